This design comes from an exercise in tuning for small area on the open sky130 flow, not from production work. Where RTL was checked, it was by simulation tests only, not by an equivalence proof against the original. Runs are listed by start time; runs that overlapped did not see each other's results, and the first one shown may already differ from the original design. The series may have gaps, and a smaller design here may also do less where the tests do not look. For runs 1 to 5, only the layout was checked, not whether the RTL still works. Power and IR drop assume default switching activity.

==> flow/design.v <==
module i2c_clock(
	apb_csel, pclk, prst_n, i_clock_en, i_clock_stop,
	i_clk
	);
input [1:0]apb_csel;
input pclk;
input prst_n;
input i_clock_en;
input i_clock_stop;
  output i_clk; 
wire ice_down;
wire ics_down;
wire ice_enable;
wire ics_enable;
wire clear;
wire pre_iclk;
wire [8:0]clock_rate;
reg [1:0] ice_counter;
reg [1:0] ics_counter;
reg [8:0]clock_counter;
reg i_clock_en_pre;
reg i_clock_stop_longer_edge_pre;
assign ice_down = i_clock_en_pre & (~i_clock_en);
assign ics_down = i_clock_stop_longer_edge_pre & (~i_clock_stop);
assign ice_enable = (ice_counter > 0); 
assign ics_enable = (ics_counter > 0);
assign clock_rate = apb_csel[1] ? (apb_csel[0] ? 15 : 125) : (apb_csel[0] ? 50 : 500);
assign pre_iclk = (clock_counter >= clock_rate/2);
assign clear = (clock_counter == clock_rate);
assign i_clk = (ics_enable | ~ice_enable | i_clock_en)?1'b1:pre_iclk;
always @(posedge pclk,negedge prst_n) 
begin
	if(~prst_n) 
	begin 
		i_clock_en_pre <= 1'b0;
		i_clock_stop_longer_edge_pre <= 1'b0;
	end
    else 
	begin 
        i_clock_en_pre <= i_clock_en;
        i_clock_stop_longer_edge_pre <= i_clock_stop;
	end
end
always @(posedge pclk, negedge prst_n)
begin
	if(~prst_n) ice_counter <= 2'b0;
	else 
	begin
	casex({ice_down, ics_down})
		2'b01: ice_counter <= 2'b00;
		2'b11: ice_counter <= 2'b00;
		2'b10: ice_counter <= ice_counter + 1'd1;
		2'b00: ice_counter <= ice_counter;
		default: ice_counter <= ice_counter;
	endcase
	end
end
always @(posedge pclk, negedge prst_n)
begin
	if(~prst_n) ics_counter <= 2'b0;
	else 
	begin
	case({ics_down, ice_down})
		2'b01: ics_counter <= 2'b00;
		2'b11: ics_counter <= 2'b00;
		2'b10: ics_counter <= ics_counter + 1'd1;
		2'b00: ics_counter <= ics_counter;
	default: ics_counter <= ics_counter;
	endcase
	end
end
always @(posedge pclk, negedge prst_n)
begin
	if (~prst_n) clock_counter <= 9'd0;
	else
	begin
		if ((~ice_enable)) 
			clock_counter <= 9'd0;
		else 
			clock_counter <= clock_counter + 9'd1; 
	end 
end
endmodule
module i2c_txff(
  txff_data,
  txff_txnf,
  txff_empty,
  pclk,
  prst_n,
  apb_ctx,
  i_txff_rd,
  apb_data,
  apb_txff_wr);
output [7:0]txff_data;
output txff_txnf;
output txff_empty;
input [7:0] apb_data;
input pclk;
input prst_n;
input apb_ctx;
input i_txff_rd;
input apb_txff_wr;
wire fbit_comp;
wire equal;
wire dt_we_txfifo, dt_re_txfifo;
wire overflow_set;
wire txff_full;
wire txff_txne ;  
wire apb_ctx_up;
reg [4:0]txff_wptr,txff_rptr;
reg [127:0]txff_memory;
reg txff_ov;
reg apb_ctx1;
reg dt_we_txfifo1;
reg dt_we_txfifo2;
reg dt_we_txfifo3;
reg dt_re_txfifo1;
reg dt_re_txfifo2;
reg dt_re_txfifo3;
assign apb_ctx_up = apb_ctx & ~apb_ctx1;
assign fbit_comp 	=  (txff_wptr[4] ^txff_rptr[4]);
assign equal 		= (txff_wptr[3:0] == txff_rptr[3:0]);
assign txff_full 	= fbit_comp & equal;
assign txff_txne 	= ~(~fbit_comp & equal);
assign txff_empty 	= ~fbit_comp & equal;
assign dt_we_txfifo = (~txff_full)& apb_txff_wr;
assign dt_re_txfifo = txff_txne & i_txff_rd;
assign overflow_set = txff_full & dt_we_txfifo;
assign txff_txnf = ~txff_full;
assign txff_data =  txff_memory[txff_rptr[3:0]*8 +: 8];
always @(posedge pclk or negedge prst_n) 
begin
	if(~prst_n)
	txff_memory <= 128'd0;
	else if(dt_we_txfifo|dt_we_txfifo1) 
	txff_memory[txff_wptr[3:0]*8 +: 8] <= apb_data;
end
always @(posedge pclk or negedge prst_n) 
begin
	if(~prst_n) 
		txff_rptr <= 5'd0;
	else if (apb_ctx_up)
		txff_rptr <= 5'd0;
	else begin
		if(dt_re_txfifo3) 
			txff_rptr <= txff_rptr + 5'd1;
        else 
			txff_rptr <= txff_rptr;
	end
end
always @(posedge pclk or negedge prst_n) 
begin
	if(~prst_n) 
		txff_wptr <= 5'd0;
	else begin
	case ({apb_ctx_up,dt_we_txfifo3})
		2'b00:  txff_wptr <= txff_wptr;
		2'b01:  txff_wptr <= txff_wptr + 5'd1;
		2'b10:  txff_wptr <= txff_rptr;
		2'b11:  txff_wptr <= txff_rptr;          
	endcase
	end
end
always @(posedge pclk or negedge prst_n) 
begin
    if(~prst_n)
		txff_ov <= 1'b0; 
    else begin
	case ({overflow_set , dt_re_txfifo})
		2'b00:  txff_ov <= txff_ov;
		2'b01:  txff_ov <= 1'b0;
		2'b10:  txff_ov <= 1'b1;
		2'b11:  txff_ov <= 1'b0;          
	endcase
    end
end    
always @(posedge pclk, negedge prst_n)
begin
	if(~prst_n) begin
	apb_ctx1 <= 1'b0;
	dt_we_txfifo1 <= 1'b0;
	dt_we_txfifo2 <= 1'b0;
	dt_we_txfifo3 <= 1'b0;
	dt_re_txfifo1 <= 1'b0;
	dt_re_txfifo2 <= 1'b0;
	dt_re_txfifo3 <= 1'b0;
	end 
	else begin	
	apb_ctx1 <= apb_ctx;
	dt_we_txfifo1 <= dt_we_txfifo;
	dt_we_txfifo2 <= dt_we_txfifo1;
	dt_we_txfifo3 <= dt_we_txfifo2;
	dt_re_txfifo1 <= dt_re_txfifo;
	dt_re_txfifo2 <= dt_re_txfifo1;
	dt_re_txfifo3 <= dt_re_txfifo2;
	end
end
endmodule
module i2c_rxff(
  rxff_data,
  rxff_rxne,
  rxff_ov,
  pclk,
  prst_n,
  apb_crx,
  i_rxff_wr,
  rxff_din,
  apb_rxff_rd);
output [7:0]rxff_data;
output rxff_rxne;
output reg rxff_ov;
input [7:0] rxff_din;
input   pclk;
input   prst_n;
input   apb_crx;
input   i_rxff_wr;
input   apb_rxff_rd;
wire  fbit_comp;
wire  equal;
wire dt_we_rxfifo, dt_re_rxfifo;
wire overflow_set;
wire rxff_full;
wire rxff_threshold;	
wire apb_crx_up;
reg [4:0]rxff_wptr,rxff_rptr;
reg [127:0]rxff_memory;
reg apb_crx1;
reg dt_we_rxfifo1;
reg dt_we_rxfifo2;
reg dt_we_rxfifo3;
assign dt_we_rxfifo = (~rxff_full)& i_rxff_wr;
assign dt_re_rxfifo = rxff_rxne & apb_rxff_rd;
assign overflow_set = rxff_full & i_rxff_wr;
assign rxff_data =  rxff_memory[rxff_rptr[3:0]*8 +: 8]; 
assign fbit_comp =  (rxff_wptr[4] ^rxff_rptr[4]);
assign equal = (rxff_wptr[3:0] - rxff_rptr[3:0])? 1'b1 : 1'b0; 
assign rxff_full = fbit_comp & equal;
assign rxff_rxne = (~fbit_comp & equal);
assign apb_crx_up = apb_crx & ~apb_crx1;
always @(posedge pclk or negedge prst_n) 
begin
	if(~prst_n)
        rxff_memory <= 128'd0;
	else if(dt_we_rxfifo | dt_we_rxfifo) 
        rxff_memory[rxff_wptr[3:0]*8 +: 8] <= rxff_din;
end
always @(posedge pclk or negedge prst_n) 
begin
    if(~prst_n) 
        rxff_rptr <= 5'd0;
	else if (apb_crx_up)
		rxff_rptr <= 5'd0;
	else begin
		if(dt_re_rxfifo) 
			rxff_rptr <= rxff_rptr + 5'd1;
        else 
			rxff_rptr <= rxff_rptr;
	end
end
always @(posedge pclk or negedge prst_n) 
begin
	if(~prst_n) 
		rxff_wptr <= 5'd0;
	else begin
	case ({apb_crx_up , dt_we_rxfifo3})
		2'b00:  rxff_wptr <= rxff_wptr;
		2'b01:  rxff_wptr <= rxff_wptr + 5'd1;
		2'b10:  rxff_wptr <= rxff_rptr;
		2'b11:  rxff_wptr <= rxff_rptr;          
	endcase
	end
end
always @(posedge pclk or negedge prst_n) 
begin
	if(~prst_n)
		rxff_ov <= 1'b0; 
	else begin
	case ({overflow_set , dt_we_rxfifo})
		2'b00:  rxff_ov <= rxff_ov;
		2'b01:  rxff_ov <= 1'b0;
		2'b10:  rxff_ov <= 1'b1;
		2'b11:  rxff_ov <= 1'b0;          
	endcase
    end
end    
always @(posedge pclk or negedge prst_n)
begin
	if(~prst_n) begin
	apb_crx1 <= 1'b0;
	dt_we_rxfifo1 <= 1'b0;
	dt_we_rxfifo2 <= 1'b0;
	dt_we_rxfifo3 <= 1'b0;
	end else begin
	apb_crx1 <= apb_crx; 
	dt_we_rxfifo1 <= dt_we_rxfifo;
	dt_we_rxfifo2 <= dt_we_rxfifo1;
	dt_we_rxfifo3 <= dt_we_rxfifo2;
	end
end
endmodule
module i2c_apb(
	prst_n		, pclk		, psel		, penable	, pwrite	, paddr		, pwdata, 
	rxff_data	, 	rxff_ov	, i_rx_busy	, i_tx_busy	, rxff_rxne	, txff_txnf	, i_mrs	,
    prdata	, apb_ctx	, apb_crx		, apb_ms		, apb_en, 
	apb_csel, apb_tadd	, apb_txff_wr	, apb_rxff_rd	, i2c_if,
	apb_add	, apb_rw	, apb_sp		, apb_rs		, apb_data
	);
input prst_n;
input pclk;
input psel;
input penable;
input pwrite;
input [7:0] paddr;
input [31:0] pwdata;
input [7:0] rxff_data;
input rxff_ov;
input i_rx_busy;
input i_tx_busy;
input rxff_rxne;
input txff_txnf;
input i_mrs;
output reg [31:0] prdata;
output apb_ctx;
output apb_crx;
output apb_ms;
output apb_en;
output reg [6:0] apb_add;
output apb_rw;
output apb_sp;
output apb_rs;
output reg [7:0] apb_data;
output [1:0]apb_csel;
output reg [6:0] apb_tadd;
output apb_txff_wr;
output apb_rxff_rd;
output i2c_if;
wire apb_oie;
wire apb_tie;
wire apb_rie; 
wire apb_busy;
wire i2c_tf;
wire i2c_rf;
wire i2c_of; 
wire i2c_te;
wire i2c_re; 
wire we;
wire read; 
wire result;
reg con_we;
reg se_we;
reg add_we;
reg com_we;
reg dt_we;
reg ie_we;
reg cd_we;
reg tadd_we;
reg [6:0] apb_con;
reg [1:0] apb_se;
reg [2:0] apb_com;
reg [2:0] apb_ie;
reg [1:0] apb_clk;
assign apb_ctx =  apb_con[0];
assign apb_crx = apb_con[1];
assign apb_ms =  apb_con[2];
assign apb_en = apb_se[0];
assign apb_busy = i_tx_busy | i_rx_busy;
assign apb_rw = apb_com[0];
assign apb_sp = apb_com[1];
assign apb_rs = apb_com[2];
assign apb_csel = apb_clk;
assign apb_rie = apb_ie[1];
assign apb_tie = apb_ie[1];
assign apb_oie = apb_ie[0];
assign apb_txff_wr = dt_we & txff_txnf;
assign read = psel & penable &(~pwrite);
assign result = (paddr[7:0]==8'h2C);
assign apb_rxff_rd =read & result;
assign i2c_te = txff_txnf;
assign i2c_re = rxff_rxne;
assign i2c_tf = apb_tie & i2c_te;
assign i2c_rf = apb_rie & i2c_re;
assign i2c_of = apb_oie & rxff_ov; 
assign i2c_if = i2c_tf | i2c_rf | i2c_of;	   
assign we= psel & pwrite & penable;
always @(*) 
begin
	case(paddr[7:0])
	8'h1C:begin
		con_we= we;
		se_we = 1'b0;
		add_we = 1'b0;
		com_we = 1'b0;
		dt_we = 1'b0;
		ie_we = 1'b0;
		cd_we = 1'b0;
		tadd_we = 1'b0;
	end
	8'h20: begin
		con_we= 1'b0;
		se_we = we;
		add_we = 1'b0;
		com_we = 1'b0;
		dt_we = 1'b0;
		ie_we = 1'b0;
		cd_we = 1'b0;
		tadd_we = 1'b0;
	end
	8'h24: begin
		con_we= 1'b0;
		se_we = 1'b0;
		add_we = we;
		com_we = 1'b0;
		dt_we = 1'b0;
		ie_we = 1'b0;
		cd_we = 1'b0;
		tadd_we = 1'b0;    
	end
	8'h28: begin 
		con_we= 1'b0;
		se_we = 1'b0;
		add_we = 1'b0;
		com_we = we;
		dt_we = 1'b0;
		ie_we = 1'b0;
		cd_we = 1'b0;
		tadd_we = 1'b0;
	end
	8'h2C: begin
		con_we= 1'b0;
		se_we = 1'b0;
		add_we = 1'b0;
		com_we = 1'b0;
		dt_we = we;
		ie_we = 1'b0;
		cd_we = 1'b0;
		tadd_we = 1'b0;
	end
	8'h30: begin
		con_we= 1'b0;
		se_we = 1'b0;
		add_we = 1'b0;
		com_we = 1'b0;
		dt_we = 1'b0;
		ie_we = we;
		cd_we = 1'b0;
		tadd_we = 1'b0;
	end
	8'h3C: begin
		con_we= 1'b0;
		se_we = 1'b0;
		add_we = 1'b0;
		com_we = 1'b0;
		dt_we = 1'b0;
		ie_we = 1'b0;
		cd_we = we;
		tadd_we = 1'b0;
	end
	8'h40: begin
		con_we= 1'b0;
		se_we = 1'b0;
		add_we = 1'b0;
		com_we = 1'b0;
		dt_we = 1'b0;
		ie_we = 1'b0;
		cd_we = 1'b0;
		tadd_we = we;
	end
	default:begin
		con_we= 1'b0;
		se_we = 1'b0;
		add_we = 1'b0;
		com_we = 1'b0;
		dt_we = 1'b0;
		ie_we = 1'b0;
		cd_we = 1'b0;
		tadd_we = 1'b0;
	end
    endcase
end
always @(posedge pclk,negedge prst_n) 
begin
    if(~prst_n) 
		apb_con<= 3'd0;
    else if(con_we) 
		apb_con<= pwdata[2:0];
end
always @(posedge pclk,negedge prst_n) 
begin
    if(~prst_n) 
		apb_se<= 2'd0;
    else if(se_we) 
		apb_se<= pwdata[1:0];
end
always @(posedge pclk,negedge prst_n) 
begin
    if(~prst_n) 
		apb_add<= 7'd0;
    else if(add_we) 
		apb_add<= pwdata[6:0];
end
always @(posedge pclk,negedge prst_n) 
begin
    if(~prst_n) 
		apb_com<= 3'd0;
    else if (i_mrs)
		apb_com[2] <= 1'b0;
	else if(com_we) 
		apb_com<= pwdata[2:0];
end
always @(posedge pclk,negedge prst_n) 
begin
	if(~prst_n)
		apb_data<= 8'd0;
	else if(dt_we) 
		apb_data<= pwdata[7:0];
end
always @(posedge pclk,negedge prst_n) 
begin
    if(~prst_n) 
		apb_ie<= 3'd0;
    else if(ie_we) 
		apb_ie<= pwdata[2:0];
end
always @(posedge pclk,negedge prst_n) 
begin
    if(~prst_n) 
		apb_clk<= 2'd0;
    else if(cd_we) 
		apb_clk<= pwdata[1:0];
end
always @(posedge pclk,negedge prst_n) 
begin
    if(~prst_n) 
		apb_tadd<= 7'd0;
    else if(tadd_we) 
		apb_tadd<= pwdata[6:0];
end
always @(*) 
begin
	casez(paddr[7:0])
		8'h1C:prdata={25'd0,apb_con[6:0]};
		8'h20:prdata={27'd0,apb_busy,rxff_rxne,txff_txnf,apb_se[1:0]};
		8'h24:prdata={25'd0,apb_add[6:0]};
		8'h28:prdata={29'd0,apb_com[2:0]};
		8'h2C:prdata={24'd0,rxff_data[7:0]};
		8'h30:prdata={29'd0,apb_ie[2:0]};
		8'h34:prdata={29'd0,i2c_re,i2c_te,rxff_ov};
		8'h38:prdata={29'd0,i2c_tf,i2c_rf,i2c_of};
		8'h3C:prdata={25'd0,apb_clk[1:0]};
		8'h40:prdata={25'd0,apb_tadd[6:0]};
		default: prdata = 32'd0;
    endcase
end
endmodule  
module i2c_interface(	
	pclk, prst_n, i_clk, txff_data, apb_en, apb_ms, apb_sp, 
	apb_rs, apb_rw,	apb_add, apb_tadd, apb_csel, rxff_ov,txff_empty,
	i_rx_busy, i_tx_busy, i_txff_rd, i_rxff_wr, rxff_din, 
	i_clock_en, i_clock_stop, i_mrs, scl_o, scl_oe, sda_o, sda_oe, scl_i, sda_i
	);
parameter 	
    M_IDLE 		   = 3'b000,
	M_FIRSTBYTE = 3'b001,
	M_RECEIVE   = 3'b010,
	M_TRANSMIT 	= 3'b011,
	S_IDLE 		   = 3'b100,
	S_FIRSTBYTE = 3'b101,
	S_RECEIVE 	 = 3'b110,
	S_TRANSMIT 	= 3'b111;
input pclk;				 
input prst_n;			 
input i_clk;			 
input [7:0]txff_data;	 
input apb_en;			 
input apb_ms;			 
input apb_sp;			 
input apb_rs;			 
input apb_rw;			 
input [1:0]apb_csel;			 
input [6:0]apb_add;		 
input [6:0]apb_tadd;	 
input rxff_ov;
input txff_empty;
output i_rx_busy;		 
output i_tx_busy;		 
output i_txff_rd;		 
output i_rxff_wr;		 
output [7:0]rxff_din;	 
output i_clock_en;		 
output i_mrs;			 
output i_clock_stop;	 
output sda_o;			 
output sda_oe;			 
output scl_o;			 
output scl_oe;			 
input sda_i;			 
input scl_i;			 
wire scl_up;			 
wire scl_down;			 
wire sda_down;			 
wire sda_up;			 
wire bc_down_complete;	 
wire bc_up_complete;	 
wire bcd0;				 
wire bcd9;				 
wire bcu0;				 
wire bcu9;				 
wire [31:0] one_cycle;	 
wire [31:0] two_cycle;	 
wire apb_ms_up;			 
wire apb_ms_down;		 
wire s_fsm_idle;		 
wire s_fsm_firstbyte;	 
wire s_fsm_receive;		 
wire s_fsm_transmit;	 
reg [7:0] s_init_value; 
wire s_tx_shift_en;		 
wire s_rx_shift_en;		 
wire s_r;				 
wire s_w;				 
wire s_right_addr;		 
wire s_rx_busy;			 
wire s_tx_busy;			 
wire s_start;			 
wire s_stop;			 
wire s_ack_ok;			 
wire start_complete;	 
wire ack_return;		 
wire s_stop_detect;		 
wire s_rs_detect;		 
wire m_fsm_firstbyte;	 
wire m_fsm_receive;		 
wire m_fsm_transmit;	 
wire [7:0] m_init_value; 
wire m_tx_shift_en;		 
wire m_rx_shift_en;		 
wire m_r;				 
wire m_w;				 
wire m_rx_busy;			 
wire m_tx_busy;			 
wire m_ack_ok;			 
wire m_rs_interval;		 
wire m_restart;			 
wire rs_clr;			 
wire mrs_one;			 
wire mrs_one_down;		 
wire mrs_three_down;		 
wire mrs_two;			 
wire mrs_three;			 
wire m_stop;			 
wire m_stop_up;			 
wire ics_en;			 
wire ics_clr;			 
wire hiz;				 
wire m_hiz;				 
wire s_hiz;				 
wire zero;				 
wire one;				 
wire ics_one;
wire ics_two;
wire ics_three;
wire sda = sda_i;		 
wire scl = scl_i;		 
wire [31:0] clock_rate;
wire s_firstbyte_to_idle;
reg [3:0]bc_down;		 
reg [3:0]bc_up;			 
reg [15:0]m_start_count; 
reg [15:0]rs_count;		 
reg [7:0]rx_shift_data;	 
reg [8:0]tx_shift_data;	 
reg [2:0]cur_state;		 
reg [2:0]next_state;	 
reg [7:0]byte_count;	 
reg [31	:0]ics_counter;	 
reg [10:0]s_scl_counter; 
reg [10:0]s_cd;			 
reg [10:0]bcd9_counter;	 
reg [4:0]ics_enable; 	 
reg scl1;				 
reg sda1;				 
reg mrs2, mrs3;			 
reg apb_ms1;
reg apb_ms2; 
reg apb_ms3;
reg m_stop1;
reg mrs_one1;
reg mrs_one2;
reg mrs_three1;
reg mrs_three2;
reg s_r1;
reg s_w1;
reg m_r1;
reg m_w1;
assign scl_down 		= ~scl & scl1;
assign scl_up 			= scl & ~scl1;
assign sda_down 		= ~sda & sda1;
assign sda_up 			= sda & ~sda1; 
assign clock_rate = apb_csel[1] ? (apb_csel[0] ? 15 : 125) : (apb_csel[0] ? 50 : 500);
assign one_cycle 	= clock_rate;
assign two_cycle 	= 2 * clock_rate;
assign bcd0 		= (bc_down ==0);
assign bcd9 		= (bc_down ==9);
assign bcu0 		= (bc_up ==0);
assign bcu9 		= (bc_up ==9);
assign bc_up_complete 	= bcu9;
assign bc_down_complete = bcd9;
assign apb_ms_down 		= ~apb_ms & apb_ms3;
assign apb_ms_up		= apb_ms & ~apb_ms3;
assign mrs_one_down 	= ~mrs_one & mrs_one2;
assign mrs_three_down 	= ~mrs_three & mrs_three2;
assign s_start 			= scl & sda_down & ~apb_ms;
assign s_stop 			= scl & sda_up & ~apb_ms;
assign i_rxff_wr 		= (m_fsm_receive | s_fsm_receive) & (bc_up == 8) & scl_down;
assign i_txff_rd		= ~txff_empty & (((s_fsm_firstbyte & rx_shift_data[0]) | (s_fsm_transmit | ((m_fsm_transmit |m_fsm_firstbyte) & ~apb_rw)))& scl_up & (bc_down == 8)) ;
assign m_ack_ok 		= scl_up & bcd0 ? ((~(~sda & (m_fsm_transmit | m_fsm_firstbyte))) & ~m_fsm_receive) : 1'b1;
assign s_ack_ok 		= s_fsm_transmit & scl_up & ~sda & bcd0;
assign m_r				= apb_rw & ~m_ack_ok;
assign m_w				= ~apb_rw & ~m_ack_ok;
assign s_right_addr 	= (byte_count != 0) & s_fsm_firstbyte & (rx_shift_data[7:1] == apb_add[6:0]);
assign s_r				= s_right_addr & (bcu9) & ~rx_shift_data[0] & (byte_count != 0) ; 	 
assign s_w				= s_right_addr & (bcu9) & rx_shift_data[0] & (byte_count != 0);		 
assign m_tx_shift_en 	= scl_down & (m_fsm_firstbyte | m_fsm_transmit) & ~(bc_up == 8);
assign m_rx_shift_en	= scl_up & m_fsm_receive & ~( bcd0 | bcd9);
assign s_tx_shift_en 	= scl_down & (s_fsm_firstbyte | s_fsm_transmit) & ~(bc_up == 8);
assign s_rx_shift_en 	= scl_up & (s_fsm_firstbyte | s_fsm_receive) & ~(bc_up == 8);
always @(posedge pclk or negedge prst_n)
begin
 if (~prst_n)
	s_init_value	<= 8'd0;
 else if (bc_up==6)
	s_init_value 	<=  txff_data[7:0] ;
	else 
	s_init_value 	<=	s_init_value;
end
assign m_init_value		= (m_fsm_firstbyte &(byte_count==0)) ? {apb_tadd [6:0]  , apb_rw } : txff_data [7:0] ;
assign m_stop 			= apb_ms & ~apb_sp & bcd0 & (byte_count !=0);
assign m_stop_up 		= m_stop & ~m_stop1;
assign ics_en 	 		= m_stop_up | (m_ack_ok & scl_up & bcd0 & (m_fsm_firstbyte | m_fsm_transmit)) ;
assign ics_one 			= (ics_counter >0) & (ics_counter < one_cycle);
assign ics_two 			= (ics_counter >0) & (ics_counter < two_cycle);
assign ics_three		= (ics_counter >0) & (ics_counter < one_cycle * 3);
assign m_rs_interval	= apb_rs & bcd0;
assign m_restart		= m_rs_interval & ~mrs3;
assign i_mrs	= mrs_three_down;
assign rs_clr			= rs_count == (one_cycle *3+4);
assign mrs_one 			= (rs_count >0) & (rs_count < one_cycle);
assign mrs_two 			= (rs_count >0) & (rs_count < two_cycle);
assign mrs_three		= (rs_count >0) & (rs_count < (one_cycle*3)+1 );
assign i_tx_busy 		= s_tx_busy | m_tx_busy;
assign i_rx_busy 		= s_rx_busy | m_rx_busy;
assign start_complete	= (m_start_count == (2 * clock_rate) );
assign i_clock_en		= ((m_start_count >= 1) & (m_start_count <= one_cycle)) | (mrs_three & ~mrs_two);
assign i_clock_stop		= apb_ms & (ics_counter == one_cycle) | mrs_one_down;
assign ics_clr 			= ics_counter == (one_cycle * 3);
assign s_rs_detect 		= (bcd9_counter > s_cd);
assign s_stop_detect = ~apb_ms & (bcd9_counter == (s_cd*5)>>2);
assign ack_return 	= ics_one | (((bcd0 | bcd9) & ~s_rs_detect  & (s_fsm_firstbyte | s_fsm_receive | (apb_sp & m_fsm_receive & (byte_count!=1)))) | ((s_fsm_transmit|s_fsm_receive)&(byte_count==1)));
assign s_firstbyte_to_idle		= (bcd0 & scl_up) &(~s_right_addr | s_ack_ok);
assign rxff_din 		= rx_shift_data[7:0];
assign m_tx_busy	= ~cur_state[2] & cur_state[0];
assign m_rx_busy	= ~cur_state[2] & cur_state[1] & ~cur_state[0];
assign m_fsm_receive	= ~cur_state[2] & cur_state[1] & ~cur_state[0];
assign m_fsm_firstbyte	= ~cur_state[2] & ~cur_state[1] & cur_state[0];
assign m_fsm_transmit	= ~cur_state[2] & cur_state[1] & cur_state[0];
assign s_tx_busy	= cur_state[2] & cur_state[1] & cur_state[0];
assign s_rx_busy	= cur_state[2] & (cur_state[1] ^ cur_state[0]);
assign s_fsm_idle	= cur_state[2] & ~cur_state[1] & ~cur_state[0];
assign s_fsm_receive	= cur_state[2] & cur_state[1] & ~cur_state[0];
assign s_fsm_firstbyte	= cur_state[2] & ~cur_state[1] & cur_state[0];
assign s_fsm_transmit	= cur_state[2] & cur_state[1] & cur_state[0];
assign hiz 		=  m_hiz | s_hiz;
assign m_hiz 	=  apb_ms & ((m_fsm_receive & (~(bcd0 | bcd9) | (bcu0 & (byte_count==1)))) | ((m_fsm_firstbyte | m_fsm_transmit) & (bcd0 | bcd9)) |mrs_one_down);
assign s_hiz 	= ~apb_ms & ((s_rs_detect & ~apb_ms)	| s_fsm_idle | ((s_fsm_receive | s_fsm_firstbyte) & (~(bcd0 | bcd9) | (byte_count ==0))) | (s_fsm_transmit & (bcd0 | bcd9 | byte_count==1)));
assign zero		= (ack_return & ~rxff_ov) | ((i_clock_en  | (~ics_one & ics_two ) | (mrs_one | mrs_three_down) )& apb_ms);
assign one		= (apb_ms &ics_three & ~ics_two)  | (ack_return &  rxff_ov) | (apb_ms & mrs_two & ~mrs_one) ;
assign scl_oe		= apb_ms | ~prst_n | rxff_ov;
assign scl_o		= apb_ms ? i_clk : ~prst_n;
assign sda_oe		= one | zero | ~hiz;
assign sda_o		= one ? 1'b1 : (zero  ? 1'b0 : tx_shift_data[8]);
always @(posedge pclk or negedge prst_n)
begin
	if(~prst_n) cur_state <= M_IDLE;
	else if (~apb_en) begin
		if (apb_ms) cur_state <= M_IDLE;
		else cur_state <= S_IDLE;
	end
	else if (apb_ms_up)		cur_state <= M_IDLE;
	else if (apb_ms_down) 	cur_state <= S_IDLE;
	else cur_state <= next_state;
end
always @(*)
begin
	case (cur_state)
		M_IDLE: 
			if (apb_sp) next_state <= M_FIRSTBYTE;
			else next_state <= cur_state;
		M_FIRSTBYTE:
			if(m_w1 )			next_state <= M_TRANSMIT;
			else if(m_r1 )	next_state <= M_RECEIVE;
			else if (bcd0 & scl_up & m_ack_ok)
							next_state <= M_IDLE;
			else 			next_state <= cur_state;
		M_TRANSMIT:
			if(ics_enable[4])next_state <= M_IDLE;
			else if(i_clock_stop)	
							next_state <= M_IDLE;
			else 			next_state <= cur_state;
		M_RECEIVE:
			if(m_stop)		next_state <= M_IDLE;
			else if(i_clock_stop)	
							next_state <= M_IDLE;
			else 		next_state <= cur_state;
		S_IDLE:
			if(s_start) next_state <= S_FIRSTBYTE;
			else next_state <= cur_state;
		S_FIRSTBYTE:
			if(s_w1)		next_state <= S_TRANSMIT;
			else if(s_r1)	next_state <= S_RECEIVE;
			else if (s_firstbyte_to_idle)
							next_state <= S_IDLE;
			else 			next_state <= cur_state;
		S_TRANSMIT:
			if(s_start)		next_state <= S_FIRSTBYTE;
			else if((~s_ack_ok & scl_up & bcd0) | s_stop)	
							next_state <= S_IDLE;
			else 			next_state <= cur_state;
		S_RECEIVE:
			if(s_stop)		next_state <= S_IDLE;
			else if(s_start)	
							next_state <= S_FIRSTBYTE;
			else 		next_state <= cur_state;
	endcase
end
always @(posedge pclk or negedge prst_n)
begin
	if(~prst_n) 
		bc_up 		<= 4'b0;
	else begin
		case ({scl_up , bc_up_complete})
			2'b00: 	bc_up <= bc_up;
			2'b01: 	bc_up <= 4'b0;
			2'b10: 	bc_up <= bc_up + 4'd1;
			2'b11: 	bc_up <= 4'b0;
			default:bc_up <= bc_up;
		endcase
	end
end
always @(posedge pclk or negedge prst_n)
begin
	if(~prst_n) 
		bc_down		<= 4'b0;
	else begin
		case ({scl_down , bc_down_complete})
			2'b00: 	bc_down <= bc_down;
			2'b01: 	bc_down <= 4'b0;
			2'b10: 	bc_down <= bc_down + 4'd1;
			2'b11: 	bc_down <= 4'b0;
			default:bc_down <= bc_down;
		endcase
	end
end
always @(posedge pclk or negedge prst_n)
begin
	if(~prst_n)
		byte_count <= 8'b0;
	else begin
		case ({((bc_up==0)&scl_down) , (ics_en | m_restart | s_start)})
			2'b00: 	byte_count <= byte_count;
			2'b01: 	byte_count <= 8'b0;
			2'b10: 	byte_count <= byte_count + 8'd1;
			2'b11: 	byte_count <= 8'b0;
			default:byte_count <= byte_count;
		endcase
	end
end
always @(posedge pclk or negedge prst_n)
begin
	if(~prst_n)
		s_scl_counter <= 10'b0;
	else begin
		if (scl_up) s_scl_counter  <= 10'b0;
		else s_scl_counter <= s_scl_counter + 10'd1;
	end
end
always @(posedge pclk or negedge prst_n)
begin
	if(~prst_n)
		s_cd <= 10'b0;
	else begin
		if (scl_up) s_cd  <= s_scl_counter;
	end
end
always @(posedge pclk or negedge prst_n)
begin
	if(~prst_n)
		m_start_count <= 16'b0;
	else begin
		case ({apb_sp , start_complete })
			2'b00: 	m_start_count <= 16'b0;
			2'b01: 	m_start_count <= m_start_count;
			2'b10: 	m_start_count <= m_start_count + 1'd1;
			2'b11: 	m_start_count <= m_start_count;
			default:m_start_count <= m_start_count;
		endcase
	end
end
always @(posedge pclk or negedge prst_n)
begin
	if(~prst_n)
		rs_count <= 16'b0;
	else begin
		case ({m_restart , rs_clr | (~apb_rs & bc_down>2)})
			2'b00: 	rs_count <= rs_count + 1'd1;
			2'b01: 	rs_count <= rs_count;
			2'b10: 	rs_count <= 16'b0;
			2'b11: 	rs_count <= 16'b0;
			default:rs_count <= rs_count;
		endcase
	end
end
always @(posedge pclk or negedge prst_n)
begin
	if(~prst_n)
		bcd9_counter <= 10'b0;
	else begin
		case ({scl_down, s_stop_detect})
			2'b00: 	bcd9_counter <= bcd9_counter + 1'b1;
			2'b01: 	bcd9_counter <= bcd9_counter;
			2'b10: 	bcd9_counter <= 1'b0;
			2'b11: 	bcd9_counter <= 1'b0;
			default:bcd9_counter <= bcd9_counter;
		endcase
	end
end
always @(posedge pclk or negedge prst_n)
begin
	if(~prst_n)
		ics_counter <= 10'b0;
	else begin
		case ({ics_en, (ics_clr | apb_sp) & byte_count!=0 })
			2'b00: 	ics_counter <= ics_counter + 1'b1;
			2'b01: 	ics_counter <= ics_counter;
			2'b10: 	ics_counter <= 1'b0;
			2'b11: 	ics_counter <= 1'b0;
			default:ics_counter <= ics_counter;
		endcase
	end
end
always @(posedge pclk or negedge prst_n)
begin
	if(~prst_n)
		rx_shift_data <= 8'd0;
	else if(m_rx_shift_en | s_rx_shift_en)
		rx_shift_data <= { rx_shift_data[6:0] , sda};	
end
always @(posedge pclk or negedge prst_n)
begin
	if(~prst_n)
		tx_shift_data <= {9{1'b1}};	
	else 
	begin
		if(apb_ms)
		begin
			case ({(bc_down_complete | (m_fsm_firstbyte &(byte_count==0)) | m_restart)  , m_tx_shift_en})
			2'b00: 	tx_shift_data <= tx_shift_data;
			2'b01: 	tx_shift_data <= { tx_shift_data[7:0] , 1'b1 };
			2'b10: 	tx_shift_data <= {1'b1,m_init_value};
			2'b11: 	tx_shift_data <= { tx_shift_data[7:0] , 1'b1 };
			default:tx_shift_data <= tx_shift_data;
		endcase
		end
		else
		begin
			case ({bc_up_complete , s_tx_shift_en})
			2'b00: 	tx_shift_data <= tx_shift_data;
			2'b01: 	tx_shift_data <= {tx_shift_data[7:0] , 1'b1};
			2'b10: 	tx_shift_data <= s_init_value;
			2'b11: 	tx_shift_data <= s_init_value;
			default:tx_shift_data <= tx_shift_data;
		endcase
		end
	end
end
always @(posedge pclk)
begin
if (~prst_n)
	begin
		scl1 		<= 1'b0;
		sda1 		<= 1'b0;
		m_stop1 	<= 1'b0;
		mrs2 		<= 1'b0;
		mrs3 		<= 1'b0;
		apb_ms1		<= 1'b0;
		apb_ms2		<= 1'b0;
		apb_ms3		<= 1'b0;
		ics_enable[0]		<= 1'b0;
		ics_enable[1]		<= 1'b0;
		ics_enable[2]		<= 1'b0;
		ics_enable[3]		<= 1'b0;
		ics_enable[4]		<= 1'b0;
		mrs_one1	<= 1'b0;
		mrs_one2	<= 1'b0;
		mrs_three1	<= 1'b0;
		mrs_three2	<= 1'b0;
		s_r1		<= 1'b0;
		s_w1		<= 1'b0;
		m_r1		<= 1'b0;
		m_w1		<= 1'b0;
	end
	else begin
		scl1 		<= scl;
		sda1 		<= sda;
		m_stop1 	<= m_stop;
		mrs2 		<= m_rs_interval;
		mrs3 		<= mrs2;
		apb_ms1		<= apb_ms;
		apb_ms2		<= apb_ms1;
		apb_ms3		<= apb_ms2;
		ics_enable[0]		<= i_clock_stop;
		ics_enable[1]		<= ics_enable[0];
		ics_enable[2]		<= ics_enable[1];
		ics_enable[3]		<= ics_enable[2];
		ics_enable[4]		<= ics_enable[3];
		mrs_one1	<= mrs_one;
		mrs_one2	<= mrs_one1;
		mrs_three1	<= mrs_three;
		mrs_three2	<= mrs_three1;
		s_r1		<= s_r;
		s_w1		<= s_w;
		m_r1		<= m_r;
		m_w1		<= m_w;
	end
end
endmodule
module i2c_core ( 
   prdata, i2c_if,
   sda_o, sda_oe, scl_o, scl_oe, sda_i, scl_i,
   pwrite, pwdata, psel, prst_n, penable, pclk, paddr
   );
input [7:0]		paddr;			 
input			pclk;			 
input			penable;		 
input			prst_n;			 
input			psel;			 
input [31:0]		pwdata;			 
input			pwrite;			 
output			i2c_if;			 
output [31:0]		prdata;			 
output sda_o, sda_oe, scl_o, scl_oe;
input sda_i, scl_i;
wire [6:0]		apb_add;		 
wire			apb_crx;		 
wire [1:0]		apb_csel;		 
wire			apb_ctx;		 
wire [7:0]		apb_data;		 
wire			apb_en;			 
wire			apb_ms;			 
wire			apb_rs;			 
wire			apb_rw;			 
wire			apb_rxff_rd;		 
wire			apb_sp;			 
wire [6:0]		apb_tadd;		 
wire			apb_txff_wr;		 
wire			i_clk;			 
wire			i_clock_en;		 
wire			i_clock_stop;		 
wire			i_mrs;			 
wire			i_rx_busy;		 
wire			i_rxff_wr;		 
wire			i_tx_busy;		 
wire			i_txff_rd;		 
wire [7:0]		rxff_data;		 
wire [7:0]		rxff_din;		 
wire			rxff_ov;		 
wire			rxff_rxne;		 
wire [7:0]		txff_data;		 
wire			txff_empty;		 
wire			txff_txnf;		 
i2c_interface 	ii( 
		   .i_rx_busy		(i_rx_busy),
		   .i_tx_busy		(i_tx_busy),
		   .i_txff_rd		(i_txff_rd),
		   .i_rxff_wr		(i_rxff_wr),
		   .rxff_din		(rxff_din[7:0]),
		   .i_clock_en		(i_clock_en),
		   .i_mrs		(i_mrs),
		   .i_clock_stop	(i_clock_stop),
		   .sda_o		(sda_o),
		   .sda_oe		(sda_oe),
		   .scl_o		(scl_o),
		   .scl_oe		(scl_oe),
		   .sda_i		(sda_i),
		   .scl_i		(scl_i),
		   .pclk		(pclk),
		   .prst_n		(prst_n),
		   .i_clk		(i_clk),
		   .txff_data		(txff_data[7:0]),
		   .apb_en		(apb_en),
		   .apb_ms		(apb_ms),
		   .apb_sp		(apb_sp),
		   .apb_rs		(apb_rs),
		   .apb_rw		(apb_rw),
		   .apb_csel		(apb_csel[1:0]),
		   .apb_add		(apb_add[6:0]),
		   .apb_tadd		(apb_tadd[6:0]),
		   .rxff_ov		(rxff_ov),
		   .txff_empty		(txff_empty));
i2c_apb			ia( 
			   .prdata		(prdata[31:0]),
			   .apb_ctx		(apb_ctx),
			   .apb_crx		(apb_crx),
			   .apb_ms		(apb_ms),
			   .apb_en		(apb_en),
			   .apb_add		(apb_add[6:0]),
			   .apb_rw		(apb_rw),
			   .apb_sp		(apb_sp),
			   .apb_rs		(apb_rs),
			   .apb_data		(apb_data[7:0]),
			   .apb_csel		(apb_csel[1:0]),
			   .apb_tadd		(apb_tadd[6:0]),
			   .apb_txff_wr		(apb_txff_wr),
			   .apb_rxff_rd		(apb_rxff_rd),
			   .i2c_if		(i2c_if),
			   .prst_n		(prst_n),
			   .pclk		(pclk),
			   .psel		(psel),
			   .penable		(penable),
			   .pwrite		(pwrite),
			   .paddr		(paddr[7:0]),
			   .pwdata		(pwdata[31:0]),
			   .rxff_data		(rxff_data[7:0]),
			   .rxff_ov		(rxff_ov),
			   .i_rx_busy		(i_rx_busy),
			   .i_tx_busy		(i_tx_busy),
			   .rxff_rxne		(rxff_rxne),
			   .txff_txnf		(txff_txnf),
			   .i_mrs		(i_mrs));
i2c_rxff		ir( 
			   .rxff_data		(rxff_data[7:0]),
			   .rxff_rxne		(rxff_rxne),
			   .rxff_ov		(rxff_ov),
			   .rxff_din		(rxff_din[7:0]),
			   .pclk		(pclk),
			   .prst_n		(prst_n),
			   .apb_crx		(apb_crx),
			   .i_rxff_wr		(i_rxff_wr),
			   .apb_rxff_rd		(apb_rxff_rd));
i2c_txff		it( 
			   .txff_data		(txff_data[7:0]),
			   .txff_txnf		(txff_txnf),
			   .txff_empty		(txff_empty),
			   .apb_data		(apb_data[7:0]),
			   .pclk		(pclk),
			   .prst_n		(prst_n),
			   .apb_ctx		(apb_ctx),
			   .i_txff_rd		(i_txff_rd),
			   .apb_txff_wr		(apb_txff_wr));
i2c_clock		ic( 
			   .i_clk		(i_clk),
			   .apb_csel		(apb_csel[1:0]),
			   .pclk		(pclk),
			   .prst_n		(prst_n),
			   .i_clock_en		(i_clock_en),
			   .i_clock_stop	(i_clock_stop));
endmodule  
==> flow/run.sh <==
#!/bin/bash
# synth_recipe.tcl (not shown) runs the flow's synth.tcl, then flattens the netlist and writes it again
# the make line also repeats each setting of config.mk as NAME=value (left out here)
make -C /OpenROAD-flow-scripts/flow DESIGN_CONFIG=/design/flow/config.mk WORK_HOME=/design/flow/orfs CLKGATE_MAP_FILE= SYNTH_SCRIPT=/design/flow/synth_recipe.tcl finish
==> flow/config.mk <==
export PLATFORM = sky130hd
export DESIGN_NAME = i2c_core
export DESIGN_NICKNAME = i2c_core
export VERILOG_FILES = /design/flow/design.v
export SDC_FILE = /design/flow/constraint.sdc
export NUM_CORES = 4
export LEC_CHECK = 0
export CAP_MARGIN = 20
export CORE_MARGIN = 2
export CORE_UTILIZATION = 40
export PLACE_DENSITY = 0.6
export SLEW_MARGIN = 20
==> flow/constraint.sdc <==
create_clock -name core_clock -period 10.0 [get_ports {pclk}]
set_input_delay 2.0000 -clock core_clock [delete_from_list [all_inputs] [get_ports {pclk}]]
set_output_delay 2.0000 -clock core_clock [all_outputs]
set_load 0.01 [all_outputs]
==> key figures, run 1 <==
Synthesis
  – Seq/Total Area, Yosys: a little under half
  – Number of flops mapped to enable cells by yosys: 0
  – Post-synth top area cell: dfrtp_1
  – Ys async rst share: 95.8%
  – Most common cell in the netlist: dfrtp_1
  – Synth cell count leaders: dfrtp_1 (470), mux2_2 (212), nand2_1 (177)
  – Count of cell types in the netlist: between 90 and 100
  – Synthesized area: between 20000 and 30000 um^2
  – FF+latch count, synth: 500
  – Synth warn: 5
  – Post-Syn Instances: around 2400
  – Synth area leaders: dfrtp_1 (44%), mux2_2 (8.8%), mux4_2 (6.7%), ha_1 (5.7%), a32o_1 (3.6%)
  – Prevailing post-synth register cell: dfrtp_1
  – Top-area cell type share of the netlist area: 43.6%
  – Mean post-synth cell area: 11.4 um^2

Clocking
  – # hold bufs at CTS: 0
  – Post_cts resized: 0
  – Worst skew pair latency: 0.63 ns
  – H-tree depth: 2
  – Worst-path clk slew: about 0.06 ns
  – Max clock buf depth: 3
  – Post-CTS Setup Inserts: 0
  – Root Driver: clkbuf_16
  – CTS tree: yes
  – CTS sink cnt: 500
  – Num CTS Buffers: 56

Detailed routing
  – Drc violations: 0
  – Post-DRT Antenna Nets: 0
  – TritonRoute pass-1 iters: 5
  – Drt via density: 5.78
  – Post-Route WL: 66800 um
  – Initial detailed-routing violation count: between 1000 and 1500
  – Vias after detailed routing: roughly 19000
  – Avg WL per Cell: between 20 and 25 um

GRT
  – Met3 Resource Use GR: about 2.6%
  – Gr ovfl total: 0
  – GR Util met2: ~31%
  – All-Layer GR Usage: a little under a fifth
  – Pin count of the biggest net entering global routing: 95
  – Grt peak-use layer: met2
  – Vias in the first global route: 19200
  – Met1 Use GR: 27.0%
  – Initial antenna violation count: 1
  – Global-route wire length before repair: 108000 um

Floorplan
  – Chip height: between 200 and 300 um
  – Die area: 69600 um^2
  – Starting density of the core: ~40%
  – Placement row count: 95
  – Boundary pin count: 84
  – Die width: between 200 and 300 um
  – Core ar.: approximately 67000 um^2

Placement
  – Setup WS pre-CTS: slightly below 3 ns
  – # placed instances: 3178
  – Post-DP HPWL: ~45000 um
  – Port bufs: 35
  – Final GP Congestion: 0.888

Timing
  – Worst setup margin: 2.17 ns
  – Min Hold Slack: ~0.35 ns
  – Tcrit/Tclk final: 78.3%
  – Clock Skew: between 0.03 and 0.04 ns
  – Unrepaired setup endpoints after global routing: false
  – Final Setup Violations: 0
  – Max_slew headroom: approximately 25%
  – Maximum clock rate: between 0.1 and 0.15 GHz
  – Final slew viol count: 0
  – Worst Tran Pin Value: between 1 and 1.5 ns
  – Hold Vio Cnt, Final: 0
  – Setup TNS: 0 ns
  – Minimum clock period: approximately 8 ns

Cells and area
  – Share of cells above drive strength 1: a little under a fifth
  – Number of diodes: 0
  – Nets: roughly 2500
  – Post-Layout Cell Count: 3280
  – Layout area overhead: 11.1%

Worst setup path
  – Critical Path End Type: output pin
  – Crit path buf inv count: 2
  – Critical path's slowest cell: dfrtp_1
  – Crit path required time: 8.00 ns
  – Worst-path cell chain: inv_1 -> ha_1 -> a311oi_1 -> xor2_1 -> ha_1 -> nand2_1 -> o21ai_0 -> a31oi_1 -> a21boi_0 -> a211o_1 -> o21ai_1 -> a311o_1 -> clkdlybuf4s50_1
  – Startpoint type of the worst setup path: flip-flop
  – Most frequent cell on the critical path: ha_1
  – CP delay by family, top: compound AO/OA/AOI/OAI gates
  – Critical path class: flip-flop to output pin
  – CP Data Arrival Time: between 5 and 6 ns
  – Crit path max fanout: 15
  – Delay of the slowest cell on the worst path: 0.78 ns

Flow run
  – # Max-Cap Violations: 0

Hold path
  – Hold Crit Class: flip-flop to flip-flop

Power
  – Pleak: 13.3 nW
  – Pwr/cell area: between 150 and 200 nW/um^2
  – Pwr Total: between 5 and 6 mW
  – VDD IR-drop max: 136 uV

Run status
  – Status: complete, no violations
[where the power goes]
part	internal (mW)	total, mW	leakage, nW	switching, mW
Clock	1.25	2.12	0.917	0.874
Combinational	0.287	0.689	5.64	0.402
Sequential	2.12	2.29	6.75	0.173
[sequential cells by signal, summed over array words and instances, names as in the netlist, 5 cells and up]
signal / cells
ia.apb_data: 8
it.txff_wptr: 5
ii.s_scl_counter: 11
ii.tx_shift_data: 9
ii.rx_shift_data: 8
ia.apb_tadd: 7
ii.s_init_value: 8
ii.ics_counter: 32
ii.bcd9_counter: 11
it.txff_memory: 128
ia.apb_add: 7
ii.byte_count: 8
ii.rs_count: 16
ii.m_start_count: 16
ir.rxff_wptr: 5
ii.ics_enable: 5
ir.rxff_memory: 128
ir.rxff_rptr: 5
ic.clock_counter: 9
ii.s_cd: 11
it.txff_rptr: 5
[metal layers]
metal / routed length [um] / part of all wire, %
met1: 30600 / 46
met2: 31700 / 47
met3: 3190 / 4.8
met4: 1340 / 2.0
met5: 10 / 0.015
[metrics by stage]
step                cell area, um^2  utilization [%]
global placement              28000             41.8
CTS                           30000             44.7
floorplan                     27100                -
global route                  30000             44.7
detailed placement            28000             41.8
finish                        30000             44.7
[cells by family after synthesis]
kind of cell | Yosys count | synth area share (%)
xor gates and xnor gates | 138 | 4.53
and+or+nand+nor | 696 | 13.5
buffers and inverters | 229 | 3.62
DFF | 500 | 46.0
other | 1 | 0.0139
muxes | 303 | 15.9
adders and majority gates | 125 | 5.82
AOI/OAI and AO/OA | 385 | 10.6
[cells in the final DEF, fill, tap and decap left out, types with 11 or more instances in the layout]
| cell | count |
|---|---|
| dfrtp_1 | 468 |
| mux2_2 | 212 |
| nand2_1 | 177 |
| nor2_1 | 161 |
| ha_1 | 124 |
| a32o_1 | 98 |
| o21ai_0 | 97 |
| xor2_1 | 85 |
| mux4_2 | 80 |
| nand3_1 | 78 |
| inv_1 | 75 |
| clkbuf_16 | 56 |
| xnor2_1 | 52 |
| a21oi_1 | 50 |
| nand4_1 | 39 |
| clkdlybuf4s50_1 | 34 |
| nor2b_1 | 31 |
| nor3_1 | 27 |
| conb_1 | 25 |
| nand2b_1 | 22 |
| and3_1 | 22 |
| or3_1 | 22 |
| buf_4 | 22 |
| and2_1 | 21 |
| dfxtp_1 | 21 |
| nor4_1 | 19 |
| nand3b_1 | 11 |
| o211ai_1 | 11 |
| mux2i_1 | 11 |
[path summary, 6_finish.rpt]
path	startpoint	end	slack (ns)	depth (start not counted)
max	ia.apb_clk[1]	sda_o	2.17	13
min	ir.dt_we_rxfifo1	ir.dt_we_rxfifo2	0.35	0
max reg2reg	ia.apb_clk[1]	ii.ics_counter[30]	5.14	12
min reg2reg	ir.dt_we_rxfifo1	ir.dt_we_rxfifo2	0.35	0
max in group asynchronous	prst_n	ir.rxff_memory[49]	6.44	3
min in group asynchronous	prst_n	ii.s_scl_counter[4]	1.34	1
[area by class of cell]
class	count	area, um^2
fillers	6211	37000
multi-input cells	1672	13700
flip-flops and latches	500	12400
clock buffers	73	1540
well taps	873	1090
repair buffers	58	532
clock inverters	29	395
inverters	75	282
==> run 2: changes to the inputs <==
--- a/flow/config.mk
+++ b/flow/config.mk
@@ -9,4 +9,6 @@
 export CORE_MARGIN = 2
 export CORE_UTILIZATION = 40
+export CTS_BUF_LIST = sky130_fd_sc_hd__clkbuf_4
+export CTS_CLUSTER_SIZE = 30
 export PLACE_DENSITY = 0.6
 export SLEW_MARGIN = 20
==> run 2 against run 1 <==
Net effect: sequential share of layout area up 0.052 points; worst setup slack worse by 0.37 ns; hold slack worse by 0.018 ns; die area unchanged.
==> key figures, run 2 <==
Run status
  – Status: complete, no violations

Clocking
  – # hold bufs at CTS: 0
  – Max clock buf depth: 3
  – Root Driver: clkbuf_4
  – CTS sink cnt: 500
  – CTS tree: yes
  – H-tree depth: 4
  – Worst skew pair latency: 1.00 ns
  – Post-CTS Setup Inserts: 0
  – Post_cts resized: 0
  – Worst-path clk slew: 0.07 ns
  – Num CTS Buffers: between 100 and 150

Cells and area
  – Post-Layout Cell Count: approximately 3400
  – Commonest cells after routing, fill and taps aside: dfrtp_1 (468), mux2_2 (212), clkbuf_4 (212)
  – Nets: 2621
  – Share of cells above drive strength 1: between 20% and 30%
  – Layout area overhead: 10.9%
  – FILL cells: between 6000 and 7000
  – Leading cell type in the layout, fill and taps excluded: dfrtp_1
  – Register area: between 10000 and 15000 um^2
  – Top Registers: ir.rxff_memory x128, it.txff_memory x128, ii.ics_counter x32
  – Area of the multi-input gates: 13700 um^2

Synthesis
  – Count of cell types in the netlist: between 90 and 100
  – Post-synth top area cell: dfrtp_1
  – Mean post-synth cell area: 11.4 um^2
  – Most common cell in the netlist: dfrtp_1
  – Top-area cell type share of the netlist area: 43.6%
  – Number of flops mapped to enable cells by yosys: 0
  – Synth cell count leaders: dfrtp_1 (470), mux2_2 (212), nand2_1 (177)
  – Seq/Total Area, Yosys: 46.0%
  – Prevailing post-synth register cell: dfrtp_1
  – FF+latch count, synth: 500
  – Synth area leaders: dfrtp_1 (44%), mux2_2 (8.8%), mux4_2 (6.7%), ha_1 (5.7%), a32o_1 (3.6%)
  – Post-Syn Instances: ~2400
  – Synthesized area: 27000 um^2
  – Synth warn: 5
  – Ys async rst share: 95.8%

Detailed routing
  – Drt via density: 5.69
  – TritonRoute pass-1 iters: 5
  – Vias after detailed routing: around 20000
  – Post-Route WL: about 68000 um
  – Avg WL per Cell: between 15 and 20 um
  – Drc violations: 0
  – Initial detailed-routing violation count: between 1000 and 1500
  – Post-DRT Antenna Nets: 0

Power
  – Pwr/cell area: 164 nW/um^2
  – Pwr Total: roughly 5 mW
  – Pleak: between 10 and 15 nW
  – VDD IR-drop max: between 100 and 150 uV

Timing
  – Final slew viol count: 0
  – Tcrit/Tclk final: ~80%
  – Maximum clock rate: 0.122 GHz
  – Final Setup Violations: 0
  – Unrepaired setup endpoints after global routing: false
  – Clock Skew: 0.0748 ns
  – Setup TNS: 0 ns
  – Hold Vio Cnt, Final: 0
  – Worst setup margin: 1.80 ns
  – Worst Tran Pin Value: between 1 and 1.5 ns
  – Minimum clock period: roughly 8.2 ns
  – Max_slew headroom: 26.7%

Floorplan
  – Core ar.: 67000 um^2
  – Starting density of the core: 40.3%
  – Chip height: ~260 um
  – Placement row count: 95
  – Die width: roughly 260 um
  – Boundary pin count: 84
  – Die area: 69600 um^2

Placement
  – Port bufs: 35
  – Post-DP HPWL: between 40000 and 50000 um
  – # placed instances: around 3200
  – Final GP Congestion: 0.888
  – Setup WS pre-CTS: ~2.9 ns

Hold path
  – Hold Crit Class: flip-flop to flip-flop

Worst setup path
  – Crit path required time: ~8 ns
  – Startpoint type of the worst setup path: flip-flop
  – Critical Path End Type: output pin
  – Critical path class: flip-flop to output pin
  – CP Data Arrival Time: slightly above 6 ns
  – Crit path max fanout: 15

Flow run
  – # Max-Cap Violations: 0

GRT
  – All-Layer GR Usage: 19.7%
  – Global-route wire length before repair: 109000 um
  – Gr ovfl total: 0
  – Pin count of the biggest net entering global routing: 95
  – Vias in the first global route: approximately 20000
  – Initial antenna violation count: 4
[run 2: critical path: stages (launching register included)]
cell and delay [ns]:
dfrtp_1 0.78, inv_1 0.45, ha_1 0.45, a311oi_1 0.80, xor2_1 0.15, ha_1 0.33, nand2_1 0.05, o21ai_0 0.15
a31oi_1 0.16, a21boi_0 0.69, a211o_1 0.18, o21ai_1 0.07, a311o_1 0.40, clkdlybuf4s50_1 0.51
[run 2: stage by stage]
step | util (%) | hold slack (ns) | instance area, um^2
after floorplan | - | 0.331 | 27100
after global placement | 41.8 | 0.333 | 28000
after detailed placement | 41.8 | 0.335 | 28000
after CTS | 44.6 | 0.334 | 29900
after global routing | 44.7 | 0.345 | 30000
final | 44.7 | 0.329 | 30000
[run 2: cell type report]
type                       instances  area share [%]
multi-input combinational       1672            45.9
sequential                       500            41.5
clock buffer                     212            5.31
tap                              873            3.65
timing repair buffer              58            1.78
clock inverter                    38           0.940
inverter                          75           0.940
antenna                            8          0.0668
[run 2: path summary, 6_finish.rpt]
check,depth (start not counted),slack [ns],start,endpoint
max,13,1.80,ia.apb_clk[1],sda_o
min,0,0.33,it.dt_we_txfifo2,it.dt_we_txfifo3
max reg2reg,12,5.10,ia.apb_clk[1],ii.ics_counter[28]
min reg2reg,0,0.33,it.dt_we_txfifo2,it.dt_we_txfifo3
max in group asynchronous,3,6.80,prst_n,ir.rxff_memory[84]
min in group asynchronous,1,0.98,prst_n,it.txff_memory[22]
[run 2: layer usage]
metal	vias to the layer above	share of wire, %	global-route usage (%)	wire length, um
li1	8970	-	-	-
met1	9898	45	26.5	30500
met2	571	47	31.1	31700
met3	121	5.4	4.17	3670
met4	4	2.4	7.56	1660
met5	-	0.036	0	24
[run 2: cell families after synthesis]
logic type               after synthesis  share of synthesized area [%]
buffers and inverters                229                           3.62
XOR/XNOR                             138                           4.53
flip-flops                           500                           46.0
adder cells (fa/ha/maj)              125                           5.82
other                                  1                         0.0139
AO/OA/AOI/OAI                        385                           10.6
multiplexers                         303                           15.9
AND/OR/NAND/NOR                      696                           13.5
[run 2: report_power, final]
part / total [mW] / internal (mW) / switching, mW / leakage [nW]
registers: 2.29 / 2.12 / 0.173 / 6.75
logic: 0.688 / 0.287 / 0.401 / 5.64
clock network: 1.92 / 0.992 / 0.931 / 1.10
==> run 3: changes to the inputs <==
--- a/flow/config.mk
+++ b/flow/config.mk
@@ -9,6 +9,6 @@
 export CORE_MARGIN = 2
 export CORE_UTILIZATION = 40
-export CTS_BUF_LIST = sky130_fd_sc_hd__clkbuf_4
-export CTS_CLUSTER_SIZE = 30
+export CTS_BUF_LIST = sky130_fd_sc_hd__clkbuf_8
+export CTS_CLUSTER_SIZE = 20
 export PLACE_DENSITY = 0.6
 export SLEW_MARGIN = 20
==> run 3 against run 2 <==
Net effect: register-to-register slack improved by 0.07 ns; still clean; critical path type unchanged; final cell count shrank 2.8%; synthesized cell count did not move.
==> key figures, run 3 <==
Timing
  – Worst Tran Pin Value: between 1 and 1.5 ns
  – Setup TNS: 0 ns
  – Tcrit/Tclk final: ~79%
  – Minimum clock period: 7.91 ns
  – Max_slew headroom: between 20% and 30%
  – Unrepaired setup endpoints after global routing: false
  – Hold Vio Cnt, Final: 0
  – Final Setup Violations: 0
  – Clock Skew: around 0.053 ns
  – Maximum clock rate: ~0.13 GHz
  – Final slew viol count: 0

Clocking
  – Post_cts resized: 0
  – Worst skew pair latency: about 0.7 ns
  – Max clock buf depth: 3
  – Root Driver: clkbuf_8
  – Worst-path clk slew: about 0.06 ns
  – Num CTS Buffers: 88
  – CTS sink cnt: 500
  – CTS tree: yes
  – # hold bufs at CTS: 0
  – H-tree depth: 3
  – Post-CTS Setup Inserts: 0

Floorplan
  – Core ar.: 67000 um^2
  – Die area: 69600 um^2
  – Starting density of the core: 40.3%
  – Chip height: 264 um
  – Die width: 264 um
  – Placement row count: 95
  – Boundary pin count: 84

Detailed routing
  – Vias after detailed routing: ~19000
  – Drc violations: 0
  – Post-Route WL: 67300 um
  – Initial detailed-routing violation count: about 1400
  – Avg WL per Cell: around 20 um
  – Drt via density: between 5 and 6
  – TritonRoute pass-1 iters: 6
  – Post-DRT Antenna Nets: 0

Hold path
  – Hold depth: 0
  – Min-delay src: it.dt_we_txfifo2
  – Endpoint, Worst Hold: it.dt_we_txfifo3
  – Hold Crit Class: flip-flop to flip-flop

Power
  – Psw: 1.47 mW
  – Part of the power in registers: between 40 and 50%
  – VDD IR-drop max: 121 uV
  – Clock power frac: between 30% and 40%
  – Pleak: roughly 13 nW
  – Pwr/cell area: around 160 nW/um^2
  – Comb pwr share: around 14%
  – Pwr Total: a little under 5 mW
  – Internal power: between 3 and 4 mW
  – Switching share of total power: about 30%

Worst setup path
  – Worst-path cell chain: ha_1 -> inv_1 -> a311oi_1 -> xor2_1 -> ha_1 -> nand2_1 -> o21ai_0 -> a31oi_1 -> a21boi_0 -> a211o_1 -> o21ai_1 -> a311o_1 -> clkdlybuf4s50_1
  – Crit path required time: roughly 8.0 ns
  – Delay of the slowest cell on the worst path: roughly 0.78 ns
  – Critical R2R Launch: ia.apb_clk[1]
  – CP Data Arrival Time: slightly below 6 ns
  – Crit path max fanout: 15
  – Reg2reg end: ii.ics_counter[30]
  – R2R Setup Slk: between 5 and 6 ns
  – Worst reg-to-reg path cell count: 12
  – Critical Path End Type: output pin
  – Most frequent cell on the critical path: ha_1
  – Critical path class: flip-flop to output pin
  – Startpoint type of the worst setup path: flip-flop
  – Critical path's slowest cell: dfrtp_1

Synthesis
  – Seq/Total Area, Yosys: ~46%
  – Post-synth top area cell: dfrtp_1
  – Synth cell count leaders: dfrtp_1 (470), mux2_2 (212), nand2_1 (177)
  – Top-area cell type share of the netlist area: roughly 44%
  – FF+latch count, synth: 500
  – Post-Syn Instances: 2377
  – Mean post-synth cell area: between 10 and 15 um^2
  – Synthesized area: about 27000 um^2
  – Prevailing post-synth register cell: dfrtp_1
  – Synth warn: 5
  – Most common cell in the netlist: dfrtp_1
  – Count of cell types in the netlist: 94
  – Synth area leaders: dfrtp_1 (44%), mux2_2 (8.8%), mux4_2 (6.7%), ha_1 (5.7%), a32o_1 (3.6%)
  – Ys async rst share: about 96%
  – Number of flops mapped to enable cells by yosys: 0

GRT
  – Global-route wire length before repair: roughly 110000 um
  – Initial antenna violation count: 3
  – Vias in the first global route: 19600
  – Pin count of the biggest net entering global routing: 95
  – Gr ovfl total: 0
  – All-Layer GR Usage: roughly a fifth

Placement
  – Post-DP HPWL: 45400 um
  – Port bufs: 35
  – Cell Area, Placed: around 28000 um^2
  – Final GP Congestion: 0.888

Flow run
  – # Max-Cap Violations: 0

Cells and area
  – Top Registers: ir.rxff_memory x128, it.txff_memory x128, ii.ics_counter x32
  – Share of cells above drive strength 1: about a fifth
  – Nets: about 2600
  – Layout area overhead: 10.8%
  – Final Cell Area: about 30000 um^2
  – Leading cell type in the layout, fill and taps excluded: dfrtp_1
  – Commonest cells after routing, fill and taps aside: dfrtp_1 (468), mux2_2 (212), nand2_1 (177)

Run status
  – Status: complete, no violations
run 3: cell families (layout without fill, tap and decap cells):
kind of cell	Yosys count	in the layout	share of synthesized area (%)
mux	303	303	15.9
simple gates	696	696	13.5
fa+ha+maj	125	125	5.82
xor+xnor	138	138	4.53
compound gates	385	385	10.6
other cells	1	27	0.0139
buf+inv	229	293	3.62
flops	500	500	46.0
run 3: final cells by class:
class | count | area [um^2]
Timing Repair Buffer | 58 | 532
Tap cell | 873 | 1090
Sequential cell | 500 | 12400
Fill cell | 6269 | 37100
Multi-Input combinational cell | 1672 | 13700
Clock inverter | 48 | 309
Antenna cell | 2 | 5.00
Inverter | 75 | 282
Clock buffer | 112 | 1540
run 3: worst max-delay path by stage:
| stage | from | end | slack (ns) | cells past startpoint |
|---|---|---|---|---|
| detailed placement | ia.apb_clk[1] | sda_o | 2.90 | 13 |
| CTS | ia.apb_clk[1] | sda_o | 2.14 | 13 |
| global placement | ia.apb_clk[1] | sda_o | 2.91 | 13 |
| floorplan | paddr[0] | prdata[1] | 4.71 | 6 |
| global route | ia.apb_clk[1] | sda_o | 1.77 | 13 |
| finish | ia.apb_clk[1] | sda_o | 2.09 | 13 |
run 3: per-layer routing:
metal	vias to the layer above	part of all wire (%)	GRT usage (%)
li1	8790	-	-
met1	9828	45	26.9
met2	519	47	30.9
met3	123	5.2	3.55
met4	4	2.4	6.04
met5	-	0.039	0
run 3: power groups by stage:
| stage | combinational, mW | clock [mW] | sequential, mW |
|---|---|---|---|
| after detailed placement | 0.689 | 0 | 2.33 |
| final | 0.688 | 1.95 | 2.29 |
| after global placement | 0.665 | 0 | 2.32 |
| after CTS | 0.694 | 2.00 | 2.29 |
| after global routing | 0.793 | 2.10 | 2.32 |
| after floorplan | 0.560 | 0 | 2.23 |
run 3: worst max-delay path, delay by kind of cell, from the launching register on:
family / cells / cell delay (ns)
flops: 1 / 0.78
xor+xnor: 1 / 0.15
fa+ha+maj: 2 / 1.00
buf+inv: 2 / 0.84
simple gates: 1 / 0.07
compound gates: 7 / 2.38
run 3: stage by stage:
step	hold slack, ns	utilization [%]	worst slack, ns	std cells
final	0.347	44.6	2.09	3340
after global routing	0.356	44.6	1.77	3339
after CTS	0.348	44.6	2.14	3338
after detailed placement	0.335	41.8	2.90	3178
after global placement	0.333	41.8	2.91	3178
after floorplan	0.331	-	4.71	2401
==> run 4: changes to the inputs <==
--- a/flow/design.v
+++ b/flow/design.v
@@ -553,239 +553,173 @@
 end
 endmodule  
-module i2c_interface(	
-	pclk, prst_n, i_clk, txff_data, apb_en, apb_ms, apb_sp, 
+module i2c_interface(
+	pclk, prst_n, i_clk, txff_data, apb_en, apb_ms, apb_sp,
 	apb_rs, apb_rw,	apb_add, apb_tadd, apb_csel, rxff_ov,txff_empty,
-	i_rx_busy, i_tx_busy, i_txff_rd, i_rxff_wr, rxff_din, 
+	i_rx_busy, i_tx_busy, i_txff_rd, i_rxff_wr, rxff_din,
 	i_clock_en, i_clock_stop, i_mrs, scl_o, scl_oe, sda_o, sda_oe, scl_i, sda_i
 	);
-parameter 	
-    M_IDLE 		   = 3'b000,
+parameter
+	M_IDLE      = 3'b000,
 	M_FIRSTBYTE = 3'b001,
 	M_RECEIVE   = 3'b010,
-	M_TRANSMIT 	= 3'b011,
-	S_IDLE 		   = 3'b100,
+	M_TRANSMIT  = 3'b011,
+	S_IDLE      = 3'b100,
 	S_FIRSTBYTE = 3'b101,
-	S_RECEIVE 	 = 3'b110,
-	S_TRANSMIT 	= 3'b111;
-input pclk;				 
-input prst_n;			 
-input i_clk;			 
-input [7:0]txff_data;	 
-input apb_en;			 
-input apb_ms;			 
-input apb_sp;			 
-input apb_rs;			 
-input apb_rw;			 
-input [1:0]apb_csel;			 
-input [6:0]apb_add;		 
-input [6:0]apb_tadd;	 
+	S_RECEIVE   = 3'b110,
+	S_TRANSMIT  = 3'b111;
+input pclk;
+input prst_n;
+input i_clk;
+input [7:0] txff_data;
+input apb_en;
+input apb_ms;
+input apb_sp;
+input apb_rs;
+input apb_rw;
+input [1:0] apb_csel;
+input [6:0] apb_add;
+input [6:0] apb_tadd;
 input rxff_ov;
 input txff_empty;
-output i_rx_busy;		 
-output i_tx_busy;		 
-output i_txff_rd;		 
-output i_rxff_wr;		 
-output [7:0]rxff_din;	 
-output i_clock_en;		 
-output i_mrs;			 
-output i_clock_stop;	 
-output sda_o;			 
-output sda_oe;			 
-output scl_o;			 
-output scl_oe;			 
-input sda_i;			 
-input scl_i;			 
-wire scl_up;			 
-wire scl_down;			 
-wire sda_down;			 
-wire sda_up;			 
-wire bc_down_complete;	 
-wire bc_up_complete;	 
-wire bcd0;				 
-wire bcd9;				 
-wire bcu0;				 
-wire bcu9;				 
-wire [31:0] one_cycle;	 
-wire [31:0] two_cycle;	 
-wire apb_ms_up;			 
-wire apb_ms_down;		 
-wire s_fsm_idle;		 
-wire s_fsm_firstbyte;	 
-wire s_fsm_receive;		 
-wire s_fsm_transmit;	 
-reg [7:0] s_init_value; 
-wire s_tx_shift_en;		 
-wire s_rx_shift_en;		 
-wire s_r;				 
-wire s_w;				 
-wire s_right_addr;		 
-wire s_rx_busy;			 
-wire s_tx_busy;			 
-wire s_start;			 
-wire s_stop;			 
-wire s_ack_ok;			 
-wire start_complete;	 
-wire ack_return;		 
-wire s_stop_detect;		 
-wire s_rs_detect;		 
-wire m_fsm_firstbyte;	 
-wire m_fsm_receive;		 
-wire m_fsm_transmit;	 
-wire [7:0] m_init_value; 
-wire m_tx_shift_en;		 
-wire m_rx_shift_en;		 
-wire m_r;				 
-wire m_w;				 
-wire m_rx_busy;			 
-wire m_tx_busy;			 
-wire m_ack_ok;			 
-wire m_rs_interval;		 
-wire m_restart;			 
-wire rs_clr;			 
-wire mrs_one;			 
-wire mrs_one_down;		 
-wire mrs_three_down;		 
-wire mrs_two;			 
-wire mrs_three;			 
-wire m_stop;			 
-wire m_stop_up;			 
-wire ics_en;			 
-wire ics_clr;			 
-wire hiz;				 
-wire m_hiz;				 
-wire s_hiz;				 
-wire zero;				 
-wire one;				 
-wire ics_one;
-wire ics_two;
-wire ics_three;
-wire sda = sda_i;		 
-wire scl = scl_i;		 
-wire [31:0] clock_rate;
-wire s_firstbyte_to_idle;
-reg [3:0]bc_down;		 
-reg [3:0]bc_up;			 
-reg [15:0]m_start_count; 
-reg [15:0]rs_count;		 
-reg [7:0]rx_shift_data;	 
-reg [8:0]tx_shift_data;	 
-reg [2:0]cur_state;		 
-reg [2:0]next_state;	 
-reg [7:0]byte_count;	 
-reg [31	:0]ics_counter;	 
-reg [10:0]s_scl_counter; 
-reg [10:0]s_cd;			 
-reg [10:0]bcd9_counter;	 
-reg [4:0]ics_enable; 	 
-reg scl1;				 
-reg sda1;				 
-reg mrs2, mrs3;			 
-reg apb_ms1;
-reg apb_ms2; 
-reg apb_ms3;
-reg m_stop1;
-reg mrs_one1;
-reg mrs_one2;
-reg mrs_three1;
-reg mrs_three2;
-reg s_r1;
-reg s_w1;
-reg m_r1;
-reg m_w1;
-assign scl_down 		= ~scl & scl1;
-assign scl_up 			= scl & ~scl1;
-assign sda_down 		= ~sda & sda1;
-assign sda_up 			= sda & ~sda1; 
-assign clock_rate = apb_csel[1] ? (apb_csel[0] ? 15 : 125) : (apb_csel[0] ? 50 : 500);
-assign one_cycle 	= clock_rate;
-assign two_cycle 	= 2 * clock_rate;
-assign bcd0 		= (bc_down ==0);
-assign bcd9 		= (bc_down ==9);
-assign bcu0 		= (bc_up ==0);
-assign bcu9 		= (bc_up ==9);
-assign bc_up_complete 	= bcu9;
-assign bc_down_complete = bcd9;
-assign apb_ms_down 		= ~apb_ms & apb_ms3;
-assign apb_ms_up		= apb_ms & ~apb_ms3;
-assign mrs_one_down 	= ~mrs_one & mrs_one2;
-assign mrs_three_down 	= ~mrs_three & mrs_three2;
-assign s_start 			= scl & sda_down & ~apb_ms;
-assign s_stop 			= scl & sda_up & ~apb_ms;
-assign i_rxff_wr 		= (m_fsm_receive | s_fsm_receive) & (bc_up == 8) & scl_down;
-assign i_txff_rd		= ~txff_empty & (((s_fsm_firstbyte & rx_shift_data[0]) | (s_fsm_transmit | ((m_fsm_transmit |m_fsm_firstbyte) & ~apb_rw)))& scl_up & (bc_down == 8)) ;
-assign m_ack_ok 		= scl_up & bcd0 ? ((~(~sda & (m_fsm_transmit | m_fsm_firstbyte))) & ~m_fsm_receive) : 1'b1;
-assign s_ack_ok 		= s_fsm_transmit & scl_up & ~sda & bcd0;
-assign m_r				= apb_rw & ~m_ack_ok;
-assign m_w				= ~apb_rw & ~m_ack_ok;
-assign s_right_addr 	= (byte_count != 0) & s_fsm_firstbyte & (rx_shift_data[7:1] == apb_add[6:0]);
-assign s_r				= s_right_addr & (bcu9) & ~rx_shift_data[0] & (byte_count != 0) ; 	 
-assign s_w				= s_right_addr & (bcu9) & rx_shift_data[0] & (byte_count != 0);		 
-assign m_tx_shift_en 	= scl_down & (m_fsm_firstbyte | m_fsm_transmit) & ~(bc_up == 8);
-assign m_rx_shift_en	= scl_up & m_fsm_receive & ~( bcd0 | bcd9);
-assign s_tx_shift_en 	= scl_down & (s_fsm_firstbyte | s_fsm_transmit) & ~(bc_up == 8);
-assign s_rx_shift_en 	= scl_up & (s_fsm_firstbyte | s_fsm_receive) & ~(bc_up == 8);
-always @(posedge pclk or negedge prst_n)
-begin
- if (~prst_n)
-	s_init_value	<= 8'd0;
- else if (bc_up==6)
-	s_init_value 	<=  txff_data[7:0] ;
-	else 
-	s_init_value 	<=	s_init_value;
-end
-assign m_init_value		= (m_fsm_firstbyte &(byte_count==0)) ? {apb_tadd [6:0]  , apb_rw } : txff_data [7:0] ;
-assign m_stop 			= apb_ms & ~apb_sp & bcd0 & (byte_count !=0);
-assign m_stop_up 		= m_stop & ~m_stop1;
-assign ics_en 	 		= m_stop_up | (m_ack_ok & scl_up & bcd0 & (m_fsm_firstbyte | m_fsm_transmit)) ;
-assign ics_one 			= (ics_counter >0) & (ics_counter < one_cycle);
-assign ics_two 			= (ics_counter >0) & (ics_counter < two_cycle);
-assign ics_three		= (ics_counter >0) & (ics_counter < one_cycle * 3);
-assign m_rs_interval	= apb_rs & bcd0;
-assign m_restart		= m_rs_interval & ~mrs3;
-assign i_mrs	= mrs_three_down;
-assign rs_clr			= rs_count == (one_cycle *3+4);
-assign mrs_one 			= (rs_count >0) & (rs_count < one_cycle);
-assign mrs_two 			= (rs_count >0) & (rs_count < two_cycle);
-assign mrs_three		= (rs_count >0) & (rs_count < (one_cycle*3)+1 );
-assign i_tx_busy 		= s_tx_busy | m_tx_busy;
-assign i_rx_busy 		= s_rx_busy | m_rx_busy;
-assign start_complete	= (m_start_count == (2 * clock_rate) );
-assign i_clock_en		= ((m_start_count >= 1) & (m_start_count <= one_cycle)) | (mrs_three & ~mrs_two);
-assign i_clock_stop		= apb_ms & (ics_counter == one_cycle) | mrs_one_down;
-assign ics_clr 			= ics_counter == (one_cycle * 3);
-assign s_rs_detect 		= (bcd9_counter > s_cd);
-assign s_stop_detect = ~apb_ms & (bcd9_counter == (s_cd*5)>>2);
-assign ack_return 	= ics_one | (((bcd0 | bcd9) & ~s_rs_detect  & (s_fsm_firstbyte | s_fsm_receive | (apb_sp & m_fsm_receive & (byte_count!=1)))) | ((s_fsm_transmit|s_fsm_receive)&(byte_count==1)));
-assign s_firstbyte_to_idle		= (bcd0 & scl_up) &(~s_right_addr | s_ack_ok);
-assign rxff_din 		= rx_shift_data[7:0];
-assign m_tx_busy	= ~cur_state[2] & cur_state[0];
-assign m_rx_busy	= ~cur_state[2] & cur_state[1] & ~cur_state[0];
-assign m_fsm_receive	= ~cur_state[2] & cur_state[1] & ~cur_state[0];
-assign m_fsm_firstbyte	= ~cur_state[2] & ~cur_state[1] & cur_state[0];
-assign m_fsm_transmit	= ~cur_state[2] & cur_state[1] & cur_state[0];
-assign s_tx_busy	= cur_state[2] & cur_state[1] & cur_state[0];
-assign s_rx_busy	= cur_state[2] & (cur_state[1] ^ cur_state[0]);
-assign s_fsm_idle	= cur_state[2] & ~cur_state[1] & ~cur_state[0];
-assign s_fsm_receive	= cur_state[2] & cur_state[1] & ~cur_state[0];
-assign s_fsm_firstbyte	= cur_state[2] & ~cur_state[1] & cur_state[0];
-assign s_fsm_transmit	= cur_state[2] & cur_state[1] & cur_state[0];
-assign hiz 		=  m_hiz | s_hiz;
-assign m_hiz 	=  apb_ms & ((m_fsm_receive & (~(bcd0 | bcd9) | (bcu0 & (byte_count==1)))) | ((m_fsm_firstbyte | m_fsm_transmit) & (bcd0 | bcd9)) |mrs_one_down);
-assign s_hiz 	= ~apb_ms & ((s_rs_detect & ~apb_ms)	| s_fsm_idle | ((s_fsm_receive | s_fsm_firstbyte) & (~(bcd0 | bcd9) | (byte_count ==0))) | (s_fsm_transmit & (bcd0 | bcd9 | byte_count==1)));
-assign zero		= (ack_return & ~rxff_ov) | ((i_clock_en  | (~ics_one & ics_two ) | (mrs_one | mrs_three_down) )& apb_ms);
-assign one		= (apb_ms &ics_three & ~ics_two)  | (ack_return &  rxff_ov) | (apb_ms & mrs_two & ~mrs_one) ;
-assign scl_oe		= apb_ms | ~prst_n | rxff_ov;
-assign scl_o		= apb_ms ? i_clk : ~prst_n;
-assign sda_oe		= one | zero | ~hiz;
-assign sda_o		= one ? 1'b1 : (zero  ? 1'b0 : tx_shift_data[8]);
-always @(posedge pclk or negedge prst_n)
-begin
-	if(~prst_n) cur_state <= M_IDLE;
-	else if (~apb_en) begin
-		if (apb_ms) cur_state <= M_IDLE;
-		else cur_state <= S_IDLE;
-	end
-	else if (apb_ms_up)		cur_state <= M_IDLE;
-	else if (apb_ms_down) 	cur_state <= S_IDLE;
+output i_rx_busy;
+output i_tx_busy;
+output i_txff_rd;
+output i_rxff_wr;
+output [7:0] rxff_din;
+output i_clock_en;
+output i_mrs;
+output i_clock_stop;
+output sda_o;
+output sda_oe;
+output scl_o;
+output scl_oe;
+input sda_i;
+input scl_i;
+wire sda = sda_i;
+wire scl = scl_i;
+reg [3:0] bc_down;
+reg [3:0] bc_up;
+reg [15:0] m_start_count;
+reg [15:0] rs_count;
+reg [7:0] rx_shift_data;
+reg [8:0] tx_shift_data;
+reg [2:0] cur_state;
+reg [2:0] next_state;
+reg [7:0] byte_count;
+reg [10:0] ics_counter;    
+reg [10:0] s_scl_counter;
+reg [10:0] s_cd;
+reg [10:0] bcd9_counter;
+reg [4:0] ics_enable;
+reg [7:0] s_init_value;
+reg scl1, sda1, mrs2, mrs3, apb_ms1, apb_ms2, apb_ms3, m_stop1;
+reg mrs_one1, mrs_one2, mrs_three1, mrs_three2;
+reg s_r1, s_w1, m_r1, m_w1;
+wire scl_down = ~scl & scl1;
+wire scl_up   = scl & ~scl1;
+wire sda_down = ~sda & sda1;
+wire sda_up   = sda & ~sda1;
+wire bcd0 = (bc_down == 4'd0);
+wire bcd9 = bc_down[3] & bc_down[0];
+wire bcd8 = bc_down[3] & ~bc_down[0];
+wire bcd_gt2 = bc_down[3] | bc_down[2] | (bc_down[1] & bc_down[0]);
+wire bcu0 = (bc_up == 4'd0);
+wire bcu9 = bc_up[3] & bc_up[0];
+wire bcu8 = bc_up[3] & ~bc_up[0];
+wire bcu6 = bc_up[2] & bc_up[1] & ~bc_up[0];
+wire apb_ms_down = ~apb_ms & apb_ms3;
+wire apb_ms_up   = apb_ms & ~apb_ms3;
+wire m_fsm_receive   = (cur_state == M_RECEIVE);
+wire m_fsm_firstbyte = (cur_state == M_FIRSTBYTE);
+wire m_fsm_transmit  = (cur_state == M_TRANSMIT);
+wire s_fsm_idle      = (cur_state == S_IDLE);
+wire s_fsm_receive   = (cur_state == S_RECEIVE);
+wire s_fsm_firstbyte = (cur_state == S_FIRSTBYTE);
+wire s_fsm_transmit  = (cur_state == S_TRANSMIT);
+wire bytec0 = (byte_count == 8'd0);
+wire bytec1 = (byte_count == 8'd1);
+wire c0 = ~apb_csel[1] & ~apb_csel[0];
+wire c1 = ~apb_csel[1] &  apb_csel[0];
+wire c2 =  apb_csel[1] & ~apb_csel[0];
+wire c3 =  apb_csel[1] &  apb_csel[0];
+wire [10:0] ic = ics_counter;
+wire ics_nz  = |ic;
+wire ics_one = ics_nz & (c0 & (ic < 500) | c1 & (ic < 50) | c2 & (ic < 125) | c3 & (ic < 15));
+wire ics_two = ics_nz & (c0 & (ic < 1000) | c1 & (ic < 100) | c2 & (ic < 250) | c3 & (ic < 30));
+wire ics_three = ics_nz & (c0 & (ic < 1500) | c1 & (ic < 150) | c2 & (ic < 375) | c3 & (ic < 45));
+wire ics_eq1 = c0 & (ic == 500) | c1 & (ic == 50) | c2 & (ic == 125) | c3 & (ic == 15);
+wire ics_clr = c0 & (ic == 1500) | c1 & (ic == 150) | c2 & (ic == 375) | c3 & (ic == 45);
+wire rs_hi0 = ~|rs_count[15:11];
+wire [10:0] rc = rs_count[10:0];
+wire rs_nz = |rs_count;
+wire mrs_one   = rs_nz & rs_hi0 & (c0 & (rc < 500) | c1 & (rc < 50) | c2 & (rc < 125) | c3 & (rc < 15));
+wire mrs_two   = rs_nz & rs_hi0 & (c0 & (rc < 1000) | c1 & (rc < 100) | c2 & (rc < 250) | c3 & (rc < 30));
+wire mrs_three = rs_nz & rs_hi0 & (c0 & (rc <= 1500) | c1 & (rc <= 150) | c2 & (rc <= 375) | c3 & (rc <= 45));
+wire rs_clr    = rs_hi0 & (c0 & (rc == 1504) | c1 & (rc == 154) | c2 & (rc == 379) | c3 & (rc == 49));
+wire mrs_one_down   = ~mrs_one & mrs_one2;
+wire mrs_three_down = ~mrs_three & mrs_three2;
+wire ms_hi0 = ~|m_start_count[15:11];
+wire [10:0] mc = m_start_count[10:0];
+wire start_complete = ms_hi0 & (c0 & (mc == 1000) | c1 & (mc == 100) | c2 & (mc == 250) | c3 & (mc == 30));
+wire ms_lo = |m_start_count & ms_hi0 & (c0 & (mc <= 500) | c1 & (mc <= 50) | c2 & (mc <= 125) | c3 & (mc <= 15));
+wire s_start = scl & sda_down & ~apb_ms;
+wire s_stop  = scl & sda_up & ~apb_ms;
+assign i_rxff_wr = (m_fsm_receive | s_fsm_receive) & bcu8 & scl_down;
+assign i_txff_rd = ~txff_empty & (((s_fsm_firstbyte & rx_shift_data[0]) | s_fsm_transmit |
+			((m_fsm_transmit | m_fsm_firstbyte) & ~apb_rw)) & scl_up & bcd8);
+wire ack_edge = scl_up & bcd0;
+wire m_ack_ok = ack_edge ? (~(~sda & (m_fsm_transmit | m_fsm_firstbyte)) & ~m_fsm_receive) : 1'b1;
+wire s_ack_ok = s_fsm_transmit & ack_edge & ~sda;
+wire m_r = apb_rw & ~m_ack_ok;
+wire m_w = ~apb_rw & ~m_ack_ok;
+wire s_right_addr = ~bytec0 & s_fsm_firstbyte & (rx_shift_data[7:1] == apb_add[6:0]);
+wire s_r = s_right_addr & bcu9 & ~rx_shift_data[0];
+wire s_w = s_right_addr & bcu9 & rx_shift_data[0];
+wire m_tx_shift_en = scl_down & (m_fsm_firstbyte | m_fsm_transmit) & ~bcu8;
+wire m_rx_shift_en = scl_up & m_fsm_receive & ~(bcd0 | bcd9);
+wire s_tx_shift_en = scl_down & (s_fsm_firstbyte | s_fsm_transmit) & ~bcu8;
+wire s_rx_shift_en = scl_up & (s_fsm_firstbyte | s_fsm_receive) & ~bcu8;
+always @(posedge pclk or negedge prst_n)
+begin
+	if (~prst_n)
+		s_init_value <= 8'd0;
+	else if (bcu6)
+		s_init_value <= txff_data[7:0];
+end
+wire [7:0] m_init_value = (m_fsm_firstbyte & bytec0) ? {apb_tadd[6:0], apb_rw} : txff_data[7:0];
+wire m_stop    = apb_ms & ~apb_sp & bcd0 & ~bytec0;
+wire m_stop_up = m_stop & ~m_stop1;
+wire ics_en    = m_stop_up | (m_ack_ok & ack_edge & (m_fsm_firstbyte | m_fsm_transmit));
+wire m_rs_interval = apb_rs & bcd0;
+wire m_restart     = m_rs_interval & ~mrs3;
+assign i_mrs       = mrs_three_down;
+assign i_tx_busy = (cur_state == S_TRANSMIT) | (~cur_state[2] & cur_state[0]);
+assign i_rx_busy = (cur_state[2] & (cur_state[1] ^ cur_state[0])) | m_fsm_receive;
+assign i_clock_en   = ms_lo | (mrs_three & ~mrs_two);
+assign i_clock_stop = apb_ms & ics_eq1 | mrs_one_down;
+wire s_rs_detect   = (bcd9_counter > s_cd);
+wire [11:0] s_cd54 = {1'b0, s_cd} + {3'b0, s_cd[10:2]};
+wire s_stop_detect = ~apb_ms & ({1'b0, bcd9_counter} == s_cd54);
+wire ack_return = ics_one | (((bcd0 | bcd9) & ~s_rs_detect & (s_fsm_firstbyte | s_fsm_receive |
+			(apb_sp & m_fsm_receive & ~bytec1))) | ((s_fsm_transmit | s_fsm_receive) & bytec1));
+wire s_firstbyte_to_idle = ack_edge & (~s_right_addr | s_ack_ok);
+assign rxff_din = rx_shift_data[7:0];
+wire m_hiz = apb_ms & ((m_fsm_receive & (~(bcd0 | bcd9) | (bcu0 & bytec1))) |
+			((m_fsm_firstbyte | m_fsm_transmit) & (bcd0 | bcd9)) | mrs_one_down);
+wire s_hiz = ~apb_ms & (s_rs_detect | s_fsm_idle | ((s_fsm_receive | s_fsm_firstbyte) & (~(bcd0 | bcd9) | bytec0)) |
+			(s_fsm_transmit & (bcd0 | bcd9 | bytec1)));
+wire hiz = m_hiz | s_hiz;
+wire zero = (ack_return & ~rxff_ov) | ((i_clock_en | (~ics_one & ics_two) | (mrs_one | mrs_three_down)) & apb_ms);
+wire one  = (apb_ms & ics_three & ~ics_two) | (ack_return & rxff_ov) | (apb_ms & mrs_two & ~mrs_one);
+assign scl_oe = apb_ms | ~prst_n | rxff_ov;
+assign scl_o  = apb_ms ? i_clk : ~prst_n;
+assign sda_oe = one | zero | ~hiz;
+assign sda_o  = one ? 1'b1 : (zero ? 1'b0 : tx_shift_data[8]);
+always @(posedge pclk or negedge prst_n)
+begin
+	if (~prst_n) cur_state <= M_IDLE;
+	else if (~apb_en) cur_state <= apb_ms ? M_IDLE : S_IDLE;
+	else if (apb_ms_up) cur_state <= M_IDLE;
+	else if (apb_ms_down) cur_state <= S_IDLE;
 	else cur_state <= next_state;
 end
@@ -793,242 +727,150 @@
 begin
 	case (cur_state)
-		M_IDLE: 
-			if (apb_sp) next_state <= M_FIRSTBYTE;
-			else next_state <= cur_state;
+		M_IDLE:
+			if (apb_sp) next_state = M_FIRSTBYTE;
+			else next_state = cur_state;
 		M_FIRSTBYTE:
-			if(m_w1 )			next_state <= M_TRANSMIT;
-			else if(m_r1 )	next_state <= M_RECEIVE;
-			else if (bcd0 & scl_up & m_ack_ok)
-							next_state <= M_IDLE;
-			else 			next_state <= cur_state;
+			if (m_w1) next_state = M_TRANSMIT;
+			else if (m_r1) next_state = M_RECEIVE;
+			else if (ack_edge & m_ack_ok) next_state = M_IDLE;
+			else next_state = cur_state;
 		M_TRANSMIT:
-			if(ics_enable[4])next_state <= M_IDLE;
-			else if(i_clock_stop)	
-							next_state <= M_IDLE;
-			else 			next_state <= cur_state;
+			if (ics_enable[4] | i_clock_stop) next_state = M_IDLE;
+			else next_state = cur_state;
 		M_RECEIVE:
-			if(m_stop)		next_state <= M_IDLE;
-			else if(i_clock_stop)	
-							next_state <= M_IDLE;
-			else 		next_state <= cur_state;
+			if (m_stop | i_clock_stop) next_state = M_IDLE;
+			else next_state = cur_state;
 		S_IDLE:
-			if(s_start) next_state <= S_FIRSTBYTE;
-			else next_state <= cur_state;
+			if (s_start) next_state = S_FIRSTBYTE;
+			else next_state = cur_state;
 		S_FIRSTBYTE:
-			if(s_w1)		next_state <= S_TRANSMIT;
-			else if(s_r1)	next_state <= S_RECEIVE;
-			else if (s_firstbyte_to_idle)
-							next_state <= S_IDLE;
-			else 			next_state <= cur_state;
+			if (s_w1) next_state = S_TRANSMIT;
+			else if (s_r1) next_state = S_RECEIVE;
+			else if (s_firstbyte_to_idle) next_state = S_IDLE;
+			else next_state = cur_state;
 		S_TRANSMIT:
-			if(s_start)		next_state <= S_FIRSTBYTE;
-			else if((~s_ack_ok & scl_up & bcd0) | s_stop)	
-							next_state <= S_IDLE;
-			else 			next_state <= cur_state;
-		S_RECEIVE:
-			if(s_stop)		next_state <= S_IDLE;
-			else if(s_start)	
-							next_state <= S_FIRSTBYTE;
-			else 		next_state <= cur_state;
+			if (s_start) next_state = S_FIRSTBYTE;
+			else if ((~s_ack_ok & ack_edge) | s_stop) next_state = S_IDLE;
+			else next_state = cur_state;
+		default:  
+			if (s_stop) next_state = S_IDLE;
+			else if (s_start) next_state = S_FIRSTBYTE;
+			else next_state = cur_state;
 	endcase
 end
 always @(posedge pclk or negedge prst_n)
 begin
-	if(~prst_n) 
-		bc_up 		<= 4'b0;
-	else begin
-		case ({scl_up , bc_up_complete})
-			2'b00: 	bc_up <= bc_up;
-			2'b01: 	bc_up <= 4'b0;
-			2'b10: 	bc_up <= bc_up + 4'd1;
-			2'b11: 	bc_up <= 4'b0;
-			default:bc_up <= bc_up;
-		endcase
-	end
+	if (~prst_n) bc_up <= 4'b0;
+	else if (bcu9) bc_up <= 4'b0;
+	else if (scl_up) bc_up <= bc_up + 4'd1;
 end
 always @(posedge pclk or negedge prst_n)
 begin
-	if(~prst_n) 
-		bc_down		<= 4'b0;
-	else begin
-		case ({scl_down , bc_down_complete})
-			2'b00: 	bc_down <= bc_down;
-			2'b01: 	bc_down <= 4'b0;
-			2'b10: 	bc_down <= bc_down + 4'd1;
-			2'b11: 	bc_down <= 4'b0;
-			default:bc_down <= bc_down;
-		endcase
-	end
+	if (~prst_n) bc_down <= 4'b0;
+	else if (bcd9) bc_down <= 4'b0;
+	else if (scl_down) bc_down <= bc_down + 4'd1;
 end
 always @(posedge pclk or negedge prst_n)
 begin
-	if(~prst_n)
-		byte_count <= 8'b0;
-	else begin
-		case ({((bc_up==0)&scl_down) , (ics_en | m_restart | s_start)})
-			2'b00: 	byte_count <= byte_count;
-			2'b01: 	byte_count <= 8'b0;
-			2'b10: 	byte_count <= byte_count + 8'd1;
-			2'b11: 	byte_count <= 8'b0;
-			default:byte_count <= byte_count;
-		endcase
-	end
+	if (~prst_n) byte_count <= 8'b0;
+	else if (ics_en | m_restart | s_start) byte_count <= 8'b0;
+	else if (bcu0 & scl_down) byte_count <= byte_count + 8'd1;
 end
 always @(posedge pclk or negedge prst_n)
 begin
-	if(~prst_n)
-		s_scl_counter <= 10'b0;
-	else begin
-		if (scl_up) s_scl_counter  <= 10'b0;
-		else s_scl_counter <= s_scl_counter + 10'd1;
-	end
+	if (~prst_n) s_scl_counter <= 11'b0;
+	else if (scl_up) s_scl_counter <= 11'b0;
+	else s_scl_counter <= s_scl_counter + 11'd1;
 end
 always @(posedge pclk or negedge prst_n)
 begin
-	if(~prst_n)
-		s_cd <= 10'b0;
-	else begin
-		if (scl_up) s_cd  <= s_scl_counter;
-	end
+	if (~prst_n) s_cd <= 11'b0;
+	else if (scl_up) s_cd <= s_scl_counter;
 end
 always @(posedge pclk or negedge prst_n)
 begin
-	if(~prst_n)
-		m_start_count <= 16'b0;
-	else begin
-		case ({apb_sp , start_complete })
-			2'b00: 	m_start_count <= 16'b0;
-			2'b01: 	m_start_count <= m_start_count;
-			2'b10: 	m_start_count <= m_start_count + 1'd1;
-			2'b11: 	m_start_count <= m_start_count;
-			default:m_start_count <= m_start_count;
-		endcase
-	end
+	if (~prst_n) m_start_count <= 16'b0;
+	else if (~start_complete) m_start_count <= apb_sp ? m_start_count + 16'd1 : 16'b0;
 end
 always @(posedge pclk or negedge prst_n)
 begin
-	if(~prst_n)
-		rs_count <= 16'b0;
-	else begin
-		case ({m_restart , rs_clr | (~apb_rs & bc_down>2)})
-			2'b00: 	rs_count <= rs_count + 1'd1;
-			2'b01: 	rs_count <= rs_count;
-			2'b10: 	rs_count <= 16'b0;
-			2'b11: 	rs_count <= 16'b0;
-			default:rs_count <= rs_count;
-		endcase
-	end
+	if (~prst_n) rs_count <= 16'b0;
+	else if (m_restart) rs_count <= 16'b0;
+	else if (~(rs_clr | (~apb_rs & bcd_gt2))) rs_count <= rs_count + 16'd1;
 end
 always @(posedge pclk or negedge prst_n)
 begin
-	if(~prst_n)
-		bcd9_counter <= 10'b0;
-	else begin
-		case ({scl_down, s_stop_detect})
-			2'b00: 	bcd9_counter <= bcd9_counter + 1'b1;
-			2'b01: 	bcd9_counter <= bcd9_counter;
-			2'b10: 	bcd9_counter <= 1'b0;
-			2'b11: 	bcd9_counter <= 1'b0;
-			default:bcd9_counter <= bcd9_counter;
-		endcase
-	end
+	if (~prst_n) bcd9_counter <= 11'b0;
+	else if (scl_down) bcd9_counter <= 11'b0;
+	else if (~s_stop_detect) bcd9_counter <= bcd9_counter + 11'd1;
 end
 always @(posedge pclk or negedge prst_n)
 begin
-	if(~prst_n)
-		ics_counter <= 10'b0;
-	else begin
-		case ({ics_en, (ics_clr | apb_sp) & byte_count!=0 })
-			2'b00: 	ics_counter <= ics_counter + 1'b1;
-			2'b01: 	ics_counter <= ics_counter;
-			2'b10: 	ics_counter <= 1'b0;
-			2'b11: 	ics_counter <= 1'b0;
-			default:ics_counter <= ics_counter;
-		endcase
-	end
+	if (~prst_n) ics_counter <= 11'b0;
+	else if (ics_en) ics_counter <= 11'b0;
+	else if (~((ics_clr | apb_sp) & ~bytec0) & ~(ics_counter[10] & ics_counter[9]))
+		ics_counter <= ics_counter + 11'd1;
 end
 always @(posedge pclk or negedge prst_n)
 begin
-	if(~prst_n)
-		rx_shift_data <= 8'd0;
-	else if(m_rx_shift_en | s_rx_shift_en)
-		rx_shift_data <= { rx_shift_data[6:0] , sda};	
+	if (~prst_n) rx_shift_data <= 8'd0;
+	else if (m_rx_shift_en | s_rx_shift_en) rx_shift_data <= {rx_shift_data[6:0], sda};
 end
 always @(posedge pclk or negedge prst_n)
 begin
-	if(~prst_n)
-		tx_shift_data <= {9{1'b1}};	
-	else 
-	begin
-		if(apb_ms)
-		begin
-			case ({(bc_down_complete | (m_fsm_firstbyte &(byte_count==0)) | m_restart)  , m_tx_shift_en})
-			2'b00: 	tx_shift_data <= tx_shift_data;
-			2'b01: 	tx_shift_data <= { tx_shift_data[7:0] , 1'b1 };
-			2'b10: 	tx_shift_data <= {1'b1,m_init_value};
-			2'b11: 	tx_shift_data <= { tx_shift_data[7:0] , 1'b1 };
-			default:tx_shift_data <= tx_shift_data;
-		endcase
-		end
-		else
-		begin
-			case ({bc_up_complete , s_tx_shift_en})
-			2'b00: 	tx_shift_data <= tx_shift_data;
-			2'b01: 	tx_shift_data <= {tx_shift_data[7:0] , 1'b1};
-			2'b10: 	tx_shift_data <= s_init_value;
-			2'b11: 	tx_shift_data <= s_init_value;
-			default:tx_shift_data <= tx_shift_data;
-		endcase
-		end
+	if (~prst_n)
+		tx_shift_data <= {9{1'b1}};
+	else if (apb_ms) begin
+		if (m_tx_shift_en)
+			tx_shift_data <= {tx_shift_data[7:0], 1'b1};
+		else if (bcd9 | (m_fsm_firstbyte & bytec0) | m_restart)
+			tx_shift_data <= {1'b1, m_init_value};
+	end
+	else begin
+		if (bcu9)
+			tx_shift_data <= {1'b0, s_init_value};
+		else if (s_tx_shift_en)
+			tx_shift_data <= {tx_shift_data[7:0], 1'b1};
 	end
 end
 always @(posedge pclk)
 begin
-if (~prst_n)
-	begin
-		scl1 		<= 1'b0;
-		sda1 		<= 1'b0;
-		m_stop1 	<= 1'b0;
-		mrs2 		<= 1'b0;
-		mrs3 		<= 1'b0;
-		apb_ms1		<= 1'b0;
-		apb_ms2		<= 1'b0;
-		apb_ms3		<= 1'b0;
-		ics_enable[0]		<= 1'b0;
-		ics_enable[1]		<= 1'b0;
-		ics_enable[2]		<= 1'b0;
-		ics_enable[3]		<= 1'b0;
-		ics_enable[4]		<= 1'b0;
-		mrs_one1	<= 1'b0;
-		mrs_one2	<= 1'b0;
-		mrs_three1	<= 1'b0;
-		mrs_three2	<= 1'b0;
-		s_r1		<= 1'b0;
-		s_w1		<= 1'b0;
-		m_r1		<= 1'b0;
-		m_w1		<= 1'b0;
+	if (~prst_n) begin
+		scl1 <= 1'b0;
+		sda1 <= 1'b0;
+		m_stop1 <= 1'b0;
+		mrs2 <= 1'b0;
+		mrs3 <= 1'b0;
+		apb_ms1 <= 1'b0;
+		apb_ms2 <= 1'b0;
+		apb_ms3 <= 1'b0;
+		ics_enable <= 5'b0;
+		mrs_one1 <= 1'b0;
+		mrs_one2 <= 1'b0;
+		mrs_three1 <= 1'b0;
+		mrs_three2 <= 1'b0;
+		s_r1 <= 1'b0;
+		s_w1 <= 1'b0;
+		m_r1 <= 1'b0;
+		m_w1 <= 1'b0;
 	end
 	else begin
-		scl1 		<= scl;
-		sda1 		<= sda;
-		m_stop1 	<= m_stop;
-		mrs2 		<= m_rs_interval;
-		mrs3 		<= mrs2;
-		apb_ms1		<= apb_ms;
-		apb_ms2		<= apb_ms1;
-		apb_ms3		<= apb_ms2;
-		ics_enable[0]		<= i_clock_stop;
-		ics_enable[1]		<= ics_enable[0];
-		ics_enable[2]		<= ics_enable[1];
-		ics_enable[3]		<= ics_enable[2];
-		ics_enable[4]		<= ics_enable[3];
-		mrs_one1	<= mrs_one;
-		mrs_one2	<= mrs_one1;
-		mrs_three1	<= mrs_three;
-		mrs_three2	<= mrs_three1;
-		s_r1		<= s_r;
-		s_w1		<= s_w;
-		m_r1		<= m_r;
-		m_w1		<= m_w;
+		scl1 <= scl;
+		sda1 <= sda;
+		m_stop1 <= m_stop;
+		mrs2 <= m_rs_interval;
+		mrs3 <= mrs2;
+		apb_ms1 <= apb_ms;
+		apb_ms2 <= apb_ms1;
+		apb_ms3 <= apb_ms2;
+		ics_enable <= {ics_enable[3:0], i_clock_stop};
+		mrs_one1 <= mrs_one;
+		mrs_one2 <= mrs_one1;
+		mrs_three1 <= mrs_three;
+		mrs_three2 <= mrs_three1;
+		s_r1 <= s_r;
+		s_w1 <= s_w;
+		m_r1 <= m_r;
+		m_w1 <= m_w;
 	end
 end
--- a/flow/config.mk
+++ b/flow/config.mk
@@ -8,7 +8,8 @@
 export CAP_MARGIN = 20
 export CORE_MARGIN = 2
-export CORE_UTILIZATION = 40
-export CTS_BUF_LIST = sky130_fd_sc_hd__clkbuf_8
-export CTS_CLUSTER_SIZE = 20
-export PLACE_DENSITY = 0.6
+export CORE_UTILIZATION = 70
+export CTS_BUF_LIST = sky130_fd_sc_hd__clkbuf_16
+export CTS_CLUSTER_DIAMETER = 60
+export CTS_CLUSTER_SIZE = 24
+export PLACE_DENSITY = 0.8
 export SLEW_MARGIN = 20
==> run 4 against run 3 <==
Net effect: clock skew is 0.014 ns lower; total power is 9.9% lower; maximum frequency is 9.2% higher; critical path depth is 4 lower; non-clock buffer count is 4 lower; routed wire length is 14% lower; utilization is 31 points higher; critical endpoint is now prdata[2]; final cell count is 20% lower.
==> key figures, run 4 <==
Run status
  – Status: complete, no violations

Cells and area
  – Number of diodes: 0
  – Layout area overhead: 6.96%
  – Area of the multi-input gates: roughly 13000 um^2
  – Leading cell type in the layout, fill and taps excluded: dfrtp_1
  – Commonest cells after routing, fill and taps aside: dfrtp_1 (447), mux2_2 (275), nand2_1 (162)
  – Share of cells above drive strength 1: 21.8%
  – Nets: 2313
  – FILL cells: around 2300
  – Post-Layout Cell Count: around 2700
  – Register area: around 12000 um^2
  – Top Registers: ir.rxff_memory x128, it.txff_memory x128

Detailed routing
  – Vias after detailed routing: around 17000
  – Post-DRT Antenna Nets: 0
  – Drc violations: 0
  – Avg WL per Cell: roughly 22 um
  – TritonRoute pass-1 iters: 6
  – Post-Route WL: between 50000 and 60000 um
  – Initial detailed-routing violation count: 1453
  – Drt via density: ~6.5

Clocking
  – Worst-path clk slew: about 0.08 ns
  – Post-CTS Setup Inserts: 0
  – Post_cts resized: 0
  – Num CTS Buffers: 35
  – Worst skew pair latency: ~0.58 ns
  – # hold bufs at CTS: 0
  – Max clock buf depth: 3
  – H-tree depth: 2
  – CTS tree: yes
  – CTS sink cnt: 479
  – Root Driver: clkbuf_16

Synthesis
  – Mean post-synth cell area: about 11 um^2
  – Prevailing post-synth register cell: dfrtp_1
  – Synth area leaders: dfrtp_1 (44%), mux2_2 (12%), mux4_2 (7.1%), ha_1 (3.4%), nand2_1 (2.4%)
  – FF+latch count, synth: around 480
  – Synth warn: 5
  – Ys async rst share: between 90% and 100%
  – Most common cell in the netlist: dfrtp_1
  – Post-Syn Instances: between 2000 and 2500
  – Synthesized area: around 25000 um^2
  – Post-synth top area cell: dfrtp_1
  – Seq/Total Area, Yosys: between 40% and 50%
  – Synth cell count leaders: dfrtp_1 (449), mux2_2 (275), nand2_1 (162)
  – Top-area cell type share of the netlist area: 44.5%
  – Count of cell types in the netlist: 92
  – Number of flops mapped to enable cells by yosys: 0

GRT
  – Gr ovfl total: 0
  – All-Layer GR Usage: a little under a third
  – Vias in the first global route: ~18000
  – Pin count of the biggest net entering global routing: between 100 and 150
  – Initial antenna violation count: 0
  – Global-route wire length before repair: 94800 um

Worst setup path
  – Critical path class: primary input to output pin
  – Crit path max fanout: 8
  – Critical Path End Type: output pin
  – Crit path required time: 8.00 ns
  – Startpoint type of the worst setup path: primary input
  – CP Data Arrival Time: 5.24 ns

Placement
  – Port bufs: 35
  – Setup WS pre-CTS: between 2 and 3 ns
  – # placed instances: 2620
  – Post-DP HPWL: between 30000 and 40000 um
  – Final GP Congestion: 0.923

Power
  – VDD IR-drop max: between 200 and 250 uV
  – Pleak: roughly 12 nW
  – Pwr/cell area: 164 nW/um^2
  – Pwr Total: 4.44 mW

Timing
  – Final slew viol count: 0
  – Maximum clock rate: ~0.14 GHz
  – Worst Tran Pin Value: roughly 0.99 ns
  – Clock Skew: 0.0390 ns
  – Worst setup margin: approximately 2.8 ns
  – Final Setup Violations: 0
  – Unrepaired setup endpoints after global routing: false
  – Hold Vio Cnt, Final: 0
  – Max_slew headroom: 33.0%
  – Tcrit/Tclk final: between 70 and 80%
  – Setup TNS: 0 ns
  – Minimum clock period: between 7 and 8 ns

Floorplan
  – Die area: 37600 um^2
  – Starting density of the core: between 70% and 80%
  – Core ar.: around 36000 um^2
  – Chip height: between 150 and 200 um
  – Placement row count: between 60 and 70
  – Die width: approximately 190 um
  – Boundary pin count: between 80 and 90

Flow run
  – # Max-Cap Violations: 0

Hold path
  – Hold Crit Class: flip-flop to flip-flop
[run 4: cell count changes in the layout (fill, tap and decap cells not counted), sizes merged, moves of 32 or more]
cell / delta
ha: -55
mux2: +63
a32o: -96
xor2: -41
inv: -32
clkbuf: -75
[run 4: path summary, 6_finish.rpt]
check	from	end	slack [ns]	depth (start not counted)
setup / recovery	paddr[1]	prdata[2]	2.76	9
hold / removal	it.dt_re_txfifo2	it.dt_re_txfifo3	0.35	0
setup reg to reg	ir.rxff_rptr[1]	ir.rxff_memory[24]	6.32	11
hold reg to reg	it.dt_re_txfifo2	it.dt_re_txfifo3	0.35	0
max in group asynchronous	prst_n	it.txff_rptr[0]	6.19	3
min in group asynchronous	prst_n	ii.m_start_count[5]	1.43	1
[run 4: cells by family after synthesis]
family          share of synthesized area [%]
compound gates                           8.44
xor+xnor                                 3.36
fa+ha+maj                                3.50
buf+inv                                  3.73
flops                                    47.1
mux                                      20.1
other cells                            0.0148
simple gates                             13.7
[run 4: power by group]
group,leakage [nW],switching (mW),internal [mW]
registers,6.46,0.190,2.03
logic,5.32,0.398,0.264
clock network,0.601,0.731,0.825
total,12.4,1.32,3.12
[run 4: worst max-delay path, cell delays in order]
cell and delay, ns:
clkdlybuf4s50_1 0.39, or2_1 0.35, or3_1 0.43, nor4_2 0.73, a222oi_1 0.25, o21ai_0 0.13, a221oi_1 0.07, o311ai_0 0.22
clkdlybuf4s50_1 0.66
[run 4: cell type report]
type | count | share of cell area [%]
multi-input combinational | 1548 | 46.3
tap | 461 | 2.14
sequential | 479 | 44.0
timing repair buffer | 54 | 1.84
clock inverter | 24 | 1.14
inverter | 78 | 1.08
clock buffer | 37 | 3.43
[run 4: metal layers]
layer / vias up / track usage (%) / routed length, um
li1: 7935 / - / -
met1: 8861 / 43.7 / 24900
met4: 0 / 12.6 / 1950
met5: - / 0 / 0
met3: 125 / 4.17 / 2940
met2: 531 / 50.8 / 27900
[run 4: stage by stage]
step,hold slack [ns],area (um^2),util [%]
6_report,0.348,27000,75.9
4_1_cts,0.349,27000,75.9
2_1_floorplan,0.331,25300,-
3_3_place_gp,0.332,25800,72.5
5_1_grt,0.359,27000,75.9
3_5_place_dp,0.345,25800,72.5
==> run 5: changes to the inputs <==
--- a/flow/config.mk
+++ b/flow/config.mk
@@ -9,7 +9,7 @@
 export CORE_MARGIN = 2
 export CORE_UTILIZATION = 70
-export CTS_BUF_LIST = sky130_fd_sc_hd__clkbuf_16
-export CTS_CLUSTER_DIAMETER = 60
-export CTS_CLUSTER_SIZE = 24
+export CTS_BUF_LIST = sky130_fd_sc_hd__clkbuf_8
+export CTS_CLUSTER_DIAMETER = 40
+export CTS_CLUSTER_SIZE = 16
 export PLACE_DENSITY = 0.8
 export SLEW_MARGIN = 20
==> run 5 against run 4 <==
Net effect: routed wire length down 0.62%; register-to-register slack better by 0.04 ns; via count up 0.91%; sequential cell count unchanged; clock power up 7%; synthesized area unchanged; global-route usage down 0.38 points; sequential power about the same; die area unchanged; critical path depth unchanged; clock-buffer cell count up 26; non-clock buffer count unchanged; critical path type unchanged; critical endpoint unchanged; highest routed layer unchanged.
==> key figures, run 5 <==
Power
  – Pleak: roughly 13 nW
  – Comb pwr share: 14.5%
  – Psw: 1.42 mW
  – Internal power: roughly 3.1 mW
  – Pwr/cell area: approximately 170 nW/um^2
  – VDD IR-drop max: slightly below 200 uV
  – Switching share of total power: 31.1%
  – Clock power frac: 36.7%
  – Part of the power in registers: between 40 and 50%

Timing
  – Final slew viol count: 0
  – Final Setup Violations: 0
  – Worst setup margin: between 2 and 3 ns
  – Unrepaired setup endpoints after global routing: false
  – Hold Vio Cnt, Final: 0
  – Setup TNS: 0 ns
  – Maximum clock rate: about 0.14 GHz
  – Clock Skew: 0.0566 ns
  – Minimum clock period: roughly 7.2 ns
  – Tcrit/Tclk final: a little over 70%
  – Min Hold Slack: between 0.3 and 0.4 ns
  – Max_slew headroom: between 30 and 40%
  – Worst Tran Pin Value: slightly below 1 ns

Detailed routing
  – Drc violations: 0
  – Drt via density: between 6 and 7
  – Initial detailed-routing violation count: 1356
  – Post-Route WL: between 50000 and 60000 um
  – Vias after detailed routing: between 15000 and 20000
  – TritonRoute pass-1 iters: 8
  – Post-DRT Antenna Nets: 0
  – Avg WL per Cell: 21.0 um

Synthesis
  – Count of cell types in the netlist: 92
  – Most common cell in the netlist: dfrtp_1
  – FF+latch count, synth: around 480
  – Number of flops mapped to enable cells by yosys: 0
  – Ys async rst share: between 90% and 100%
  – Post-synth top area cell: dfrtp_1
  – Seq/Total Area, Yosys: between 40% and 50%
  – Top-area cell type share of the netlist area: between 40% and 50%
  – Synth area leaders: dfrtp_1 (44%), mux2_2 (12%), mux4_2 (7.1%), ha_1 (3.4%), nand2_1 (2.4%)
  – Post-Syn Instances: 2222
  – Mean post-synth cell area: roughly 11 um^2
  – Synth cell count leaders: dfrtp_1 (449), mux2_2 (275), nand2_1 (162)
  – Prevailing post-synth register cell: dfrtp_1
  – Synth warn: 5
  – Synthesized area: approximately 25000 um^2

Clocking
  – Max clock buf depth: 3
  – Num CTS Buffers: slightly below 60
  – Post_cts resized: 0
  – CTS sink cnt: roughly 480
  – Worst-path clk slew: ~0.07 ns
  – CTS tree: yes
  – H-tree depth: 2
  – Root Driver: clkbuf_8
  – # hold bufs at CTS: 0
  – Worst skew pair latency: around 0.70 ns
  – Post-CTS Setup Inserts: 0

Cells and area
  – Number of diodes: 0
  – Final Cell Area: ~27000 um^2
  – Leading cell type in the layout, fill and taps excluded: dfrtp_1
  – Top Registers: ir.rxff_memory x128, it.txff_memory x128
  – Share of cells above drive strength 1: about a quarter
  – Layout area overhead: 7.78%
  – Nets: 2336
  – FILL cells: approximately 2300
  – Commonest cells after routing, fill and taps aside: dfrtp_1 (447), mux2_2 (275), nand2_1 (162)

Worst setup path
  – Crit path required time: roughly 8.0 ns
  – Worst-path cell chain: clkdlybuf4s50_1 -> or2_1 -> or3_1 -> nor4_2 -> a222oi_1 -> o21ai_0 -> a221oi_1 -> o311ai_0 -> clkdlybuf4s50_1
  – Most frequent cell on the critical path: clkdlybuf4s50_1
  – Crit path buf inv count: 2
  – Crit path max fanout: 8
  – Critical path class: primary input to output pin
  – Delay of the slowest cell on the worst path: around 0.73 ns
  – CP Data Arrival Time: between 5 and 6 ns
  – Critical Path End Type: output pin
  – Critical path's slowest cell: nor4_2
  – CP delay by family, top: simple AND/OR/NAND/NOR gates
  – Startpoint type of the worst setup path: primary input

Floorplan
  – Die width: approximately 190 um
  – Boundary pin count: 84
  – Die area: roughly 38000 um^2
  – Starting density of the core: between 70% and 80%
  – Core ar.: ~36000 um^2
  – Placement row count: 69
  – Chip height: around 190 um

Placement
  – Post-DP HPWL: just under 40000 um
  – Port bufs: 35
  – Setup WS pre-CTS: approximately 2.8 ns
  – Final GP Congestion: ~0.92
  – Cell Area, Placed: roughly 26000 um^2

Flow run
  – # Max-Cap Violations: 0

GRT
  – Pin count of the biggest net entering global routing: 109
  – Gr ovfl total: 0
  – Vias in the first global route: ~18000
  – All-Layer GR Usage: between 30 and 40%
  – Global-route wire length before repair: 93900 um
  – Initial antenna violation count: 0

Hold path
  – Hold Crit Class: flip-flop to flip-flop

Run status
  – Status: complete, no violations
[run 5: cells by family (layout without fill, tap and decap cells)]
group	Yosys count	in the layout	share of synthesized area [%]
AO/OA/AOI/OAI	327	327	8.44
XOR/XNOR	97	97	3.36
adder cells (fa/ha/maj)	70	70	3.50
buffers and inverters	218	242	3.73
flip-flops	479	479	47.1
multiplexers	373	373	20.1
other	1	24	0.0148
AND/OR/NAND/NOR	657	657	13.7
[run 5: final cells by class]
| cell class | count | area, um^2 | share of cell area (%) |
|---|---|---|---|
| clock buffer | 63 | 867 | 3.19 |
| clock inverter | 47 | 574 | 2.11 |
| inverter | 78 | 293 | 1.08 |
| multi-input combinational | 1548 | 12500 | 46.0 |
| sequential | 479 | 11900 | 43.7 |
| tap | 461 | 577 | 2.12 |
| timing repair buffer | 54 | 498 | 1.83 |
[run 5: power groups by stage]
stage               clock (mW)  combinational [mW]  sequential [mW]
finish                    1.67               0.660             2.22
global route              1.78               0.748             2.24
CTS                       1.70               0.660             2.21
detailed placement           0               0.656             2.25
global placement             0               0.637             2.25
floorplan                    0               0.557             2.14
[run 5: worst paths after layout]
path,startpoint,end,slack [ns],cells past startpoint
setup / recovery,paddr[1],prdata[2],2.75,9
hold / removal,ir.dt_we_rxfifo2,ir.dt_we_rxfifo3,0.35,0
setup reg to reg,ir.rxff_rptr[1],ir.rxff_memory[37],6.36,11
hold reg to reg,ir.dt_we_rxfifo2,ir.dt_we_rxfifo3,0.35,0
max in group asynchronous,prst_n,it.txff_rptr[0],6.31,3
min in group asynchronous,prst_n,ii.m_start_count[5],1.32,1
[run 5: per-stage QoR]
step	power [mW]	std cells	util (%)
6_report	4.55	2730	76.5
5_1_grt	4.77	2730	76.5
4_1_cts	4.57	2730	76.5
3_5_place_dp	2.91	2620	72.5
3_3_place_gp	2.89	2620	72.5
2_1_floorplan	2.70	2245	-
[run 5: metal layers]
layer,vias up,wire [um],GRT usage [%]
met3,118,3260,4.92
met2,579,27500,49.5
met5,-,0,0
met1,8922,24900,43.6
li1,7991,-,-
met4,0,1800,11.7
==> run 6: changes to the inputs <==
--- a/flow/design.v
+++ b/flow/design.v
@@ -83,14 +83,14 @@
 endmodule
 module i2c_txff(
-  txff_data,
-  txff_txnf,
-  txff_empty,
-  pclk,
-  prst_n,
-  apb_ctx,
-  i_txff_rd,
-  apb_data,
-  apb_txff_wr);
-output [7:0]txff_data;
+	txff_data,
+	txff_txnf,
+	txff_empty,
+	pclk,
+	prst_n,
+	apb_ctx,
+	i_txff_rd,
+	apb_data,
+	apb_txff_wr);
+output [7:0] txff_data;
 output txff_txnf;
 output txff_empty;
@@ -101,97 +101,70 @@
 input i_txff_rd;
 input apb_txff_wr;
-wire fbit_comp;
-wire equal;
-wire dt_we_txfifo, dt_re_txfifo;
-wire overflow_set;
-wire txff_full;
-wire txff_txne ;  
-wire apb_ctx_up;
-reg [4:0]txff_wptr,txff_rptr;
-reg [127:0]txff_memory;
-reg txff_ov;
+reg [4:0] txff_wptr, txff_rptr;
 reg apb_ctx1;
-reg dt_we_txfifo1;
-reg dt_we_txfifo2;
-reg dt_we_txfifo3;
-reg dt_re_txfifo1;
-reg dt_re_txfifo2;
-reg dt_re_txfifo3;
-assign apb_ctx_up = apb_ctx & ~apb_ctx1;
-assign fbit_comp 	=  (txff_wptr[4] ^txff_rptr[4]);
-assign equal 		= (txff_wptr[3:0] == txff_rptr[3:0]);
-assign txff_full 	= fbit_comp & equal;
-assign txff_txne 	= ~(~fbit_comp & equal);
-assign txff_empty 	= ~fbit_comp & equal;
-assign dt_we_txfifo = (~txff_full)& apb_txff_wr;
-assign dt_re_txfifo = txff_txne & i_txff_rd;
-assign overflow_set = txff_full & dt_we_txfifo;
-assign txff_txnf = ~txff_full;
-assign txff_data =  txff_memory[txff_rptr[3:0]*8 +: 8];
-always @(posedge pclk or negedge prst_n) 
-begin
-	if(~prst_n)
-	txff_memory <= 128'd0;
-	else if(dt_we_txfifo|dt_we_txfifo1) 
-	txff_memory[txff_wptr[3:0]*8 +: 8] <= apb_data;
-end
-always @(posedge pclk or negedge prst_n) 
+reg dt_we_txfifo1, dt_we_txfifo2, dt_we_txfifo3;
+reg dt_re_txfifo1, dt_re_txfifo2, dt_re_txfifo3;
+wire apb_ctx_up   = apb_ctx & ~apb_ctx1;
+wire fbit_comp    = txff_wptr[4] ^ txff_rptr[4];
+wire equal        = (txff_wptr[3:0] == txff_rptr[3:0]);
+wire txff_full    = fbit_comp & equal;
+assign txff_empty = ~fbit_comp & equal;
+assign txff_txnf  = ~txff_full;
+wire dt_we_txfifo = ~txff_full & apb_txff_wr;
+wire dt_re_txfifo = ~txff_empty & i_txff_rd;
+wire mem_we       = dt_we_txfifo | dt_we_txfifo1;
+wire [127:0] txff_memory;
+genvar i;
+generate
+	for (i = 0; i < 16; i = i + 1) begin : g_ent
+		reg [7:0] ent;
+		always @(posedge pclk or negedge prst_n)
+		begin
+			if (~prst_n)
+				ent <= 8'd0;
+			else if (mem_we & (txff_wptr[3:0] == i))
+				ent <= apb_data;
+		end
+		assign txff_memory[i*8 +: 8] = ent;
+	end
+endgenerate
+assign txff_data = txff_memory[txff_rptr[3:0]*8 +: 8];
+always @(posedge pclk or negedge prst_n)
 begin
-	if(~prst_n) 
+	if (~prst_n)
 		txff_rptr <= 5'd0;
 	else if (apb_ctx_up)
 		txff_rptr <= 5'd0;
-	else begin
-		if(dt_re_txfifo3) 
-			txff_rptr <= txff_rptr + 5'd1;
-        else 
-			txff_rptr <= txff_rptr;
-	end
+	else if (dt_re_txfifo3)
+		txff_rptr <= txff_rptr + 5'd1;
 end
-always @(posedge pclk or negedge prst_n) 
+always @(posedge pclk or negedge prst_n)
 begin
-	if(~prst_n) 
+	if (~prst_n)
 		txff_wptr <= 5'd0;
-	else begin
-	case ({apb_ctx_up,dt_we_txfifo3})
-		2'b00:  txff_wptr <= txff_wptr;
-		2'b01:  txff_wptr <= txff_wptr + 5'd1;
-		2'b10:  txff_wptr <= txff_rptr;
-		2'b11:  txff_wptr <= txff_rptr;          
-	endcase
-	end
+	else if (apb_ctx_up)
+		txff_wptr <= txff_rptr;
+	else if (dt_we_txfifo3)
+		txff_wptr <= txff_wptr + 5'd1;
 end
-always @(posedge pclk or negedge prst_n) 
-begin
-    if(~prst_n)
-		txff_ov <= 1'b0; 
-    else begin
-	case ({overflow_set , dt_re_txfifo})
-		2'b00:  txff_ov <= txff_ov;
-		2'b01:  txff_ov <= 1'b0;
-		2'b10:  txff_ov <= 1'b1;
-		2'b11:  txff_ov <= 1'b0;          
-	endcase
-    end
-end    
-always @(posedge pclk, negedge prst_n)
+always @(posedge pclk or negedge prst_n)
 begin
-	if(~prst_n) begin
-	apb_ctx1 <= 1'b0;
-	dt_we_txfifo1 <= 1'b0;
-	dt_we_txfifo2 <= 1'b0;
-	dt_we_txfifo3 <= 1'b0;
-	dt_re_txfifo1 <= 1'b0;
-	dt_re_txfifo2 <= 1'b0;
-	dt_re_txfifo3 <= 1'b0;
-	end 
-	else begin	
-	apb_ctx1 <= apb_ctx;
-	dt_we_txfifo1 <= dt_we_txfifo;
-	dt_we_txfifo2 <= dt_we_txfifo1;
-	dt_we_txfifo3 <= dt_we_txfifo2;
-	dt_re_txfifo1 <= dt_re_txfifo;
-	dt_re_txfifo2 <= dt_re_txfifo1;
-	dt_re_txfifo3 <= dt_re_txfifo2;
+	if (~prst_n) begin
+		apb_ctx1 <= 1'b0;
+		dt_we_txfifo1 <= 1'b0;
+		dt_we_txfifo2 <= 1'b0;
+		dt_we_txfifo3 <= 1'b0;
+		dt_re_txfifo1 <= 1'b0;
+		dt_re_txfifo2 <= 1'b0;
+		dt_re_txfifo3 <= 1'b0;
+	end
+	else begin
+		apb_ctx1 <= apb_ctx;
+		dt_we_txfifo1 <= dt_we_txfifo;
+		dt_we_txfifo2 <= dt_we_txfifo1;
+		dt_we_txfifo3 <= dt_we_txfifo2;
+		dt_re_txfifo1 <= dt_re_txfifo;
+		dt_re_txfifo2 <= dt_re_txfifo1;
+		dt_re_txfifo3 <= dt_re_txfifo2;
 	end
 end
==> flow/flow/run.sh (new file) <==
#!/bin/bash
# Layout flow: the standard synthesis, then an area-oriented re-mapping of the
# combinational logic only (every register instance is kept as synthesis made it),
# then the standard layout steps on the re-mapped netlist.
set -euo pipefail
W=$(pwd)
RES=$W/orfs/results/$FLOW_PLATFORM/i2c_core/base
PDK=$FLOW_HOME/platforms/$FLOW_PLATFORM
export LIB=$PDK/lib/sky130_fd_sc_hd__tt_025C_1v80.lib
YOSYS=$(command -v yosys || echo "$FLOW_HOME/../tools/install/yosys/bin/yosys")
export DONT_USE=$(sed -n '/DONT_USE_CELLS/,/^$/p' $PDK/config.mk | grep -o "sky130_fd_sc_hd__[A-Za-z0-9_]*" | sed 's/^/-dont_use /' | tr '\n' ' ')

# 1. standard synthesis
bash standard.sh synth > $W/synth.log 2>&1
cp $RES/1_2_yosys.v $W/std_synth.v

# 2. re-map the combinational logic for area, then prove it equal to the standard netlist
$YOSYS -c $W/flow/remap.tcl > $W/remap.log 2>&1
$YOSYS -c $W/flow/equiv.tcl > $W/equiv.log 2>&1
cp $W/remap.v $RES/1_2_yosys.v
touch $RES/1_2_yosys.v

# 3. standard layout from the re-mapped netlist
export CTS_ARGS="-sink_clustering_enable -repair_clock_nets -sink_clustering_size 24 -sink_clustering_max_diameter 60 -buf_list sky130_fd_sc_hd__clkbuf_16 -dont_use_dummy_load"
bash standard.sh > $W/layout.log 2>&1
==> flow/flow/equiv.tcl (new file) <==
yosys -import
read_liberty -ignore_miss_func $::env(LIB)
read_verilog std_synth.v
yosys rename $::env(FLOW_TOP) gold
read_verilog remap.v
yosys rename $::env(FLOW_TOP) gate
flatten gold gate
yosys rename -hide w:_*
async2sync
opt_clean
equiv_make gold gate eq
hierarchy -top eq
equiv_simple -seq 2
equiv_induct
equiv_status -assert
==> flow/flow/remap.tcl (new file) <==
yosys -import
read_liberty -ignore_miss_func $::env(LIB)
blackbox sky130_fd_sc_hd__df* sky130_fd_sc_hd__edf* sky130_fd_sc_hd__sdf* sky130_fd_sc_hd__dl*
read_verilog std_synth.v
hierarchy -top $::env(FLOW_TOP)
flatten
opt -fast
stat -liberty $::env(LIB)
abc -liberty $::env(LIB) {*}$::env(DONT_USE) -script "+strash;dch,-f;amap,-A,10,-F,5;topo;stime,-c"
opt_clean -purge
hilomap -singleton -hicell sky130_fd_sc_hd__conb_1 HI -locell sky130_fd_sc_hd__conb_1 LO
insbuf -buf sky130_fd_sc_hd__buf_4 A X
splitnets
opt_clean -purge
stat -liberty $::env(LIB)
write_verilog -noattr -nohex -nodec remap.v
==> flow/standard.sh (new file) <==
#!/bin/bash
# synth_recipe.tcl (not shown) runs the flow's synth.tcl, then flattens the netlist and writes it again
# the make line also repeats each setting of config.mk as NAME=value (left out here)
make -C /OpenROAD-flow-scripts/flow DESIGN_CONFIG=/design/flow/config.mk WORK_HOME=/design/flow/orfs CLKGATE_MAP_FILE= SYNTH_SCRIPT=/design/flow/synth_recipe.tcl "${@:-finish}"
--- a/flow/config.mk
+++ b/flow/config.mk
@@ -9,7 +9,4 @@
 export CORE_MARGIN = 2
 export CORE_UTILIZATION = 70
-export CTS_BUF_LIST = sky130_fd_sc_hd__clkbuf_8
-export CTS_CLUSTER_DIAMETER = 40
-export CTS_CLUSTER_SIZE = 16
 export PLACE_DENSITY = 0.8
 export SLEW_MARGIN = 20
removed: flow/run.sh
==> run 6 against run 5 <==
Net effect: maximum frequency is 0.93% lower; critical path depth is 2 lower; synthesized cell count rose by 5.6%; sequential power rose by 3%; combinational power grew 79%; hold slack better by 0.0037 ns; design area down 12%; synthesized area shrank 12%; clock skew is 0.014 ns lower; utilization rose by 0.14 points; highest routed layer is now met5.
==> key figures, run 6 <==
Clocking
  – Max clock buf depth: 3
  – # hold bufs at CTS: 0
  – CTS tree: yes
  – Worst skew pair latency: approximately 0.55 ns
  – CTS sink cnt: roughly 480
  – Post-CTS Setup Inserts: 0
  – Worst-path clk slew: approximately 0.050 ns
  – Post_cts resized: 0
  – Root Driver: clkbuf_16
  – H-tree depth: 2
  – Num CTS Buffers: 37

GRT
  – Pin count of the biggest net entering global routing: 109
  – Vias in the first global route: 19300
  – Gr ovfl total: 0
  – All-Layer GR Usage: a little under two fifths
  – Global-route wire length before repair: 99000 um
  – Initial antenna violation count: 1

Worst setup path
  – Reg2reg end: ii.rs_count[15]
  – Crit path required time: 8.00 ns
  – Worst reg-to-reg path cell count: 34
  – CP delay by family, top: buffers and inverters
  – Crit path max fanout: 6
  – Critical Path End Type: output pin
  – Critical path's slowest cell: clkdlybuf4s50_1
  – Critical R2R Launch: ii.rs_count[7]
  – R2R Setup Slk: approximately 4.9 ns
  – Worst-path cell chain: clkdlybuf4s50_1 -> or2_0 -> or3_1 -> nor2_1 -> clkinv_1 -> o21ai_0 -> clkdlybuf4s50_1
  – CP Data Arrival Time: roughly 5.3 ns
  – Most frequent cell on the critical path: clkdlybuf4s50_1
  – Startpoint type of the worst setup path: primary input
  – Critical path class: primary input to output pin
  – Crit path buf inv count: 3
  – Delay of the slowest cell on the worst path: roughly 0.66 ns

Synthesis
  – Post-Syn Instances: approximately 2300
  – Synth warn: 5
  – Synthesized area: 22100 um^2
  – Mean post-synth cell area: about 9.4 um^2

Power
  – Part of the power in registers: between 40% and 50%
  – Pwr Total: around 4.8 mW
  – Internal power: around 3.2 mW
  – Psw: roughly 1.6 mW
  – Pwr/cell area: between 150 and 200 nW/um^2
  – Pleak: 9.86 nW
  – Comb pwr share: about a quarter
  – VDD IR-drop max: roughly 180 uV
  – Switching share of total power: ~34%
  – Clock power frac: 27.3%

Cells and area
  – Leading cell type in the layout, fill and taps excluded: dfrtp_1
  – Layout area overhead: 8.42%
  – Final Cell Area: 24000 um^2
  – Post-Layout Cell Count: between 2000 and 3000
  – Top Registers: ir.rxff_memory x128, it.g_ent.ent x128
  – Share of cells above drive strength 1: 3.08%
  – FILL cells: 2150
  – Number of diodes: 0
  – Nets: roughly 2500
  – Commonest cells after routing, fill and taps aside: dfrtp_1 (448), nor2_1 (421), clkinv_1 (250)
  – Final core occ: approximately 77%

Placement
  – Final GP Congestion: a little under 1
  – Port bufs: 35
  – Post-DP HPWL: 41300 um
  – Cell Area, Placed: 23100 um^2
  – # placed instances: 2802
  – Setup WS pre-CTS: ~2.7 ns

Timing
  – Clock Skew: around 0.043 ns
  – Tcrit/Tclk final: 73.1%
  – Worst setup margin: ~2.7 ns
  – Unrepaired setup endpoints after global routing: false
  – Maximum clock rate: roughly 0.14 GHz
  – Final slew viol count: 0
  – Worst Tran Pin Value: between 1 and 1.5 ns
  – Final Setup Violations: 0
  – Hold Vio Cnt, Final: 0
  – Minimum clock period: 7.31 ns
  – Max_slew headroom: roughly a quarter
  – Setup TNS: 0 ns
  – Min Hold Slack: around 0.35 ns

Detailed routing
  – Avg WL per Cell: between 20 and 25 um
  – Post-DRT Antenna Nets: 0
  – Drc violations: 0
  – Post-Route WL: just over 60000 um
  – Initial detailed-routing violation count: 2204
  – Vias after detailed routing: 19800
  – TritonRoute pass-1 iters: 7
  – Drt via density: around 7

Floorplan
  – Chip height: around 180 um
  – Die width: 182 um
  – Core ar.: between 30000 and 40000 um^2
  – Placement row count: between 60 and 70
  – Starting density of the core: a little over two thirds
  – Boundary pin count: 84
  – Die area: 33100 um^2

Hold path
  – Min-delay src: ir.dt_we_rxfifo2
  – Endpoint, Worst Hold: ir.dt_we_rxfifo3
  – Hold depth: 0
  – Hold Crit Class: flip-flop to flip-flop

Flow run
  – # Max-Cap Violations: 0

Run status
  – Status: complete, no violations
[run 6: cell count changes in the layout (fill, tap and decap cells not counted), moves of 69 or more]
| cell | delta |
|---|---|
| inv_1 | -80 |
| ha_1 | -69 |
| nand2_1 | -71 |
| nor2_1 | +267 |
| o22ai_1 | +91 |
| clkinv_1 | +249 |
| mux4_2 | -80 |
| o221ai_1 | +73 |
| o22a_1 | +145 |
| a21oi_1 | +131 |
| mux2_2 | -275 |
[run 6: routing by layer]
layer,part of all wire [%],track usage [%],vias to the layer above
met5,0.021,0,-
met4,4.7,17.2,2
met3,8.7,6.44,220
met2,47,60.1,1039
met1,39,50.2,9644
li1,-,-,8907
[run 6: final cells by class]
class	count	area [um^2]	share of cell area (%)
inverter	252	946	3.94
timing repair buffer	57	520	2.17
sequential	479	11900	49.5
clock buffer	37	926	3.86
tap	402	503	2.10
multi-input combinational	1614	9220	38.4
[run 6: worst reg2reg max path, delay by kind of cell (launching register included)]
family	cells	cell delay [ns]
AND/OR/NAND/NOR	19	2.68
buffers and inverters	11	1.22
AO/OA/AOI/OAI	4	0.67
flip-flops	1	0.46
[run 6: power groups by stage]
stage          Combinational, mW  Clock, mW  Sequential, mW
2_1_floorplan              0.748          0            2.29
3_3_place_gp                1.12          0            2.31
3_5_place_dp                1.15          0            2.32
4_1_cts                     1.15       1.30            2.28
5_1_grt                     1.29       1.37            2.31
6_report                    1.18       1.30            2.29
[run 6: worst max-delay path by stage]
stage / from / endpoint / slack [ns] / cells after the start
global placement: paddr[7] / prdata[3] / 2.92 / 7
global route: paddr[7] / prdata[3] / 2.63 / 7
CTS: paddr[7] / prdata[3] / 2.89 / 7
finish: paddr[7] / prdata[3] / 2.69 / 7
floorplan: ir.rxff_rptr[0] / prdata[4] / 4.10 / 6
detailed placement: paddr[7] / it.g_ent[5].ent[1] / 2.70 / 13
==> run 7: changes to the inputs <==
--- a/flow/flow/run.sh
+++ b/flow/flow/run.sh
@@ -22,4 +22,5 @@
 
 # 3. standard layout from the re-mapped netlist
-export CTS_ARGS="-sink_clustering_enable -repair_clock_nets -sink_clustering_size 24 -sink_clustering_max_diameter 60 -buf_list sky130_fd_sc_hd__clkbuf_16 -dont_use_dummy_load"
+export CTS_ARGS="-sink_clustering_enable -repair_clock_nets -sink_clustering_size 30 -sink_clustering_max_diameter 80 -buf_list sky130_fd_sc_hd__clkbuf_16 -dont_use_dummy_load"
+export BUFFER_PORTS_ARGS="-buffer_cell sky130_fd_sc_hd__buf_1"
 bash standard.sh > $W/layout.log 2>&1
==> run 7 against run 6 <==
Net effect: sequential share of layout area grew 1.1 points; design area shrank 2.3%; sequential cell count is the same; register-to-register slack is essentially flat; via count shrank 0.96%; largest cell class unchanged.
==> key figures, run 7 <==
Detailed routing
  – Initial detailed-routing violation count: about 2500
  – TritonRoute pass-1 iters: 6
  – Drc violations: 0
  – Drt via density: between 6 and 7
  – Post-Route WL: about 61000 um
  – Post-DRT Antenna Nets: 0
  – Vias after detailed routing: 19600
  – Avg WL per Cell: around 22 um

GRT
  – Pin count of the biggest net entering global routing: slightly above 90
  – Global-route wire length before repair: 98400 um
  – Initial antenna violation count: 3
  – All-Layer GR Usage: between 30% and 40%
  – Gr ovfl total: 0
  – Vias in the first global route: between 15000 and 20000

Power
  – Pleak: 9.59 nW
  – VDD IR-drop max: 158 uV
  – Pwr/cell area: ~190 nW/um^2
  – Pwr Total: roughly 4.5 mW
  – Clock power frac: around 23%
  – Switching share of total power: a little over a third
  – Psw: 1.56 mW
  – Internal power: 2.90 mW
  – Part of the power in registers: slightly above 50%
  – Comb pwr share: about a quarter

Flow run
  – # Max-Cap Violations: 0

Synthesis
  – Post-Syn Instances: between 2000 and 2500
  – Synthesized area: between 20000 and 25000 um^2
  – Mean post-synth cell area: 9.44 um^2
  – Synth warn: 5

Cells and area
  – Final Cell Area: roughly 23000 um^2
  – Share of cells above drive strength 1: around 2.6%
  – Leading cell type in the layout, fill and taps excluded: dfrtp_1
  – Area of the multi-input gates: 9230 um^2
  – Final core occ: roughly three quarters
  – Commonest cells after routing, fill and taps aside: dfrtp_1 (448), nor2_1 (420), clkinv_1 (251)
  – Register area: 11900 um^2
  – Nets: around 2500
  – Layout area overhead: 5.97%
  – Top Registers: ir.rxff_memory x128, it.g_ent.ent x128
  – FILL cells: about 2200

Worst setup path
  – Startpoint type of the worst setup path: primary input
  – Critical path class: primary input to flip-flop
  – Crit path max fanout: 12
  – CP Data Arrival Time: between 6 and 7 ns
  – Critical Path End Type: flip-flop
  – R2R Setup Slk: slightly below 5 ns
  – Crit path required time: around 10 ns

Timing
  – Tcrit/Tclk final: 64.4%
  – Setup TNS: 0 ns
  – Max_slew headroom: 27.7%
  – Minimum clock period: about 6.4 ns
  – Final slew viol count: 0
  – Hold Vio Cnt, Final: 0
  – Worst Tran Pin Value: between 1 and 1.5 ns
  – Maximum clock rate: 0.155 GHz
  – Unrepaired setup endpoints after global routing: false
  – Final Setup Violations: 0
  – Clock Skew: between 0.05 and 0.06 ns
  – Min Hold Slack: roughly 0.37 ns

Clocking
  – Post-CTS Setup Inserts: 0
  – Max clock buf depth: 3
  – Root Driver: clkbuf_16
  – Num CTS Buffers: 23
  – Worst-path clk slew: roughly 0.11 ns
  – CTS tree: yes
  – # hold bufs at CTS: 0
  – H-tree depth: 1
  – Worst skew pair latency: 0.57 ns
  – CTS sink cnt: roughly 480
  – Post_cts resized: 0

Floorplan
  – Placement row count: 65
  – Core ar.: 31300 um^2
  – Die width: 182 um
  – Starting density of the core: between 70% and 80%
  – Chip height: ~180 um
  – Die area: between 30000 and 40000 um^2
  – Boundary pin count: 84

Hold path
  – Hold Crit Class: flip-flop to flip-flop

Placement
  – Port bufs: 35
  – Final GP Congestion: about 0.96
  – Post-DP HPWL: slightly above 40000 um
  – Cell Area, Placed: approximately 23000 um^2

Run status
  – Status: complete, no violations
run 7: worst paths after layout:
| kind | from | endpoint | cells after the start |
|---|---|---|---|
| worst max-delay path | paddr[7] | it.g_ent[13].ent[7] | 13 |
| worst min-delay path | ir.dt_we_rxfifo1 | ir.dt_we_rxfifo2 | 0 |
| worst max register to register | ia.apb_clk[0] | ii.rs_count[15] | 35 |
| worst min register to register | ir.dt_we_rxfifo1 | ir.dt_we_rxfifo2 | 0 |
| max in group asynchronous | prst_n | ir.rxff_memory[39] | 4 |
| min in group asynchronous | prst_n | ii.s_cd[10] | 1 |
run 7: layout make-up:
| cell class | count | share of cell area, % |
|---|---|---|
| diodes | 2 | 0.0213 |
| clock buffers | 23 | 2.45 |
| inverters | 252 | 4.03 |
| multi-input cells | 1614 | 39.3 |
| flip-flops and latches | 479 | 50.7 |
| well taps | 402 | 2.14 |
| repair buffers | 57 | 1.31 |
run 7: critical path, stage by stage:
cell      delay [ns]
buf_1           0.12
or2_0           0.27
or3_1           0.42
nor2_1          0.56
clkinv_1        0.33
nor2_1          0.68
clkinv_1        0.37
nor2_1          0.21
nor2_1          0.10
or3_1           0.48
nor2_1          0.61
clkinv_1        0.48
o22a_1          0.28
run 7: stage by stage:
step	worst slack, ns	cells
3_5_place_dp	3.20	2803
5_1_grt	3.30	2827
4_1_cts	3.71	2826
2_1_floorplan	4.10	2369
3_3_place_gp	3.37	2803
6_report	3.56	2829
run 7: routing by layer:
metal  wire length, um  GRT usage [%]  up-vias
met5                13              0        -
met3              5290           5.23      229
met4              3130           16.7        2
met1             24000           50.7     9413
li1                  -              -     8864
met2             28500           59.8     1113
run 7: power groups by stage:
| stage | clock network (mW) | logic, mW | registers [mW] |
|---|---|---|---|
| after floorplan | 0 | 0.748 | 2.29 |
| after global placement | 0 | 1.10 | 2.31 |
| after detailed placement | 0 | 1.13 | 2.31 |
| after CTS | 1.01 | 1.13 | 2.28 |
| after global routing | 1.08 | 1.28 | 2.31 |
| final | 1.00 | 1.17 | 2.29 |
==> run 8: changes to the inputs <==
--- a/flow/design.v
+++ b/flow/design.v
@@ -672,6 +672,9 @@
 assign i_clock_stop = apb_ms & ics_eq1 | mrs_one_down;
 wire s_rs_detect   = (bcd9_counter > s_cd);
-wire [11:0] s_cd54 = {1'b0, s_cd} + {3'b0, s_cd[10:2]};
-wire s_stop_detect = ~apb_ms & ({1'b0, bcd9_counter} == s_cd54);
+wire [11:0] sx = {1'b0, s_cd};
+wire [11:0] sy = {3'b0, s_cd[10:2]};
+wire [11:0] sz = {1'b0, bcd9_counter};
+wire [11:0] sc = (sx & sy) | ((sx | sy) & ~sz);
+wire s_stop_detect = ~apb_ms & ((sx ^ sy ^ sz) == {sc[10:0], 1'b0});
 wire ack_return = ics_one | (((bcd0 | bcd9) & ~s_rs_detect & (s_fsm_firstbyte | s_fsm_receive |
 			(apb_sp & m_fsm_receive & ~bytec1))) | ((s_fsm_transmit | s_fsm_receive) & bytec1));
==> flow/flow/run.sh (replaced) <==
#!/bin/bash
# Layout flow: the standard synthesis, then an area-oriented re-mapping of the
# combinational logic only (every register instance is kept as synthesis made it),
# then the standard layout steps on the re-mapped netlist, with a smaller clock
# tree and smaller port buffers.
set -euo pipefail
W=$(pwd)
RES=$W/orfs/results/$FLOW_PLATFORM/i2c_core/base
PDK=$FLOW_HOME/platforms/$FLOW_PLATFORM
export LIB=$PDK/lib/sky130_fd_sc_hd__tt_025C_1v80.lib
YOSYS=$(command -v yosys || echo "$FLOW_HOME/../tools/install/yosys/bin/yosys")
export DONT_USE=$(sed -n '/DONT_USE_CELLS/,/^$/p' $PDK/config.mk | grep -o "sky130_fd_sc_hd__[A-Za-z0-9_]*" | sed 's/^/-dont_use /' | tr '\n' ' ')

# 1. standard synthesis
bash standard.sh synth > $W/synth.log 2>&1
cp $RES/1_2_yosys.v $W/std_synth.v

# 2. re-map the combinational logic for area with a few ABC scripts, keep the smallest,
#    then prove it equal to the standard netlist
best=""; best_area=""
for n in 1 2 3; do
  case $n in
    1) export ABC_SCRIPT="+strash;dch,-f;amap,-A,10,-F,5;topo;stime,-c" ;;
    2) export ABC_SCRIPT="+strash;dch,-f;amap,-A,10,-F,5;strash;dch,-f;amap,-A,10,-F,5;topo;stime,-c" ;;
    3) export ABC_SCRIPT="+strash;dch;amap,-A,10,-F,5;topo;stime,-c" ;;
  esac
  export REMAP_OUT=remap_$n.v
  $YOSYS -c $W/flow/remap.tcl > $W/remap_$n.log 2>&1
  a=$(grep "Chip area for module" $W/remap_$n.log | tail -1 | awk '{print $NF}')
  echo "script $n area $a" >> $W/remap_choice.log
  if [[ -z "$best" ]] || awk "BEGIN{exit !($a < $best_area)}"; then best=$n; best_area=$a; fi
done
echo "chosen $best" >> $W/remap_choice.log
cp $W/remap_$best.v $W/remap.v
$YOSYS -c $W/flow/equiv.tcl > $W/equiv.log 2>&1
cp $W/remap.v $RES/1_2_yosys.v
touch $RES/1_2_yosys.v

# 3. standard layout from the re-mapped netlist
export CTS_ARGS="-sink_clustering_enable -repair_clock_nets -sink_clustering_size 10 -sink_clustering_max_diameter 40 -buf_list sky130_fd_sc_hd__clkbuf_4 -dont_use_dummy_load"
export BUFFER_PORTS_ARGS="-buffer_cell sky130_fd_sc_hd__buf_1"
bash standard.sh > $W/layout.log 2>&1
--- a/flow/flow/remap.tcl
+++ b/flow/flow/remap.tcl
@@ -7,5 +7,5 @@
 opt -fast
 stat -liberty $::env(LIB)
-abc -liberty $::env(LIB) {*}$::env(DONT_USE) -script "+strash;dch,-f;amap,-A,10,-F,5;topo;stime,-c"
+abc -liberty $::env(LIB) {*}$::env(DONT_USE) -script $::env(ABC_SCRIPT)
 opt_clean -purge
 hilomap -singleton -hicell sky130_fd_sc_hd__conb_1 HI -locell sky130_fd_sc_hd__conb_1 LO
@@ -14,3 +14,3 @@
 opt_clean -purge
 stat -liberty $::env(LIB)
-write_verilog -noattr -nohex -nodec remap.v
+write_verilog -noattr -nohex -nodec $::env(REMAP_OUT)
--- a/flow/config.mk
+++ b/flow/config.mk
@@ -6,7 +6,7 @@
 export NUM_CORES = 4
 export LEC_CHECK = 0
-export CAP_MARGIN = 20
+export CAP_MARGIN = 0
 export CORE_MARGIN = 2
-export CORE_UTILIZATION = 70
-export PLACE_DENSITY = 0.8
-export SLEW_MARGIN = 20
+export CORE_UTILIZATION = 65
+export PLACE_DENSITY = 0.75
+export SLEW_MARGIN = 0
==> run 8 against run 7 <==
Net effect: register-to-register slack better by 0.05 ns; non-clock buffer count down 4; largest power group unchanged; global-route usage shrank 2.5 points; still clean on timing, DRC and antenna; clock-buffer cell count grew 36; design area is 1.2% lower; highest routed layer is now met4; sequential power decreased by 2%.
==> key figures, run 8 <==
Run status
  – Status: complete, no violations

Cells and area
  – Nets: 2611
  – Commonest cells after routing, fill and taps aside: dfrtp_1 (448), nor2_1 (326), clkinv_1 (325)
  – Leading cell type in the layout, fill and taps excluded: dfrtp_1
  – Share of cells above drive strength 1: under 10%
  – Final core occ: approximately 70%
  – Final Cell Area: approximately 23000 um^2
  – Top Registers: ir.rxff_memory x128, it.g_ent.ent x128
  – Layout area overhead: 5.54%
  – FILL cells: about 2700

Power
  – VDD IR-drop max: ~120 uV
  – Pwr/cell area: approximately 170 nW/um^2
  – Pleak: a little over 9 nW

GRT
  – Global-route wire length before repair: around 100000 um
  – Vias in the first global route: 19000
  – Pin count of the biggest net entering global routing: about 190
  – Initial antenna violation count: 1
  – Gr ovfl total: 0
  – All-Layer GR Usage: around a third

Worst setup path
  – Startpoint type of the worst setup path: flip-flop
  – Crit path max fanout: 8
  – Critical path's slowest cell: dfrtp_1
  – CP Data Arrival Time: around 4.7 ns
  – Crit path required time: roughly 8 ns
  – CP delay by family, top: simple AND/OR/NAND/NOR gates
  – Worst-path cell chain: clkinv_1 -> nor2_1 -> clkinv_1 -> nor2_1 -> o21ai_0 -> o22a_1 -> o221ai_1 -> o32ai_1 -> or4_1 -> nor3_1 -> a22oi_1 -> buf_1
  – Delay of the slowest cell on the worst path: around 0.6 ns
  – Critical Path End Type: output pin
  – Critical path class: flip-flop to output pin
  – Crit path buf inv count: 3

Clocking
  – CTS sink cnt: roughly 480
  – H-tree depth: 2
  – Max clock buf depth: 3
  – Post-CTS Setup Inserts: 0
  – Root Driver: clkbuf_4
  – Post_cts resized: 0
  – # hold bufs at CTS: 0
  – Worst-path clk slew: roughly 0.1 ns
  – CTS tree: yes
  – Num CTS Buffers: between 50 and 60
  – Worst skew pair latency: just under 0.9 ns

Timing
  – Max_slew headroom: 17.5%
  – Final slew viol count: 0
  – Worst setup margin: ~3.3 ns
  – Final Setup Violations: 0
  – Worst Tran Pin Value: roughly 1.2 ns
  – Min Hold Slack: 0.311 ns
  – Tcrit/Tclk final: approximately two thirds
  – Maximum clock rate: roughly 0.15 GHz
  – Unrepaired setup endpoints after global routing: false
  – Minimum clock period: roughly 6.7 ns
  – Hold Vio Cnt, Final: 0
  – Clock Skew: 0.0807 ns
  – Setup TNS: 0 ns

Synthesis
  – Synthesized area: around 22000 um^2
  – Post-Syn Instances: 2451
  – Synth warn: 5
  – Mean post-synth cell area: 8.96 um^2

Detailed routing
  – Drc violations: 0
  – Drt via density: approximately 6.5
  – Initial detailed-routing violation count: about 2300
  – Post-Route WL: a little under 60000 um
  – Post-DRT Antenna Nets: 0
  – TritonRoute pass-1 iters: 6
  – Avg WL per Cell: 19.8 um
  – Vias after detailed routing: roughly 19000

Floorplan
  – Die width: 188 um
  – Core ar.: about 33000 um^2
  – Placement row count: 67
  – Boundary pin count: 84
  – Die area: between 30000 and 40000 um^2
  – Chip height: 188 um
  – Starting density of the core: 65.8%

Placement
  – Post-DP HPWL: a little over 40000 um
  – Setup WS pre-CTS: 3.25 ns
  – Port bufs: 35
  – Cell Area, Placed: about 23000 um^2
  – Final GP Congestion: between 0.9 and 1

Hold path
  – Hold Crit Class: flip-flop to flip-flop

Flow run
  – # Max-Cap Violations: 0
-- run 8: cell count changes in the layout (fill, tap and decap cells not counted), moves of 20 or more --
cell	delta
a21oi_1	-81
a221oi_1	+20
a31oi_1	-23
clkbuf_16	-23
clkbuf_4	+59
clkinv_1	+74
nand2_1	+173
nand3_1	-37
nor2_1	-94
nor3_1	-20
o21ai_0	+170
o221ai_1	-68
o22a_1	-122
o22ai_1	+122
-- run 8: layout make-up --
| type | count | area (um^2) | share of cell area [%] |
|---|---|---|---|
| inverters | 325 | 1220 | 5.26 |
| repair buffers | 53 | 283 | 1.22 |
| diodes | 1 | 2.50 | 0.0108 |
| flip-flops and latches | 479 | 11900 | 51.3 |
| multi-input cells | 1646 | 8770 | 37.9 |
| well taps | 448 | 561 | 2.42 |
| clock buffers | 59 | 443 | 1.91 |
-- run 8: per-layer routing --
metal  part of all wire (%)  wire length [um]  track usage, %
met5                      0                 0               0
met4                    3.0              1770            13.1
met3                    9.0              5370            5.63
met2                     45             27000            53.4
met1                     43             25400            49.7
-- run 8: power breakdown --
group | leakage [nW] | internal [mW] | switching, mW | total [mW]
clock | 0.271 | 0.269 | 0.614 | 0.883
combinational | 3.08 | 0.266 | 0.536 | 0.802
sequential | 5.97 | 2.08 | 0.158 | 2.24
total | 9.32 | 2.62 | 1.31 | 3.93
-- run 8: path summary, 6_finish.rpt --
path / start / to / slack, ns / cells after the start
max in group asynchronous: prst_n / ir.rxff_rptr[0] / 6.29 / 3
min in group asynchronous: prst_n / it.txff_wptr[2] / 1.21 / 1
hold / removal: it.dt_we_txfifo2 / it.dt_we_txfifo3 / 0.31 / 0
setup reg to reg: ia.apb_clk[0] / ii.rs_count[15] / 4.98 / 31
setup / recovery: ia.apb_clk[0] / sda_oe / 3.29 / 12
hold reg to reg: it.dt_we_txfifo2 / it.dt_we_txfifo3 / 0.31 / 0
-- run 8: worst register-to-register path: cells and delay by family (launching register included) --
| family | cells | cell delay, ns |
|---|---|---|
| compound gates | 6 | 1.01 |
| buf+inv | 10 | 1.23 |
| flops | 1 | 0.54 |
| simple gates | 15 | 2.14 |
-- run 8: metrics by stage --
| step | power, mW | std cells |
|---|---|---|
| after global placement | 3.06 | 2951 |
| final | 3.93 | 3011 |
| after floorplan | 2.80 | 2474 |
| after detailed placement | 3.06 | 2951 |
| after CTS | 3.93 | 3010 |
| after global routing | 4.14 | 3011 |
==> run 9: changes to the inputs <==
--- a/flow/flow/run.sh
+++ b/flow/flow/run.sh
@@ -19,9 +19,10 @@
 #    then prove it equal to the standard netlist
 best=""; best_area=""
-for n in 1 2 3; do
+for n in 1 2 3 4; do
   case $n in
     1) export ABC_SCRIPT="+strash;dch,-f;amap,-A,10,-F,5;topo;stime,-c" ;;
     2) export ABC_SCRIPT="+strash;dch,-f;amap,-A,10,-F,5;strash;dch,-f;amap,-A,10,-F,5;topo;stime,-c" ;;
     3) export ABC_SCRIPT="+strash;dch;amap,-A,10,-F,5;topo;stime,-c" ;;
+    4) export ABC_SCRIPT="+strash;dch,-f;amap,-A,10,-F,5;strash;dch,-f;amap,-A,10,-F,5;strash;dch,-f;amap,-A,10,-F,5;topo;stime,-c" ;;
   esac
   export REMAP_OUT=remap_$n.v
--- a/flow/config.mk
+++ b/flow/config.mk
@@ -8,5 +8,5 @@
 export CAP_MARGIN = 0
 export CORE_MARGIN = 2
-export CORE_UTILIZATION = 65
-export PLACE_DENSITY = 0.75
+export CORE_UTILIZATION = 80
+export PLACE_DENSITY = 0.88
 export SLEW_MARGIN = 0
==> run 9 against run 8 <==
Net effect: via count increased by 4.5%; largest cell class unchanged; sequential cell count is the same; synthesized cell count decreased by 6.2%; synthesized area decreased by 0.26%; worst setup slack improved by 0.18 ns; utilization rose by 16 points; clock skew hardly changed; critical endpoint is now sda_o; non-clock buffer count shrank 3; clock power down 0.7%; combinational power increased by 5.7%; first-iteration DRC count up 38%.
==> key figures, run 9 <==
Detailed routing
  – Post-Route WL: about 62000 um
  – TritonRoute pass-1 iters: 8
  – Post-DRT Antenna Nets: 0
  – Initial detailed-routing violation count: between 3000 and 4000
  – Vias after detailed routing: between 20000 and 25000
  – Drc violations: 0
  – Drt via density: approximately 7.4
  – Avg WL per Cell: roughly 23 um

GRT
  – Global-route wire length before repair: roughly 99000 um
  – All-Layer GR Usage: around 43%
  – Vias in the first global route: 19400
  – Pin count of the biggest net entering global routing: between 100 and 150
  – Gr ovfl total: 0
  – Initial antenna violation count: 1

Floorplan
  – Starting density of the core: between 80% and 90%
  – Die width: approximately 170 um
  – Placement row count: 60
  – Core ar.: between 20000 and 30000 um^2
  – Die area: ~29000 um^2
  – Boundary pin count: between 80 and 90
  – Chip height: around 170 um

Cells and area
  – Post-Layout Cell Count: ~2700
  – Leading cell type in the layout, fill and taps excluded: dfrtp_1
  – Layout area overhead: 4.77%
  – FILL cells: approximately 1400
  – Nets: ~2500
  – Top Registers: ir.rxff_memory x128, it.g_ent.ent x128
  – Final Cell Area: approximately 23000 um^2
  – Share of cells above drive strength 1: under 10%
  – Commonest cells after routing, fill and taps aside: dfrtp_1 (448), nor2_1 (362), clkinv_1 (285)

Worst setup path
  – CP delay by family, top: simple AND/OR/NAND/NOR gates
  – Most frequent cell on the critical path: o21ai_0
  – Critical path class: flip-flop to output pin
  – Startpoint type of the worst setup path: flip-flop
  – Crit path required time: 8.00 ns
  – R2R Setup Slk: roughly 5.5 ns
  – Reg2reg end: ii.rs_count[15]
  – Critical Path End Type: output pin
  – Delay of the slowest cell on the worst path: 0.55 ns
  – Critical R2R Launch: ia.apb_clk[0]
  – Critical path launch point: ii.s_cd[4]
  – Critical path's slowest cell: or4_1
  – Crit path max fanout: 6
  – CP Data Arrival Time: roughly 4.5 ns
  – Crit path buf inv count: 3
  – Worst reg-to-reg path cell count: 26
  – Worst-path cell chain: clkinv_1 -> nand2_1 -> o21ai_0 -> or4_1 -> o21ai_0 -> nand3_1 -> o21ai_0 -> nand3b_1 -> o21ai_0 -> nor2_1 -> a222oi_1 -> clkinv_1 -> or4_1 -> o21ai_0 -> a22oi_1 -> o21ai_0 -> buf_1

Hold path
  – Hold depth: 0
  – Min-delay src: it.dt_we_txfifo1
  – Endpoint, Worst Hold: it.dt_we_txfifo2
  – Hold Crit Class: flip-flop to flip-flop

Timing
  – Maximum clock rate: around 0.15 GHz
  – Tcrit/Tclk final: 65.3%
  – Final slew viol count: 0
  – Clock Skew: approximately 0.081 ns
  – Hold Vio Cnt, Final: 0
  – Minimum clock period: 6.53 ns
  – Unrepaired setup endpoints after global routing: false
  – Final Setup Violations: 0
  – Setup TNS: 0 ns
  – Worst Tran Pin Value: 1.27 ns
  – Max_slew headroom: between 10% and 20%

Power
  – Pwr/cell area: ~170 nW/um^2
  – Pleak: 9.41 nW
  – Pwr Total: 3.99 mW
  – VDD IR-drop max: 131 uV

Placement
  – Cell Area, Placed: roughly 23000 um^2
  – Post-DP HPWL: ~42000 um
  – Port bufs: 35
  – Final GP Congestion: roughly 1.0
  – # placed instances: around 2700

Clocking
  – Worst skew pair latency: approximately 0.79 ns
  – Worst-path clk slew: around 0.1 ns
  – H-tree depth: 2
  – Num CTS Buffers: 58
  – CTS tree: yes
  – Max clock buf depth: 3
  – Post_cts resized: 0
  – Root Driver: clkbuf_4
  – CTS sink cnt: 479
  – Post-CTS Setup Inserts: 0
  – # hold bufs at CTS: 0

Synthesis
  – Synth warn: 5
  – Synthesized area: about 22000 um^2
  – Mean post-synth cell area: 9.53 um^2
  – Post-Syn Instances: roughly 2300

Flow run
  – # Max-Cap Violations: 0

Run status
  – Status: complete, no violations
run 9: cell types whose count changed in the layout (fill, tap and decap cells not counted), sizes merged, moves of 40 or more:
cell    delta
o22a     +150
clkinv    -40
nand2    -143
a21oi     +56
o21ai    -166
o22ai     -48
run 9: stage by stage:
stage               setup slack (ns)  utilization [%]  hold WS (ns)
CTS                             3.54             85.1         0.354
finish                          3.47             85.2         0.349
global route                    3.22             85.2         0.366
floorplan                       4.09                -         0.331
detailed placement              3.08             83.5         0.336
global placement                3.34             83.5         0.333
run 9: worst reg2reg max path: cells and delay by family (launching register included):
kind / cells / cell delay [ns]
compound gates: 4 / 0.61
flops: 1 / 0.52
buf+inv: 7 / 1.02
simple gates: 15 / 2.30
run 9: how the worst max path moves through the flow:
stage	end	slack [ns]	depth (start not counted)
6_report	sda_o	3.47	17
5_1_grt	sda_o	3.22	17
4_1_cts	sda_o	3.54	17
3_5_place_dp	it.g_ent[14].ent[0]	3.08	13
3_3_place_gp	it.g_ent[3].ent[6]	3.34	13
2_1_floorplan	prdata[2]	4.09	6
run 9: per-layer routing:
layer / track usage, % / routed length [um] / vias up
met5: 0 / 0 / -
met4: 22.5 / 3440 / 0
met3: 9.26 / 7670 / 356
met2: 68.3 / 28800 / 1650
met1: 57.8 / 22100 / 9628
li1: - / - / 8714
run 9: where the power goes:
part | internal [mW] | total, mW | switching (mW)
clock network | 0.265 | 0.877 | 0.612
logic | 0.285 | 0.848 | 0.563
registers | 2.09 | 2.26 | 0.173
run 9: layout make-up:
class	instances	area (um^2)	share of cell area (%)
diodes	1	2.50	0.0109
multi-input cells	1533	8860	38.6
flip-flops and latches	479	11900	51.8
clock buffers	58	435	1.90
repair buffers	50	260	1.13
well taps	341	427	1.86
inverters	285	1070	4.66
==> run 10: changes to the inputs <==
==> flow/flow/run.sh (replaced) <==
#!/bin/bash
# Layout flow: the standard synthesis, then an area-oriented re-mapping of the
# combinational logic only (every register instance is kept as synthesis made it),
# then the standard layout steps on the re-mapped netlist, with a smaller clock
# tree and smaller port buffers.
set -euo pipefail
W=$(pwd)
RES=$W/orfs/results/$FLOW_PLATFORM/i2c_core/base
PDK=$FLOW_HOME/platforms/$FLOW_PLATFORM
export LIB=$PDK/lib/sky130_fd_sc_hd__tt_025C_1v80.lib
YOSYS=$(command -v yosys || echo "$FLOW_HOME/../tools/install/yosys/bin/yosys")
export DONT_USE=$(sed -n '/DONT_USE_CELLS/,/^$/p' $PDK/config.mk | grep -o "sky130_fd_sc_hd__[A-Za-z0-9_]*" | sed 's/^/-dont_use /' | tr '\n' ' ')

# 1. standard synthesis
bash standard.sh synth > $W/synth.log 2>&1
cp $RES/1_2_yosys.v $W/std_synth.v

# 2. re-map the combinational logic for area with a few ABC scripts in parallel, keep
#    the smallest, then prove it equal to the standard netlist
AMAP="dch,-f;amap,-A,10,-F,5"
script() {
  case $1 in
    1) echo "+strash;$AMAP;strash;$AMAP;strash;$AMAP;topo;stime,-c" ;;
    2) echo "+&get,-n;&st;&deepsyn,-T,600,-S,0;&put;$AMAP;strash;$AMAP;topo;stime,-c" ;;
    3) echo "+&get,-n;&st;&deepsyn,-T,600,-S,1;&put;$AMAP;strash;$AMAP;topo;stime,-c" ;;
    4) echo "+&get,-n;&st;&deepsyn,-T,600,-S,2;&put;$AMAP;strash;$AMAP;topo;stime,-c" ;;
  esac
}
for n in 1 2 3 4; do
  ( export ABC_SCRIPT="$(script $n)" REMAP_OUT=remap_$n.v
    $YOSYS -c $W/flow/remap.tcl > $W/remap_$n.log 2>&1 || true ) &
done
wait
best=""; best_area=""
for n in 1 2 3 4; do
  a=$(grep "Chip area for module" $W/remap_$n.log | tail -1 | awk '{print $NF}')
  echo "script $n area ${a:-failed}" >> $W/remap_choice.log
  [[ -n "$a" && -f $W/remap_$n.v ]] || continue
  if [[ -z "$best" ]] || awk "BEGIN{exit !($a < $best_area)}"; then best=$n; best_area=$a; fi
done
echo "chosen $best" >> $W/remap_choice.log
cp $W/remap_$best.v $W/remap.v
$YOSYS -c $W/flow/equiv.tcl > $W/equiv.log 2>&1
cp $W/remap.v $RES/1_2_yosys.v
touch $RES/1_2_yosys.v

# 3. standard layout from the re-mapped netlist
export CTS_ARGS="-sink_clustering_enable -repair_clock_nets -sink_clustering_size 9 -sink_clustering_max_diameter 40 -buf_list sky130_fd_sc_hd__clkbuf_4 -dont_use_dummy_load"
export BUFFER_PORTS_ARGS="-buffer_cell sky130_fd_sc_hd__buf_1"
bash standard.sh > $W/layout.log 2>&1
==> run 10 against run 9 <==
Net effect: non-clock buffer count increased by 3; still clean; clock skew decreased by 0.0069 ns; worst setup slack got worse by 0.11 ns; synthesized area decreased by 2.1%; hold slack improved by 0.0080 ns; utilization increased by 0.76 points; first-iteration DRC count decreased by 1.8%; clock power increased by 1%; highest routed layer unchanged; die area decreased by 2.1%; global-route usage decreased by 0.59 points.
==> key figures, run 10 <==
Run status
  – Status: complete, no violations

Synthesis
  – Mean post-synth cell area: between 9 and 10 um^2
  – Synthesized area: about 21000 um^2
  – Synth warn: 5
  – Post-Syn Instances: 2197

Placement
  – Setup WS pre-CTS: about 2.8 ns
  – Post-DP HPWL: 40700 um
  – Final GP Congestion: between 1 and 1.5
  – Port bufs: 35
  – Cell Area, Placed: ~22000 um^2

Worst setup path
  – Worst reg-to-reg path cell count: 19
  – Crit path required time: 10.64 ns
  – Critical R2R Launch: ia.apb_clk[1]
  – Crit path buf inv count: 5
  – Critical path's slowest cell: nor2_1
  – Delay of the slowest cell on the worst path: roughly 0.64 ns
  – CP delay by family, top: simple AND/OR/NAND/NOR gates
  – Startpoint type of the worst setup path: primary input
  – Crit path max fanout: 11
  – Reg2reg end: ii.rs_count[15]
  – R2R Setup Slk: between 5 and 6 ns
  – Most frequent cell on the critical path: nor2_1
  – Critical path class: primary input to flip-flop
  – Worst-path cell chain: buf_1 -> or3_1 -> or2_0 -> nor3_1 -> clkinv_1 -> nor2_1 -> clkinv_1 -> nor2_1 -> clkinv_1 -> nor2_1 -> nor2_1 -> or3_1 -> nor2_1 -> clkinv_1 -> o22a_1
  – Critical Path End Type: flip-flop
  – CP Data Arrival Time: 7.28 ns

Cells and area
  – Commonest cells after routing, fill and taps aside: dfrtp_1 (449), nor2_1 (355), clkinv_1 (310)
  – Final Cell Area: around 23000 um^2
  – Top Registers: ir.rxff_memory x128, it.g_ent.ent x128
  – Layout area overhead: 5.04%
  – Leading cell type in the layout, fill and taps excluded: dfrtp_1
  – Area of the multi-input gates: just over 8000 um^2
  – FILL cells: 1408
  – Nets: ~2400
  – Share of cells above drive strength 1: 3.98%
  – Register area: about 12000 um^2

Detailed routing
  – Drc violations: 0
  – Drt via density: between 7 and 8
  – Post-DRT Antenna Nets: 0
  – Avg WL per Cell: ~22 um
  – Vias after detailed routing: about 19000
  – Initial detailed-routing violation count: roughly 3200
  – Post-Route WL: between 50000 and 60000 um
  – TritonRoute pass-1 iters: 10

Timing
  – Final Setup Violations: 0
  – Tcrit/Tclk final: roughly two thirds
  – Min Hold Slack: 0.357 ns
  – Maximum clock rate: 0.151 GHz
  – Hold Vio Cnt, Final: 0
  – Setup TNS: 0 ns
  – Unrepaired setup endpoints after global routing: false
  – Max_slew headroom: roughly a quarter
  – Minimum clock period: about 6.6 ns
  – Final slew viol count: 0
  – Worst setup margin: 3.36 ns
  – Clock Skew: ~0.074 ns
  – Worst Tran Pin Value: 1.12 ns

Flow run
  – # Max-Cap Violations: 0

Clocking
  – CTS tree: yes
  – Max clock buf depth: 3
  – Worst skew pair latency: approximately 0.8 ns
  – Root Driver: clkbuf_4
  – CTS sink cnt: about 480
  – Num CTS Buffers: 61
  – Post_cts resized: 0
  – Post-CTS Setup Inserts: 0
  – H-tree depth: 2
  – Worst-path clk slew: around 0.10 ns
  – # hold bufs at CTS: 0

Floorplan
  – Starting density of the core: between 80% and 90%
  – Die width: roughly 170 um
  – Die area: around 28000 um^2
  – Boundary pin count: 84
  – Placement row count: 59
  – Chip height: 168 um
  – Core ar.: ~26000 um^2

Hold path
  – Endpoint, Worst Hold: it.dt_re_txfifo2
  – Min-delay src: it.dt_re_txfifo1
  – Hold depth: 0
  – Hold Crit Class: flip-flop to flip-flop

GRT
  – Global-route wire length before repair: around 95000 um
  – Vias in the first global route: about 19000
  – Gr ovfl total: 0
  – All-Layer GR Usage: 42.8%
  – Pin count of the biggest net entering global routing: approximately 180
  – Initial antenna violation count: 2

Power
  – Clock power frac: a little under a quarter
  – Psw: approximately 1.3 mW
  – Internal power: approximately 2.6 mW
  – Part of the power in registers: 57.6%
  – Pleak: about 9.4 nW
  – VDD IR-drop max: approximately 160 uV
  – Comb pwr share: 19.6%
  – Pwr Total: 3.89 mW
  – Switching share of total power: approximately a third
  – Pwr/cell area: 173 nW/um^2
[run 10: power by group through the flow]
| stage | clock network (mW) | logic, mW | registers [mW] |
|---|---|---|---|
| after floorplan | 0 | 0.547 | 2.23 |
| after global placement | 0 | 0.703 | 2.26 |
| after detailed placement | 0 | 0.745 | 2.27 |
| after CTS | 0.884 | 0.748 | 2.24 |
| after global routing | 0.953 | 0.855 | 2.26 |
| final | 0.886 | 0.764 | 2.24 |
[run 10: final cells by class]
class,count,share of cell area [%]
antenna,2,0.0222
clock buffer,61,2.03
inverter,310,5.17
multi-input combinational,1407,36.8
sequential,479,52.8
tap,335,1.86
timing repair buffer,53,1.26
[run 10: metrics by stage]
step           instances  util (%)
2_1_floorplan       2220         -
3_5_place_dp        2584      84.1
4_1_cts             2645      85.9
3_3_place_gp        2584      84.1
6_report            2647      85.9
5_1_grt             2646      85.9
[run 10: metal layers]
layer / part of all wire, % / track usage [%] / vias to the layer above
li1: - / - / 8283
met1: 36 / 57.5 / 9104
met2: 45 / 66.7 / 1337
met3: 13 / 10.0 / 297
met4: 5.6 / 21.4 / 0
met5: 0 / 0 / -
[run 10: how the worst max path moves through the flow]
stage / to / from / slack (ns) / cells past startpoint
after floorplan: prdata[6] / paddr[0] / 4.37 / 9
after global placement: it.g_ent[15].ent[2] / paddr[0] / 2.97 / 15
after detailed placement: it.g_ent[5].ent[1] / paddr[0] / 2.79 / 15
after CTS: it.g_ent[4].ent[0] / paddr[0] / 3.58 / 15
after global routing: it.g_ent[15].ent[7] / paddr[0] / 3.03 / 15
final: it.g_ent[4].ent[0] / paddr[0] / 3.36 / 15
==> run 11: changes to the inputs <==
--- a/flow/flow/run.sh
+++ b/flow/flow/run.sh
@@ -22,7 +22,7 @@
   case $1 in
     1) echo "+strash;$AMAP;strash;$AMAP;strash;$AMAP;topo;stime,-c" ;;
-    2) echo "+&get,-n;&st;&deepsyn,-T,600,-S,0;&put;$AMAP;strash;$AMAP;topo;stime,-c" ;;
-    3) echo "+&get,-n;&st;&deepsyn,-T,600,-S,1;&put;$AMAP;strash;$AMAP;topo;stime,-c" ;;
-    4) echo "+&get,-n;&st;&deepsyn,-T,600,-S,2;&put;$AMAP;strash;$AMAP;topo;stime,-c" ;;
+    2) echo "+&get,-n;&st;&deepsyn,-T,300,-S,0;&put;$AMAP;strash;$AMAP;topo;stime,-c" ;;
+    3) echo "+&get,-n;&st;&deepsyn,-T,300,-S,1;&put;$AMAP;strash;$AMAP;topo;stime,-c" ;;
+    4) echo "+&get,-n;&st;&deepsyn,-T,300,-S,2;&put;$AMAP;strash;$AMAP;topo;stime,-c" ;;
   esac
 }
@@ -34,5 +34,5 @@
 best=""; best_area=""
 for n in 1 2 3 4; do
-  a=$(grep "Chip area for module" $W/remap_$n.log | tail -1 | awk '{print $NF}')
+  a=$(grep "Chip area for module" $W/remap_$n.log 2>/dev/null | tail -1 | awk "{print \$NF}" || true)
   echo "script $n area ${a:-failed}" >> $W/remap_choice.log
   [[ -n "$a" && -f $W/remap_$n.v ]] || continue
--- a/flow/config.mk
+++ b/flow/config.mk
@@ -8,5 +8,5 @@
 export CAP_MARGIN = 0
 export CORE_MARGIN = 2
-export CORE_UTILIZATION = 80
-export PLACE_DENSITY = 0.88
+export CORE_UTILIZATION = 72
+export PLACE_DENSITY = 0.82
 export SLEW_MARGIN = 0
==> run 11 against run 10 <==
Net effect: clock skew increased by 0.043 ns; critical endpoint is now sda_oe; via count decreased by 0.47%; critical path type is now flip-flop to output pin; non-clock buffer count increased by 9; design area increased by 0.24%; hold slack improved by 0.0013 ns; worst setup slack got worse by 0.14 ns; sequential share of layout area decreased by 0.13 points; sequential power about the same; register-to-register slack got worse by 0.05 ns; maximum frequency decreased by 2.0%; final cell count increased by 9.0%; critical path depth decreased by 2.
==> key figures, run 11 <==
Clocking
  – CTS tree: yes
  – Num CTS Buffers: 67
  – Root Driver: clkbuf_4
  – H-tree depth: 3
  – Post_cts resized: 0
  – Worst skew pair latency: 0.75 ns
  – Max clock buf depth: 3
  – Post-CTS Setup Inserts: 0
  – CTS sink cnt: ~480
  – # hold bufs at CTS: 0
  – Worst-path clk slew: 0.09 ns

Hold path
  – Min-delay src: ir.dt_we_rxfifo1
  – Hold depth: 0
  – Hold Crit Class: flip-flop to flip-flop
  – Endpoint, Worst Hold: ir.dt_we_rxfifo2

Detailed routing
  – Avg WL per Cell: 19.9 um
  – TritonRoute pass-1 iters: 9
  – Drt via density: roughly 6.6
  – Post-DRT Antenna Nets: 0
  – Initial detailed-routing violation count: 2412
  – Vias after detailed routing: between 15000 and 20000
  – Drc violations: 0
  – Post-Route WL: 57500 um

Timing
  – Maximum clock rate: 0.148 GHz
  – Worst setup margin: between 3 and 4 ns
  – Final Setup Violations: 0
  – Clock Skew: between 0.1 and 0.15 ns
  – Unrepaired setup endpoints after global routing: false
  – Worst Tran Pin Value: roughly 1.3 ns
  – Final slew viol count: 0
  – Tcrit/Tclk final: between 60% and 70%
  – Setup TNS: 0 ns
  – Minimum clock period: 6.78 ns
  – Hold Vio Cnt, Final: 0
  – Max_slew headroom: about an eighth

Placement
  – Cell Area, Placed: 22100 um^2
  – Post-DP HPWL: 39300 um
  – # placed instances: 2812
  – Final GP Congestion: about 1
  – Port bufs: 35
  – Setup WS pre-CTS: 2.97 ns

Cells and area
  – Post-Layout Cell Count: ~2900
  – Area of the multi-input gates: 8350 um^2
  – Share of cells above drive strength 1: about 4.2%
  – Final Cell Area: about 23000 um^2
  – Register area: approximately 12000 um^2
  – Leading cell type in the layout, fill and taps excluded: nor2_1
  – Layout area overhead: 5.90%
  – Commonest cells after routing, fill and taps aside: nor2_1 (561), dfrtp_1 (449), a21oi_1 (347)
  – FILL cells: ~2000
  – Nets: roughly 2500
  – Top Registers: ir.rxff_memory x128, it.g_ent.ent x128

Floorplan
  – Die width: 176 um
  – Placement row count: 62
  – Core ar.: around 29000 um^2
  – Chip height: between 150 and 200 um
  – Boundary pin count: 84
  – Starting density of the core: about three quarters
  – Die area: 31000 um^2

Worst setup path
  – R2R Setup Slk: 5.45 ns
  – Critical path class: flip-flop to output pin
  – Critical R2R Launch: ia.apb_clk[0]
  – Critical Path End Type: output pin
  – Crit path required time: 8.00 ns
  – Startpoint type of the worst setup path: flip-flop
  – CP Data Arrival Time: between 4 and 5 ns
  – Crit path max fanout: 12
  – Worst reg-to-reg path cell count: 19
  – Reg2reg end: ii.rs_count[15]

Synthesis
  – Synthesized area: 21300 um^2
  – Mean post-synth cell area: around 9 um^2
  – Post-Syn Instances: roughly 2400
  – Synth warn: 5

Power
  – Pwr Total: 3.94 mW
  – Pwr/cell area: approximately 170 nW/um^2
  – Pleak: 9.63 nW
  – VDD IR-drop max: 125 uV

Flow run
  – # Max-Cap Violations: 0

Run status
  – Status: complete, no violations

GRT
  – Pin count of the biggest net entering global routing: 188
  – Gr ovfl total: 0
  – All-Layer GR Usage: a little under two fifths
  – Initial antenna violation count: 5
  – Global-route wire length before repair: slightly above 90000 um
  – Vias in the first global route: 18500
run 11: final cells by class:
type | count | share of cell area (%)
inverter | 262 | 4.36
tap | 384 | 2.13
clock buffer | 67 | 2.23
timing repair buffer | 62 | 1.55
sequential | 479 | 52.7
multi-input combinational | 1625 | 37.0
antenna | 6 | 0.0665
run 11: worst max-delay path by stage:
stage,end,from,slack [ns],depth (start not counted)
2_1_floorplan,prdata[7],paddr[0],4.50,6
3_3_place_gp,it.g_ent[9].ent[3],paddr[0],3.22,14
3_5_place_dp,it.g_ent[9].ent[3],paddr[0],2.97,15
4_1_cts,sda_oe,ia.apb_clk[0],3.33,13
5_1_grt,sda_oe,ia.apb_clk[0],3.02,13
6_report,sda_oe,ia.apb_clk[0],3.22,13
run 11: worst max-delay path, stage by stage, from the launching register on:
cell and delay [ns]:
dfrtp_1 0.75, clkinv_1 0.61, nor2_1 0.47, a22oi_1 0.15
a31o_1 0.26, nor2_1 0.11, nor3_1 0.09, a21oi_1 0.25
clkinv_1 0.13, a2111oi_0 0.55, o21ai_0 0.23, a31oi_1 0.17
o311ai_0 0.13, buf_1 0.19
run 11: where the power goes:
part / leakage, nW / switching, mW / internal (mW)
sequential: 6.21 / 0.138 / 2.09
combinational: 3.11 / 0.519 / 0.259
clock: 0.308 / 0.623 / 0.309
total: 9.63 / 1.28 / 2.66
run 11: routing by layer:
| layer | up-vias | track usage [%] | share of wire [%] |
|---|---|---|---|
| met2 | 1097 | 60.3 | 47 |
| met4 | 0 | 18.8 | 5.0 |
| met5 | - | 0 | 0 |
| met3 | 211 | 6.78 | 9.8 |
| li1 | 8646 | - | - |
| met1 | 8978 | 51.1 | 39 |
run 11: metrics by stage:
step	hold slack, ns	util [%]
after detailed placement	0.339	76.2
final	0.358	78.0
after CTS	0.363	78.0
after global routing	0.378	78.0
after floorplan	0.331	-
after global placement	0.332	76.2
==> run 12: changes to the inputs <==
--- a/flow/flow/run.sh
+++ b/flow/flow/run.sh
@@ -22,7 +22,7 @@
   case $1 in
     1) echo "+strash;$AMAP;strash;$AMAP;strash;$AMAP;topo;stime,-c" ;;
-    2) echo "+&get,-n;&st;&deepsyn,-T,300,-S,0;&put;$AMAP;strash;$AMAP;topo;stime,-c" ;;
-    3) echo "+&get,-n;&st;&deepsyn,-T,300,-S,1;&put;$AMAP;strash;$AMAP;topo;stime,-c" ;;
-    4) echo "+&get,-n;&st;&deepsyn,-T,300,-S,2;&put;$AMAP;strash;$AMAP;topo;stime,-c" ;;
+    2) echo "+&get,-n;&st;&deepsyn,-T,600,-S,0;&put;$AMAP;strash;$AMAP;topo;stime,-c" ;;
+    3) echo "+&get,-n;&st;&deepsyn,-T,600,-S,1;&put;$AMAP;strash;$AMAP;topo;stime,-c" ;;
+    4) echo "+&get,-n;&st;&deepsyn,-T,600,-S,2;&put;$AMAP;strash;$AMAP;topo;stime,-c" ;;
   esac
 }
--- a/flow/config.mk
+++ b/flow/config.mk
@@ -8,5 +8,5 @@
 export CAP_MARGIN = 0
 export CORE_MARGIN = 2
-export CORE_UTILIZATION = 72
-export PLACE_DENSITY = 0.82
+export CORE_UTILIZATION = 80
+export PLACE_DENSITY = 0.88
 export SLEW_MARGIN = 0
==> run 12 against run 11 <==
Net effect: still clean; first-iteration DRC count increased by 32%; sequential power about the same; synthesized area increased by 0.57%; utilization is 7.9 points higher; synthesized cell count decreased by 7.2%; die area fell by 9.3%; worst setup slack improved by 0.14 ns; design area decreased by 0.24%; hold slack worse by 0.0013 ns; clock-buffer cell count decreased by 6; combinational power shrank 2%; largest cell class unchanged; largest power group unchanged.
==> key figures, run 12 <==
Timing
  – Maximum clock rate: between 0.15 and 0.2 GHz
  – Worst Tran Pin Value: approximately 1.1 ns
  – Final slew viol count: 0
  – Tcrit/Tclk final: 66.4%
  – Setup TNS: 0 ns
  – Hold Vio Cnt, Final: 0
  – Clock Skew: ~0.074 ns
  – Max_slew headroom: ~24%
  – Final Setup Violations: 0
  – Worst setup margin: between 3 and 4 ns
  – Unrepaired setup endpoints after global routing: false
  – Min Hold Slack: roughly 0.36 ns
  – Minimum clock period: around 6.6 ns

Floorplan
  – Boundary pin count: 84
  – Starting density of the core: between 80% and 90%
  – Die width: 168 um
  – Die area: 28100 um^2
  – Chip height: ~170 um
  – Core ar.: about 26000 um^2
  – Placement row count: 59

GRT
  – Global-route wire length before repair: 95200 um
  – Initial antenna violation count: 2
  – All-Layer GR Usage: between 40% and 50%
  – Vias in the first global route: about 19000
  – Pin count of the biggest net entering global routing: approximately 180
  – Gr ovfl total: 0

Clocking
  – Worst-path clk slew: approximately 0.1 ns
  – Root Driver: clkbuf_4
  – Max clock buf depth: 3
  – Num CTS Buffers: 61
  – Post_cts resized: 0
  – Post-CTS Setup Inserts: 0
  – CTS tree: yes
  – Worst skew pair latency: between 0.7 and 0.8 ns
  – # hold bufs at CTS: 0
  – CTS sink cnt: roughly 480
  – H-tree depth: 2

Run status
  – Status: complete, no violations

Power
  – VDD IR-drop max: approximately 160 uV
  – Comb pwr share: about a fifth
  – Clock power frac: 22.7%
  – Switching share of total power: 32.3%
  – Internal power: approximately 2.6 mW
  – Part of the power in registers: roughly 58%
  – Pwr/cell area: around 170 nW/um^2
  – Pleak: ~9.4 nW
  – Psw: ~1.3 mW

Cells and area
  – Final core occ: between 80 and 90%
  – Area of the multi-input gates: around 8300 um^2
  – Register area: roughly 12000 um^2
  – Commonest cells after routing, fill and taps aside: dfrtp_1 (449), nor2_1 (355), clkinv_1 (310)
  – Top Registers: ir.rxff_memory x128, it.g_ent.ent x128
  – FILL cells: around 1400
  – Layout area overhead: 5.04%
  – Nets: 2359
  – Leading cell type in the layout, fill and taps excluded: dfrtp_1
  – Share of cells above drive strength 1: about 4%

Detailed routing
  – Post-Route WL: roughly 59000 um
  – Drt via density: between 7 and 8
  – Post-DRT Antenna Nets: 0
  – Initial detailed-routing violation count: between 3000 and 4000
  – TritonRoute pass-1 iters: 10
  – Avg WL per Cell: 22.4 um
  – Vias after detailed routing: ~19000
  – Drc violations: 0

Worst setup path
  – Worst reg-to-reg path cell count: 19
  – Crit path max fanout: 11
  – Reg2reg end: ii.rs_count[15]
  – Critical path class: primary input to flip-flop
  – Startpoint type of the worst setup path: primary input
  – Critical R2R Launch: ia.apb_clk[1]
  – CP Data Arrival Time: around 7.3 ns
  – Crit path required time: 10.64 ns
  – Critical Path End Type: flip-flop
  – R2R Setup Slk: between 5 and 6 ns

Placement
  – Setup WS pre-CTS: roughly 2.8 ns
  – Post-DP HPWL: ~40000 um
  – Final GP Congestion: 1.03
  – Port bufs: 35

Synthesis
  – Synth warn: 5
  – Mean post-synth cell area: 9.76 um^2
  – Post-Syn Instances: ~2200
  – Synthesized area: ~21000 um^2

Flow run
  – # Max-Cap Violations: 0

Hold path
  – Hold depth: 0
  – Min-delay src: it.dt_re_txfifo1
  – Endpoint, Worst Hold: it.dt_re_txfifo2
  – Hold Crit Class: flip-flop to flip-flop
[run 12: area by class of cell]
type	instances	area share, %
repair buffers	53	1.26
multi-input cells	1407	36.8
diodes	2	0.0222
well taps	335	1.86
flip-flops and latches	479	52.8
inverters	310	5.17
clock buffers	61	2.03
[run 12: how the worst max path moves through the flow]
stage,from,to,slack [ns],cells past startpoint
final,paddr[0],it.g_ent[4].ent[0],3.36,15
after global routing,paddr[0],it.g_ent[15].ent[7],3.03,15
after CTS,paddr[0],it.g_ent[4].ent[0],3.58,15
after detailed placement,paddr[0],it.g_ent[5].ent[1],2.79,15
after global placement,paddr[0],it.g_ent[15].ent[2],2.97,15
after floorplan,paddr[0],prdata[6],4.37,9
[run 12: power by group through the flow]
stage / clock network [mW] / registers (mW) / logic [mW]
after floorplan: 0 / 2.23 / 0.547
after global placement: 0 / 2.26 / 0.703
after detailed placement: 0 / 2.27 / 0.745
after CTS: 0.884 / 2.24 / 0.748
after global routing: 0.953 / 2.26 / 0.855
final: 0.886 / 2.24 / 0.764
[run 12: per-stage QoR]
step / area (um^2) / instances / total power [mW]
after floorplan: 21500 / 2220 / 2.78
after global placement: 22100 / 2584 / 2.96
after detailed placement: 22100 / 2584 / 3.02
after CTS: 22500 / 2645 / 3.87
after global routing: 22500 / 2646 / 4.07
final: 22500 / 2647 / 3.89
[run 12: metal layers]
metal  wire length, um  up-vias  share of wire (%)  GRT usage, %
li1                  -     8283                  -             -
met1             21600     9104                 36          57.5
met2             26900     1337                 45          66.7
met3              7500      297                 13          10.0
met4              3330        0                5.6          21.4
met5                 0        -                  0             0
[run 12: worst max-delay path, stage by stage]
cell,delay (ns)
buf_1,0.06
or3_1,0.40
or2_0,0.24
nor3_1,0.33
clkinv_1,0.27
nor2_1,0.29
clkinv_1,0.22
nor2_1,0.63
clkinv_1,0.45
nor2_1,0.29
nor2_1,0.11
or3_1,0.51
nor2_1,0.64
clkinv_1,0.53
o22a_1,0.30
==> run 13: changes to the inputs <==
--- a/flow/flow/run.sh
+++ b/flow/flow/run.sh
@@ -21,8 +21,9 @@
 script() {
   case $1 in
-    1) echo "+strash;$AMAP;strash;$AMAP;strash;$AMAP;topo;stime,-c" ;;
-    2) echo "+&get,-n;&st;&deepsyn,-T,600,-S,0;&put;$AMAP;strash;$AMAP;topo;stime,-c" ;;
-    3) echo "+&get,-n;&st;&deepsyn,-T,600,-S,1;&put;$AMAP;strash;$AMAP;topo;stime,-c" ;;
-    4) echo "+&get,-n;&st;&deepsyn,-T,600,-S,2;&put;$AMAP;strash;$AMAP;topo;stime,-c" ;;
+    1) echo "+&get,-n;&st;&deepsyn,-T,300,-S,0;&put;$AMAP;strash;$AMAP;topo;stime,-c" ;;
+    2) echo "+&get,-n;&st;&deepsyn,-T,300,-S,1;&put;$AMAP;strash;$AMAP;topo;stime,-c" ;;
+    3) echo "+&get,-n;&st;&deepsyn,-T,300,-S,2;&put;$AMAP;strash;$AMAP;topo;stime,-c" ;;
+    4) echo "+&get,-n;&st;&deepsyn,-T,300,-S,3,-o;&put;$AMAP;strash;$AMAP;topo;stime,-c" ;;
+    5) echo "+strash;$AMAP;strash;$AMAP;strash;$AMAP;topo;stime,-c" ;;
   esac
 }
@@ -32,14 +33,22 @@
 done
 wait
-best=""; best_area=""
+# candidates from smallest to largest area; the first that the equivalence check proves is used
+: > $W/remap_choice.log
 for n in 1 2 3 4; do
   a=$(grep "Chip area for module" $W/remap_$n.log 2>/dev/null | tail -1 | awk "{print \$NF}" || true)
   echo "script $n area ${a:-failed}" >> $W/remap_choice.log
-  [[ -n "$a" && -f $W/remap_$n.v ]] || continue
-  if [[ -z "$best" ]] || awk "BEGIN{exit !($a < $best_area)}"; then best=$n; best_area=$a; fi
+  [[ -n "$a" && -f $W/remap_$n.v ]] && echo "$a $n" >> $W/remap_cands.txt || true
 done
-echo "chosen $best" >> $W/remap_choice.log
-cp $W/remap_$best.v $W/remap.v
-$YOSYS -c $W/flow/equiv.tcl > $W/equiv.log 2>&1
+( export ABC_SCRIPT="$(script 5)" REMAP_OUT=remap_5.v; $YOSYS -c $W/flow/remap.tcl > $W/remap_5.log 2>&1 ) || true
+a=$(grep "Chip area for module" $W/remap_5.log 2>/dev/null | tail -1 | awk "{print \$NF}" || true)
+echo "script 5 area ${a:-failed}" >> $W/remap_choice.log
+[[ -n "$a" && -f $W/remap_5.v ]] && echo "$a 5" >> $W/remap_cands.txt || true
+chosen=""
+for n in $(sort -g $W/remap_cands.txt | awk '{print $2}'); do
+  cp $W/remap_$n.v $W/remap.v
+  if $YOSYS -c $W/flow/equiv.tcl > $W/equiv_$n.log 2>&1; then chosen=$n; break; fi
+done
+[[ -n "$chosen" ]] || { echo "no re-mapped netlist passed the equivalence check" >> $W/remap_choice.log; cp $W/std_synth.v $W/remap.v; }
+echo "chosen ${chosen:-standard}" >> $W/remap_choice.log
 cp $W/remap.v $RES/1_2_yosys.v
 touch $RES/1_2_yosys.v
--- a/flow/config.mk
+++ b/flow/config.mk
@@ -8,5 +8,5 @@
 export CAP_MARGIN = 0
 export CORE_MARGIN = 2
-export CORE_UTILIZATION = 80
-export PLACE_DENSITY = 0.88
+export CORE_UTILIZATION = 76
+export PLACE_DENSITY = 0.85
 export SLEW_MARGIN = 0
==> run 13 against run 12 <==
Net effect: still clean on timing, DRC and antenna; sequential power about the same; routed wire length decreased by 2.0%; worst setup slack lost 0.11 ns; hold slack gained 0.00089 ns; largest power group unchanged.
==> key figures, run 13 <==
Detailed routing
  – Vias after detailed routing: a little under 20000
  – Metal3 WL: about 6000 um
  – Drc violations: 0
  – Initial detailed-routing violation count: 2574
  – TritonRoute pass-1 iters: 9
  – Met1 wire length: between 20000 and 25000 um
  – Max Used Layer: met4
  – Post-Route WL: 58200 um
  – Post-DRT Antenna Nets: 0
  – Drt via density: around 6.7
  – Met2 wire len: ~27000 um
  – Avg WL per Cell: ~20 um

Clocking
  – Worst-path clk slew: 0.11 ns
  – Post_cts resized: 0
  – Worst skew pair latency: between 0.7 and 0.8 ns
  – Num CTS Buffers: 66
  – Root Driver: clkbuf_4
  – Max clock buf depth: 3
  – # hold bufs at CTS: 0
  – Post-CTS Setup Inserts: 0
  – CTS sink cnt: between 400 and 500
  – H-tree depth: 3
  – CTS tree: yes

Floorplan
  – Starting density of the core: 76.9%
  – Placement row count: about 60
  – Chip height: about 170 um
  – Die area: ~29000 um^2
  – Core ar.: ~28000 um^2
  – Die width: around 170 um
  – Boundary pin count: 84

GRT
  – Gr ovfl total: 0
  – All-Layer GR Usage: between 40% and 50%
  – Initial antenna violation count: 3
  – Pin count of the biggest net entering global routing: 85
  – Vias in the first global route: 18700
  – Global-route wire length before repair: a little over 90000 um

Timing
  – Final slew viol count: 0
  – Maximum clock rate: about 0.15 GHz
  – Minimum clock period: a little under 7 ns
  – Setup TNS: 0 ns
  – Max_slew headroom: under 10%
  – Final Setup Violations: 0
  – Hold Vio Cnt, Final: 0
  – Clock Skew: around 0.13 ns
  – Min Hold Slack: approximately 0.36 ns
  – Worst Tran Pin Value: about 1.4 ns
  – Tcrit/Tclk final: roughly two thirds
  – Unrepaired setup endpoints after global routing: false

Hold path
  – Hold depth: 0
  – Min-delay src: ir.dt_we_rxfifo2
  – Hold Crit Class: flip-flop to flip-flop
  – Endpoint, Worst Hold: ir.dt_we_rxfifo3

Cells and area
  – Leading cell type in the layout, fill and taps excluded: nor2_1
  – Register area: between 10000 and 15000 um^2
  – Commonest cells after routing, fill and taps aside: nor2_1 (562), dfrtp_1 (449), a21oi_1 (347)
  – Final Cell Area: between 20000 and 25000 um^2
  – Layout area overhead: 5.75%
  – Post-Layout Cell Count: about 2900
  – Area of the multi-input gates: 8340 um^2
  – Share of cells above drive strength 1: around 4.2%
  – Nets: 2544
  – FILL cells: approximately 1800
  – Top Registers: ir.rxff_memory x128, it.g_ent.ent x128

Synthesis
  – Mean post-synth cell area: 9.00 um^2
  – Synthesized area: between 20000 and 25000 um^2
  – Synth warn: 5
  – Post-Syn Instances: between 2000 and 2500

Worst setup path
  – CP Data Arrival Time: 4.75 ns
  – Worst-path cell chain: clkinv_1 -> nor2_1 -> a22oi_1 -> a31o_1 -> nor2_1 -> nor3_1 -> a21oi_1 -> clkinv_1 -> a2111oi_0 -> o21ai_0 -> a31oi_1 -> o311ai_0 -> buf_1
  – Crit path max fanout: 12
  – CP delay by family, top: compound AO/OA/AOI/OAI gates
  – R2R Setup Slk: about 5.5 ns
  – Crit path buf inv count: 3
  – Reg2reg end: ii.rs_count[15]
  – Critical R2R Launch: ia.apb_clk[0]
  – Critical Path End Type: output pin
  – Worst reg-to-reg path cell count: 18
  – Crit path required time: ~8.0 ns
  – Critical path's slowest cell: dfrtp_1
  – Delay of the slowest cell on the worst path: ~0.73 ns
  – Critical path class: flip-flop to output pin
  – Startpoint type of the worst setup path: flip-flop

Power
  – VDD IR-drop max: 161 uV
  – Psw: between 1 and 1.5 mW
  – Comb pwr share: between 10% and 20%
  – Clock power frac: around a quarter
  – Pleak: just under 10 nW
  – Internal power: about 2.7 mW
  – Pwr/cell area: ~170 nW/um^2
  – Pwr Total: 3.93 mW
  – Switching share of total power: roughly a third
  – Part of the power in registers: between 50% and 60%

Placement
  – # placed instances: 2807
  – Final GP Congestion: 0.980
  – Cell Area, Placed: about 22000 um^2
  – Post-DP HPWL: just under 40000 um
  – Port bufs: 35

Run status
  – Status: complete, no violations

Flow run
  – # Max-Cap Violations: 0
[run 13: worst reg2reg max path: stages (launching register included)]
cell and delay (ns):
dfrtp_1 0.73, clkinv_1 0.57, nand4_1 0.31, o221ai_1 0.16, a311oi_1 0.28, o32ai_1 0.18
or2_0 0.29, nor2_1 0.18, clkinv_1 0.18, nor2_1 0.17, clkinv_1 0.10, nor2_1 0.18
clkinv_1 0.12, nor2_1 0.19, and3_1 0.25, nand2_1 0.11, nor2_1 0.17, nor2_1 0.06
a211oi_1 0.17
[run 13: routing by layer]
metal  vias up  global-route usage, %
met5         -                      0
met4         0                   21.7
met1      9129                   53.7
met2      1184                   63.1
li1       8658                      -
met3       251                   8.67
[run 13: per-stage QoR]
step	utilization, %	setup slack [ns]
after floorplan	-	4.50
after global placement	79.5	3.14
after detailed placement	79.5	2.87
after CTS	81.3	3.35
after global routing	81.3	3.01
final	81.3	3.25
[run 13: how the worst max path moves through the flow]
stage                   from            endpoint  cells past startpoint  slack (ns)
6_report       ia.apb_clk[0]              sda_oe                     13        3.25
5_1_grt        ia.apb_clk[0]              sda_oe                     13        3.01
4_1_cts        ia.apb_clk[0]              sda_oe                     13        3.35
3_5_place_dp        paddr[0]  it.g_ent[2].ent[6]                     15        2.87
3_3_place_gp        paddr[0]  it.g_ent[2].ent[6]                     14        3.14
2_1_floorplan       paddr[0]           prdata[7]                      6        4.50
[run 13: power by group through the flow]
stage                     Combinational [mW]  Sequential (mW)  Clock (mW)
after floorplan                        0.553             2.23           0
after global placement                 0.729             2.25           0
after detailed placement               0.760             2.26           0
after CTS                              0.763             2.23       0.928
after global routing                   0.865             2.25       0.999
final                                  0.775             2.23       0.928
[run 13: area by class of cell]
cell class / instances / area share, %
Antenna cell: 2 / 0.0222
Clock buffer: 66 / 2.20
Tap cell: 378 / 2.10
Sequential cell: 479 / 52.8
Inverter: 262 / 4.36
Timing Repair Buffer: 63 / 1.53
Multi-Input combinational cell: 1625 / 37.0
==> run 14: changes to the inputs <==
--- a/flow/flow/run.sh
+++ b/flow/flow/run.sh
@@ -22,11 +22,12 @@
   case $1 in
     1) echo "+&get,-n;&st;&deepsyn,-T,300,-S,0;&put;$AMAP;strash;$AMAP;topo;stime,-c" ;;
-    2) echo "+&get,-n;&st;&deepsyn,-T,300,-S,1;&put;$AMAP;strash;$AMAP;topo;stime,-c" ;;
-    3) echo "+&get,-n;&st;&deepsyn,-T,300,-S,2;&put;$AMAP;strash;$AMAP;topo;stime,-c" ;;
-    4) echo "+&get,-n;&st;&deepsyn,-T,300,-S,3,-o;&put;$AMAP;strash;$AMAP;topo;stime,-c" ;;
+    2) echo "+&get,-n;&st;&deepsyn,-T,300,-S,4;&put;$AMAP;strash;$AMAP;topo;stime,-c" ;;
+    3) echo "+&get,-n;&st;&deepsyn,-T,300,-S,5;&put;$AMAP;strash;$AMAP;topo;stime,-c" ;;
+    4) echo "+&get,-n;&st;&deepsyn,-T,300,-S,6;&put;$AMAP;strash;$AMAP;topo;stime,-c" ;;
+    6) echo "+&get,-n;&st;&deepsyn,-T,300,-S,7,-o;&put;$AMAP;strash;$AMAP;topo;stime,-c" ;;
     5) echo "+strash;$AMAP;strash;$AMAP;strash;$AMAP;topo;stime,-c" ;;
   esac
 }
-for n in 1 2 3 4; do
+for n in 1 2 3 4 6; do
   ( export ABC_SCRIPT="$(script $n)" REMAP_OUT=remap_$n.v
     $YOSYS -c $W/flow/remap.tcl > $W/remap_$n.log 2>&1 || true ) &
@@ -35,5 +36,5 @@
 # candidates from smallest to largest area; the first that the equivalence check proves is used
 : > $W/remap_choice.log
-for n in 1 2 3 4; do
+for n in 1 2 3 4 6; do
   a=$(grep "Chip area for module" $W/remap_$n.log 2>/dev/null | tail -1 | awk "{print \$NF}" || true)
   echo "script $n area ${a:-failed}" >> $W/remap_choice.log
==> run 14 against run 13 <==
Net effect: largest cell class unchanged; clock-buffer cell count unchanged; critical path depth fell by 1; still clean on timing, DRC and antenna; design area stayed put; sequential share of layout area stayed put; worst setup slack got worse by 0.48 ns; via count is 1.0% higher; synthesized cell count decreased by 0.13%; final cell count decreased by 0.52%; sequential power hardly changed; die area grew 0.34%.
==> key figures, run 14 <==
Power
  – Pleak: approximately 9.2 nW
  – VDD IR-drop max: 154 uV
  – Pwr Total: 3.94 mW
  – Pwr/cell area: 175 nW/um^2

Floorplan
  – Placement row count: 61
  – Chip height: ~170 um
  – Die width: 172 um
  – Core ar.: ~28000 um^2
  – Starting density of the core: between 70% and 80%
  – Die area: 29500 um^2
  – Boundary pin count: 84

Timing
  – Minimum clock period: ~7.2 ns
  – Worst Tran Pin Value: ~1.2 ns
  – Tcrit/Tclk final: 72.3%
  – Final Setup Violations: 0
  – Unrepaired setup endpoints after global routing: false
  – Setup TNS: 0 ns
  – Worst setup margin: 2.77 ns
  – Min Hold Slack: 0.362 ns
  – Maximum clock rate: approximately 0.14 GHz
  – Hold Vio Cnt, Final: 0
  – Final slew viol count: 0
  – Max_slew headroom: 20.5%
  – Clock Skew: roughly 0.10 ns

Clocking
  – Max clock buf depth: 3
  – Root Driver: clkbuf_4
  – Worst skew pair latency: ~0.73 ns
  – CTS sink cnt: about 480
  – Num CTS Buffers: between 60 and 70
  – CTS tree: yes
  – # hold bufs at CTS: 0
  – Worst-path clk slew: 0.09 ns
  – H-tree depth: 3
  – Post_cts resized: 0
  – Post-CTS Setup Inserts: 0

Run status
  – Status: complete, no violations

Detailed routing
  – Post-DRT Antenna Nets: 0
  – TritonRoute pass-1 iters: 8
  – Drc violations: 0
  – Avg WL per Cell: around 21 um
  – Vias after detailed routing: around 19000
  – Post-Route WL: between 50000 and 60000 um
  – Drt via density: roughly 6.8
  – Initial detailed-routing violation count: about 2400

GRT
  – Pin count of the biggest net entering global routing: between 150 and 200
  – Vias in the first global route: between 15000 and 20000
  – Global-route wire length before repair: between 90000 and 100000 um
  – Initial antenna violation count: 2
  – Gr ovfl total: 0
  – All-Layer GR Usage: 40.9%

Synthesis
  – Post-Syn Instances: 2364
  – Mean post-synth cell area: 9.05 um^2
  – Synth warn: 5
  – Synthesized area: around 21000 um^2

Cells and area
  – Nets: roughly 2500
  – Commonest cells after routing, fill and taps aside: dfrtp_1 (449), clkinv_1 (334), nor2_1 (314)
  – Area of the multi-input gates: 8150 um^2
  – Top Registers: ir.rxff_memory x128, it.g_ent.ent x128
  – Leading cell type in the layout, fill and taps excluded: dfrtp_1
  – Final Cell Area: roughly 23000 um^2
  – Layout area overhead: 5.38%
  – Post-Layout Cell Count: approximately 2900
  – Share of cells above drive strength 1: approximately 3.8%
  – Register area: approximately 12000 um^2
  – FILL cells: 1738
  – Final core occ: between 80% and 90%

Worst setup path
  – Worst-path cell chain: buf_1 -> or3_1 -> nand2b_1 -> or3_1 -> or3_1 -> or2_0 -> nor2_1 -> clkinv_1 -> nor4_1 -> nor3_1 -> o31ai_1 -> buf_1
  – Startpoint type of the worst setup path: primary input
  – Critical path class: primary input to output pin
  – Critical path launch point: paddr[0]
  – Critical path's slowest cell: or3_1
  – Reg2reg end: ii.rs_count[15]
  – CP Data Arrival Time: 5.23 ns
  – Critical R2R Launch: ia.apb_clk[0]
  – Crit path required time: 8.00 ns
  – R2R Setup Slk: roughly 4.7 ns
  – CP delay by family, top: simple AND/OR/NAND/NOR gates
  – Critical Path End Type: output pin
  – Crit path max fanout: 5
  – Worst reg-to-reg path cell count: 26
  – Delay of the slowest cell on the worst path: approximately 0.54 ns
  – Crit path buf inv count: 3
  – Most frequent cell on the critical path: or3_1

Hold path
  – Min-delay src: ir.dt_we_rxfifo2
  – Hold depth: 0
  – Endpoint, Worst Hold: ir.dt_we_rxfifo3
  – Hold Crit Class: flip-flop to flip-flop

Placement
  – # placed instances: approximately 2800
  – Post-DP HPWL: approximately 40000 um
  – Setup WS pre-CTS: approximately 3.0 ns
  – Final GP Congestion: ~0.96
  – Port bufs: 35
  – Cell Area, Placed: 22000 um^2

Flow run
  – # Max-Cap Violations: 0
[run 14: worst max-delay path by stage]
stage                      endpoint  cells past startpoint
after floorplan           prdata[0]                     10
after global placement    prdata[1]                     11
after detailed placement  prdata[0]                     12
after CTS                 prdata[3]                     12
after global routing      prdata[0]                     12
final                     prdata[3]                     12
[run 14: metal layers]
metal	part of all wire [%]	vias to the layer above	global-route usage, %
met4	4.4	0	17.1
met2	45	1276	63.0
met3	12	274	11.5
met5	0	-	0
met1	39	9244	55.3
li1	-	8628	-
[run 14: worst reg2reg max path, delay by kind of cell, from the launching register on]
family	cells	cell delay (ns)
buffers and inverters	6	1.17
flip-flops	1	0.67
AO/OA/AOI/OAI	6	1.29
AND/OR/NAND/NOR	14	2.07
[run 14: area by class of cell]
| class | count | area share (%) |
|---|---|---|
| well taps | 378 | 2.10 |
| clock buffers | 66 | 2.20 |
| diodes | 2 | 0.0222 |
| multi-input cells | 1550 | 36.2 |
| inverters | 334 | 5.56 |
| flip-flops and latches | 479 | 52.8 |
| repair buffers | 51 | 1.19 |
[run 14: report_power, final]
group,internal (mW),switching [mW],total (mW)
clock,0.305,0.617,0.922
combinational,0.262,0.524,0.785
sequential,2.09,0.144,2.24
total,2.66,1.28,3.94
==> run 15: changes to the inputs <==
--- a/flow/flow/run.sh
+++ b/flow/flow/run.sh
@@ -21,13 +21,12 @@
 script() {
   case $1 in
-    1) echo "+&get,-n;&st;&deepsyn,-T,300,-S,0;&put;$AMAP;strash;$AMAP;topo;stime,-c" ;;
-    2) echo "+&get,-n;&st;&deepsyn,-T,300,-S,4;&put;$AMAP;strash;$AMAP;topo;stime,-c" ;;
-    3) echo "+&get,-n;&st;&deepsyn,-T,300,-S,5;&put;$AMAP;strash;$AMAP;topo;stime,-c" ;;
-    4) echo "+&get,-n;&st;&deepsyn,-T,300,-S,6;&put;$AMAP;strash;$AMAP;topo;stime,-c" ;;
-    6) echo "+&get,-n;&st;&deepsyn,-T,300,-S,7,-o;&put;$AMAP;strash;$AMAP;topo;stime,-c" ;;
+    1) echo "+&get,-n;&st;&deepsyn,-T,400,-S,0;&put;$AMAP;strash;$AMAP;topo;stime,-c" ;;
+    2) echo "+&get,-n;&st;&deepsyn,-T,400,-S,8;&put;$AMAP;strash;$AMAP;topo;stime,-c" ;;
+    3) echo "+&get,-n;&st;&deepsyn,-T,400,-S,9;&put;$AMAP;strash;$AMAP;topo;stime,-c" ;;
+    4) echo "+&get,-n;&st;&deepsyn,-T,400,-S,1;&put;$AMAP;strash;$AMAP;topo;stime,-c" ;;
     5) echo "+strash;$AMAP;strash;$AMAP;strash;$AMAP;topo;stime,-c" ;;
   esac
 }
-for n in 1 2 3 4 6; do
+for n in 1 2 3 4; do
   ( export ABC_SCRIPT="$(script $n)" REMAP_OUT=remap_$n.v
     $YOSYS -c $W/flow/remap.tcl > $W/remap_$n.log 2>&1 || true ) &
@@ -36,5 +35,5 @@
 # candidates from smallest to largest area; the first that the equivalence check proves is used
 : > $W/remap_choice.log
-for n in 1 2 3 4 6; do
+for n in 1 2 3 4; do
   a=$(grep "Chip area for module" $W/remap_$n.log 2>/dev/null | tail -1 | awk "{print \$NF}" || true)
   echo "script $n area ${a:-failed}" >> $W/remap_choice.log
==> run 15 against run 14 <==
Net effect: hold slack worse by 0.0068 ns; global-route usage down 1.3 points; worst setup slack better by 0.32 ns; register-to-register slack better by 0.66 ns; first-iteration DRC count up 3.6%; design area down 0.11%; clock-buffer cell count down 6; clock skew down 0.029 ns; non-clock buffer count up 3; critical endpoint is now prdata[2].
==> key figures, run 15 <==
Placement
  – Post-DP HPWL: ~40000 um
  – Final GP Congestion: 0.963
  – Port bufs: 35
  – Cell Area, Placed: about 22000 um^2
  – # placed instances: 2791

Detailed routing
  – Drc violations: 0
  – Post-Route WL: roughly 58000 um
  – Post-DRT Antenna Nets: 0
  – Vias after detailed routing: between 15000 and 20000
  – TritonRoute pass-1 iters: 12
  – Avg WL per Cell: just over 20 um
  – Initial detailed-routing violation count: about 2500
  – Drt via density: between 6 and 7

Worst setup path
  – Critical path's slowest cell: clkinv_1
  – Crit path max fanout: 6
  – Levels on crit path: 11
  – CP Data Arrival Time: around 4.9 ns
  – Critical R2R Launch: ia.apb_clk[0]
  – Critical Path End Type: output pin
  – Critical path launch point: paddr[0]
  – Crit path buf inv count: 4
  – R2R Setup Slk: roughly 5.4 ns
  – CP Capture Point: prdata[2]
  – Delay of the slowest cell on the worst path: 0.48 ns
  – Critical path class: primary input to output pin
  – Worst reg-to-reg path cell count: 22
  – Crit path required time: ~8.0 ns
  – Reg2reg end: ii.rs_count[15]
  – Worst-path cell chain: buf_1 -> or3_1 -> nand2b_1 -> nor3_1 -> clkinv_1 -> nor2_1 -> clkinv_1 -> a21oi_1 -> a21oi_1 -> o21ai_0 -> buf_1
  – Startpoint type of the worst setup path: primary input
  – CP delay by family, top: simple AND/OR/NAND/NOR gates

Cells and area
  – Commonest cells after routing, fill and taps aside: dfrtp_1 (449), clkinv_1 (337), nor2_1 (311)
  – Share of cells above drive strength 1: about 3.6%
  – FILL cells: between 1500 and 2000
  – Post-Layout Cell Count: ~2900
  – Final core occ: just over 80%
  – Area of the multi-input gates: slightly above 8000 um^2
  – Leading cell type in the layout, fill and taps excluded: dfrtp_1
  – Nets: 2522
  – Final Cell Area: roughly 23000 um^2
  – Top Registers: ir.rxff_memory x128, it.g_ent.ent x128
  – Layout area overhead: 5.26%
  – Register area: about 12000 um^2

Power
  – VDD IR-drop max: about 190 uV
  – Internal power: between 2 and 3 mW
  – Psw: 1.33 mW
  – Clock power frac: about 22%
  – Part of the power in registers: about 56%
  – Switching share of total power: between 30% and 40%
  – Pwr/cell area: approximately 180 nW/um^2
  – Comb pwr share: a little over a fifth
  – Pleak: about 9 nW

Timing
  – Worst Tran Pin Value: approximately 1.2 ns
  – Setup TNS: 0 ns
  – Max_slew headroom: a little over 20%
  – Hold Vio Cnt, Final: 0
  – Min Hold Slack: 0.355 ns
  – Tcrit/Tclk final: between 60% and 70%
  – Minimum clock period: 6.91 ns
  – Final slew viol count: 0
  – Final Setup Violations: 0
  – Unrepaired setup endpoints after global routing: false
  – Maximum clock rate: approximately 0.14 GHz
  – Clock Skew: between 0.07 and 0.08 ns

GRT
  – All-Layer GR Usage: approximately two fifths
  – Pin count of the biggest net entering global routing: 150
  – Gr ovfl total: 0
  – Global-route wire length before repair: around 92000 um
  – Initial antenna violation count: 1
  – Vias in the first global route: approximately 18000

Synthesis
  – Mean post-synth cell area: between 9 and 10 um^2
  – Synthesized area: about 21000 um^2
  – Synth warn: 5
  – Post-Syn Instances: 2360

Clocking
  – CTS sink cnt: about 480
  – Root Driver: clkbuf_4
  – Max clock buf depth: 3
  – Worst skew pair latency: slightly below 0.8 ns
  – Worst-path clk slew: 0.09 ns
  – Num CTS Buffers: 60
  – # hold bufs at CTS: 0
  – H-tree depth: 2
  – Post-CTS Setup Inserts: 0
  – CTS tree: yes
  – Post_cts resized: 0

Floorplan
  – Die width: ~170 um
  – Starting density of the core: 77.0%
  – Placement row count: slightly above 60
  – Die area: 29500 um^2
  – Chip height: roughly 170 um
  – Boundary pin count: 84
  – Core ar.: between 20000 and 30000 um^2

Hold path
  – Hold Crit Class: flip-flop to flip-flop

Flow run
  – # Max-Cap Violations: 0

Run status
  – Status: complete, no violations
## run 15: changes by cell type in the layout (fill, tap and decap cells not counted), sizes merged, moves of 6 or more
cell	previous run	this run
a21oi	100	92
nor4	21	14
o211a	1	8
o22ai	191	182
clkbuf	67	61
a221oi	28	19
o21ai	275	285
## run 15: final cells by class
cell class	count	area share, %
Sequential cell	479	52.8
Multi-Input combinational cell	1543	36.1
Inverter	337	5.62
Tap cell	378	2.10
Clock buffer	60	2.00
Timing Repair Buffer	54	1.29
Antenna cell	2	0.0222
## run 15: power by group through the flow
stage,clock network (mW),logic (mW),registers [mW]
after floorplan,0,0.594,2.24
after global placement,0,0.792,2.27
after global routing,0.953,0.942,2.27
after detailed placement,0,0.830,2.28
after CTS,0.879,0.831,2.24
final,0.888,0.849,2.25
## run 15: stage by stage
stage | setup WS [ns] | total power [mW]
3_5_place_dp | 2.76 | 3.11
3_3_place_gp | 3.02 | 3.06
4_1_cts | 3.23 | 3.95
2_1_floorplan | 4.30 | 2.84
5_1_grt | 3.02 | 4.16
6_report | 3.09 | 3.99
## run 15: per-layer routing
layer | routed length (um) | up-vias | track usage [%]
li1 | - | 8644 | -
met1 | 22700 | 9182 | 54.1
met2 | 26200 | 1246 | 61.1
met3 | 6120 | 254 | 8.33
met4 | 2700 | 0 | 19.3
met5 | 0 | - | 0
## run 15: worst min path at each step
stage                     start               end  cells past startpoint
3_3_place_gp   ir.dt_we_rxfifo2  ir.dt_we_rxfifo3                      0
6_report       it.dt_re_txfifo2  it.dt_re_txfifo3                      0
4_1_cts        it.dt_we_txfifo2  it.dt_we_txfifo3                      0
3_5_place_dp   ir.dt_we_rxfifo2  ir.dt_we_rxfifo3                      0
2_1_floorplan  ir.dt_we_rxfifo1  ir.dt_we_rxfifo2                      0
5_1_grt        it.dt_we_txfifo2  it.dt_we_txfifo3                      0

[port drivers added, routing unchanged]
In the flow no input, the clock included, has a driving cell. The finished layouts below were timed again as built, in two steps. Step 1, drivers: a clkbuf_16 drives pclk and a buf_2 each remaining input, both assumed. Step 2 times the ports against the registers' clock, not the clock port: input delays grow and output delays shrink by t, the midpoint of the rising clock arrivals with the driver on. a / b / c = no drivers / after step 1 / after step 2; a / b = the first two.
| run | shift t [ns] | slack for setup (ns) | worst hold slack (ns) | latest minus earliest clock arrival (ns) |
|---|---|---|---|---|
| run 1 | 0.680 | 2.169 / 2.113 / 2.793 | 0.347 / 0.347 / 0.347 | 0.071 / 0.071 |
| run 2 | 1.034 | 1.796 / 1.740 / 2.774 | 0.329 / 0.329 / 0.329 | 0.106 / 0.106 |
| run 3 | 0.738 | 2.087 / 2.032 / 2.770 | 0.347 / 0.347 / 0.347 | 0.063 / 0.062 |
| run 4 | 0.615 | 2.757 / 2.737 / 2.737 | 0.348 / 0.348 / 0.348 | 0.045 / 0.045 |
| run 5 | 0.725 | 2.753 / 2.733 / 2.733 | 0.349 / 0.349 / 0.349 | 0.062 / 0.062 |
| run 6 | 0.578 | 2.685 / 2.664 / 2.549 | 0.353 / 0.353 / 0.353 | 0.055 / 0.055 |
| run 7 | 0.599 | 3.560 / 3.561 / 2.991 | 0.365 / 0.365 / 0.365 | 0.058 / 0.058 |
| run 8 | 0.887 | 3.294 / 3.240 / 3.005 | 0.311 / 0.311 / 0.311 | 0.094 / 0.095 |
| run 9 | 0.781 | 3.469 / 3.420 / 3.041 | 0.349 / 0.349 / 0.349 | 0.113 / 0.113 |
| run 10 | 0.793 | 3.359 / 3.388 / 2.595 | 0.357 / 0.357 / 0.357 | 0.077 / 0.077 |
| run 11 | 0.739 | 3.224 / 3.173 / 2.817 | 0.358 / 0.358 / 0.358 | 0.117 / 0.117 |
| run 12 | 0.793 | 3.359 / 3.388 / 2.595 | 0.357 / 0.357 / 0.357 | 0.077 / 0.077 |
| run 13 | 0.750 | 3.254 / 3.202 / 2.778 | 0.358 / 0.358 / 0.358 | 0.131 / 0.131 |
| run 14 | 0.725 | 2.772 / 2.750 / 2.750 | 0.362 / 0.362 / 0.362 | 0.112 / 0.112 |
| run 15 | 0.804 | 3.095 / 3.075 / 2.490 | 0.355 / 0.355 / 0.355 | 0.082 / 0.082 |
After both steps every run listed still meets setup and hold.
